Context: an optimization exercise on an open-source flow, tuned for small area, a short achievable clock period and few clock cycles. The choices shown serve that exercise and are no tape-out recipe. At most, simulation tests tie the RTL to the original design; equivalence was not proved. Order is by start time. A run may have started before the one above it ended, and the first run may already hold edits. The series may have gaps, and a smaller design here may also do less where the tests do not look. No functional check of the RTL was part of runs 2, 3, 5, 6 and 9. No activity file was given, so power comes from the tool's default toggle rates.

==> design/flow/design.v <==
`timescale 1ns/1ps
module DRAM32x32(
  input  [4:0]  a,
  input  [31:0] d,
  input  [4:0]  dpra,
  input         clk,
  input         we,
  output [31:0] dpo
);
reg [31:0] mem [0:31];
always @(posedge clk)
  if (we)
    mem[a] <= d;
assign dpo = mem[dpra];
endmodule
`timescale 1ns / 1ps
module REGFILE(
    input CLK,
    input RA2SEL,
    input WASEL,
    input WERF,
    input [4:0] RA,
    input [4:0] RB,
    input [4:0] RC,
    input [31:0] WDATA,
    output reg [31:0] RADATA,
    output reg [31:0] RBDATA
    );
reg [4:0] rc_i;
reg [4:0] rb_i;
wire [31:0] rd1_i;
wire [31:0] rd2_i;
DRAM32x32 A_DIST (
  .a(rc_i),  
  .d(WDATA),  
  .dpra(RA),  
  .clk(CLK),  
  .we(WERF),  
  .dpo(rd1_i)  
);
DRAM32x32 B_DIST (
  .a(rc_i),  
  .d(WDATA),  
  .dpra(rb_i),  
  .clk(CLK),  
  .we(WERF),  
  .dpo(rd2_i)  
);
always @ (*) begin
	case(WASEL)
		0:rc_i=RC;
		1:rc_i=30;
	endcase
	case(RA2SEL)
		0:rb_i=RB;
		1:rb_i=RC;
	endcase
	case(RA)
		31:RADATA=0;
		default: RADATA=rd1_i;
	endcase	
	case(rb_i)
		31:RBDATA=0;
		default: RBDATA=rd2_i;
	endcase		
end
endmodule
`timescale 1ns / 1ps
module PC (
  input CLK,
  input RESET,
  input [2:0] PCSEL,
  input [15:0] ID,
  input [31:0] JT,
  output reg [31:0] PC,
  output reg [31:0] PC_INC,
  output reg [31:0] PC_OFFSET
  );
reg [31:0] pc_4;
always @ ( * ) begin
  PC_INC[30:0]=PC+4;
  PC_INC[31]=PC[31];
  PC_OFFSET[31]=PC[31];
  PC_OFFSET[30:0]=PC_INC+{{14{ID[15]}},ID,2'b00};
end
always @ ( posedge CLK ) begin
  if(!RESET  ) begin
    case(PCSEL)
      0: PC<=PC_INC;
      1: PC<=PC_OFFSET;
      2: begin
        PC[30:0]<={JT[30:2],2'b00};
        if(PC[31]==1)
          PC[31]<=PC[31] & JT[31];
      end
      3: PC<=32'b10000000000000000000000000000100;
      4: PC<=32'b10000000000000000000000000001000;
      default: PC<=0;
    endcase
  end
  else if(RESET) begin
    PC<=32'b10000000000000000000000000000000;
	 end
end
endmodule  
`timescale 1ns / 1ps
module CTL (
  input [5:0] OP,
  input RESET,
  input IRQ,
  input Z,
  output reg [5:0] ALUFN,
  output reg ASEL,
  output reg BSEL,
  output reg MOE,
  output reg MWR,
  output reg [2:0] PCSEL,
  output reg RA2SEL,
  output reg WASEL,
  output reg [1:0] WDSEL,
  output reg WERF
  );
reg mwr_i;
reg [2:0] pcsel_i;
reg wasel_i;
reg [1:0] wdsel_i;
reg werf_i;
always @ ( * ) begin
  case(OP)
    6'b011000: begin  
      ALUFN<=6'b010000;
      ASEL<=0;
      BSEL<=1;
      MOE<=1;
      mwr_i<=0;
      pcsel_i<=0;
      RA2SEL<=0;
      wasel_i<=0;
      wdsel_i<=2;
      werf_i<=1;
    end
    6'b011001: begin  
      ALUFN<=6'b010000;
      ASEL<=0;
      BSEL<=1;
      MOE<=0;
      mwr_i<=1;
      pcsel_i<=0;
      RA2SEL<=1;
      wasel_i<=0;
      wdsel_i<=2'b00;
      werf_i<=0;
    end
    6'b011011: begin  
      ALUFN<=6'b000000;
      ASEL<=0;
      BSEL<=0;
      MOE<=0;
      mwr_i<=0;
      pcsel_i<=3'b010;
      RA2SEL<=0;
      wasel_i<=0;
      wdsel_i<=2'b00;
      werf_i<=1;
    end
    6'b011100: begin  
      ALUFN<=6'b000000;
      ASEL<=0;
      BSEL<=0;
      MOE<=0;
      mwr_i<=0;
      if(Z==1)
        pcsel_i<=3'b001;
      else
        pcsel_i<=3'b000;
      RA2SEL<=0;
      wasel_i<=0;
      wdsel_i<=2'b00;
      werf_i<=1;
    end
    6'b011101: begin  
      ALUFN<=6'b000000;
      ASEL<=0;
      BSEL<=0;
      MOE<=0;
      mwr_i<=0;
      if(Z==0)
        pcsel_i<=3'b001;
      else
        pcsel_i<=3'b000;
      RA2SEL<=0;
      wasel_i<=0;
      wdsel_i<=2'b00;
      werf_i<=1;
    end
    6'b011111: begin  
      ALUFN<=6'b101010;
      ASEL<=1;
      BSEL<=0;
      MOE<=1;
      mwr_i<=0;
      pcsel_i<=3'b000;
      RA2SEL<=0;
      wasel_i<=0;
      wdsel_i<=2'b10;
      werf_i<=1;
    end
    6'b100000: begin  
      ALUFN<=6'b010000;
      ASEL<=0;
      BSEL<=0;
      MOE<=0;
      mwr_i<=0;
      pcsel_i<=3'b000;
      RA2SEL<=0;
      wasel_i<=0;
      wdsel_i<=2'b01;
      werf_i<=1;
    end
    6'b100001: begin  
      ALUFN<=6'b010001;
      ASEL<=0;
      BSEL<=0;
      MOE<=0;
      mwr_i<=0;
      pcsel_i<=3'b000;
      RA2SEL<=0;
      wasel_i<=0;
      wdsel_i<=2'b01;
      werf_i<=1;
    end
    6'b100100: begin  
      ALUFN<=6'b000011;
      ASEL<=0;
      BSEL<=0;
      MOE<=0;
      mwr_i<=0;
      pcsel_i<=3'b000;
      RA2SEL<=0;
      wasel_i<=0;
      wdsel_i<=2'b01;
      werf_i<=1;
    end
    6'b100101: begin  
      ALUFN<=6'b000101;
      ASEL<=0;
      BSEL<=0;
      MOE<=0;
      mwr_i<=0;
      pcsel_i<=3'b000;
      RA2SEL<=0;
      wasel_i<=0;
      wdsel_i<=2'b01;
      werf_i<=1;
    end
    6'b100110: begin  
      ALUFN<=6'b000111;
      ASEL<=0;
      BSEL<=0;
      MOE<=0;
      mwr_i<=0;
      pcsel_i<=3'b000;
      RA2SEL<=0;
      wasel_i<=0;
      wdsel_i<=2'b01;
      werf_i<=1;
    end
    6'b101000: begin  
      ALUFN<=6'b101000;
      ASEL<=0;
      BSEL<=0;
      MOE<=0;
      mwr_i<=0;
      pcsel_i<=3'b000;
      RA2SEL<=0;
      wasel_i<=0;
      wdsel_i<=2'b01;
      werf_i<=1;
    end
    6'b101001: begin  
      ALUFN<=6'b101110;
      ASEL<=0;
      BSEL<=0;
      MOE<=0;
      mwr_i<=0;
      pcsel_i<=3'b000;
      RA2SEL<=0;
      wasel_i<=0;
      wdsel_i<=2'b01;
      werf_i<=1;
    end
    6'b101010: begin  
      ALUFN<=6'b100110;
      ASEL<=0;
      BSEL<=0;
      MOE<=0;
      mwr_i<=0;
      pcsel_i<=3'b000;
      RA2SEL<=0;
      wasel_i<=0;
      wdsel_i<=2'b01;
      werf_i<=1;
    end
    6'b101011: begin  
      ALUFN<=6'b101001;
      ASEL<=0;
      BSEL<=0;
      MOE<=0;
      mwr_i<=0;
      pcsel_i<=3'b000;
      RA2SEL<=0;
      wasel_i<=0;
      wdsel_i<=2'b01;
      werf_i<=1;
    end
    6'b101100: begin  
      ALUFN<=6'b110000;
      ASEL<=0;
      BSEL<=0;
      MOE<=0;
      mwr_i<=0;
      pcsel_i<=3'b000;
      RA2SEL<=0;
      wasel_i<=0;
      wdsel_i<=2'b01;
      werf_i<=1;
    end
    6'b101101: begin  
      ALUFN<=6'b110001;
      ASEL<=0;
      BSEL<=0;
      MOE<=0;
      mwr_i<=0;
      pcsel_i<=3'b000;
      RA2SEL<=0;
      wasel_i<=0;
      wdsel_i<=2'b01;
      werf_i<=1;
    end
    6'b101110: begin  
      ALUFN<=6'b110011;
      ASEL<=0;
      BSEL<=0;
      MOE<=0;
      mwr_i<=0;
      pcsel_i<=3'b000;
      RA2SEL<=0;
      wasel_i<=0;
      wdsel_i<=2'b01;
      werf_i<=1;
    end
    6'b110000: begin  
      ALUFN<=6'b010000;
      ASEL<=0;
      BSEL<=1;
      MOE<=0;
      mwr_i<=0;
      pcsel_i<=3'b000;
      RA2SEL<=0;
      wasel_i<=0;
      wdsel_i<=2'b01;
      werf_i<=1;
    end
    6'b110001: begin  
      ALUFN<=6'b010001;
      ASEL<=0;
      BSEL<=1;
      MOE<=0;
      mwr_i<=0;
      pcsel_i<=3'b000;
      RA2SEL<=0;
      wasel_i<=0;
      wdsel_i<=2'b01;
      werf_i<=1;
    end
    6'b110100: begin  
      ALUFN<=6'b000011;
      ASEL<=0;
      BSEL<=1;
      MOE<=0;
      mwr_i<=0;
      pcsel_i<=3'b000;
      RA2SEL<=0;
      wasel_i<=0;
      wdsel_i<=2'b01;
      werf_i<=1;
    end
    6'b110101: begin  
      ALUFN<=6'b000101;
      ASEL<=0;
      BSEL<=1;
      MOE<=0;
      mwr_i<=0;
      pcsel_i<=3'b000;
      RA2SEL<=0;
      wasel_i<=0;
      wdsel_i<=2'b01;
      werf_i<=1;
    end
    6'b110110: begin  
      ALUFN<=6'b000111;
      ASEL<=0;
      BSEL<=1;
      MOE<=0;
      mwr_i<=0;
      pcsel_i<=3'b000;
      RA2SEL<=0;
      wasel_i<=0;
      wdsel_i<=2'b01;
      werf_i<=1;
    end
    6'b111000: begin  
      ALUFN<=6'b101000;
      ASEL<=0;
      BSEL<=1;
      MOE<=0;
      mwr_i<=0;
      pcsel_i<=3'b000;
      RA2SEL<=0;
      wasel_i<=0;
      wdsel_i<=2'b01;
      werf_i<=1;
    end
    6'b111001: begin  
      ALUFN<=6'b101110;
      ASEL<=0;
      BSEL<=1;
      MOE<=0;
      mwr_i<=0;
      pcsel_i<=3'b000;
      RA2SEL<=0;
      wasel_i<=0;
      wdsel_i<=2'b01;
      werf_i<=1;
    end
    6'b111010: begin  
      ALUFN<=6'b100110;
      ASEL<=0;
      BSEL<=1;
      MOE<=0;
      mwr_i<=0;
      pcsel_i<=3'b000;
      RA2SEL<=0;
      wasel_i<=0;
      wdsel_i<=2'b01;
      werf_i<=1;
    end
    6'b111011: begin  
      ALUFN<=6'b101001;
      ASEL<=0;
      BSEL<=1;
      MOE<=0;
      mwr_i<=0;
      pcsel_i<=3'b000;
      RA2SEL<=0;
      wasel_i<=0;
      wdsel_i<=2'b01;
      werf_i<=1;
    end
    6'b111100: begin  
      ALUFN<=6'b110000;
      ASEL<=0;
      BSEL<=1;
      MOE<=0;
      mwr_i<=0;
      pcsel_i<=3'b000;
      RA2SEL<=0;
      wasel_i<=0;
      wdsel_i<=2'b01;
      werf_i<=1;
    end
    6'b111101: begin  
      ALUFN<=6'b110001;
      ASEL<=0;
      BSEL<=1;
      MOE<=0;
      mwr_i<=0;
      pcsel_i<=3'b000;
      RA2SEL<=0;
      wasel_i<=0;
      wdsel_i<=2'b01;
      werf_i<=1;
    end
    6'b111110: begin  
      ALUFN<=6'b110011;
      ASEL<=0;
      BSEL<=1;
      MOE<=0;
      mwr_i<=0;
      pcsel_i<=3'b000;
      RA2SEL<=0;
      wasel_i<=0;
      wdsel_i<=2'b01;
      werf_i<=1;
    end
  default: begin
    ALUFN<=6'b000000;
    ASEL<=0;
    BSEL<=0;
    MOE<=0;
    mwr_i<=0;
    pcsel_i<=3'b011;
    RA2SEL<=0;
    wasel_i<=1;
    wdsel_i<=2'b00;
    werf_i<=1;
  end
  endcase
  if(IRQ) begin
    MWR<=0;
    PCSEL<=3'b100;
    WASEL<=1;
    WDSEL<=0;
    WERF<=1;
  end
  else begin
	 if(RESET)
		MWR<=0;
	 else
		MWR<=mwr_i;
    PCSEL<=pcsel_i;
    WASEL<=wasel_i;
    WDSEL<=wdsel_i;
    WERF<=werf_i;
  end
end
endmodule  
`timescale 1ns / 1ps
module CMP (
  input [1:0] CFN,
  input Z,
  input V,
  input N,
  output reg [31:0] Y
  );
  always @ ( * ) begin
    case(CFN)
      2'b01: Y<={31'b0,Z};
      2'b10: Y<={31'b0,N^V};
      2'b11: Y<={31'b0,Z | (N^V)};
      default: Y<=0;
    endcase
  end
endmodule  
`timescale 1ns / 1ps
module SHIFT (
  input [1:0] SFN,
  input signed [31:0] A,
  input [4:0] B,
  output reg [31:0] Y
  );
  always @ ( * ) begin
    case (SFN)
      2'b00: Y<=A<<B;
      2'b01: Y<=A>>B;
      2'b11: Y<=A>>>B;
      default: Y<=32'b0;
    endcase
  end
endmodule  
`timescale 1ns / 1ps
module BOOL (
  input [31:0] A,
  input [31:0] B,
  input [3:0] BFN,
  output  [31:0] Y
  );
  genvar i;
  generate
    for(i=0;i<32;i=i+1)
      MUX4 m({B[i],A[i]},BFN,Y[i]);
  endgenerate
endmodule  
module MUX4 (
  input [1:0] SEL,
  input [3:0] DIN,
  output reg OUT
  );
  always @ ( * ) begin
    OUT<=DIN[SEL];
  end
endmodule  
`timescale 1ns / 1ps
module ARITH (
  input signed [31:0] A,
  input signed [31:0] B,
  input AFN,
  output reg [31:0] S,
  output reg Z,V,N
  );
always @ ( * ) begin
    if(AFN==0)
      S<=A+B;
    else
      S<=A-B;
  N<=S[31];
  if(A[31]==(B[31]^AFN) & S[31]!=A[31])
    V<=1;
  else
    V<=0;
  if(S==0)
    Z<=1;
  else
    Z<=0;
end
endmodule  
`timescale 1ns / 1ps
module ALU (
  input [31:0] A,
  input [31:0] B,
  input [5:0] FN,
  output reg [31:0] Y,
  output reg Z,V,N
  );
  wire [31:0] shft_opt;
  wire [31:0] bool_opt;
  wire [31:0] arith_opt;
  wire [31:0] cmp_opt;
  wire z_i,v_i,n_i;
  SHIFT shft_ckt(.SFN(FN[1:0]),.A(A),.B(B[4:0]),.Y(shft_opt));
  BOOL bool_ckt(.BFN(FN[3:0]),.A(A),.B(B),.Y(bool_opt));
  ARITH arith_ckt(.AFN(FN[0]),.A(A),.B(B),.S(arith_opt),.Z(z_i),.V(v_i),.N(n_i));
  CMP cmp_ckt(.CFN(FN[2:1]),.Z(z_i),.V(v_i),.N(n_i),.Y(cmp_opt));
  always @ ( * ) begin
    case(FN[5:4])
      2'b00: Y=cmp_opt;
      2'b01: Y=arith_opt;
      2'b10: Y=bool_opt;
      2'b11: Y=shft_opt;
    endcase
	 Z<=z_i;
	 V<=v_i;
	 N<=n_i;
  end
endmodule  
`timescale 1ns / 1ps
module BETA_CORE(
    input CLK,
    input RESET,
    input IRQ,
    input [31:0] MRD,
    input [31:0] ID,
    output [31:0] IA,
    output [31:0] MA,
    output MOE,
    output  MWR,
    output [31:0] MWD
    );
reg irq_i;
reg z_i;
reg [31:0] regWriteData_i;
reg [31:0] aluA_i;
reg [31:0] aluB_i;
wire [31:0] radata_i;
wire asel_i;
wire bsel_i;
wire [5:0] alufn_i;
wire [2:0] pcsel_i;
wire ra2sel_i;
wire wasel_i;
wire [1:0] wdsel_i;
wire werf_i;
wire [31:0] pcInc_i;
wire [31:0] pcOffset_i;
CTL control_unit (
    .OP(ID[31:26]), 
    .RESET(RESET), 
    .IRQ(irq_i), 
    .Z(z_i), 
    .ALUFN(alufn_i), 
    .ASEL(asel_i), 
    .BSEL(bsel_i), 
    .MOE(MOE), 
    .MWR(MWR), 
    .PCSEL(pcsel_i), 
    .RA2SEL(ra2sel_i), 
    .WASEL(wasel_i), 
    .WDSEL(wdsel_i), 
    .WERF(werf_i)
    );
REGFILE rf (
    .CLK(CLK), 
    .RA2SEL(ra2sel_i), 
    .WASEL(wasel_i), 
    .WERF(werf_i), 
    .RA(ID[20:16]), 
    .RB(ID[15:11]), 
    .RC(ID[25:21]), 
    .WDATA(regWriteData_i), 
    .RADATA(radata_i), 
    .RBDATA(MWD)
    );
PC prog_counter (
    .CLK(CLK), 
    .RESET(RESET), 
    .PCSEL(pcsel_i), 
    .ID(ID[15:0]), 
    .JT(radata_i), 
    .PC(IA), 
    .PC_INC(pcInc_i), 
    .PC_OFFSET(pcOffset_i)
    );
ALU arithlog_unit (
    .A(aluA_i), 
    .B(aluB_i), 
    .FN(alufn_i), 
    .Y(MA)
    );
always @(*) begin
	irq_i=~IA[31] & IRQ;
	if(radata_i==0)
		z_i=1;
	else
		z_i=0;   
	case(wdsel_i)
		0: regWriteData_i=pcInc_i;
		1: regWriteData_i=MA;
		2: regWriteData_i=MRD;
		default: regWriteData_i=0;
	endcase
	case(asel_i)
		0: aluA_i=radata_i;
		1: aluA_i={1'b0,pcOffset_i[30:0]};
	endcase
	case(bsel_i)
		0: aluB_i=MWD;
		1: aluB_i={{16{ID[15]}},ID[15:0]};
	endcase
end
endmodule
==> design/flow/run.sh <==
#!/bin/bash
# synth_recipe.tcl (not shown) runs the flow's synth.tcl, then flattens the netlist and writes it again
# the make line also repeats each setting of config.mk as NAME=value (left out here)
make -C /OpenROAD-flow-scripts/flow DESIGN_CONFIG=/design/flow/config.mk WORK_HOME=/design/flow/orfs CLKGATE_MAP_FILE= SYNTH_SCRIPT=/design/flow/synth_recipe.tcl finish
==> design/flow/config.mk <==
export PLATFORM = sky130hd
export DESIGN_NAME = BETA_CORE
export DESIGN_NICKNAME = BETA_CORE
export VERILOG_FILES = /design/flow/design.v
export SDC_FILE = /design/flow/constraint.sdc
export NUM_CORES = 8
export LEC_CHECK = 0
export CAP_MARGIN = 20
export CORE_MARGIN = 2
export CORE_UTILIZATION = 40
export SETUP_SLACK_MARGIN = 0.4
export SLEW_MARGIN = 20
==> design/flow/constraint.sdc <==
create_clock -name core_clock -period 13.0 [get_ports {CLK}]
set_input_delay 2.6000 -clock core_clock [delete_from_list [all_inputs] [get_ports {CLK}]]
set_output_delay 2.6000 -clock core_clock [all_outputs]
set_load 0.01 [all_outputs]
==> flow_metrics.env, run 1 <==
export IMPL_synthCells=5763
export IMPL_cts_max_path_buffers=3
export IMPL_rows=146
export IMPL_fin_nets=6592
export IMPL_maxSlewHeadroom=0.183
export IMPL_cts_root_buf="clkbuf_16"
export IMPL_layout_min_cycle_time_ps=12440
export IMPL_fp_dieW_um=404
export IMPL_ios=165
export IMPL_seqCellArea_um2=31400
export IMPL_crit_fanout=5
export IMPL_grt_pass1_wl_mm=462
export IMPL_path_common_cell="buf_4"
export IMPL_htree_levels=3
export IMPL_coreArea_um2=159000
export IMPL_ys_seq_area_frac=0.490
export IMPL_finalCritPeriodShare=0.957
export IMPL_synth_seq_cells=1054
export IMPL_stdcell_count=8643
export IMPL_clkLatencyLatePin_ps=810
export IMPL_async_flop_share=0
export IMPL_rsz0062_at_grt="false"
export IMPL_via_per_inst=7.04
export IMPL_clk_pin_slew_ps=70
export IMPL_skew_ps=62.5
export IMPL_dp_slack_ps=-705
export IMPL_finalHoldViolCount=0
export IMPL_netlist_area_um2=64000
export IMPL_dieArea_um2=163000
export IMPL_yosys_area_top_type="edfxtp_1"
export IMPL_fmax_mhz=80.4
export IMPL_synth_avg_cell_area_um2=11.1
export IMPL_die_h_um=404
export IMPL_antenna_left=0
export IMPL_portBuffers=162
export IMPL_grt_max_degree=70
export IMPL_dp_hpwl_mm=237
export IMPL_placed_area_um2=73700
export IMPL_outcome="timing/DRC/antenna clean"
export IMPL_report_final_slew_viol_count=0
export IMPL_yosysWarnings=10
export IMPL_cts_hold_buf=0
export IMPL_dr_pass1_iters=9
export IMPL_cp_end_kind="output pin"
export IMPL_hp_class="reg -> reg"
export IMPL_drt_wl_total_mm=344
export IMPL_cts_sinks=1054
export IMPL_vias=60900
export IMPL_cts_tree="done"
export IMPL_antenna_found_initial=22
export IMPL_synth_enable_flop_cells=1024
export IMPL_synthTopCellsByArea="edfxtp_1 48%, mux4_2 6.7%, mux2i_1 6.4%, nand2_1 3.4%, a21oi_1 2.5%"
export IMPL_layout_common_cells="1024 x edfxtp_1, 813 x buf_4, 566 x nand2_1, 405 x mux2i_1, 315 x nor2_1"
export IMPL_worstPathArrival_ps=9840
export IMPL_netlist_cell_type_count=114
export IMPL_worst_slew_pin_slew_ps=1230
export IMPL_ir_worst_vdd_v=0.000121
export IMPL_track_usage=0.408
export IMPL_drt_iter0_drc=11000
export IMPL_cap_violations=0
export IMPL_place_inst=8377
export IMPL_final_util=0.496
export IMPL_synthFlopType="edfxtp_1"
export IMPL_leakagePower_nw=28.8
export IMPL_multi_input_area_um2=31400
export IMPL_fin_area_um2=78600
export IMPL_num_fill_cells=14300
export IMPL_cts_inserted_buffers=115
export IMPL_crit_type="in -> out"
export IMPL_worstPathRequired_ps=10400
export IMPL_power_density_nw_per_um2=135
export IMPL_grt_ovfl_total=0
export IMPL_start_util=0.404
export IMPL_crit_slowest_cell="o32a_1"
export IMPL_setup_tns_ps=0
export IMPL_drive_gt1_frac=0.241
export IMPL_first_global_vias=56400
export IMPL_wl_per_cell_um=39.8
export IMPL_synth_top_cell_area_share=0.481
export IMPL_crit_path_max_incr_delay_ps=380
export IMPL_drc=0
export IMPL_layout_commonest_cell="edfxtp_1"
export IMPL_setup_ws_ps=557
export IMPL_gp_congestion=1.03
export IMPL_syn2layout_area_growth_pct=22.8
export IMPL_crit_path_start_kind="input pin"
export IMPL_setup_viol=0
==> flip-flops by register name (all words and copies together) (netlist names) <==
register and cells:
rf.B_DIST.mem 1024, prog_counter.PC 30
==> metal layers <==
layer | vias to the layer above | global-route usage | wire length, um
met5 | - | 0 | 97
met2 | 5198 | 0.598 | 145000
met1 | 30300 | 0.516 | 122000
li1 | 24200 | - | -
met4 | 16 | 0.270 | 27700
met3 | 1189 | 0.131 | 48900
==> cell families after synthesis <==
group | after synthesis | synth area share
compound gates | 1694 | 0.180
simple gates | 1618 | 0.118
flops | 1054 | 0.490
mux | 692 | 0.147
buf+inv | 527 | 0.0368
xor+xnor | 113 | 0.0156
fa+ha+maj | 64 | 0.0127
other cells | 1 | 0.0000586
==> worst paths after layout <==
kind | start | endpoint | slack (ps) | depth (start not counted)
max | ID[26] | MA[29] | 560 | 38
min | prog_counter.PC[31]$_SDFFE_PP1N_ | prog_counter.PC[31]$_SDFFE_PP1N_ | 660 | 1
max reg2reg | prog_counter.PC[2]$_SDFF_PP0_ | rf.B_DIST.mem[24][31]$_DFFE_PP_ | 4220 | 32
min reg2reg | prog_counter.PC[31]$_SDFFE_PP1N_ | prog_counter.PC[31]$_SDFFE_PP1N_ | 660 | 1
==> power by group <==
| part | internal, mW | total (mW) | switching (mW) |
|---|---|---|---|
| sequential | 3.87 | 3.90 | 0.0345 |
| clock | 1.95 | 3.44 | 1.49 |
| combinational | 1.20 | 3.25 | 2.05 |
| total | 7.02 | 10.6 | 3.57 |
==> critical path, delay by kind of cell <==
kind	cells	cell delay [ps]
simple gates	5	980
xor+xnor	2	260
compound gates	19	3600
buf+inv	11	2100
fa+ha+maj	1	290
==> per-stage QoR <==
step,hold slack [ps],power [mW]
after global placement,607,7.03
after CTS,638,10.4
final,663,10.6
after detailed placement,632,7.01
after floorplan,542,5.45
after global routing,665,10.8
==> cell usage after synthesis (37+ instances only) <==
| cell type | instances |
|---|---|
| clkbuf_1 | 238 |
| o21ai_1 | 46 |
| o21ai_0 | 317 |
| mux2_2 | 86 |
| and3_1 | 94 |
| mux4_2 | 189 |
| nand2b_1 | 51 |
| a21oi_1 | 325 |
| ha_1 | 62 |
| nor2_1 | 350 |
| edfxtp_1 | 1024 |
| a221oi_1 | 56 |
| o221ai_1 | 86 |
| nor3_1 | 66 |
| inv_1 | 49 |
| buf_2 | 154 |
| nand4_1 | 39 |
| buf_1 | 37 |
| a211oi_1 | 147 |
| xor2_1 | 46 |
| a31oi_1 | 78 |
| nand2_1 | 575 |
| a21o_1 | 46 |
| buf_4 | 39 |
| o211ai_1 | 51 |
| xnor2_1 | 66 |
| mux2i_1 | 409 |
| a22oi_1 | 58 |
| nand3_1 | 259 |
| o22ai_1 | 101 |
==> repair_timing <==
| action | CTS | global route |
|---|---|---|
| buffers inserted | 12 | 24 |
| resized for setup | 55 | 76 |
| pin swaps | 28 | 49 |
| cloned | 0 | 3 |
| setup endpoints to repair | 13 | 11 |
==> final cells by class <==
type | instances | area share
sequential | 1054 | 0.399
clock inverter | 86 | 0.0122
inverter | 54 | 0.00258
tap | 2072 | 0.0330
multi-input combinational | 4184 | 0.399
clock buffer | 134 | 0.0379
timing repair buffer | 1052 | 0.116
antenna | 7 | 0.000223
Testbench counts, summed over its fixed seeds: cycles 24,729.
==> run 2, diff against run 1 <==
==> design/flow/design.v (replaced) <==
module RF_AOI222 (input a1, a2, b1, b2, c1, c2, output y);
  assign y = ~((a1 & a2) | (b1 & b2) | (c1 & c2));
endmodule
module RF_AOI22 (input a1, a2, b1, b2, output y);
  assign y = ~((a1 & a2) | (b1 & b2));
endmodule
module RF_NAND4 (input a, b, c, d, output y);
  assign y = ~(a & b & c & d);
endmodule
module RF_NAND3 (input a, b, c, output y);
  assign y = ~(a & b & c);
endmodule
module RF_OR3 (input a, b, c, output y);
  assign y = a | b | c;
endmodule
module RF_RDBIT (
  input  [30:0] Q,
  input  [30:0] S,
  input         F,
  input         W,
  output        Y
  );
  wire [10:0] l;
  wire [2:0]  h;
  genvar g;
  generate
    for (g = 0; g < 10; g = g + 1) begin : T
      RF_AOI222 u (.a1(S[3*g]), .a2(Q[3*g]), .b1(S[3*g+1]), .b2(Q[3*g+1]),
                   .c1(S[3*g+2]), .c2(Q[3*g+2]), .y(l[g]));
    end
  endgenerate
  RF_AOI22 u10 (.a1(S[30]), .a2(Q[30]), .b1(F), .b2(W), .y(l[10]));
  RF_NAND4 n0 (.a(l[0]), .b(l[1]), .c(l[2]), .d(l[3]), .y(h[0]));
  RF_NAND4 n1 (.a(l[4]), .b(l[5]), .c(l[6]), .d(l[7]), .y(h[1]));
  RF_NAND3 n2 (.a(l[8]), .b(l[9]), .c(l[10]), .y(h[2]));
  RF_OR3   o  (.a(h[0]), .b(h[1]), .c(h[2]), .y(Y));
endmodule
module REGFILE (
  input  [31*32-1:0] REGS,    
  input  [30:0]      SEL,     
  input              F,       
  input  [31:0]      W,
  output [31:0]      Y
  );
  genvar b, k;
  generate
    for (b = 0; b < 32; b = b + 1) begin : B
      wire [30:0] q;
      for (k = 0; k < 31; k = k + 1) begin : K
        assign q[k] = REGS[32*k + b];
      end
      RF_RDBIT u (.Q(q), .S(SEL), .F(F), .W(W[b]), .Y(Y[b]));
    end
  endgenerate
endmodule
module ALU_MX2I (input a, b, s, output y);
  assign y = ~(s ? b : a);
endmodule
module ALU_MX2 (input a, b, s, output y);
  assign y = s ? b : a;
endmodule
module ALU_A222OI (input a1, a2, b1, b2, c1, c2, output y);
  assign y = ~((a1 & a2) | (b1 & b2) | (c1 & c2));
endmodule
module ALU_A22OI (input a1, a2, b1, b2, output y);
  assign y = ~((a1 & a2) | (b1 & b2));
endmodule
module ALU_ND2 (input a, b, output y);
  assign y = ~(a & b);
endmodule
module ALU_AOI21 (input a1, a2, b1, output y);
  assign y = ~((a1 & a2) | b1);
endmodule
module ALU_OAI21 (input a1, a2, b1, output y);
  assign y = ~((a1 | a2) & b1);
endmodule
module ALU_NR2 (input a, b, output y);
  assign y = ~(a | b);
endmodule
module ALU_INV (input a, output y);
  assign y = ~a;
endmodule
module ALU_XNOR2 (input a, b, output y);
  assign y = ~(a ^ b);
endmodule
module ALU_XOR2 (input a, b, output y);
  assign y = a ^ b;
endmodule
module ALU_A21O (input a1, a2, b1, output y);
  assign y = (a1 & a2) | b1;
endmodule
module ALU_KSADD (
  input  [31:0] P,
  input  [31:0] G,
  input         CIN,
  output [31:0] SUM
  );
  wire [31:0] g0, g1, g2, g3, g4, g5;
  wire [31:0] p1, p2, p3, p4;
  ALU_A21O c0 (.a1(P[0]), .a2(CIN), .b1(G[0]), .y(g0[0]));
  assign g0[31:1] = G[31:1];
  genvar i;
  generate
    for (i = 0; i < 32; i = i + 1) begin : L
      if (i >= 1) begin : A1
        ALU_AOI21 g (.a1(P[i]), .a2(g0[i-1]), .b1(g0[i]), .y(g1[i]));
      end else begin : B1
        ALU_INV g (.a(g0[i]), .y(g1[i]));
      end
      if (i >= 2) begin : C1
        ALU_ND2 p (.a(P[i]), .b(P[i-1]), .y(p1[i]));
      end else begin : D1
        assign p1[i] = 1'b1;
      end
      if (i >= 2) begin : A2
        ALU_OAI21 g (.a1(p1[i]), .a2(g1[i-2]), .b1(g1[i]), .y(g2[i]));
      end else begin : B2
        ALU_INV g (.a(g1[i]), .y(g2[i]));
      end
      if (i >= 4) begin : C2
        ALU_NR2 p (.a(p1[i]), .b(p1[i-2]), .y(p2[i]));
      end else begin : D2
        assign p2[i] = 1'b0;
      end
      if (i >= 4) begin : A3
        ALU_AOI21 g (.a1(p2[i]), .a2(g2[i-4]), .b1(g2[i]), .y(g3[i]));
      end else begin : B3
        ALU_INV g (.a(g2[i]), .y(g3[i]));
      end
      if (i >= 8) begin : C3
        ALU_ND2 p (.a(p2[i]), .b(p2[i-4]), .y(p3[i]));
      end else begin : D3
        assign p3[i] = 1'b1;
      end
      if (i >= 8) begin : A4
        ALU_OAI21 g (.a1(p3[i]), .a2(g3[i-8]), .b1(g3[i]), .y(g4[i]));
      end else begin : B4
        ALU_INV g (.a(g3[i]), .y(g4[i]));
      end
      if (i >= 16) begin : C4
        ALU_NR2 p (.a(p3[i]), .b(p3[i-8]), .y(p4[i]));
      end else begin : D4
        assign p4[i] = 1'b0;
      end
      if (i >= 16) begin : A5
        ALU_AOI21 g (.a1(p4[i]), .a2(g4[i-16]), .b1(g4[i]), .y(g5[i]));
      end else begin : B5
        ALU_INV g (.a(g4[i]), .y(g5[i]));
      end
      if (i == 0) begin : S0
        ALU_XOR2 s (.a(P[0]), .b(CIN), .y(SUM[0]));
      end else begin : SN
        ALU_XNOR2 s (.a(P[i]), .b(g5[i-1]), .y(SUM[i]));
      end
    end
  endgenerate
endmodule
`timescale 1ns / 1ps
module BETA_CORE(
    input CLK,
    input RESET,
    input IRQ,
    input [31:0] MRD,
    input [31:0] ID,
    output [31:0] IA,
    output [31:0] MA,
    output MOE,
    output MWR,
    output [31:0] MWD
    );
localparam [5:0] OP_LD = 6'b011000, OP_ST = 6'b011001, OP_JMP = 6'b011011,
                 OP_BEQ = 6'b011100, OP_BNE = 6'b011101, OP_LDR = 6'b011111;
reg [31:0] pc_base;      
reg [30:0] pc_tgt;       
reg        pc_tk;        
wire [31:0] pc = pc_tk ? {pc_base[31], pc_tgt} : pc_base;
reg        s2_we;        
reg [4:0]  s2_wa;        
reg        s2_ld;        
reg        s2_st;        
reg        s2_cin;       
reg [3:0]  s2_fn;        
reg [31:0] s2_p;        
reg [31:0] s2_g;        
reg [31:0] s2_d;         
reg [4:0]  s2_sh;        
wire [31:0] sum;
  ALU_KSADD add (.P(s2_p), .G(s2_g), .CIN(s2_cin), .SUM(sum));
  wire eq = &s2_p;
  wire lt = s2_p[31] ? sum[31] : s2_g[31];
  wire cmp = s2_fn[1] ? (lt | (s2_fn[0] ? 1'b0 : eq)) : (s2_fn[0] ? lt : eq);
  wire        shl  = ~s2_fn[1] & ~s2_fn[0];
  wire        fill = s2_fn[1] & s2_p[31];
  wire [31:0] l0, l1, l2, l3, l4, l5, sh;
  genvar si2;
  generate
    for (si2 = 0; si2 < 32; si2 = si2 + 1) begin : SHF
      ALU_MX2I r0 (.a(s2_p[si2]), .b(s2_p[31-si2]), .s(shl), .y(l0[si2]));
      ALU_MX2I s0 (.a(l0[si2]), .b(si2+1  < 32 ? l0[(si2+1)%32]  : ~fill), .s(s2_sh[0]), .y(l1[si2]));
      ALU_MX2I s1 (.a(l1[si2]), .b(si2+2  < 32 ? l1[(si2+2)%32]  :  fill), .s(s2_sh[1]), .y(l2[si2]));
      ALU_MX2I s2 (.a(l2[si2]), .b(si2+4  < 32 ? l2[(si2+4)%32]  : ~fill), .s(s2_sh[2]), .y(l3[si2]));
      ALU_MX2I s3 (.a(l3[si2]), .b(si2+8  < 32 ? l3[(si2+8)%32]  :  fill), .s(s2_sh[3]), .y(l4[si2]));
      ALU_MX2I s4 (.a(l4[si2]), .b(si2+16 < 32 ? l4[(si2+16)%32] : ~fill), .s(s2_sh[4]), .y(l5[si2]));
      ALU_MX2  r1 (.a(l5[si2]), .b(l5[31-si2]), .s(shl), .y(sh[si2]));
    end
  endgenerate
  wire r_sum  = ~s2_ld & (s2_fn[3:2] == 2'b00);
  wire r_cmp  = ~s2_ld & (s2_fn[3:2] == 2'b01);
  wire r_bool = ~s2_ld & (s2_fn[3:2] == 2'b10);
  wire r_sh   = ~s2_ld & (s2_fn[3:2] == 2'b11);
  wire u_g    = r_bool & ~s2_fn[1];
  wire u_p    = r_bool & (s2_fn[1] | s2_fn[0]);
  wire [31:0] x1, x2, wdata;
  generate
    for (si2 = 0; si2 < 32; si2 = si2 + 1) begin : RES
      ALU_A222OI a (.a1(r_sum), .a2(sum[si2]), .b1(s2_ld), .b2(MRD[si2]),
                    .c1(r_sh), .c2(sh[si2]), .y(x1[si2]));
      if (si2 == 0) begin : B0
        ALU_A222OI b (.a1(u_g), .a2(s2_g[0]), .b1(u_p), .b2(s2_p[0]),
                      .c1(r_cmp), .c2(cmp), .y(x2[0]));
      end else begin : BN
        ALU_A22OI b (.a1(u_g), .a2(s2_g[si2]), .b1(u_p), .b2(s2_p[si2]), .y(x2[si2]));
      end
      ALU_ND2 n (.a(x1[si2]), .b(x2[si2]), .y(wdata[si2]));
    end
  endgenerate
assign MA  = sum;
assign MOE = s2_ld;
assign MWR = s2_st & ~RESET;
assign MWD = s2_d;
assign IA  = pc;
wire [5:0] op = ID[31:26];
wire [4:0] rc = ID[25:21];
wire [4:0] ra = ID[20:16];
wire [4:0] rb = ID[15:11];
wire [31:0] lit = {{16{ID[15]}}, ID[15:0]};
wire is_ld  = (op == OP_LD);
wire is_st  = (op == OP_ST);
wire is_jmp = (op == OP_JMP);
wire is_beq = (op == OP_BEQ);
wire is_bne = (op == OP_BNE);
wire is_ldr = (op == OP_LDR);
wire is_alu = op[5] & ((op[3:1] == 3'b000) | (op[3:2] == 2'b01 & op[1:0] != 2'b11) |
                       (op[3:2] == 2'b10) | (op[3:2] == 2'b11 & op[1:0] != 2'b11));
wire illegal = ~(is_ld | is_st | is_jmp | is_beq | is_bne | is_ldr | is_alu);
wire irq = IRQ & ~pc[31];
wire [4:0] rbx = is_st ? rc : rb;
reg [31*32-1:0] regs;
genvar gi;
generate
  for (gi = 0; gi < 31; gi = gi + 1) begin : RW
    always @(posedge CLK)
      if (wsel[gi])
        regs[gi*32 +: 32] <= wdata;
  end
endgenerate
reg [30:0] wsel, sel_a, sel_b;
integer si;
always @(*) begin
  for (si = 0; si < 31; si = si + 1) begin
    wsel[si]  = s2_we & (s2_wa == si);
    sel_a[si] = (ra == si) & ~wsel[si];
    sel_b[si] = (is_st ? (rc == si) : (rb == si)) & ~wsel[si];
  end
end
wire fwd_a = s2_we & (s2_wa == ra);
wire fwd_b = s2_we & (s2_wa == rbx);
wire [31:0] va, vb;
REGFILE rpa (.REGS(regs), .SEL(sel_a), .F(fwd_a), .W(wdata), .Y(va));
REGFILE rpb (.REGS(regs), .SEL(sel_b), .F(fwd_b), .W(wdata), .Y(vb));
wire [30:0] pc4 = pc[30:0] + 31'd4;
wire [30:0] tgt = pc4 + {lit[28:0], 2'b00};
wire z = (va == 32'b0);
wire taken = (is_beq & z) | (is_bne & ~z);
wire link = is_jmp | is_beq | is_bne;
wire sub  = is_alu & ~op[3] & (op[2] | op[0]);
wire inv  = sub | (is_alu & (op[3:0] == 4'b1011));    
always @(posedge CLK) begin
  if (RESET) begin
    pc_base <= 32'h80000000;
  end else if (irq) begin
    pc_base <= 32'h80000008;
  end else if (illegal) begin
    pc_base <= 32'h80000004;
  end else if (is_jmp) begin
    pc_base <= {pc[31] & va[31], va[30:2], 2'b00};
  end else begin
    pc_base <= {pc[31], pc4};
  end
  pc_tk  <= taken & ~irq & ~RESET;
  pc_tgt <= tgt;
end
always @(posedge CLK) begin
  if (RESET) begin
    s2_we <= 1'b0;
    s2_ld <= 1'b0;
    s2_st <= 1'b0;
  end else if (irq | illegal) begin
    s2_we <= 1'b1;
    s2_ld <= 1'b0;
    s2_st <= 1'b0;
  end else begin
    s2_we <= (is_ld | is_ldr | is_alu | link) & (rc != 5'd31);
    s2_ld <= is_ld | is_ldr;
    s2_st <= is_st;
  end
end
wire is_shift = is_alu & (op[3:2] == 2'b11);
reg [31:0] aop, bop;
always @(*) begin
  if (irq | illegal | link) begin
    aop = {pc[31], pc4};
    bop = 32'b0;
  end else if (is_ldr) begin
    aop = {1'b0, tgt};
    bop = 32'b0;
  end else begin
    aop = va;
    bop = is_shift ? 32'b0 : (((is_alu & ~op[4]) ? vb : lit) ^ {32{inv}});
  end
end
always @(posedge CLK) begin
  s2_wa  <= (irq | illegal) ? 5'd30 : rc;
  s2_fn  <= (is_alu & ~irq) ? op[3:0] : 4'b0000;
  s2_cin <= sub & ~irq;
  s2_d   <= vb;
  s2_p   <= aop ^ bop;
  s2_g   <= aop & bop;
  s2_sh  <= (~op[4]) ? vb[4:0] : lit[4:0];
end
endmodule
==> design/flow/flow/run.sh (new file) <==
#!/bin/bash
# The standard synthesis and layout (standard.sh), with these changes to
# how ORFS makes the layout (the SDC and clock period are the standard flow's):
#  - timing repair aims at a larger setup margin, so that it works on the
#    paths that set the achieved period;
#  - port buffers are buf_2 cells (every port still gets its buffer).
# The tools' full output is in flow_make.log and in orfs/logs/.
set -euo pipefail
bash standard.sh SETUP_SLACK_MARGIN=7.5 \
  "BUFFER_PORTS_ARGS=-buffer_cell sky130_fd_sc_hd__buf_2" \
  finish > flow_make.log 2>&1
==> design/flow/standard.sh (new file) <==
#!/bin/bash
# synth_recipe.tcl (not shown) runs the flow's synth.tcl, then flattens the netlist and writes it again
# the make line also repeats each setting of config.mk as NAME=value (left out here)
make -C /OpenROAD-flow-scripts/flow DESIGN_CONFIG=/design/flow/config.mk WORK_HOME=/design/flow/orfs CLKGATE_MAP_FILE= SYNTH_SCRIPT=/design/flow/synth_recipe.tcl "${@:-finish}"
--- a/design/flow/config.mk
+++ b/design/flow/config.mk
@@ -8,5 +8,8 @@
 export CAP_MARGIN = 20
 export CORE_MARGIN = 2
 export CORE_UTILIZATION = 40
-export SETUP_SLACK_MARGIN = 0.4
+export CTS_BUF_LIST = sky130_fd_sc_hd__clkbuf_8
+export CTS_CLUSTER_DIAMETER = 80
+export CTS_CLUSTER_SIZE = 16
 export SLEW_MARGIN = 20
+export SYNTH_HIERARCHICAL = 1
removed: design/flow/run.sh
==> flow_metrics.env, run 2 <==
export IMPL_first_global_vias=39700
export IMPL_final_util=0.471
export IMPL_dieArea_um2=136000
export IMPL_finalHoldViolCount=0
export IMPL_worstPathArrival_ps=6460
export IMPL_die_h_um=369
export IMPL_dr_pass1_iters=14
export IMPL_fmax_mhz=174
export IMPL_antenna_left=0
export IMPL_layout_common_cells="992 x edfxtp_1, 673 x a222oi_1, 220 x nand2_1, 207 x mux2i_1, 171 x buf_4"
export IMPL_synth_seq_cells=1170
export IMPL_yosys_area_top_type="edfxtp_1"
export IMPL_seqCellArea_um2=33400
export IMPL_leakagePower_nw=20.7
export IMPL_clk_pin_slew_ps=90
export IMPL_crit_type="in -> reg"
export IMPL_place_inst=5738
export IMPL_num_fill_cells=11600
export IMPL_pwr_share_seq=0.560
export IMPL_synthFlopType="edfxtp_1"
export IMPL_swShare=0.319
export IMPL_power_density_nw_per_um2=133
export IMPL_drive_gt1_frac=0.253
export IMPL_maxSlewHeadroom=0.203
export IMPL_gp_congestion=1.02
export IMPL_crit_chain="buf_2 -> or2_2 -> nor3_4 -> buf_4 -> a222oi_1 -> nand4_1 -> or3_1 -> mux2i_1 -> o21ai_4 -> ha_2"
export IMPL_cts_tree="done"
export IMPL_cts_hold_buf=0
export IMPL_cts_inserted_buffers=86
export IMPL_p_switching_mw=2.63
export IMPL_ys_seq_area_frac=0.627
export IMPL_stdcell_count=5975
export IMPL_synth_top_cell_area_share=0.560
export IMPL_cp_end_kind="flop"
export IMPL_drc=0
export IMPL_ios=165
export IMPL_crit_path_start_kind="input pin"
export IMPL_coreArea_um2=132000
export IMPL_dp_hpwl_mm=135
export IMPL_rows=133
export IMPL_p_int_mw=5.61
export IMPL_crit_path_max_incr_delay_ps=630
export IMPL_antenna_found_initial=11
export IMPL_synthTopCellsByArea="edfxtp_1 56%, a222oi_1 13%, dfxtp_1 6.7%, mux2i_1 4.4%, a22oi_2 2.3%"
export IMPL_skew_ps=62.9
export IMPL_cts_sinks=1170
export IMPL_worstPathRequired_ps=13710
export IMPL_report_final_slew_viol_count=0
export IMPL_yosysWarnings=7
export IMPL_yosysMostFrequentCell="edfxtp_1"
export IMPL_track_usage=0.314
export IMPL_largest_reg_flops=992
export IMPL_synth_enable_flop_cells=992
export IMPL_clkLatencyLatePin_ps=850
export IMPL_fp_dieW_um=369
export IMPL_drt_wl_total_mm=225
export IMPL_holdWs_ps=557
export IMPL_layout_commonest_cell="edfxtp_1"
export IMPL_setup_tns_ps=0
export IMPL_wl_per_cell_um=37.6
export IMPL_start_util=0.404
export IMPL_cp_buffers_inverters=2
export IMPL_drt_iter0_drc=10500
export IMPL_finalCritPeriodShare=0.443
export IMPL_cap_violations=0
export IMPL_syn2layout_area_growth_pct=16.6
export IMPL_portBuffers=164
export IMPL_clkPwrFrac=0.229
export IMPL_hp_class="reg -> reg"
export IMPL_grt_max_degree=50
export IMPL_ir_worst_vdd_v=0.0000878
export IMPL_grt_ovfl_total=0
export IMPL_crit_cells=10
export IMPL_p_comb_frac=0.211
export IMPL_fin_nets=4300
export IMPL_critPathTopFamily="simple AND/OR/NAND/NOR gates"
export IMPL_setup_viol=0
export IMPL_synthCells=3734
export IMPL_grt_pass1_wl_mm=305
export IMPL_largest_register="regs"
export IMPL_rsz0062_at_grt="true"
export IMPL_crit_slowest_cell="nor3_4"
export IMPL_netlist_cell_type_count=67
export IMPL_vias=42900
export IMPL_outcome="timing/DRC/antenna clean"
export IMPL_synth_common_cells="992 x edfxtp_1, 673 x a222oi_1, 235 x mux2i_1"
export IMPL_total_power_mw=8.24
export IMPL_worst_slew_pin_slew_ps=1190
export IMPL_crit_fanout=24
export IMPL_htree_levels=3
export IMPL_cts_max_path_buffers=3
export IMPL_ff2ff_path_depth=20
export IMPL_cts_root_buf="clkbuf_8"
export IMPL_async_flop_share=0
export IMPL_layout_min_cycle_time_ps=5750
export IMPL_synth_avg_cell_area_um2=14.3
export IMPL_holdPathStages=1
export IMPL_netlist_area_um2=53200
export IMPL_multi_input_area_um2=21100
export IMPL_via_per_inst=7.18
## run 2: changes by cell type after synthesis, sizes merged, moves of 189 or more
cell | before | now
o21ai | 367 | 87
a222oi | 0 | 673
clkbuf | 238 | 45
nand2 | 579 | 229
buf | 235 | 20
mux4 | 189 | 0
## run 2: layout make-up
cell class | count | share of cell area
timing repair buffer | 409 | 0.0581
tap | 1755 | 0.0354
sequential | 1170 | 0.539
clock buffer | 88 | 0.0195
antenna | 4 | 0.000161
multi-input combinational | 2441 | 0.340
inverter | 58 | 0.00351
clock inverter | 50 | 0.00435
## run 2: worst register-to-register path: cells and delay by family (launching register included)
kind,cells,cell delay (ps)
multiplexers,7,1650
AND/OR/NAND/NOR,8,1640
AO/OA/AOI/OAI,2,1050
buffers and inverters,2,500
flip-flops,1,360
XOR/XNOR,1,140
## run 2: metrics by stage
stage	worst slack, ps	cell area (um2)
finish	7250	62100
global route	7300	62100
CTS	7470	61200
detailed placement	5560	57900
global placement	5670	57900
floorplan	5070	53500
## run 2: routing by layer
| layer | GRT usage | wire length [um] | up-vias |
|---|---|---|---|
| li1 | - | - | 17300 |
| met1 | 0.413 | 79800 | 21200 |
| met2 | 0.463 | 95200 | 3801 |
| met3 | 0.0987 | 34400 | 608 |
| met4 | 0.168 | 15100 | 12 |
| met5 | 0 | 221 | - |
## run 2: kinds of logic after synthesis
family                     share of synthesized area
DFF                                            0.627
AOI/OAI and AO/OA                              0.187
and+or+nand+nor                               0.0807
muxes                                         0.0586
xor gates and xnor gates                      0.0215
buffers and inverters                        0.00938
adders and majority gates                     0.0159
## run 2: per-module statistics from Yosys, one instance, submodules excluded, a selection
module	area, um2	cells	flip-flops and latches
RF_OR3	6.26	1	0
ALU_INV	3.75	1	0
BETA_CORE	39600	2172	1170
ALU_A222OI	10.0	1	0
ALU_MX2	15.0	1	0
ALU_A22OI	12.5	1	0
ALU_XNOR2	8.76	1	0
RF_NAND4	6.26	1	0
ALU_ND2	3.75	1	0
## run 2: timing repair
item                                    in CTS  in global routing
resized for setup                          216                132
endpoints found under the setup margin     126                 82
pin swaps                                  107                141
gates cloned                                16                  7
setup buffers                               37                 35
## run 2: final timing paths
kind                                             from           endpoint  slack [ps]
worst max-delay path                           ID[16]   s2_p[28]$_DFF_P_        7250
worst min-delay path            pc_base[0]$_SDFF_PP0_  pc_tgt[0]$_DFF_P_         560
worst max register to register    s2_fn[0]$_SDFF_PN0_      pc_tk$_DFF_P_        7530
worst min register to register  pc_base[0]$_SDFF_PP0_  pc_tgt[0]$_DFF_P_         560
## run 2: power by group through the flow
stage,Clock [mW],Sequential [mW],Combinational (mW)
global route,2.04,4.63,1.80
global placement,0,4.68,1.53
detailed placement,0,4.68,1.55
finish,1.89,4.62,1.74
CTS,1.90,4.60,1.62
floorplan,0,4.60,0.828
==> run 3, diff against run 2 <==
--- a/design/flow/design.v
+++ b/design/flow/design.v
@@ -180,11 +180,15 @@
 reg        s2_st;        
 reg        s2_cin;       
 reg [3:0]  s2_fn;        
-reg [31:0] s2_p;        
-reg [31:0] s2_g;        
+reg [31:0] s2_a;        
+reg [31:0] s2_b;        
+reg        s2_inv;      
 reg [31:0] s2_d;         
 reg [4:0]  s2_sh;        
 wire [31:0] sum;
+  wire [31:0] s2_bi = s2_b ^ {32{s2_inv}};
+  wire [31:0] s2_p = s2_a ^ s2_bi;
+  wire [31:0] s2_g = s2_a & s2_bi;
   ALU_KSADD add (.P(s2_p), .G(s2_g), .CIN(s2_cin), .SUM(sum));
   wire eq = &s2_p;
   wire lt = s2_p[31] ? sum[31] : s2_g[31];
@@ -244,7 +248,7 @@
                        (op[3:2] == 2'b10) | (op[3:2] == 2'b11 & op[1:0] != 2'b11));
 wire illegal = ~(is_ld | is_st | is_jmp | is_beq | is_bne | is_ldr | is_alu);
 wire irq = IRQ & ~pc[31];
-wire [4:0] rbx = is_st ? rc : rb;
+wire [4:0] rbx = op[5] ? rb : rc;
 reg [31*32-1:0] regs;
 genvar gi;
 generate
@@ -260,7 +264,7 @@
   for (si = 0; si < 31; si = si + 1) begin
     wsel[si]  = s2_we & (s2_wa == si);
     sel_a[si] = (ra == si) & ~wsel[si];
-    sel_b[si] = (is_st ? (rc == si) : (rb == si)) & ~wsel[si];
+    sel_b[si] = (op[5] ? (rb == si) : (rc == si)) & ~wsel[si];
   end
 end
 wire fwd_a = s2_we & (s2_wa == ra);
@@ -316,7 +320,7 @@
     bop = 32'b0;
   end else begin
     aop = va;
-    bop = is_shift ? 32'b0 : (((is_alu & ~op[4]) ? vb : lit) ^ {32{inv}});
+    bop = is_shift ? 32'b0 : ((is_alu & ~op[4]) ? vb : lit);
   end
 end
 always @(posedge CLK) begin
@@ -324,8 +328,9 @@
   s2_fn  <= (is_alu & ~irq) ? op[3:0] : 4'b0000;
   s2_cin <= sub & ~irq;
   s2_d   <= vb;
-  s2_p   <= aop ^ bop;
-  s2_g   <= aop & bop;
+  s2_a   <= aop;
+  s2_b   <= bop;
+  s2_inv <= inv & ~irq;
   s2_sh  <= (~op[4]) ? vb[4:0] : lit[4:0];
 end
 endmodule
--- a/design/flow/config.mk
+++ b/design/flow/config.mk
@@ -8,8 +8,7 @@
 export CAP_MARGIN = 20
 export CORE_MARGIN = 2
 export CORE_UTILIZATION = 40
-export CTS_BUF_LIST = sky130_fd_sc_hd__clkbuf_8
-export CTS_CLUSTER_DIAMETER = 80
-export CTS_CLUSTER_SIZE = 16
+export CTS_CLUSTER_DIAMETER = 100
+export CTS_CLUSTER_SIZE = 20
 export SLEW_MARGIN = 20
 export SYNTH_HIERARCHICAL = 1
==> flow_metrics.env, run 3 <==
export IMPL_vias=43100
export IMPL_layout_min_cycle_time_ps=5680
export IMPL_drt_iter0_drc=10500
export IMPL_skew_ps=45.8
export IMPL_clk_pin_slew_ps=80
export IMPL_worstPathRequired_ps=10400
export IMPL_netlist_area_um2=53300
export IMPL_outcome="timing/DRC/antenna clean"
export IMPL_finalHoldViolCount=0
export IMPL_crit_fanout=6
export IMPL_timing_rr_start="s2_inv$_DFF_P_"
export IMPL_start_util=0.404
export IMPL_wl_per_cell_um=37.3
export IMPL_dp_hpwl_mm=141
export IMPL_rsz0062_at_grt="true"
export IMPL_ff2ff_path_depth=24
export IMPL_yosys_area_top_type="edfxtp_1"
export IMPL_leakagePower_nw=21.0
export IMPL_drive_gt1_frac=0.270
export IMPL_largest_register="regs"
export IMPL_rows=133
export IMPL_layout_common_cells="992 x edfxtp_1, 673 x a222oi_1, 221 x buf_4, 217 x nand2_1, 206 x mux2i_1"
export IMPL_synthTopCellsByArea="edfxtp_1 56%, a222oi_1 13%, dfxtp_1 6.7%, mux2i_1 4.3%, a22oi_2 2.2%"
export IMPL_ys_seq_area_frac=0.626
export IMPL_yosysMostFrequentCell="edfxtp_1"
export IMPL_cts_hold_buf=0
export IMPL_ir_worst_vdd_v=0.0000985
export IMPL_coreArea_um2=132000
export IMPL_report_final_slew_viol_count=0
export IMPL_synth_seq_cells=1171
export IMPL_gp_congestion=1.00
export IMPL_dieArea_um2=136000
export IMPL_syn2layout_area_growth_pct=18.1
export IMPL_synth_avg_cell_area_um2=14.2
export IMPL_cts_max_path_buffers=3
export IMPL_synthCells=3744
export IMPL_total_power_mw=9.42
export IMPL_yosysWarnings=7
export IMPL_startpoint="s2_inv$_DFF_P_"
export IMPL_grt_pass1_wl_mm=304
export IMPL_die_h_um=369
export IMPL_crit_type="reg -> out"
export IMPL_setup_viol=0
export IMPL_cp_end_kind="output pin"
export IMPL_fp_dieW_um=369
export IMPL_drc=0
export IMPL_synthFlopType="edfxtp_1"
export IMPL_antenna_left=0
export IMPL_portBuffers=164
export IMPL_clkLatencyLatePin_ps=680
export IMPL_drt_wl_total_mm=223
export IMPL_power_density_nw_per_um2=150
export IMPL_dr_pass1_iters=13
export IMPL_fmax_mhz=176
export IMPL_grt_ovfl_total=0
export IMPL_maxSlewHeadroom=0.269
export IMPL_largest_reg_flops=992
export IMPL_grt_max_degree=53
export IMPL_finalCritPeriodShare=0.437
export IMPL_num_fill_cells=11500
export IMPL_min_to="s2_a[31]$_DFF_P_"
export IMPL_worstPathArrival_ps=3080
export IMPL_r2r_slack_ps=7430
export IMPL_netlist_cell_type_count=71
export IMPL_holdPathStages=2
export IMPL_cts_root_buf="clkbuf_16"
export IMPL_cts_tree="done"
export IMPL_dp_slack_ps=6400
export IMPL_layout_commonest_cell="edfxtp_1"
export IMPL_cap_violations=0
export IMPL_cts_sinks=1171
export IMPL_via_per_inst=7.23
export IMPL_hold_start="pc_base[31]$_SDFFE_PP1P_"
export IMPL_fin_nets=4299
export IMPL_synth_common_cells="992 x edfxtp_1, 673 x a222oi_1, 252 x nand2_1"
export IMPL_async_flop_share=0
export IMPL_htree_levels=3
export IMPL_setup_tns_ps=0
export IMPL_cts_inserted_buffers=69
export IMPL_first_global_vias=39500
export IMPL_track_usage=0.312
export IMPL_ios=165
export IMPL_crit_path_start_kind="flop"
export IMPL_synth_enable_flop_cells=992
export IMPL_worst_slew_pin_slew_ps=1100
export IMPL_setup_ws_ps=7320
export IMPL_synth_top_cell_area_share=0.558
export IMPL_reg2reg_to="pc_tk$_DFF_P_"
export IMPL_antenna_found_initial=11
export IMPL_hp_class="reg -> reg"
-- run 3: cell count changes in the layout (fill, tap and decap cells not counted), sizes merged, moves of 13 or more --
cell,before,now
nor2,182,149
a21oi,144,175
o21ai,87,74
clkbuf,95,111
nand2,229,253
xnor2,110,73
inv,103,64
xor2,18,53
-- run 3: worst max-delay path by stage --
stage / endpoint / cells past startpoint / slack (ps)
floorplan: pc_tk$_DFF_P_ / 11 / 6220
global placement: pc_tk$_DFF_P_ / 20 / 6410
detailed placement: pc_tk$_DFF_P_ / 20 / 6400
CTS: pc_tk$_DFF_P_ / 23 / 7350
global route: pc_tk$_DFF_P_ / 23 / 7240
finish: MA[31] / 12 / 7320
-- run 3: timing repair --
item,in CTS,in global routing
gates cloned,3,1
pin swaps,63,72
buffers inserted,62,33
endpoints found under the setup margin,141,42
gates resized for setup,266,135
-- run 3: critical path: stages (launching register included) --
cell and delay (ps):
dfxtp_4 370, buf_8 160, xor2_4 190, ha_4 280, a21o_1 190, buf_4 150
inv_2 40, o21ai_4 180, a21oi_2 90, o21ai_2 210, a21oi_2 120, xnor2_2 240
buf_2 180
-- run 3: report_power, final --
| part | internal (mW) | switching [mW] |
|---|---|---|
| clock network | 1.03 | 1.24 |
| logic | 0.851 | 1.66 |
| registers | 4.49 | 0.143 |
-- run 3: layer usage --
layer  global-route usage  vias up  wire (um)
li1                     -    17300          -
met1                0.418    21600      81100
met2                0.465     3587      95900
met3               0.0795      585      30900
met4                0.166       10      14500
met5                    0        -         93
-- run 3: cell families after synthesis --
kind of cell,share of synthesized area
xor+xnor,0.0208
fa+ha+maj,0.0156
flops,0.626
mux,0.0564
compound gates,0.189
buf+inv,0.00966
simple gates,0.0825
-- run 3: area by class of cell --
| cell class | count | area, um2 | share of cell area |
|---|---|---|---|
| Clock inverter | 6 | 88.8 | 0.00141 |
| Antenna cell | 3 | 7.51 | 0.000119 |
| Inverter | 60 | 228 | 0.00362 |
| Multi-Input combinational cell | 2449 | 22100 | 0.351 |
| Timing Repair Buffer | 415 | 3030 | 0.0481 |
| Sequential cell | 1171 | 33400 | 0.530 |
| Tap cell | 1755 | 2200 | 0.0349 |
| Clock buffer | 109 | 1910 | 0.0303 |
-- run 3: metrics by stage --
| stage | area (um2) | instances | hold slack, ps | util |
|---|---|---|---|---|
| finish | 63000 | 5968 | 553 | 0.477 |
| floorplan | 53600 | 3744 | 448 | - |
| global placement | 58000 | 5749 | 548 | 0.440 |
| detailed placement | 58000 | 5751 | 537 | 0.440 |
| CTS | 62000 | 5931 | 548 | 0.470 |
| global route | 63000 | 5965 | 584 | 0.477 |
-- run 3: modules after synthesis, one instance, submodules excluded, a selection --
module	flops+latches	cells
ALU_XOR2	0	1
RF_OR3	0	1
RF_AOI222	0	1
ALU_ND2	0	1
ALU_OAI21	0	1
ALU_MX2	0	1
ALU_A21O	0	1
RF_NAND4	0	1
RF_AOI22	0	1
ALU_XNOR2	0	1
ALU_MX2I	0	1
ALU_A22OI	0	1
ALU_AOI21	0	1
==> run 4, diff against run 3 <==
--- a/design/flow/design.v
+++ b/design/flow/design.v
@@ -1,9 +1,6 @@
 module RF_AOI222 (input a1, a2, b1, b2, c1, c2, output y);
   assign y = ~((a1 & a2) | (b1 & b2) | (c1 & c2));
 endmodule
-module RF_AOI22 (input a1, a2, b1, b2, output y);
-  assign y = ~((a1 & a2) | (b1 & b2));
-endmodule
 module RF_NAND4 (input a, b, c, d, output y);
   assign y = ~(a & b & c & d);
 endmodule
@@ -13,11 +10,18 @@
 module RF_OR3 (input a, b, c, output y);
   assign y = a | b | c;
 endmodule
+module RF_ND2 (input a, b, output y);
+  assign y = ~(a & b);
+endmodule
+module RF_A21O (input a1, a2, b1, output y);
+  assign y = (a1 & a2) | b1;
+endmodule
 module RF_RDBIT (
   input  [30:0] Q,
   input  [30:0] S,
   input         F,
   input         W,
+  output        TR,
   output        Y
   );
   wire [10:0] l;
@@ -29,17 +33,19 @@
                    .c1(S[3*g+2]), .c2(Q[3*g+2]), .y(l[g]));
     end
   endgenerate
-  RF_AOI22 u10 (.a1(S[30]), .a2(Q[30]), .b1(F), .b2(W), .y(l[10]));
+  RF_ND2   u10 (.a(S[30]), .b(Q[30]), .y(l[10]));
   RF_NAND4 n0 (.a(l[0]), .b(l[1]), .c(l[2]), .d(l[3]), .y(h[0]));
   RF_NAND4 n1 (.a(l[4]), .b(l[5]), .c(l[6]), .d(l[7]), .y(h[1]));
   RF_NAND3 n2 (.a(l[8]), .b(l[9]), .c(l[10]), .y(h[2]));
-  RF_OR3   o  (.a(h[0]), .b(h[1]), .c(h[2]), .y(Y));
+  RF_OR3   o  (.a(h[0]), .b(h[1]), .c(h[2]), .y(TR));
+  RF_A21O  f  (.a1(F), .a2(W), .b1(TR), .y(Y));
 endmodule
 module REGFILE (
   input  [31*32-1:0] REGS,    
   input  [30:0]      SEL,     
   input              F,       
   input  [31:0]      W,
+  output [31:0]      TR,      
   output [31:0]      Y
   );
   genvar b, k;
@@ -49,7 +55,7 @@
       for (k = 0; k < 31; k = k + 1) begin : K
         assign q[k] = REGS[32*k + b];
       end
-      RF_RDBIT u (.Q(q), .S(SEL), .F(F), .W(W[b]), .Y(Y[b]));
+      RF_RDBIT u (.Q(q), .S(SEL), .F(F), .W(W[b]), .TR(TR[b]), .Y(Y[b]));
     end
   endgenerate
 endmodule
@@ -182,30 +188,40 @@
 reg [3:0]  s2_fn;        
 reg [31:0] s2_a;        
 reg [31:0] s2_b;        
-reg        s2_inv;      
 reg [31:0] s2_d;         
 reg [4:0]  s2_sh;        
 wire [31:0] sum;
-  wire [31:0] s2_bi = s2_b ^ {32{s2_inv}};
-  wire [31:0] s2_p = s2_a ^ s2_bi;
-  wire [31:0] s2_g = s2_a & s2_bi;
+  wire [31:0] s2_p = s2_a ^ s2_b;
+  wire [31:0] s2_g = s2_a & s2_b;
   ALU_KSADD add (.P(s2_p), .G(s2_g), .CIN(s2_cin), .SUM(sum));
   wire eq = &s2_p;
   wire lt = s2_p[31] ? sum[31] : s2_g[31];
   wire cmp = s2_fn[1] ? (lt | (s2_fn[0] ? 1'b0 : eq)) : (s2_fn[0] ? lt : eq);
   wire        shl  = ~s2_fn[1] & ~s2_fn[0];
-  wire        fill = s2_fn[1] & s2_p[31];
-  wire [31:0] l0, l1, l2, l3, l4, l5, sh;
+  wire        fill = s2_fn[1] & s2_a[31];
+  wire [4:0]  sk = ~s2_sh;
+  wire [4:0]  sl = s2_sh & {5{shl}};
+  wire [4:0]  sr = s2_sh & {5{~shl}};
+  wire [31:0] l0, l1, l2, l3, l4, sh;
   genvar si2;
   generate
     for (si2 = 0; si2 < 32; si2 = si2 + 1) begin : SHF
-      ALU_MX2I r0 (.a(s2_p[si2]), .b(s2_p[31-si2]), .s(shl), .y(l0[si2]));
-      ALU_MX2I s0 (.a(l0[si2]), .b(si2+1  < 32 ? l0[(si2+1)%32]  : ~fill), .s(s2_sh[0]), .y(l1[si2]));
-      ALU_MX2I s1 (.a(l1[si2]), .b(si2+2  < 32 ? l1[(si2+2)%32]  :  fill), .s(s2_sh[1]), .y(l2[si2]));
-      ALU_MX2I s2 (.a(l2[si2]), .b(si2+4  < 32 ? l2[(si2+4)%32]  : ~fill), .s(s2_sh[2]), .y(l3[si2]));
-      ALU_MX2I s3 (.a(l3[si2]), .b(si2+8  < 32 ? l3[(si2+8)%32]  :  fill), .s(s2_sh[3]), .y(l4[si2]));
-      ALU_MX2I s4 (.a(l4[si2]), .b(si2+16 < 32 ? l4[(si2+16)%32] : ~fill), .s(s2_sh[4]), .y(l5[si2]));
-      ALU_MX2  r1 (.a(l5[si2]), .b(l5[31-si2]), .s(shl), .y(sh[si2]));
+      ALU_INV    n  (.a(s2_a[si2]), .y(l0[si2]));
+      ALU_A222OI h0 (.a1(sk[0]), .a2(l0[si2]),
+                     .b1(sl[0]), .b2(si2 >= 1  ? l0[(si2+31)%32] : 1'b1),
+                     .c1(sr[0]), .c2(si2 + 1  < 32 ? l0[(si2+1)%32]  : ~fill), .y(l1[si2]));
+      ALU_A222OI h1 (.a1(sk[1]), .a2(l1[si2]),
+                     .b1(sl[1]), .b2(si2 >= 2  ? l1[(si2+30)%32] : 1'b0),
+                     .c1(sr[1]), .c2(si2 + 2  < 32 ? l1[(si2+2)%32]  :  fill), .y(l2[si2]));
+      ALU_A222OI h2 (.a1(sk[2]), .a2(l2[si2]),
+                     .b1(sl[2]), .b2(si2 >= 4  ? l2[(si2+28)%32] : 1'b1),
+                     .c1(sr[2]), .c2(si2 + 4  < 32 ? l2[(si2+4)%32]  : ~fill), .y(l3[si2]));
+      ALU_A222OI h3 (.a1(sk[3]), .a2(l3[si2]),
+                     .b1(sl[3]), .b2(si2 >= 8  ? l3[(si2+24)%32] : 1'b0),
+                     .c1(sr[3]), .c2(si2 + 8  < 32 ? l3[(si2+8)%32]  :  fill), .y(l4[si2]));
+      ALU_A222OI h4 (.a1(sk[4]), .a2(l4[si2]),
+                     .b1(sl[4]), .b2(si2 >= 16 ? l4[(si2+16)%32] : 1'b1),
+                     .c1(sr[4]), .c2(si2 + 16 < 32 ? l4[(si2+16)%32] : ~fill), .y(sh[si2]));
     end
   endgenerate
   wire r_sum  = ~s2_ld & (s2_fn[3:2] == 2'b00);
@@ -270,11 +286,14 @@
 wire fwd_a = s2_we & (s2_wa == ra);
 wire fwd_b = s2_we & (s2_wa == rbx);
 wire [31:0] va, vb;
-REGFILE rpa (.REGS(regs), .SEL(sel_a), .F(fwd_a), .W(wdata), .Y(va));
-REGFILE rpb (.REGS(regs), .SEL(sel_b), .F(fwd_b), .W(wdata), .Y(vb));
+wire [31:0] ta, tb;
+REGFILE rpa (.REGS(regs), .SEL(sel_a), .F(fwd_a), .W(wdata), .TR(ta), .Y(va));
+REGFILE rpb (.REGS(regs), .SEL(sel_b), .F(fwd_b), .W(wdata), .TR(tb), .Y(vb));
 wire [30:0] pc4 = pc[30:0] + 31'd4;
 wire [30:0] tgt = pc4 + {lit[28:0], 2'b00};
-wire z = (va == 32'b0);
+wire z_w = (wdata == 32'b0);
+wire z_r = (ta == 32'b0);
+wire z = z_r & (z_w | ~fwd_a);
 wire taken = (is_beq & z) | (is_bne & ~z);
 wire link = is_jmp | is_beq | is_bne;
 wire sub  = is_alu & ~op[3] & (op[2] | op[0]);
@@ -310,19 +329,28 @@
   end
 end
 wire is_shift = is_alu & (op[3:2] == 2'b11);
-reg [31:0] aop, bop;
+reg [31:0] aop;
 always @(*) begin
-  if (irq | illegal | link) begin
+  if (irq | illegal | link)
     aop = {pc[31], pc4};
-    bop = 32'b0;
-  end else if (is_ldr) begin
+  else if (is_ldr)
     aop = {1'b0, tgt};
-    bop = 32'b0;
-  end else begin
+  else
     aop = va;
-    bop = is_shift ? 32'b0 : ((is_alu & ~op[4]) ? vb : lit);
-  end
 end
+wire use_vb  = is_alu & ~op[4] & ~is_shift & ~irq;
+wire use_lit = (is_ld | is_st | (is_alu & op[4] & ~is_shift)) & ~irq;
+wire inv_e   = inv & ~irq;
+wire [31:0] lit_e = (lit ^ {32{inv_e}}) & {32{use_lit}};
+wire [31:0] b0 = use_vb ? {32{inv_e}}  : lit_e;
+wire [31:0] b1 = use_vb ? {32{~inv_e}} : lit_e;
+wire [31:0] bop;
+genvar bi;
+generate
+  for (bi = 0; bi < 32; bi = bi + 1) begin : BOP
+    ALU_MX2 m (.a(b0[bi]), .b(b1[bi]), .s(vb[bi]), .y(bop[bi]));
+  end
+endgenerate
 always @(posedge CLK) begin
   s2_wa  <= (irq | illegal) ? 5'd30 : rc;
   s2_fn  <= (is_alu & ~irq) ? op[3:0] : 4'b0000;
@@ -330,7 +358,6 @@
   s2_d   <= vb;
   s2_a   <= aop;
   s2_b   <= bop;
-  s2_inv <= inv & ~irq;
   s2_sh  <= (~op[4]) ? vb[4:0] : lit[4:0];
 end
 endmodule
--- a/design/flow/flow/run.sh
+++ b/design/flow/flow/run.sh
@@ -6,6 +6,6 @@
 #  - port buffers are buf_2 cells (every port still gets its buffer).
 # The tools' full output is in flow_make.log and in orfs/logs/.
 set -euo pipefail
-bash standard.sh SETUP_SLACK_MARGIN=7.5 \
+bash standard.sh SETUP_SLACK_MARGIN=7.8 \
   "BUFFER_PORTS_ARGS=-buffer_cell sky130_fd_sc_hd__buf_2" \
   finish > flow_make.log 2>&1
==> flow_metrics.env, run 4 <==
export IMPL_yosysMostFrequentCell="edfxtp_1"
export IMPL_cts_hold_buf=0
export IMPL_vias=45200
export IMPL_seqCellArea_um2=33400
export IMPL_layout_commonest_cell="edfxtp_1"
export IMPL_cap_violations=0
export IMPL_drt_iter0_drc=12300
export IMPL_synth_seq_cells=1170
export IMPL_skew_ps=50.2
export IMPL_wl_per_cell_um=37.8
export IMPL_synth_common_cells="992 x edfxtp_1, 833 x a222oi_1, 289 x nand2_1"
export IMPL_ios=165
export IMPL_timing_rr_start="s2_we$_SDFF_PP0_"
export IMPL_grt_ovfl_total=0
export IMPL_multi_input_area_um2=20900
export IMPL_gp_congestion=0.977
export IMPL_antenna_found_initial=23
export IMPL_outcome="timing/DRC/antenna clean"
export IMPL_first_global_vias=40900
export IMPL_grt_pass1_wl_mm=313
export IMPL_start_util=0.403
export IMPL_track_usage=0.322
export IMPL_crit_cells=14
export IMPL_syn2layout_area_growth_pct=17.6
export IMPL_place_inst=5872
export IMPL_synthCells=3836
export IMPL_yosysWarnings=7
export IMPL_finalCritPeriodShare=0.443
export IMPL_crit_fanout=34
export IMPL_crit_chain="nor2b_1 -> nand3_1 -> nor2_4 -> buf_4 -> nor3_2 -> buf_4 -> a222oi_1 -> nand4_1 -> or3_4 -> nor4_4 -> nand4_1 -> nor3_2 -> xnor2_1 -> nor3_1"
export IMPL_yosys_area_top_type="edfxtp_1"
export IMPL_setup_ws_ps=7240
export IMPL_reg2reg_to="pc_tk$_DFF_P_"
export IMPL_cts_root_buf="clkbuf_16"
export IMPL_cp_end_kind="flop"
export IMPL_maxSlewHeadroom=0.332
export IMPL_layout_min_cycle_time_ps=5760
export IMPL_leakagePower_nw=20.8
export IMPL_min_to="s2_a[31]$_DFF_P_"
export IMPL_netlist_cell_type_count=72
export IMPL_critPathTopFamily="simple AND/OR/NAND/NOR gates"
export IMPL_setup_viol=0
export IMPL_ir_worst_vdd_v=0.000106
export IMPL_htree_levels=3
export IMPL_setup_tns_ps=0
export IMPL_ys_seq_area_frac=0.630
export IMPL_synth_enable_flop_cells=992
export IMPL_coreArea_um2=131000
export IMPL_power_density_nw_per_um2=146
export IMPL_fmax_mhz=174
export IMPL_finalHoldViolCount=0
export IMPL_async_flop_share=0
export IMPL_rows=133
export IMPL_crit_path_max_incr_delay_ps=720
export IMPL_layout_common_cells="992 x edfxtp_1, 833 x a222oi_1, 268 x nand2_1, 199 x buf_4, 151 x buf_2"
export IMPL_synth_avg_cell_area_um2=13.8
export IMPL_crit_slowest_cell="dfxtp_1"
export IMPL_worstPathArrival_ps=6360
export IMPL_largest_reg_flops=992
export IMPL_worst_slew_pin_slew_ps=1000
export IMPL_report_final_slew_viol_count=0
export IMPL_final_util=0.474
export IMPL_total_power_mw=9.08
export IMPL_rsz0062_at_grt="true"
export IMPL_via_per_inst=7.43
export IMPL_drc=0
export IMPL_ff2ff_path_depth=14
export IMPL_fin_nets=4410
export IMPL_synthTopCellsByArea="edfxtp_1 56%, a222oi_1 16%, dfxtp_1 6.7%, nand2_1 2.0%, nand4_1 1.7%"
export IMPL_grt_max_degree=50
export IMPL_crit_path_start_kind="flop"
export IMPL_antenna_left=0
export IMPL_portBuffers=164
export IMPL_die_h_um=368
export IMPL_netlist_area_um2=53000
export IMPL_r2r_slack_ps=7240
export IMPL_synthFlopType="edfxtp_1"
export IMPL_cts_inserted_buffers=70
export IMPL_gr_usage_met3=0.0939
export IMPL_synth_top_cell_area_share=0.562
export IMPL_hold_start="pc_base[31]$_SDFFE_PP1P_"
export IMPL_stdcell_count=6089
export IMPL_gr_max_usage_layer="met2"
export IMPL_cp_buffers_inverters=2
export IMPL_hp_class="reg -> reg"
export IMPL_cts_max_path_buffers=3
export IMPL_fin_area_um2=62300
export IMPL_dp_hpwl_mm=142
export IMPL_dr_pass1_iters=20
export IMPL_drt_wl_total_mm=230
export IMPL_worstPathRequired_ps=13610
export IMPL_grtUsageMet1=0.419
export IMPL_clk_pin_slew_ps=90
export IMPL_clkLatencyLatePin_ps=690
export IMPL_holdWs_ps=482
export IMPL_drive_gt1_frac=0.229
export IMPL_met2_usage=0.479
export IMPL_cts_tree="done"
export IMPL_holdPathStages=2
export IMPL_dieArea_um2=135000
export IMPL_fp_dieW_um=368
export IMPL_cts_sinks=1170
export IMPL_largest_register="regs"
export IMPL_dp_slack_ps=5930
export IMPL_crit_type="reg -> reg"
export IMPL_num_fill_cells=11500
export IMPL_placed_area_um2=57700
==> run 4: cell types whose count changed after synthesis, sizes merged, moves of 10 or more <==
cell and delta:
nand2 +37, clkbuf +13, inv +51, o21ai +26, nor4 +10, a21o +57
nor3 +10, o22ai +13, mux2i -196, a222oi +160, a22o +17, a22oi -61
xor2 -32
==> run 4: area by class of cell <==
class | count | area share
multi-input cells | 2514 | 0.336
flip-flops and latches | 1170 | 0.536
diodes | 13 | 0.000522
repair inverters | 1 | 0.0000804
clock inverters | 9 | 0.00161
repair buffers | 412 | 0.0515
clock buffers | 104 | 0.0315
inverters | 111 | 0.00681
well taps | 1755 | 0.0353
==> run 4: modules after synthesis, one instance, submodules excluded, excerpt <==
module / cells inside / flip-flops and latches / times used
ALU_XNOR2: 1 / 0 / 31
BETA_CORE: 2210 / 1170 / 1
ALU_OAI21: 1 / 0 / 52
RF_OR3: 1 / 0 / 64
RF_NAND3: 1 / 0 / 64
ALU_AOI21: 1 / 0 / 72
RF_A21O: 1 / 0 / 64
==> run 4: worst min-delay path: stages (launching register included) <==
cell and delay [ps]:
dfxtp_1 340, nand2_1 60, nand2_1 40
==> run 4: what timing repair did <==
action,4_1_cts,5_1_grt
endpoints found under the setup margin,129,86
cloned,5,4
setup buffers,31,51
resized for setup,209,164
pin swaps,46,92
==> run 4: report_power, final <==
group          switching, mW  internal (mW)
Combinational           1.49          0.659
Clock                   1.27           1.06
Sequential             0.134           4.46
Total                   2.90           6.18
==> run 4: cell families after synthesis <==
kind of cell | count (synthesis) | share of synthesized area
compound gates | 1306 | 0.221
flops | 1170 | 0.630
simple gates | 943 | 0.0877
buf+inv | 181 | 0.0135
xor+xnor | 92 | 0.0152
mux | 79 | 0.0183
fa+ha+maj | 63 | 0.0150
other cells | 2 | 0.000142
==> run 4: layer usage <==
| layer | routed length, um | part of all wire |
|---|---|---|
| met2 | 97800 | 0.43 |
| met1 | 79300 | 0.34 |
| met4 | 17500 | 0.076 |
| met5 | 264 | 0.0011 |
| met3 | 35100 | 0.15 |
==> run 4: worst max-delay path by stage <==
stage                     startpoint                to
finish              s2_we$_SDFF_PP0_     pc_tk$_DFF_P_
global route        s2_sh[0]$_DFF_P_     pc_tk$_DFF_P_
CTS                            RESET               MWR
detailed placement            ID[19]     pc_tk$_DFF_P_
global placement              ID[19]     pc_tk$_DFF_P_
floorplan                     ID[20]  s2_a[26]$_DFF_P_
Testbench counts for the RTL of run 4, summed over its fixed seeds: cycles 24,737.
==> run 5, diff against run 4 <==
--- a/design/flow/design.v
+++ b/design/flow/design.v
@@ -10,6 +10,9 @@
 module RF_OR3 (input a, b, c, output y);
   assign y = a | b | c;
 endmodule
+module RF_NOR3 (input a, b, c, output y);
+  assign y = ~(a | b | c);
+endmodule
 module RF_ND2 (input a, b, output y);
   assign y = ~(a & b);
 endmodule
@@ -22,6 +25,7 @@
   input         F,
   input         W,
   output        TR,
+  output        ZN,      
   output        Y
   );
   wire [10:0] l;
@@ -38,6 +42,7 @@
   RF_NAND4 n1 (.a(l[4]), .b(l[5]), .c(l[6]), .d(l[7]), .y(h[1]));
   RF_NAND3 n2 (.a(l[8]), .b(l[9]), .c(l[10]), .y(h[2]));
   RF_OR3   o  (.a(h[0]), .b(h[1]), .c(h[2]), .y(TR));
+  RF_NOR3  z  (.a(h[0]), .b(h[1]), .c(h[2]), .y(ZN));
   RF_A21O  f  (.a1(F), .a2(W), .b1(TR), .y(Y));
 endmodule
 module REGFILE (
@@ -46,6 +51,7 @@
   input              F,       
   input  [31:0]      W,
   output [31:0]      TR,      
+  output [31:0]      ZN,      
   output [31:0]      Y
   );
   genvar b, k;
@@ -55,7 +61,7 @@
       for (k = 0; k < 31; k = k + 1) begin : K
         assign q[k] = REGS[32*k + b];
       end
-      RF_RDBIT u (.Q(q), .S(SEL), .F(F), .W(W[b]), .TR(TR[b]), .Y(Y[b]));
+      RF_RDBIT u (.Q(q), .S(SEL), .F(F), .W(W[b]), .TR(TR[b]), .ZN(ZN[b]), .Y(Y[b]));
     end
   endgenerate
 endmodule
@@ -286,13 +292,13 @@
 wire fwd_a = s2_we & (s2_wa == ra);
 wire fwd_b = s2_we & (s2_wa == rbx);
 wire [31:0] va, vb;
-wire [31:0] ta, tb;
-REGFILE rpa (.REGS(regs), .SEL(sel_a), .F(fwd_a), .W(wdata), .TR(ta), .Y(va));
-REGFILE rpb (.REGS(regs), .SEL(sel_b), .F(fwd_b), .W(wdata), .TR(tb), .Y(vb));
+wire [31:0] ta, tb, tan, tbn;
+REGFILE rpa (.REGS(regs), .SEL(sel_a), .F(fwd_a), .W(wdata), .TR(ta), .ZN(tan), .Y(va));
+REGFILE rpb (.REGS(regs), .SEL(sel_b), .F(fwd_b), .W(wdata), .TR(tb), .ZN(tbn), .Y(vb));
 wire [30:0] pc4 = pc[30:0] + 31'd4;
 wire [30:0] tgt = pc4 + {lit[28:0], 2'b00};
 wire z_w = (wdata == 32'b0);
-wire z_r = (ta == 32'b0);
+wire z_r = &tan;
 wire z = z_r & (z_w | ~fwd_a);
 wire taken = (is_beq & z) | (is_bne & ~z);
 wire link = is_jmp | is_beq | is_bne;
--- a/design/flow/flow/run.sh
+++ b/design/flow/flow/run.sh
@@ -6,6 +6,6 @@
 #  - port buffers are buf_2 cells (every port still gets its buffer).
 # The tools' full output is in flow_make.log and in orfs/logs/.
 set -euo pipefail
-bash standard.sh SETUP_SLACK_MARGIN=7.8 \
+bash standard.sh SETUP_SLACK_MARGIN=7.5 \
   "BUFFER_PORTS_ARGS=-buffer_cell sky130_fd_sc_hd__buf_2" \
   finish > flow_make.log 2>&1
==> flow_metrics.env, run 5 <==
export IMPL_drt_iter0_drc=11300
export IMPL_largest_register="regs"
export IMPL_rows=133
export IMPL_seqCellArea_um2=33400
export IMPL_p_comb_frac=0.230
export IMPL_hp_class="reg -> reg"
export IMPL_crit_path_start_kind="input pin"
export IMPL_worstPathRequired_ps=13560
export IMPL_cts_tree="done"
export IMPL_ios=165
export IMPL_layout_common_cells="992 x edfxtp_1, 833 x a222oi_1, 292 x nand2_1, 188 x buf_4, 169 x dfxtp_1"
export IMPL_skew_ps=54.8
export IMPL_num_fill_cells=11800
export IMPL_r2r_slack_ps=7390
export IMPL_cp_end_kind="flop"
export IMPL_drive_gt1_frac=0.199
export IMPL_timing_rr_start="s2_fn[1]$_SDFF_PN0_"
export IMPL_outcome="timing/DRC/antenna clean"
export IMPL_synthCells=3827
export IMPL_cts_sinks=1170
export IMPL_grt_pass1_wl_mm=304
export IMPL_antenna_left=0
export IMPL_die_h_um=369
export IMPL_dp_slack_ps=6570
export IMPL_coreArea_um2=132000
export IMPL_netlist_area_um2=53200
export IMPL_drt_wl_total_mm=222
export IMPL_wl_per_cell_um=37.0
export IMPL_cap_violations=0
export IMPL_rsz0062_at_grt="true"
export IMPL_gp_congestion=1.04
export IMPL_grt_max_degree=51
export IMPL_setup_tns_ps=0
export IMPL_ir_worst_vdd_v=0.0000975
export IMPL_clk_pin_slew_ps=90
export IMPL_htree_levels=3
export IMPL_p_switching_mw=2.81
export IMPL_fp_dieW_um=369
export IMPL_vias=43900
export IMPL_antenna_found_initial=18
export IMPL_reg2reg_to="pc_tk$_DFF_P_"
export IMPL_maxSlewHeadroom=0.226
export IMPL_finalCritPeriodShare=0.442
export IMPL_worstSetupEndpoint="pc_tk$_DFF_P_"
export IMPL_via_per_inst=7.32
export IMPL_total_power_mw=8.91
export IMPL_multi_input_area_um2=20400
export IMPL_report_final_slew_viol_count=0
export IMPL_clkLatencyLatePin_ps=680
export IMPL_worst_slew_pin_slew_ps=1150
export IMPL_power_density_nw_per_um2=147
export IMPL_drc=0
export IMPL_start_util=0.404
export IMPL_cts_root_buf="clkbuf_16"
export IMPL_dr_pass1_iters=19
export IMPL_crit_fanout=24
export IMPL_fmax_mhz=174
export IMPL_track_usage=0.312
export IMPL_first_global_vias=39700
export IMPL_startpoint="ID[19]"
export IMPL_layout_min_cycle_time_ps=5740
export IMPL_swShare=0.315
export IMPL_dp_hpwl_mm=143
export IMPL_cts_max_path_buffers=3
export IMPL_leakagePower_nw=20.3
export IMPL_cts_inserted_buffers=69
export IMPL_synth_avg_cell_area_um2=13.9
export IMPL_final_util=0.461
export IMPL_largest_reg_flops=992
export IMPL_clkPwrFrac=0.257
export IMPL_setup_ws_ps=7260
export IMPL_ff2ff_path_depth=18
export IMPL_dieArea_um2=136000
export IMPL_grt_ovfl_total=0
export IMPL_yosysWarnings=7
export IMPL_portBuffers=164
export IMPL_fin_nets=4343
export IMPL_syn2layout_area_growth_pct=14.1
export IMPL_worstPathArrival_ps=6300
export IMPL_p_int_mw=6.10
export IMPL_setup_viol=0
export IMPL_pwr_share_seq=0.514
export IMPL_finalHoldViolCount=0
export IMPL_crit_type="in -> reg"
export IMPL_layout_commonest_cell="edfxtp_1"
-- run 5: through the flow --
step	cells	hold slack, ps	instance area [um2]
5_1_grt	5996	532	60700
6_report	6000	517	60700
3_3_place_gp	5864	546	57900
4_1_cts	5963	523	60200
3_5_place_dp	5864	551	57900
2_1_floorplan	3856	442	53500
-- run 5: how the worst min path moves through the flow --
stage                              from                       end  slack, ps  cells after the start
5_1_grt        pc_base[31]$_SDFFE_PP1P_          s2_a[31]$_DFF_P_        530                      2
3_3_place_gp   pc_base[31]$_SDFFE_PP1P_  pc_base[31]$_SDFFE_PP1P_        550                      2
4_1_cts        pc_base[31]$_SDFFE_PP1P_          s2_a[31]$_DFF_P_        520                      2
2_1_floorplan  pc_base[31]$_SDFFE_PP1P_          s2_a[31]$_DFF_P_        440                      2
3_5_place_dp   pc_base[31]$_SDFFE_PP1P_  pc_base[31]$_SDFFE_PP1P_        550                      2
6_report       pc_base[31]$_SDFFE_PP1P_          s2_a[31]$_DFF_P_        520                      2
-- run 5: layout make-up --
class	count	area share
Sequential cell	1170	0.549
Multi-Input combinational cell	2518	0.337
Timing Repair Buffer	358	0.0387
Tap cell	1755	0.0362
Clock buffer	88	0.0308
Inverter	95	0.00600
Clock inverter	8	0.00204
Antenna cell	7	0.000288
Timing Repair inverter	1	0.0000824
-- run 5: power groups by stage --
stage	clock network, mW	logic [mW]	registers, mW
global route	2.43	2.10	4.57
global placement	0	1.86	4.64
detailed placement	0	1.87	4.64
floorplan	0	0.983	4.58
finish	2.29	2.05	4.58
CTS	2.31	1.90	4.56
-- run 5: critical path, stage by stage --
cell and delay (ps):
buf_2 210, nand3b_1 320, nor3_2 180, buf_4 330, a222oi_1 710, nand4_1 500
nor3_2 290, nand4_1 210, nor4_1 380, nand3_1 190, xor2_1 220, nor3_1 160
-- run 5: metal layers --
| layer | GRT usage | wire, um |
|---|---|---|
| met1 | 0.417 | 81700 |
| met5 | 0 | 43 |
| met4 | 0.172 | 14000 |
| met3 | 0.0779 | 30600 |
| met2 | 0.465 | 95500 |
-- run 5: timing repair --
item                       in CTS  in global routing
setup endpoints to repair      63                 53
pin swaps                       4                 44
hold buffers                    0                  0
hold endpoints to repair        0                  0
gates resized for setup        62                 56
buffers inserted                2                 29
cloned                          1                  0
==> run 6, diff against run 5 <==
--- a/design/flow/design.v
+++ b/design/flow/design.v
@@ -10,9 +10,6 @@
 module RF_OR3 (input a, b, c, output y);
   assign y = a | b | c;
 endmodule
-module RF_NOR3 (input a, b, c, output y);
-  assign y = ~(a | b | c);
-endmodule
 module RF_ND2 (input a, b, output y);
   assign y = ~(a & b);
 endmodule
@@ -25,7 +22,6 @@
   input         F,
   input         W,
   output        TR,
-  output        ZN,      
   output        Y
   );
   wire [10:0] l;
@@ -42,7 +38,6 @@
   RF_NAND4 n1 (.a(l[4]), .b(l[5]), .c(l[6]), .d(l[7]), .y(h[1]));
   RF_NAND3 n2 (.a(l[8]), .b(l[9]), .c(l[10]), .y(h[2]));
   RF_OR3   o  (.a(h[0]), .b(h[1]), .c(h[2]), .y(TR));
-  RF_NOR3  z  (.a(h[0]), .b(h[1]), .c(h[2]), .y(ZN));
   RF_A21O  f  (.a1(F), .a2(W), .b1(TR), .y(Y));
 endmodule
 module REGFILE (
@@ -51,7 +46,6 @@
   input              F,       
   input  [31:0]      W,
   output [31:0]      TR,      
-  output [31:0]      ZN,      
   output [31:0]      Y
   );
   genvar b, k;
@@ -61,9 +55,33 @@
       for (k = 0; k < 31; k = k + 1) begin : K
         assign q[k] = REGS[32*k + b];
       end
-      RF_RDBIT u (.Q(q), .S(SEL), .F(F), .W(W[b]), .TR(TR[b]), .ZN(ZN[b]), .Y(Y[b]));
+      RF_RDBIT u (.Q(q), .S(SEL), .F(F), .W(W[b]), .TR(TR[b]), .Y(Y[b]));
+    end
+  endgenerate
+endmodule
+module RF_AOI21 (input a1, a2, b1, output y);
+  assign y = ~((a1 & a2) | b1);
+endmodule
+module RF_ZTREE (
+  input  [30:0] Z,
+  input  [30:0] S,
+  input         D31,
+  output        Y
+  );
+  wire [10:0] l;
+  wire [2:0]  h;
+  genvar g;
+  generate
+    for (g = 0; g < 10; g = g + 1) begin : T
+      RF_AOI222 u (.a1(S[3*g]), .a2(Z[3*g]), .b1(S[3*g+1]), .b2(Z[3*g+1]),
+                   .c1(S[3*g+2]), .c2(Z[3*g+2]), .y(l[g]));
     end
   endgenerate
+  RF_AOI21 u10 (.a1(S[30]), .a2(Z[30]), .b1(D31), .y(l[10]));
+  RF_NAND4 n0 (.a(l[0]), .b(l[1]), .c(l[2]), .d(l[3]), .y(h[0]));
+  RF_NAND4 n1 (.a(l[4]), .b(l[5]), .c(l[6]), .d(l[7]), .y(h[1]));
+  RF_NAND3 n2 (.a(l[8]), .b(l[9]), .c(l[10]), .y(h[2]));
+  RF_OR3   o  (.a(h[0]), .b(h[1]), .c(h[2]), .y(Y));
 endmodule
 module ALU_MX2I (input a, b, s, output y);
   assign y = ~(s ? b : a);
@@ -292,14 +310,23 @@
 wire fwd_a = s2_we & (s2_wa == ra);
 wire fwd_b = s2_we & (s2_wa == rbx);
 wire [31:0] va, vb;
-wire [31:0] ta, tb, tan, tbn;
-REGFILE rpa (.REGS(regs), .SEL(sel_a), .F(fwd_a), .W(wdata), .TR(ta), .ZN(tan), .Y(va));
-REGFILE rpb (.REGS(regs), .SEL(sel_b), .F(fwd_b), .W(wdata), .TR(tb), .ZN(tbn), .Y(vb));
+wire [31:0] ta, tb;
+REGFILE rpa (.REGS(regs), .SEL(sel_a), .F(fwd_a), .W(wdata), .TR(ta), .Y(va));
+REGFILE rpb (.REGS(regs), .SEL(sel_b), .F(fwd_b), .W(wdata), .TR(tb), .Y(vb));
 wire [30:0] pc4 = pc[30:0] + 31'd4;
 wire [30:0] tgt = pc4 + {lit[28:0], 2'b00};
 wire z_w = (wdata == 32'b0);
-wire z_r = &tan;
-wire z = z_r & (z_w | ~fwd_a);
+reg [30:0] zf;
+generate
+  for (gi = 0; gi < 31; gi = gi + 1) begin : ZW
+    always @(posedge CLK)
+      if (wsel[gi])
+        zf[gi] <= z_w;
+  end
+endgenerate
+wire z_r;
+RF_ZTREE zt (.Z(zf), .S(sel_a), .D31(ra == 5'd31), .Y(z_r));
+wire z = z_r | (fwd_a & z_w);
 wire taken = (is_beq & z) | (is_bne & ~z);
 wire link = is_jmp | is_beq | is_bne;
 wire sub  = is_alu & ~op[3] & (op[2] | op[0]);
==> flow_metrics.env, run 6 <==
export IMPL_outcome="timing/DRC/antenna clean"
export IMPL_setup_tns_ps=0
export IMPL_vias=44800
export IMPL_ir_worst_vdd_v=0.0000982
export IMPL_synth_avg_cell_area_um2=14.0
export IMPL_crit_slowest_cell="nand4_1"
export IMPL_netlist_area_um2=54100
export IMPL_grt_ovfl_total=0
export IMPL_antenna_left=0
export IMPL_cts_root_buf="clkbuf_16"
export IMPL_rsz0062_at_grt="true"
export IMPL_layout_min_cycle_time_ps=5630
export IMPL_netlist_cell_type_count=80
export IMPL_finalHoldViolCount=0
export IMPL_synth_enable_flop_cells=1023
export IMPL_ios=165
export IMPL_hp_class="reg -> reg"
export IMPL_layout_commonest_cell="edfxtp_1"
export IMPL_synth_top_cell_area_share=0.567
export IMPL_start_util=0.404
export IMPL_place_inst=5916
export IMPL_grt_max_degree=45
export IMPL_gp_congestion=0.967
export IMPL_drive_gt1_frac=0.194
export IMPL_synthCells=3863
export IMPL_drc=0
export IMPL_r2r_slack_ps=7390
export IMPL_crit_path_max_incr_delay_ps=620
export IMPL_maxSlewHeadroom=0.226
export IMPL_synthTopCellsByArea="edfxtp_1 57%, a222oi_1 16%, dfxtp_1 6.6%, nand2_1 2.0%, nand4_1 1.7%"
export IMPL_power_density_nw_per_um2=146
export IMPL_async_flop_share=0
export IMPL_die_h_um=372
export IMPL_coreArea_um2=134000
export IMPL_stdcell_count=6071
export IMPL_fin_area_um2=61900
export IMPL_worstPathArrival_ps=6180
export IMPL_dr_pass1_iters=15
export IMPL_drt_wl_total_mm=230
export IMPL_antenna_found_initial=29
export IMPL_layout_common_cells="1023 x edfxtp_1, 843 x a222oi_1, 279 x nand2_1, 172 x buf_4, 169 x dfxtp_1"
export IMPL_clkLatencyLatePin_ps=690
export IMPL_holdWs_ps=561
export IMPL_grt_pass1_wl_mm=314
export IMPL_dp_slack_ps=6070
export IMPL_crit_type="in -> reg"
export IMPL_worst_slew_pin_slew_ps=1160
export IMPL_setup_ws_ps=7370
export IMPL_synthFlopType="edfxtp_1"
export IMPL_cts_max_path_buffers=3
export IMPL_fp_dieW_um=372
export IMPL_finalCritPeriodShare=0.433
export IMPL_crit_chain="buf_2 -> nor2_1 -> a31oi_1 -> nor2_4 -> buf_4 -> a222oi_1 -> nand4_1 -> or3_1 -> a21o_1 -> mux2_4"
export IMPL_setup_viol=0
export IMPL_cts_tree="done"
export IMPL_largest_reg_flops=992
export IMPL_placed_area_um2=58900
export IMPL_clk_pin_slew_ps=90
export IMPL_crit_fanout=32
export IMPL_cts_inserted_buffers=71
export IMPL_synth_seq_cells=1201
export IMPL_cts_sinks=1201
export IMPL_yosysWarnings=7
export IMPL_report_final_slew_viol_count=0
export IMPL_dp_hpwl_mm=145
export IMPL_portBuffers=164
export IMPL_largest_register="regs"
export IMPL_cp_end_kind="flop"
export IMPL_crit_path_start_kind="input pin"
export IMPL_yosysMostFrequentCell="edfxtp_1"
export IMPL_fmax_mhz=178
export IMPL_leakagePower_nw=20.8
export IMPL_yosys_area_top_type="edfxtp_1"
export IMPL_synth_common_cells="1023 x edfxtp_1, 843 x a222oi_1, 286 x nand2_1"
export IMPL_cap_violations=0
export IMPL_fin_nets=4382
export IMPL_skew_ps=54.0
export IMPL_dieArea_um2=138000
export IMPL_drt_iter0_drc=11200
export IMPL_syn2layout_area_growth_pct=14.3
export IMPL_via_per_inst=7.38
export IMPL_num_fill_cells=11900
export IMPL_htree_levels=3
export IMPL_rows=134
export IMPL_track_usage=0.319
export IMPL_wl_per_cell_um=37.9
export IMPL_ys_seq_area_frac=0.633
export IMPL_worstPathRequired_ps=13550
export IMPL_first_global_vias=40900
## run 6: cell types whose count changed in the layout (fill, tap and decap cells not counted), moves of 9 or more
cell / change
nand4_1: -12
clkbuf_1: +16
nand2_1: -13
nor3_2: -41
xnor2_2: +9
a222oi_1: +10
edfxtp_1: +31
a31oi_1: -11
nor4_2: +9
a21o_1: -11
buf_4: -16
## run 6: where the power goes
part / switching [mW] / internal [mW] / total, mW
combinational: 1.42 / 0.567 / 1.99
sequential: 0.120 / 4.55 / 4.67
clock: 1.27 / 1.07 / 2.35
## run 6: Yosys stat by module, one instance, submodules excluded, excerpt
module,times used,flops+latches,area (um2),cells
ALU_XNOR2,31,0,8.76,1
ALU_INV,63,0,3.75,1
RF_ND2,64,0,3.75,1
ALU_A21O,1,0,7.51,1
RF_AOI21,1,0,8.76,1
ALU_XOR2,1,0,8.76,1
ALU_MX2,32,0,15.0,1
RF_NAND3,65,0,5.00,1
ALU_OAI21,52,0,5.00,1
ALU_A22OI,31,0,12.5,1
RF_NAND4,130,0,6.26,1
RF_A21O,64,0,7.51,1
ALU_A222OI,193,0,10.0,1
RF_OR3,65,0,6.26,1
## run 6: logic make-up after synthesis
group | synth area share
buffers and inverters | 0.0122
adders and majority gates | 0.0154
DFF | 0.633
AOI/OAI and AO/OA | 0.218
muxes | 0.0183
xor gates and xnor gates | 0.0157
other | 0.000139
and+or+nand+nor | 0.0870
## run 6: through the flow
step | power (mW) | utilization
2_1_floorplan | 5.63 | -
3_3_place_gp | 6.55 | 0.440
4_1_cts | 8.87 | 0.458
6_report | 9.00 | 0.462
5_1_grt | 9.19 | 0.462
3_5_place_dp | 6.55 | 0.440
## run 6: cell type report
class,count,area [um2],area share
Clock inverter,7,85.1,0.00138
Timing Repair Buffer,348,2300,0.0373
Inverter,97,372,0.00601
Timing Repair inverter,1,7.51,0.000121
Multi-Input combinational cell,2529,20600,0.332
Sequential cell,1201,34300,0.554
Clock buffer,106,1990,0.0322
Tap cell,1768,2210,0.0358
Antenna cell,14,35.0,0.000566
## run 6: worst max-delay path, delay by kind of cell
kind                   cells  cell delay [ps]
AO/OA/AOI/OAI              3             1180
buffers and inverters      2              690
AND/OR/NAND/NOR            4             1340
multiplexers               1              300
## run 6: timing repair
action | 4_1_cts | 5_1_grt
pin swaps | 13 | 31
cloned | 2 | 0
hold endpoints to repair | 0 | 0
hold buffers | 0 | 0
setup buffers | 11 | 15
setup endpoints to repair | 113 | 91
resized for setup | 68 | 73
## run 6: path summary, 6_finish.rpt
check,cells after the start,endpoint,from
worst max-delay path,10,s2_b[16]$_DFF_P_,ID[11]
worst max register to register,18,pc_tk$_DFF_P_,s2_fn[0]$_SDFF_PN0_
worst min register to register,1,pc_tgt[1]$_DFF_P_,pc_base[1]$_SDFF_PP0_
worst min-delay path,1,pc_tgt[1]$_DFF_P_,pc_base[1]$_SDFF_PP0_
## run 6: per-layer routing
metal  wire (um)  global-route usage  share of wire  vias up
met5         112                   0        0.00049        -
met4       13000               0.155          0.056       18
met3       33600              0.0894           0.15      550
met2      100000               0.482           0.44     3756
met1       83300               0.423           0.36    22400
li1            -                   -              -    18100
==> run 7, diff against run 6 <==
--- a/design/flow/design.v
+++ b/design/flow/design.v
@@ -59,30 +59,6 @@
     end
   endgenerate
 endmodule
-module RF_AOI21 (input a1, a2, b1, output y);
-  assign y = ~((a1 & a2) | b1);
-endmodule
-module RF_ZTREE (
-  input  [30:0] Z,
-  input  [30:0] S,
-  input         D31,
-  output        Y
-  );
-  wire [10:0] l;
-  wire [2:0]  h;
-  genvar g;
-  generate
-    for (g = 0; g < 10; g = g + 1) begin : T
-      RF_AOI222 u (.a1(S[3*g]), .a2(Z[3*g]), .b1(S[3*g+1]), .b2(Z[3*g+1]),
-                   .c1(S[3*g+2]), .c2(Z[3*g+2]), .y(l[g]));
-    end
-  endgenerate
-  RF_AOI21 u10 (.a1(S[30]), .a2(Z[30]), .b1(D31), .y(l[10]));
-  RF_NAND4 n0 (.a(l[0]), .b(l[1]), .c(l[2]), .d(l[3]), .y(h[0]));
-  RF_NAND4 n1 (.a(l[4]), .b(l[5]), .c(l[6]), .d(l[7]), .y(h[1]));
-  RF_NAND3 n2 (.a(l[8]), .b(l[9]), .c(l[10]), .y(h[2]));
-  RF_OR3   o  (.a(h[0]), .b(h[1]), .c(h[2]), .y(Y));
-endmodule
 module ALU_MX2I (input a, b, s, output y);
   assign y = ~(s ? b : a);
 endmodule
@@ -316,17 +292,8 @@
 wire [30:0] pc4 = pc[30:0] + 31'd4;
 wire [30:0] tgt = pc4 + {lit[28:0], 2'b00};
 wire z_w = (wdata == 32'b0);
-reg [30:0] zf;
-generate
-  for (gi = 0; gi < 31; gi = gi + 1) begin : ZW
-    always @(posedge CLK)
-      if (wsel[gi])
-        zf[gi] <= z_w;
-  end
-endgenerate
-wire z_r;
-RF_ZTREE zt (.Z(zf), .S(sel_a), .D31(ra == 5'd31), .Y(z_r));
-wire z = z_r | (fwd_a & z_w);
+wire z_r = (ta == 32'b0);
+wire z = z_r & (z_w | ~fwd_a);
 wire taken = (is_beq & z) | (is_bne & ~z);
 wire link = is_jmp | is_beq | is_bne;
 wire sub  = is_alu & ~op[3] & (op[2] | op[0]);
==> flow_metrics.env, run 7 <==
export IMPL_outcome="timing/DRC/antenna clean"
export IMPL_crit_chain="buf_4 -> nand2b_4 -> or2_4 -> nor4_2 -> buf_4 -> a222oi_1 -> nand4_1 -> or3_4 -> nor4_4 -> nand4_1 -> nor3_2 -> xnor2_1 -> nor3_1"
export IMPL_largest_register="regs"
export IMPL_fin_nets=4366
export IMPL_stdcell_count=6039
export IMPL_holdWs_ps=517
export IMPL_drive_gt1_frac=0.192
export IMPL_layout_min_cycle_time_ps=5600
export IMPL_via_per_inst=7.44
export IMPL_place_inst=5869
export IMPL_crit_path_start_kind="input pin"
export IMPL_clkLatencyLatePin_ps=690
export IMPL_p_comb_frac=0.233
export IMPL_cts_hold_buf=0
export IMPL_startpoint="ID[17]"
export IMPL_worstPathRequired_ps=13560
export IMPL_p_switching_mw=2.88
export IMPL_final_util=0.462
export IMPL_fp_dieW_um=368
export IMPL_dieArea_um2=135000
export IMPL_report_final_slew_viol_count=0
export IMPL_htree_levels=3
export IMPL_synth_common_cells="992 x edfxtp_1, 833 x a222oi_1, 289 x nand2_1"
export IMPL_maxSlewHeadroom=0.243
export IMPL_cts_tree="done"
export IMPL_first_global_vias=40400
export IMPL_placed_area_um2=57700
export IMPL_layout_commonest_cell="edfxtp_1"
export IMPL_synth_enable_flop_cells=992
export IMPL_hold_start="pc_base[31]$_SDFFE_PP1P_"
export IMPL_synth_top_cell_area_share=0.562
export IMPL_dr_pass1_iters=21
export IMPL_cap_violations=0
export IMPL_dp_hpwl_mm=143
export IMPL_grt_max_degree=46
export IMPL_yosys_area_top_type="edfxtp_1"
export IMPL_syn2layout_area_growth_pct=14.6
export IMPL_ys_seq_area_frac=0.630
export IMPL_async_flop_share=0
export IMPL_setup_tns_ps=0
export IMPL_synthFlopType="edfxtp_1"
export IMPL_crit_slowest_cell="or3_4"
export IMPL_gp_congestion=1.01
export IMPL_cp_end_kind="flop"
export IMPL_rows=133
export IMPL_total_power_mw=8.95
export IMPL_coreArea_um2=131000
export IMPL_drt_iter0_drc=13300
export IMPL_wl_per_cell_um=38.1
export IMPL_portBuffers=164
export IMPL_largest_reg_flops=992
export IMPL_setup_ws_ps=7400
export IMPL_p_int_mw=6.07
export IMPL_swShare=0.322
export IMPL_track_usage=0.321
export IMPL_finalCritPeriodShare=0.431
export IMPL_yosysMostFrequentCell="edfxtp_1"
export IMPL_pwr_share_seq=0.512
export IMPL_cts_inserted_buffers=69
export IMPL_fmax_mhz=178
export IMPL_die_h_um=368
export IMPL_netlist_area_um2=53000
export IMPL_crit_path_max_incr_delay_ps=610
export IMPL_synth_avg_cell_area_um2=13.8
export IMPL_setup_viol=0
export IMPL_worstPathArrival_ps=6170
export IMPL_timing_rr_start="s2_fn[1]$_SDFF_PN0_"
export IMPL_grt_ovfl_total=0
export IMPL_start_util=0.403
export IMPL_crit_type="in -> reg"
export IMPL_drt_wl_total_mm=230
export IMPL_antenna_found_initial=23
export IMPL_synthTopCellsByArea="edfxtp_1 56%, a222oi_1 16%, dfxtp_1 6.7%, nand2_1 2.0%, nand4_1 1.7%"
export IMPL_num_fill_cells=11700
export IMPL_layout_common_cells="992 x edfxtp_1, 833 x a222oi_1, 284 x nand2_1, 185 x buf_4, 174 x dfxtp_1"
export IMPL_cts_max_path_buffers=3
export IMPL_rsz0062_at_grt="true"
export IMPL_worst_slew_pin_slew_ps=1140
export IMPL_synth_seq_cells=1170
export IMPL_ios=165
export IMPL_crit_fanout=32
export IMPL_skew_ps=33.9
export IMPL_leakagePower_nw=20.2
export IMPL_fin_area_um2=60700
export IMPL_yosysWarnings=7
export IMPL_drc=0
export IMPL_grt_pass1_wl_mm=312
export IMPL_cts_root_buf="clkbuf_16"
export IMPL_hp_class="reg -> reg"
export IMPL_power_density_nw_per_um2=147
export IMPL_clkPwrFrac=0.255
export IMPL_ir_worst_vdd_v=0.000127
export IMPL_finalHoldViolCount=0
export IMPL_clk_pin_slew_ps=90
export IMPL_dp_slack_ps=6380
export IMPL_netlist_cell_type_count=72
export IMPL_antenna_left=0
export IMPL_synthCells=3836
export IMPL_vias=44900
export IMPL_cts_sinks=1170
-- run 7: changes by cell type in the layout (fill, tap and decap cells not counted), sizes merged, moves of 7 or more --
cell    delta
edfxtp    -31
buf       +17
inv       +16
a222oi    -10
nor4      +10
and3       -8
and2       +7
mux2       -7
-- run 7: cell families after synthesis --
| logic type | synth area share |
|---|---|
| compound gates | 0.221 |
| buf+inv | 0.0135 |
| simple gates | 0.0877 |
| other cells | 0.000142 |
| mux | 0.0183 |
| fa+ha+maj | 0.0150 |
| flops | 0.630 |
| xor+xnor | 0.0152 |
-- run 7: per-layer routing --
metal / vias to the layer above / global-route usage / routed length, um
met1: 22100 / 0.418 / 81800
met5: - / 0 / 34
met3: 767 / 0.0891 / 32700
met4: 6 / 0.181 / 17700
li1: 18000 / - / -
met2: 4044 / 0.481 / 97700
-- run 7: critical path, delay by kind of cell --
family | cells | cell delay, ps
AO/OA/AOI/OAI | 1 | 400
XOR/XNOR | 1 | 160
buffers and inverters | 2 | 540
AND/OR/NAND/NOR | 9 | 2420
-- run 7: final timing paths --
kind / end / slack [ps] / depth (start not counted)
hold reg to reg: s2_a[31]$_DFF_P_ / 520 / 2
setup / recovery: pc_tk$_DFF_P_ / 7400 / 13
hold / removal: s2_a[31]$_DFF_P_ / 520 / 2
setup reg to reg: pc_tk$_DFF_P_ / 7570 / 17
-- run 7: final cells by class --
class	count	area, um2	area share
Antenna cell	11	27.5	0.000453
Clock buffer	98	1860	0.0306
Clock inverter	10	141	0.00233
Inverter	111	424	0.00698
Multi-Input combinational cell	2514	20200	0.333
Sequential cell	1170	33400	0.549
Tap cell	1755	2200	0.0362
Timing Repair Buffer	369	2510	0.0414
Timing Repair inverter	1	7.51	0.000124
-- run 7: power by group through the flow --
stage	Clock, mW	Sequential, mW	Combinational, mW
3_3_place_gp	0	4.66	1.86
2_1_floorplan	0	4.59	0.985
3_5_place_dp	0	4.65	1.88
6_report	2.28	4.58	2.08
4_1_cts	2.29	4.57	1.92
5_1_grt	2.42	4.58	2.13
-- run 7: Yosys stat by module (local to each module, per instance), excerpt --
| module | cells inside | times used | flops+latches |
|---|---|---|---|
| ALU_NR2 | 1 | 42 | 0 |
| ALU_INV | 1 | 63 | 0 |
| RF_ND2 | 1 | 64 | 0 |
| RF_A21O | 1 | 64 | 0 |
| RF_NAND3 | 1 | 64 | 0 |
| BETA_CORE | 2210 | 1 | 1170 |
| ALU_XOR2 | 1 | 1 | 0 |
| ALU_OAI21 | 1 | 52 | 0 |
| ALU_MX2 | 1 | 32 | 0 |
| ALU_XNOR2 | 1 | 31 | 0 |
| RF_NAND4 | 1 | 128 | 0 |
| ALU_A21O | 1 | 1 | 0 |
| ALU_A222OI | 1 | 193 | 0 |
| ALU_ND2 | 1 | 84 | 0 |
| ALU_A22OI | 1 | 31 | 0 |
| RF_OR3 | 1 | 64 | 0 |
-- run 7: timing repair --
action,CTS,global route
buffers inserted,13,33
gates resized for setup,42,109
pin swaps,17,60
endpoints found under the setup margin,48,78
cloned,1,4
Testbench counts for the RTL of run 7, summed over its fixed seeds: cycles 24,737.
==> run 8, diff against run 7 <==
--- a/design/flow/design.v
+++ b/design/flow/design.v
@@ -247,6 +247,8 @@
 assign MA  = sum;
 assign MOE = s2_ld;
 assign MWR = s2_st & ~RESET;
+reg rst;
+always @(posedge CLK) rst <= RESET;
 assign MWD = s2_d;
 assign IA  = pc;
 wire [5:0] op = ID[31:26];
@@ -299,7 +301,7 @@
 wire sub  = is_alu & ~op[3] & (op[2] | op[0]);
 wire inv  = sub | (is_alu & (op[3:0] == 4'b1011));    
 always @(posedge CLK) begin
-  if (RESET) begin
+  if (rst) begin
     pc_base <= 32'h80000000;
   end else if (irq) begin
     pc_base <= 32'h80000008;
@@ -310,11 +312,11 @@
   end else begin
     pc_base <= {pc[31], pc4};
   end
-  pc_tk  <= taken & ~irq & ~RESET;
+  pc_tk  <= taken & ~irq & ~rst;
   pc_tgt <= tgt;
 end
 always @(posedge CLK) begin
-  if (RESET) begin
+  if (rst) begin
     s2_we <= 1'b0;
     s2_ld <= 1'b0;
     s2_st <= 1'b0;
--- a/design/flow/flow/run.sh
+++ b/design/flow/flow/run.sh
@@ -6,6 +6,6 @@
 #  - port buffers are buf_2 cells (every port still gets its buffer).
 # The tools' full output is in flow_make.log and in orfs/logs/.
 set -euo pipefail
-bash standard.sh SETUP_SLACK_MARGIN=7.5 \
+bash standard.sh SETUP_SLACK_MARGIN=7.6 \
   "BUFFER_PORTS_ARGS=-buffer_cell sky130_fd_sc_hd__buf_2" \
   finish > flow_make.log 2>&1
--- a/design/flow/config.mk
+++ b/design/flow/config.mk
@@ -7,7 +7,7 @@
 export LEC_CHECK = 0
 export CAP_MARGIN = 20
 export CORE_MARGIN = 2
-export CORE_UTILIZATION = 40
+export CORE_UTILIZATION = 55
 export CTS_CLUSTER_DIAMETER = 100
 export CTS_CLUSTER_SIZE = 20
 export SLEW_MARGIN = 20
==> flow_metrics.env, run 8 <==
export IMPL_synth_avg_cell_area_um2=13.9
export IMPL_yosysWarnings=7
export IMPL_synthCells=3796
export IMPL_largest_register="regs"
export IMPL_layout_min_cycle_time_ps=5660
export IMPL_placed_area_um2=56900
export IMPL_drt_wl_total_mm=231
export IMPL_final_util=0.633
export IMPL_vias=45600
export IMPL_cts_root_buf="clkbuf_16"
export IMPL_synthTopCellsByArea="edfxtp_1 56%, a222oi_1 16%, dfxtp_1 6.8%, nand2_1 2.1%, nand4_1 1.8%"
export IMPL_crit_type="in -> reg"
export IMPL_cts_sinks=1171
export IMPL_cp_end_kind="flop"
export IMPL_rsz0062_at_grt="true"
export IMPL_syn2layout_area_growth_pct=14.0
export IMPL_worstPathArrival_ps=6240
export IMPL_ff2ff_path_depth=15
export IMPL_dieArea_um2=98500
export IMPL_htree_levels=3
export IMPL_maxSlewHeadroom=0.200
export IMPL_leakagePower_nw=20.2
export IMPL_drt_iter0_drc=13200
export IMPL_clkLatencyLatePin_ps=710
export IMPL_wl_per_cell_um=41.8
export IMPL_layout_commonest_cell="edfxtp_1"
export IMPL_hp_class="reg -> reg"
export IMPL_cts_tree="done"
export IMPL_fp_dieW_um=314
export IMPL_rows=113
export IMPL_place_inst=5338
export IMPL_antenna_found_initial=22
export IMPL_yosys_area_top_type="edfxtp_1"
export IMPL_fmax_mhz=177
export IMPL_finalCritPeriodShare=0.436
export IMPL_first_global_vias=42500
export IMPL_track_usage=0.452
export IMPL_finalHoldViolCount=0
export IMPL_synth_seq_cells=1171
export IMPL_crit_fanout=32
export IMPL_ys_seq_area_frac=0.632
export IMPL_ir_worst_vdd_v=0.000173
export IMPL_cts_max_path_buffers=3
export IMPL_antenna_left=0
export IMPL_largest_reg_flops=992
export IMPL_via_per_inst=8.27
export IMPL_synth_common_cells="992 x edfxtp_1, 833 x a222oi_1, 296 x nand2_1"
export IMPL_layout_common_cells="992 x edfxtp_1, 833 x a222oi_1, 292 x nand2_1, 189 x buf_4, 162 x buf_2"
export IMPL_clkPwrFrac=0.255
export IMPL_drc=0
export IMPL_drive_gt1_frac=0.201
export IMPL_cap_violations=0
export IMPL_pwr_share_seq=0.511
export IMPL_p_switching_mw=2.87
export IMPL_grt_max_degree=51
export IMPL_yosysMostFrequentCell="edfxtp_1"
export IMPL_portBuffers=164
export IMPL_netlist_cell_type_count=67
export IMPL_report_final_slew_viol_count=0
export IMPL_fin_area_um2=60200
export IMPL_start_util=0.555
export IMPL_skew_ps=41.9
export IMPL_synth_top_cell_area_share=0.564
export IMPL_ios=165
export IMPL_netlist_area_um2=52800
export IMPL_async_flop_share=0
export IMPL_outcome="timing/DRC/antenna clean"
export IMPL_synth_enable_flop_cells=992
export IMPL_worstPathRequired_ps=13580
export IMPL_dp_hpwl_mm=141
export IMPL_clk_pin_slew_ps=90
export IMPL_swShare=0.320
export IMPL_crit_path_start_kind="input pin"
export IMPL_dr_pass1_iters=20
export IMPL_p_comb_frac=0.234
export IMPL_setup_viol=0
export IMPL_holdPathStages=1
export IMPL_stdcell_count=5513
export IMPL_worst_slew_pin_slew_ps=1200
export IMPL_p_int_mw=6.10
export IMPL_power_density_nw_per_um2=149
export IMPL_num_fill_cells=7233
export IMPL_die_h_um=314
export IMPL_grt_ovfl_total=0
export IMPL_fin_nets=4328
export IMPL_coreArea_um2=95000
export IMPL_setup_tns_ps=0
export IMPL_gp_congestion=1.02
export IMPL_cts_inserted_buffers=69
export IMPL_synthFlopType="edfxtp_1"
export IMPL_grt_pass1_wl_mm=315
[run 8: cell types whose count changed after synthesis, sizes merged, moves of 8 or more]
| cell | before | now |
|---|---|---|
| a21o | 71 | 86 |
| a31oi | 16 | 25 |
| buf | 13 | 22 |
| inv | 111 | 96 |
| nand3 | 100 | 89 |
| nor2 | 150 | 141 |
| nor4 | 31 | 22 |
| o21ai | 100 | 92 |
[run 8: final timing paths]
check,slack (ps),startpoint,endpoint
max,7340,ID[20],pc_tk$_DFF_P_
min,570,rst$_DFF_P_,pc_base[3]$_SDFF_PP0_
max reg2reg,7610,s2_fn[1]$_SDFF_PN0_,s2_a[28]$_DFF_P_
min reg2reg,570,rst$_DFF_P_,pc_base[3]$_SDFF_PP0_
[run 8: what timing repair did]
| action | in CTS | in global routing |
|---|---|---|
| setup buffers | 26 | 26 |
| resized for setup | 101 | 88 |
| pin swaps | 22 | 37 |
| hold buffers | 0 | 0 |
| endpoints found under the setup margin | 97 | 61 |
| gates cloned | 1 | 1 |
[run 8: cells by family (layout without fill, tap and decap cells)]
kind of cell,Yosys count,in the layout,synth area share
other cells,2,40,0.000142
flops,1171,1171,0.632
simple gates,921,921,0.0856
mux,74,74,0.0175
buf+inv,169,583,0.0128
compound gates,1300,1300,0.221
fa+ha+maj,63,63,0.0151
xor+xnor,96,96,0.0161
[run 8: layout make-up]
type / instances / area (um2) / area share
clock inverter: 9 / 145 / 0.00241
clock buffer: 103 / 1880 / 0.0312
tap: 1265 / 1580 / 0.0263
sequential: 1171 / 33400 / 0.555
timing repair inverter: 2 / 12.5 / 0.000208
antenna: 9 / 22.5 / 0.000374
multi-input combinational: 2485 / 20300 / 0.337
inverter: 96 / 364 / 0.00605
timing repair buffer: 373 / 2500 / 0.0416
[run 8: critical path, stage by stage]
cell and delay, ps:
buf_2 160, or3b_4 290, nor3_2 50, buf_4 310, a222oi_1 430, nand4_1 570, or3_4 590, nor4_2 320
nand4_1 330, nor3_2 350, xnor2_1 160, nor3_1 50
[run 8: routing by layer]
| layer | track usage | routed length [um] | up-vias |
|---|---|---|---|
| met5 | 0 | 81 | - |
| met4 | 0.339 | 22500 | 12 |
| met3 | 0.144 | 36000 | 1030 |
| met2 | 0.676 | 98900 | 4852 |
| met1 | 0.549 | 73000 | 21900 |
| li1 | - | - | 17800 |
[run 8: modules after synthesis, one instance, submodules excluded, excerpt]
| module | flops+latches | copies in the design |
|---|---|---|
| ALU_AOI21 | 0 | 72 |
| ALU_XOR2 | 0 | 1 |
| ALU_ND2 | 0 | 84 |
| RF_AOI222 | 0 | 640 |
| RF_ND2 | 0 | 64 |
| ALU_A21O | 0 | 1 |
| ALU_A22OI | 0 | 31 |
| ALU_INV | 0 | 63 |
[run 8: power by group through the flow]
stage	logic, mW	clock network [mW]	registers [mW]
2_1_floorplan	0.967	0	4.59
3_3_place_gp	1.81	0	4.64
3_5_place_dp	1.85	0	4.65
4_1_cts	1.95	2.27	4.57
5_1_grt	2.14	2.39	4.59
6_report	2.10	2.28	4.59
[run 8: per-stage QoR]
stage | hold WS, ps | power (mW) | setup slack, ps
after CTS | 554 | 8.79 | 7480
after global routing | 579 | 9.12 | 7380
after global placement | 547 | 6.46 | 6390
after detailed placement | 528 | 6.50 | 6500
final | 568 | 8.97 | 7340
after floorplan | 402 | 5.56 | 7040
Testbench counts for the RTL of run 8, summed over its fixed seeds: cycles 24,745.
==> run 9, diff against run 8 <==
--- a/design/flow/design.v
+++ b/design/flow/design.v
@@ -59,6 +59,30 @@
     end
   endgenerate
 endmodule
+module RF_AOI21 (input a1, a2, b1, output y);
+  assign y = ~((a1 & a2) | b1);
+endmodule
+module RF_ZTREE (
+  input  [30:0] Z,
+  input  [30:0] S,
+  input         D31,
+  output        Y
+  );
+  wire [10:0] l;
+  wire [2:0]  h;
+  genvar g;
+  generate
+    for (g = 0; g < 10; g = g + 1) begin : T
+      RF_AOI222 u (.a1(S[3*g]), .a2(Z[3*g]), .b1(S[3*g+1]), .b2(Z[3*g+1]),
+                   .c1(S[3*g+2]), .c2(Z[3*g+2]), .y(l[g]));
+    end
+  endgenerate
+  RF_AOI21 u10 (.a1(S[30]), .a2(Z[30]), .b1(D31), .y(l[10]));
+  RF_NAND4 n0 (.a(l[0]), .b(l[1]), .c(l[2]), .d(l[3]), .y(h[0]));
+  RF_NAND4 n1 (.a(l[4]), .b(l[5]), .c(l[6]), .d(l[7]), .y(h[1]));
+  RF_NAND3 n2 (.a(l[8]), .b(l[9]), .c(l[10]), .y(h[2]));
+  RF_OR3   o  (.a(h[0]), .b(h[1]), .c(h[2]), .y(Y));
+endmodule
 module ALU_MX2I (input a, b, s, output y);
   assign y = ~(s ? b : a);
 endmodule
@@ -294,8 +318,17 @@
 wire [30:0] pc4 = pc[30:0] + 31'd4;
 wire [30:0] tgt = pc4 + {lit[28:0], 2'b00};
 wire z_w = (wdata == 32'b0);
-wire z_r = (ta == 32'b0);
-wire z = z_r & (z_w | ~fwd_a);
+reg [30:0] zf;
+generate
+  for (gi = 0; gi < 31; gi = gi + 1) begin : ZW
+    always @(posedge CLK)
+      if (wsel[gi])
+        zf[gi] <= z_w;
+  end
+endgenerate
+wire z_r;
+RF_ZTREE zt (.Z(zf), .S(sel_a), .D31(ra == 5'd31), .Y(z_r));
+wire z = z_r | (fwd_a & z_w);
 wire taken = (is_beq & z) | (is_bne & ~z);
 wire link = is_jmp | is_beq | is_bne;
 wire sub  = is_alu & ~op[3] & (op[2] | op[0]);
==> design/flow/flow/run.sh (replaced) <==
#!/bin/bash
# The standard synthesis and layout (standard.sh), with these changes to
# how ORFS makes the layout (the SDC and clock period are the standard flow's):
#  - timing repair aims at a larger setup margin, so that it works on the
#    paths that set the achieved period;
#  - port buffers are buf_2 cells (every port still gets its buffer);
#  - ABC maps with a 1 fF output load per module instead of 5 fF, so the
#    small one-cell modules get minimum-size cells (registers unchanged).
# The tools' full output is in flow_make.log and in orfs/logs/.
set -euo pipefail
bash standard.sh SETUP_SLACK_MARGIN=7.6 ABC_LOAD_IN_FF=1 \
  "BUFFER_PORTS_ARGS=-buffer_cell sky130_fd_sc_hd__buf_2" \
  finish > flow_make.log 2>&1
--- a/design/flow/config.mk
+++ b/design/flow/config.mk
@@ -7,7 +7,7 @@
 export LEC_CHECK = 0
 export CAP_MARGIN = 20
 export CORE_MARGIN = 2
-export CORE_UTILIZATION = 55
+export CORE_UTILIZATION = 40
 export CTS_CLUSTER_DIAMETER = 100
 export CTS_CLUSTER_SIZE = 20
 export SLEW_MARGIN = 20
==> flow_metrics.env, run 9 <==
export IMPL_num_fill_cells=11900
export IMPL_cp_end_kind="output pin"
export IMPL_dp_slack_ps=6580
export IMPL_synth_seq_cells=1202
export IMPL_stdcell_count=6111
export IMPL_dr_pass1_iters=20
export IMPL_htree_levels=3
export IMPL_layout_common_cells="1023 x edfxtp_1, 843 x a222oi_1, 289 x nand2_1, 193 x buf_4, 159 x buf_2"
export IMPL_crit_type="in -> out"
export IMPL_hold_start="pc_base[31]$_SDFFE_PP1P_"
export IMPL_ys_seq_area_frac=0.639
export IMPL_setup_viol=0
export IMPL_worstPathArrival_ps=2900
export IMPL_largest_register="regs"
export IMPL_worst_slew_pin_slew_ps=1070
export IMPL_async_flop_share=0
export IMPL_synth_enable_flop_cells=1023
export IMPL_worstPathRequired_ps=10400
export IMPL_drt_iter0_drc=12200
export IMPL_report_final_slew_viol_count=0
export IMPL_leakagePower_nw=20.7
export IMPL_synth_common_cells="1023 x edfxtp_1, 843 x a222oi_1, 292 x nand2_1"
export IMPL_synthTopCellsByArea="edfxtp_1 57%, a222oi_1 16%, dfxtp_1 6.7%, nand2_1 2.0%, nand4_1 1.8%"
export IMPL_cap_violations=0
export IMPL_layout_commonest_cell="edfxtp_1"
export IMPL_rows=134
export IMPL_fp_dieW_um=370
export IMPL_outcome="timing/DRC/antenna clean"
export IMPL_vias=45300
export IMPL_drc=0
export IMPL_cts_sinks=1202
export IMPL_antenna_found_initial=22
export IMPL_crit_chain="buf_6 -> nor2b_1 -> buf_2"
export IMPL_synthFlopType="edfxtp_1"
export IMPL_syn2layout_area_growth_pct=14.9
export IMPL_ios=165
export IMPL_cts_inserted_buffers=70
export IMPL_routed_top_layer="met5"
export IMPL_fmax_mhz=182
export IMPL_via_per_inst=7.42
export IMPL_cts_tree="done"
export IMPL_largest_reg_flops=992
export IMPL_dp_hpwl_mm=144
export IMPL_grt_max_degree=61
export IMPL_wl_met1_mm=83.2
export IMPL_wl_per_cell_um=37.8
export IMPL_coreArea_um2=133000
export IMPL_crit_path_start_kind="input pin"
export IMPL_start_util=0.403
export IMPL_finalHoldViolCount=0
export IMPL_netlist_area_um2=53700
export IMPL_startpoint="RESET"
export IMPL_cts_root_buf="clkbuf_16"
export IMPL_clkLatencyLatePin_ps=670
export IMPL_synth_top_cell_area_share=0.572
export IMPL_track_usage=0.321
export IMPL_route_met3_wl_mm=33.3
export IMPL_crit_fanout=2
export IMPL_yosysMostFrequentCell="edfxtp_1"
export IMPL_yosys_area_top_type="edfxtp_1"
export IMPL_crit_path_max_incr_delay_ps=130
export IMPL_clk_pin_slew_ps=90
export IMPL_skew_ps=38.1
export IMPL_dieArea_um2=137000
export IMPL_antenna_left=0
export IMPL_portBuffers=164
export IMPL_setup_tns_ps=0
export IMPL_cts_max_path_buffers=3
export IMPL_drt_wl_total_mm=231
export IMPL_hp_class="reg -> reg"
export IMPL_place_inst=5937
export IMPL_power_density_nw_per_um2=144
export IMPL_crit_slowest_cell="buf_2"
export IMPL_drive_gt1_frac=0.177
export IMPL_maxSlewHeadroom=0.282
export IMPL_first_global_vias=40600
export IMPL_route_met2_wl_mm=100
export IMPL_die_h_um=370
export IMPL_timing_rr_start="s2_fn[1]$_SDFF_PN0_"
export IMPL_fin_nets=4421
export IMPL_netlist_cell_type_count=76
export IMPL_grt_pass1_wl_mm=314
export IMPL_setup_ws_ps=7500
export IMPL_ir_worst_vdd_v=0.0000908
export IMPL_synthCells=3889
export IMPL_layout_min_cycle_time_ps=5500
export IMPL_finalCritPeriodShare=0.423
export IMPL_gp_congestion=1.04
export IMPL_synth_avg_cell_area_um2=13.8
export IMPL_yosysWarnings=7
export IMPL_grt_ovfl_total=0
export IMPL_rsz0062_at_grt="true"
-- run 9: cell count changes in the layout (fill, tap and decap cells not counted), moves of 30 or more --
| cell | change |
|---|---|
| a22oi_1 | +32 |
| edfxtp_1 | +31 |
| a21oi_1 | +40 |
| a21oi_2 | -34 |
| a22oi_2 | -31 |
| nor2_1 | +30 |
-- run 9: repair_timing --
action / CTS / global route
gates resized for setup: 86 / 87
hold buffers: 0 / 0
setup buffers: 8 / 36
gates cloned: 3 / 0
pin swaps: 10 / 60
endpoints found under the setup margin: 112 / 100
-- run 9: critical path, delay by kind of cell --
family	cells	cell delay [ps]
simple gates	1	80
buf+inv	2	220
-- run 9: stage by stage --
step	power, mW	hold WS, ps	util	area, um2
2_1_floorplan	5.56	402	-	54100
3_3_place_gp	6.40	533	0.439	58500
3_5_place_dp	6.41	538	0.439	58500
4_1_cts	8.68	551	0.457	60900
5_1_grt	9.04	585	0.462	61600
6_report	8.85	559	0.463	61600
-- run 9: cells by family (layout without fill, tap and decap cells) --
family / Yosys count / count (layout) / share of synthesized area
buffers and inverters: 169 / 584 / 0.0128
AND/OR/NAND/NOR: 947 / 949 / 0.0876
adder cells (fa/ha/maj): 66 / 66 / 0.0155
other: 2 / 39 / 0.000140
multiplexers: 81 / 81 / 0.0163
flip-flops: 1202 / 1202 / 0.639
XOR/XNOR: 93 / 93 / 0.0154
AO/OA/AOI/OAI: 1329 / 1329 / 0.213
-- run 9: power by group --
group | leakage (nW) | internal [mW] | switching (mW) | total (mW)
Sequential | 10.8 | 4.53 | 0.133 | 4.67
Combinational | 8.92 | 0.558 | 1.31 | 1.87
Clock | 0.969 | 1.05 | 1.27 | 2.32
Total | 20.7 | 6.14 | 2.71 | 8.85
-- run 9: cell type report --
| cell class | count | area (um2) | area share |
|---|---|---|---|
| clock buffers | 114 | 1960 | 0.0318 |
| well taps | 1768 | 2210 | 0.0359 |
| repair buffers | 368 | 2460 | 0.0398 |
| clock inverters | 5 | 70.1 | 0.00114 |
| diodes | 8 | 20.0 | 0.000325 |
| flip-flops and latches | 1202 | 34400 | 0.557 |
| inverters | 96 | 368 | 0.00597 |
| multi-input cells | 2549 | 20200 | 0.328 |
| repair inverters | 1 | 7.51 | 0.000122 |
-- run 9: layer usage --
layer | global-route usage | vias to the layer above
met5 | 0 | -
met4 | 0.168 | 10
met3 | 0.0803 | 590
met2 | 0.480 | 3938
met1 | 0.431 | 22600
li1 | - | 18200
-- run 9: worst paths after layout --
check,depth (start not counted),slack [ps],endpoint
setup / recovery,3,7500,MWR
hold / removal,2,560,pc_base[31]$_SDFFE_PP1P_
setup reg to reg,19,7530,pc_tk$_DFF_P_
hold reg to reg,2,560,pc_base[31]$_SDFFE_PP1P_
-- run 9: per-module statistics from Yosys, one instance, submodules excluded, excerpt --
module	flops+latches	copies in the design	area, um2	cells
RF_AOI222	0	650	10.0	1
ALU_XNOR2	0	31	8.76	1
ALU_OAI21	0	52	5.00	1
RF_ND2	0	64	3.75	1
ALU_A22OI	0	31	7.51	1
ALU_A222OI	0	193	10.0	1
==> run 10, diff against run 9 <==
--- a/design/flow/design.v
+++ b/design/flow/design.v
@@ -59,30 +59,6 @@
     end
   endgenerate
 endmodule
-module RF_AOI21 (input a1, a2, b1, output y);
-  assign y = ~((a1 & a2) | b1);
-endmodule
-module RF_ZTREE (
-  input  [30:0] Z,
-  input  [30:0] S,
-  input         D31,
-  output        Y
-  );
-  wire [10:0] l;
-  wire [2:0]  h;
-  genvar g;
-  generate
-    for (g = 0; g < 10; g = g + 1) begin : T
-      RF_AOI222 u (.a1(S[3*g]), .a2(Z[3*g]), .b1(S[3*g+1]), .b2(Z[3*g+1]),
-                   .c1(S[3*g+2]), .c2(Z[3*g+2]), .y(l[g]));
-    end
-  endgenerate
-  RF_AOI21 u10 (.a1(S[30]), .a2(Z[30]), .b1(D31), .y(l[10]));
-  RF_NAND4 n0 (.a(l[0]), .b(l[1]), .c(l[2]), .d(l[3]), .y(h[0]));
-  RF_NAND4 n1 (.a(l[4]), .b(l[5]), .c(l[6]), .d(l[7]), .y(h[1]));
-  RF_NAND3 n2 (.a(l[8]), .b(l[9]), .c(l[10]), .y(h[2]));
-  RF_OR3   o  (.a(h[0]), .b(h[1]), .c(h[2]), .y(Y));
-endmodule
 module ALU_MX2I (input a, b, s, output y);
   assign y = ~(s ? b : a);
 endmodule
@@ -318,17 +294,8 @@
 wire [30:0] pc4 = pc[30:0] + 31'd4;
 wire [30:0] tgt = pc4 + {lit[28:0], 2'b00};
 wire z_w = (wdata == 32'b0);
-reg [30:0] zf;
-generate
-  for (gi = 0; gi < 31; gi = gi + 1) begin : ZW
-    always @(posedge CLK)
-      if (wsel[gi])
-        zf[gi] <= z_w;
-  end
-endgenerate
-wire z_r;
-RF_ZTREE zt (.Z(zf), .S(sel_a), .D31(ra == 5'd31), .Y(z_r));
-wire z = z_r | (fwd_a & z_w);
+wire z_r = (ta == 32'b0);
+wire z = z_r & (z_w | ~fwd_a);
 wire taken = (is_beq & z) | (is_bne & ~z);
 wire link = is_jmp | is_beq | is_bne;
 wire sub  = is_alu & ~op[3] & (op[2] | op[0]);
==> flow_metrics.env, run 10 <==
export IMPL_drt_wl_total_mm=228
export IMPL_grt_pass1_wl_mm=308
export IMPL_dr_pass1_iters=19
export IMPL_gp_congestion=0.964
export IMPL_vias=44600
export IMPL_synth_top_family_by_area="compound AO/OA/AOI/OAI gates"
export IMPL_crit_path_start_kind="input pin"
export IMPL_cts_root_buf="clkbuf_16"
export IMPL_setup_viol=0
export IMPL_htree_levels=3
export IMPL_yosysWarnings=7
export IMPL_synth_common_cells="992 x edfxtp_1, 833 x a222oi_1, 296 x nand2_1"
export IMPL_finalHoldViolCount=0
export IMPL_ir_worst_vdd_v=0.0000829
export IMPL_dieArea_um2=133000
export IMPL_num_fill_cells=11500
export IMPL_ys_seq_area_frac=0.639
export IMPL_netlist_cell_type_count=66
export IMPL_total_power_mw=8.82
export IMPL_outcome="timing/DRC/antenna clean"
export IMPL_cts_inserted_buffers=68
export IMPL_clk_pin_slew_ps=100
export IMPL_die_h_um=365
export IMPL_hp_class="reg -> reg"
export IMPL_worst_slew_pin_slew_ps=995
export IMPL_skew_ps=43.3
export IMPL_synth_seq_cells=1171
export IMPL_fmax_mhz=182
export IMPL_largest_reg_flops=992
export IMPL_final_util=0.466
export IMPL_synth_compound_area_frac=0.215
export IMPL_synth_enable_flop_cells=992
export IMPL_netlist_area_um2=52200
export IMPL_start_util=0.403
export IMPL_crit_fanout=2
export IMPL_setup_tns_ps=0
export IMPL_grt_ovfl_total=0
export IMPL_coreArea_um2=129000
export IMPL_maxSlewHeadroom=0.337
export IMPL_leakagePower_nw=20.2
export IMPL_yosys_area_top_type="edfxtp_1"
export IMPL_yosys_area_share_adder=0.0152
export IMPL_synthTopCellsByArea="edfxtp_1 57%, a222oi_1 16%, dfxtp_1 6.9%, nand2_1 2.1%, nand4_1 1.8%"
export IMPL_cp_end_kind="output pin"
export IMPL_fin_nets=4332
export IMPL_post_synth_mux_area_share=0.0154
export IMPL_synth_top_cell_area_share=0.570
export IMPL_clkLatencyLatePin_ps=690
export IMPL_report_final_slew_viol_count=0
export IMPL_power_density_nw_per_um2=146
export IMPL_drc=0
export IMPL_cts_max_path_buffers=3
export IMPL_cts_tree="done"
export IMPL_portBuffers=164
export IMPL_grt_max_degree=51
export IMPL_worstPathRequired_ps=10400
export IMPL_crit_path_max_incr_delay_ps=100
export IMPL_drt_iter0_drc=12300
export IMPL_synthCells=3796
export IMPL_finalCritPeriodShare=0.424
export IMPL_async_flop_share=0
export IMPL_ios=165
export IMPL_worstPathArrival_ps=2910
export IMPL_cap_violations=0
export IMPL_rows=132
export IMPL_antenna_left=0
export IMPL_drive_gt1_frac=0.186
export IMPL_layout_min_cycle_time_ps=5510
export IMPL_r2r_slack_ps=7570
export IMPL_fp_dieW_um=365
export IMPL_fin_area_um2=60300
export IMPL_synth_avg_cell_area_um2=13.8
export IMPL_crit_chain="buf_8 -> nor2b_4 -> buf_6"
export IMPL_synth_simple_area_share=0.0865
export IMPL_layout_commonest_cell="edfxtp_1"
export IMPL_synthFlopType="edfxtp_1"
export IMPL_cts_hold_buf=0
export IMPL_track_usage=0.326
export IMPL_crit_type="in -> out"
export IMPL_layout_common_cells="992 x edfxtp_1, 833 x a222oi_1, 290 x nand2_1, 177 x buf_4, 159 x buf_2"
export IMPL_antenna_found_initial=21
export IMPL_yosysMostFrequentCell="edfxtp_1"
export IMPL_via_per_inst=7.43
export IMPL_largest_register="regs"
export IMPL_synthXorXnorAreaFrac=0.0162
export IMPL_rsz0062_at_grt="true"
export IMPL_cts_sinks=1171
export IMPL_placed_area_um2=57000
export IMPL_first_global_vias=39900
export IMPL_dp_hpwl_mm=139
export IMPL_syn2layout_area_growth_pct=15.5
export IMPL_wl_per_cell_um=38.0
export IMPL_crit_slowest_cell="buf_8"
==> run 10: modules after synthesis, one instance, submodules excluded, a selection <==
module / cells / flops+latches / times used / area, um2
RF_NAND4: 1 / 0 / 128 / 6.26
ALU_XNOR2: 1 / 0 / 31 / 8.76
RF_AOI222: 1 / 0 / 640 / 10.0
ALU_A21O: 1 / 0 / 1 / 7.51
ALU_XOR2: 1 / 0 / 1 / 8.76
ALU_NR2: 1 / 0 / 42 / 3.75
ALU_OAI21: 1 / 0 / 52 / 5.00
==> run 10: path summary, 6_finish.rpt <==
path | startpoint | to | depth (start not counted)
worst min register to register | pc_base[31]$_SDFFE_PP1P_ | pc_base[31]$_SDFFE_PP1P_ | 2
worst max-delay path | RESET | MWR | 3
worst min-delay path | pc_base[31]$_SDFFE_PP1P_ | pc_base[31]$_SDFFE_PP1P_ | 2
worst max register to register | s2_fn[1]$_SDFF_PN0_ | s2_a[18]$_DFF_P_ | 16
==> run 10: cell type report <==
class / count / area (um2) / share of cell area
flip-flops and latches: 1171 / 33400 / 0.554
multi-input cells: 2485 / 19700 / 0.326
repair buffers: 379 / 2690 / 0.0446
well taps: 1742 / 2180 / 0.0361
clock buffers: 109 / 1880 / 0.0311
inverters: 96 / 368 / 0.00610
clock inverters: 6 / 75.1 / 0.00124
diodes: 11 / 27.5 / 0.000456
repair inverters: 1 / 7.51 / 0.000124
==> run 10: power breakdown <==
part | total (mW) | leakage [nW] | internal [mW] | switching, mW
registers | 4.58 | 10.5 | 4.46 | 0.123
clock network | 2.24 | 0.934 | 1.01 | 1.23
logic | 2.00 | 8.70 | 0.590 | 1.41
total | 8.82 | 20.2 | 6.05 | 2.76
==> run 10: per-layer routing <==
layer,part of all wire,up-vias,track usage
met5,0.00045,-,0
met4,0.068,10,0.175
met3,0.15,633,0.0967
met2,0.43,4032,0.495
met1,0.35,22100,0.420
li1,-,17800,-
==> run 10: critical path, delay by kind of cell <==
family                 cells  cell delay (ps)
buffers and inverters      2              200
and+or+nand+nor            1              100
==> run 10: metrics by stage <==
stage                     setup slack [ps]  cells  hold slack, ps
after floorplan                       7030   3825             402
after global placement                6470   5821             522
after detailed placement              6430   5821             518
after CTS                             7490   5950             537
after global routing                  7490   5993             555
final                                 7490   6000             537
==> run 10: logic make-up after synthesis <==
family                     count (synthesis)
xor gates and xnor gates                  96
and+or+nand+nor                          921
AOI/OAI and AO/OA                       1300
muxes                                     74
other                                      2
adders and majority gates                 63
DFF                                     1171
buffers and inverters                    169
==> run 10: timing repair <==
action	CTS	global route
setup endpoints to repair	75	71
resized for setup	88	163
setup buffers	13	36
pin swaps	20	80
cloned	1	3
Testbench counts for the RTL of run 10, summed over its fixed seeds: cycles 24,745.
==> run 11, diff against run 10 <==
--- a/design/flow/flow/run.sh
+++ b/design/flow/flow/run.sh
@@ -8,6 +8,6 @@
 #    small one-cell modules get minimum-size cells (registers unchanged).
 # The tools' full output is in flow_make.log and in orfs/logs/.
 set -euo pipefail
-bash standard.sh SETUP_SLACK_MARGIN=7.6 ABC_LOAD_IN_FF=1 \
+bash standard.sh SETUP_SLACK_MARGIN=7.75 ABC_LOAD_IN_FF=1 \
   "BUFFER_PORTS_ARGS=-buffer_cell sky130_fd_sc_hd__buf_2" \
   finish > flow_make.log 2>&1
==> flow_metrics.env, run 11 <==
export IMPL_yosysMostFrequentCell="edfxtp_1"
export IMPL_yosys_area_share_adder=0.0152
export IMPL_leakagePower_nw=20.2
export IMPL_setup_viol=0
export IMPL_synthCells=3796
export IMPL_p_switching_mw=2.81
export IMPL_grt_ovfl_total=0
export IMPL_cts_sinks=1171
export IMPL_seqCellArea_um2=33500
export IMPL_finalCritPeriodShare=0.423
export IMPL_fmax_mhz=182
export IMPL_rsz0062_at_grt="true"
export IMPL_worstPathRequired_ps=10400
export IMPL_crit_slowest_cell="buf_8"
export IMPL_start_util=0.403
export IMPL_clk_pin_slew_ps=90
export IMPL_holdWs_ps=560
export IMPL_total_power_mw=8.90
export IMPL_worst_slew_pin_slew_ps=1090
export IMPL_htree_levels=3
export IMPL_pwr_share_seq=0.516
export IMPL_synth_common_cells="992 x edfxtp_1, 833 x a222oi_1, 296 x nand2_1"
export IMPL_wl_per_cell_um=38.1
export IMPL_dp_hpwl_mm=139
export IMPL_skew_ps=59.4
export IMPL_fin_nets=4320
export IMPL_netlist_cell_type_count=66
export IMPL_synth_avg_cell_area_um2=13.8
export IMPL_swShare=0.316
export IMPL_synth_top_family_by_area="compound AO/OA/AOI/OAI gates"
export IMPL_reg2reg_to="s2_a[23]$_DFF_P_"
export IMPL_ios=165
export IMPL_timing_rr_start="s2_sh[0]$_DFF_P_"
export IMPL_async_flop_share=0
export IMPL_ys_seq_area_frac=0.639
export IMPL_crit_path_max_incr_delay_ps=100
export IMPL_synth_seq_cells=1171
export IMPL_hp_class="reg -> reg"
export IMPL_multi_input_area_um2=20100
export IMPL_yosysWarnings=7
export IMPL_synth_simple_area_share=0.0865
export IMPL_fp_dieW_um=365
export IMPL_cp_end_kind="output pin"
export IMPL_finalHoldViolCount=0
export IMPL_synthFlopType="edfxtp_1"
export IMPL_synth_top_cell_area_share=0.570
export IMPL_dieArea_um2=133000
export IMPL_crit_type="in -> out"
export IMPL_antenna_found_initial=24
export IMPL_dr_pass1_iters=20
export IMPL_drc=0
export IMPL_layout_common_cells="992 x edfxtp_1, 833 x a222oi_1, 287 x nand2_1, 176 x buf_4, 160 x buf_2"
export IMPL_drt_wl_total_mm=228
export IMPL_first_global_vias=40200
export IMPL_via_per_inst=7.41
export IMPL_die_h_um=365
export IMPL_crit_chain="buf_8 -> nor2b_4 -> buf_6"
export IMPL_num_fill_cells=11500
export IMPL_ir_worst_vdd_v=0.000114
export IMPL_synth_enable_flop_cells=992
export IMPL_ff2ff_path_depth=13
export IMPL_setup_tns_ps=0
export IMPL_track_usage=0.327
export IMPL_min_to="pc_base[3]$_SDFF_PP0_"
export IMPL_r2r_slack_ps=7600
export IMPL_cap_violations=0
export IMPL_vias=44300
export IMPL_critPathTopFamily="buffers and inverters"
export IMPL_holdPathStages=1
export IMPL_drt_iter0_drc=11800
export IMPL_p_comb_frac=0.225
export IMPL_grt_max_degree=51
export IMPL_netlist_area_um2=52200
export IMPL_synthTopCellsByArea="edfxtp_1 57%, a222oi_1 16%, dfxtp_1 6.9%, nand2_1 2.1%, nand4_1 1.8%"
export IMPL_antenna_left=0
export IMPL_drive_gt1_frac=0.198
export IMPL_cts_inserted_buffers=69
export IMPL_layout_commonest_cell="edfxtp_1"
export IMPL_power_density_nw_per_um2=147
export IMPL_post_synth_mux_area_share=0.0154
export IMPL_largest_reg_flops=992
export IMPL_cts_tree="done"
export IMPL_cp_buffers_inverters=2
export IMPL_largest_register="regs"
export IMPL_layout_min_cycle_time_ps=5490
export IMPL_worstPathArrival_ps=2890
export IMPL_p_int_mw=6.09
export IMPL_grt_pass1_wl_mm=309
export IMPL_report_final_slew_viol_count=0
export IMPL_clkPwrFrac=0.259
export IMPL_maxSlewHeadroom=0.276
export IMPL_yosys_area_top_type="edfxtp_1"
export IMPL_outcome="timing/DRC/antenna clean"
export IMPL_syn2layout_area_growth_pct=16.2
export IMPL_synthXorXnorAreaFrac=0.0162
export IMPL_hold_start="rst$_DFF_P_"
export IMPL_crit_fanout=2
export IMPL_coreArea_um2=129000
export IMPL_portBuffers=164
export IMPL_synth_compound_area_frac=0.215
export IMPL_rows=132
export IMPL_gp_congestion=1.00
export IMPL_cts_root_buf="clkbuf_16"
export IMPL_cts_max_path_buffers=3
export IMPL_clkLatencyLatePin_ps=710
export IMPL_crit_path_start_kind="input pin"
-- run 11: cell counts after synthesis --
No cell type changed its count.
-- run 11: area by class of cell --
cell class                      count  area share
Timing Repair Buffer              365      0.0406
Sequential cell                  1171       0.551
Multi-Input combinational cell   2485       0.331
Tap cell                         1742      0.0359
Timing Repair inverter              2    0.000206
Clock buffer                      107      0.0310
Inverter                           96     0.00606
Antenna cell                        7    0.000289
Clock inverter                      9     0.00297
-- run 11: timing repair --
item                       CTS  global route
buffers inserted            13            28
hold buffers                 0             0
gates cloned                 2             2
pin swaps                   33            51
gates resized for setup    208           115
setup endpoints to repair  104            78
-- run 11: power by group through the flow --
stage	clock network (mW)	registers (mW)	logic [mW]
after floorplan	0	4.59	0.937
after global placement	0	4.66	1.74
after detailed placement	0	4.65	1.76
after CTS	2.31	4.58	1.84
after global routing	2.45	4.59	2.07
final	2.30	4.59	2.00
-- run 11: metal layers --
metal | vias up | track usage | part of all wire
met5 | - | 0 | 0.00024
met4 | 8 | 0.194 | 0.073
met3 | 643 | 0.106 | 0.16
met2 | 4132 | 0.485 | 0.42
met1 | 21700 | 0.418 | 0.35
li1 | 17800 | - | -
-- run 11: worst max-delay path by stage --
stage / start / to / cells after the start
final: RESET / MWR / 3
after CTS: RESET / MWR / 3
after floorplan: ID[31] / s2_b[0]$_DFF_P_ / 10
after global routing: RESET / MWR / 3
after global placement: ID[31] / s2_a[17]$_DFF_P_ / 9
after detailed placement: ID[31] / s2_a[17]$_DFF_P_ / 9
-- run 11: Yosys stat by module (local to each module, per instance), a selection --
module | flip-flops and latches | cell area (um2)
ALU_MX2 | 0 | 11.3
RF_AOI222 | 0 | 10.0
ALU_XNOR2 | 0 | 8.76
ALU_XOR2 | 0 | 8.76
ALU_A22OI | 0 | 7.51
RF_A21O | 0 | 7.51
RF_OR3 | 0 | 6.26
ALU_ND2 | 0 | 3.75
ALU_NR2 | 0 | 3.75
RF_ND2 | 0 | 3.75
-- run 11: through the flow --
step / area [um2] / setup slack [ps] / cells / utilization
floorplan: 52600 / 7030 / 3825 / -
global placement: 57000 / 6570 / 5816 / 0.440
detailed placement: 57000 / 6470 / 5816 / 0.440
CTS: 59900 / 7510 / 5947 / 0.463
global route: 60700 / 7480 / 5979 / 0.469
finish: 60700 / 7510 / 5984 / 0.469
-- run 11: logic make-up (layout without fill, tap and decap cells) --
group,after synthesis,count (layout)
muxes,74,74
adders and majority gates,63,63
and+or+nand+nor,921,921
xor gates and xnor gates,96,96
DFF,1171,1171
AOI/OAI and AO/OA,1300,1300
other,2,38
buffers and inverters,169,579
==> run 12, diff against run 11 <==
==> design/flow/flow/run.sh (replaced) <==
#!/bin/bash
# The standard synthesis and layout (standard.sh), with these changes to
# how ORFS makes the layout (the SDC and clock period are the standard flow's):
#  - timing repair aims at a larger setup margin, so that it works on the
#    paths that set the achieved period;
#  - port buffers are buf_1 cells (every port still gets its buffer);
#  - ABC maps with a 1 fF output load per module instead of 5 fF, so the
#    small one-cell modules get minimum-size cells (registers unchanged).
# The tools' full output is in flow_make.log and in orfs/logs/.
set -euo pipefail
bash standard.sh SETUP_SLACK_MARGIN=7.6 ABC_LOAD_IN_FF=1 \
  "BUFFER_PORTS_ARGS=-buffer_cell sky130_fd_sc_hd__buf_1" \
  finish > flow_make.log 2>&1
==> flow_metrics.env, run 12 <==
export IMPL_syn2layout_area_growth_pct=15.7
export IMPL_antenna_found_initial=20
export IMPL_leakagePower_nw=19.8
export IMPL_synthTopCellsByArea="edfxtp_1 57%, a222oi_1 16%, dfxtp_1 6.9%, nand2_1 2.1%, nand4_1 1.8%"
export IMPL_first_global_vias=39800
export IMPL_synth_compound_area_frac=0.215
export IMPL_stdcell_count=6001
export IMPL_grt_max_degree=51
export IMPL_via_per_inst=7.40
export IMPL_holdWs_ps=524
export IMPL_yosysWarnings=7
export IMPL_skew_ps=53.6
export IMPL_async_flop_share=0
export IMPL_power_density_nw_per_um2=145
export IMPL_drc=0
export IMPL_cts_max_path_buffers=3
export IMPL_crit_fanout=2
export IMPL_finalCritPeriodShare=0.427
export IMPL_rsz0062_at_grt="true"
export IMPL_synth_top_family_by_area="compound AO/OA/AOI/OAI gates"
export IMPL_cp_end_kind="output pin"
export IMPL_coreArea_um2=129000
export IMPL_ir_worst_vdd_v=0.0000848
export IMPL_worstPathRequired_ps=10400
export IMPL_drt_wl_total_mm=228
export IMPL_clkLatencyLatePin_ps=690
export IMPL_yosys_area_share_adder=0.0152
export IMPL_yosys_area_top_type="edfxtp_1"
export IMPL_crit_path_start_kind="input pin"
export IMPL_vias=44400
export IMPL_hp_class="reg -> reg"
export IMPL_ios=165
export IMPL_gp_congestion=0.972
export IMPL_cts_tree="done"
export IMPL_ys_seq_area_frac=0.639
export IMPL_wl_per_cell_um=38.0
export IMPL_synthXorXnorAreaFrac=0.0162
export IMPL_report_final_slew_viol_count=0
export IMPL_dp_hpwl_mm=139
export IMPL_post_synth_mux_area_share=0.0154
export IMPL_synth_common_cells="992 x edfxtp_1, 833 x a222oi_1, 296 x nand2_1"
export IMPL_fmax_mhz=180
export IMPL_netlist_cell_type_count=66
export IMPL_layout_commonest_cell="edfxtp_1"
export IMPL_grt_ovfl_total=0
export IMPL_synthCells=3796
export IMPL_synthFlopType="edfxtp_1"
export IMPL_drive_gt1_frac=0.155
export IMPL_synth_enable_flop_cells=992
export IMPL_die_h_um=365
export IMPL_track_usage=0.324
export IMPL_cts_hold_buf=0
export IMPL_fin_nets=4348
export IMPL_layout_min_cycle_time_ps=5550
export IMPL_layout_common_cells="992 x edfxtp_1, 833 x a222oi_1, 289 x nand2_1, 191 x buf_4, 154 x dfxtp_1"
export IMPL_place_inst=5820
export IMPL_synth_avg_cell_area_um2=13.8
export IMPL_cts_root_buf="clkbuf_16"
export IMPL_dr_pass1_iters=22
export IMPL_maxSlewHeadroom=0.253
export IMPL_grt_pass1_wl_mm=306
export IMPL_finalHoldViolCount=0
export IMPL_start_util=0.403
export IMPL_synth_top_cell_area_share=0.570
export IMPL_r2r_slack_ps=7560
export IMPL_dieArea_um2=133000
export IMPL_portBuffers=164
export IMPL_cap_violations=0
export IMPL_cts_inserted_buffers=68
export IMPL_worstPathArrival_ps=2950
export IMPL_rows=132
export IMPL_setup_viol=0
export IMPL_largest_register="regs"
export IMPL_netlist_area_um2=52200
export IMPL_htree_levels=3
export IMPL_fp_dieW_um=365
export IMPL_crit_type="in -> out"
export IMPL_yosysMostFrequentCell="edfxtp_1"
export IMPL_largest_reg_flops=992
export IMPL_clk_pin_slew_ps=80
export IMPL_setup_tns_ps=0
export IMPL_synth_simple_area_share=0.0865
export IMPL_worst_slew_pin_slew_ps=1120
export IMPL_antenna_left=0
export IMPL_synth_seq_cells=1171
export IMPL_outcome="timing/DRC/antenna clean"
export IMPL_drt_iter0_drc=11900
export IMPL_cts_sinks=1171
==> run 12: cell counts after synthesis <==
Identical to the previous run, type by type.
==> run 12: layout make-up <==
| class | count | area, um2 |
|---|---|---|
| multi-input cells | 2485 | 19800 |
| inverters | 96 | 368 |
| flip-flops and latches | 1171 | 33400 |
| well taps | 1742 | 2180 |
| repair inverters | 2 | 12.5 |
| repair buffers | 394 | 2740 |
| diodes | 11 | 27.5 |
| clock buffers | 92 | 1790 |
| fillers | 11500 | 69000 |
| clock inverters | 8 | 116 |
==> run 12: worst max-delay path, cell delays in order <==
cell,delay (ps)
buf_8,100
nor2b_4,130
buf_6,110
==> run 12: logic make-up after synthesis <==
group / count (synthesis)
compound gates: 1300
other cells: 2
fa+ha+maj: 63
buf+inv: 169
simple gates: 921
xor+xnor: 96
flops: 1171
mux: 74
==> run 12: final timing paths <==
kind	to	cells after the start	start
setup / recovery	MWR	3	RESET
hold / removal	pc_base[31]$_SDFFE_PP1P_	2	pc_base[31]$_SDFFE_PP1P_
setup reg to reg	s2_a[21]$_DFF_P_	14	s2_sh[0]$_DFF_P_
hold reg to reg	pc_base[31]$_SDFFE_PP1P_	2	pc_base[31]$_SDFFE_PP1P_
==> run 12: metrics by stage <==
step / power (mW) / util / instance area [um2] / worst slack, ps
final: 8.77 / 0.467 / 60400 / 7450
after global routing: 8.96 / 0.467 / 60400 / 7460
after CTS: 8.60 / 0.457 / 59200 / 7450
after detailed placement: 6.41 / 0.439 / 56800 / 6480
after floorplan: 5.52 / - / 52600 / 7030
after global placement: 6.40 / 0.439 / 56800 / 6510
==> run 12: routing by layer <==
layer	up-vias	part of all wire	track usage
met5	-	0.00075	0.00763
met4	6	0.069	0.184
met3	641	0.15	0.100
met2	4041	0.43	0.482
met1	21800	0.35	0.420
li1	17900	-	-
==> run 12: power breakdown <==
| group | leakage [nW] | switching [mW] | internal (mW) |
|---|---|---|---|
| registers | 10.5 | 0.122 | 4.46 |
| clock network | 0.919 | 1.25 | 0.982 |
| logic | 8.37 | 1.40 | 0.561 |
==> run 12: repair_timing <==
item                                    in CTS  in global routing
gates resized for setup                    106                178
endpoints found under the setup margin      83                 59
pin swaps                                   20                 85
cloned                                       1                  7
buffers inserted                             8                 54
==> run 12: per-module statistics from Yosys, one instance, submodules excluded, excerpt <==
module	times used	area (um2)	flops+latches
RF_ND2	64	3.75	0
RF_NAND4	128	6.26	0
RF_NAND3	64	5.00	0
RF_AOI222	640	10.0	0
ALU_NR2	42	3.75	0
ALU_A21O	1	7.51	0
ALU_XOR2	1	8.76	0
ALU_MX2	32	11.3	0
==> run 13, diff against run 12 <==
--- a/design/flow/flow/run.sh
+++ b/design/flow/flow/run.sh
@@ -8,6 +8,6 @@
 #    small one-cell modules get minimum-size cells (registers unchanged).
 # The tools' full output is in flow_make.log and in orfs/logs/.
 set -euo pipefail
-bash standard.sh SETUP_SLACK_MARGIN=7.6 ABC_LOAD_IN_FF=1 \
+bash standard.sh SETUP_SLACK_MARGIN=7.75 ABC_LOAD_IN_FF=1 \
   "BUFFER_PORTS_ARGS=-buffer_cell sky130_fd_sc_hd__buf_1" \
   finish > flow_make.log 2>&1
==> flow_metrics.env, run 13 <==
export IMPL_first_global_vias=40200
export IMPL_netlist_cell_type_count=66
export IMPL_cp_end_kind="output pin"
export IMPL_largest_register="regs"
export IMPL_ios=165
export IMPL_outcome="timing/DRC/antenna clean"
export IMPL_synth_seq_cells=1171
export IMPL_worstPathRequired_ps=10400
export IMPL_die_h_um=365
export IMPL_setup_tns_ps=0
export IMPL_synth_top_cell_area_share=0.570
export IMPL_finalCritPeriodShare=0.427
export IMPL_fmax_mhz=180
export IMPL_setup_viol=0
export IMPL_drive_gt1_frac=0.171
export IMPL_clk_pin_slew_ps=90
export IMPL_skew_ps=53.5
export IMPL_fp_dieW_um=365
export IMPL_portBuffers=164
export IMPL_ys_seq_area_frac=0.639
export IMPL_grt_ovfl_total=0
export IMPL_synth_enable_flop_cells=992
export IMPL_coreArea_um2=129000
export IMPL_gr_max_usage_layer="met2"
export IMPL_gr_usage_met3=0.100
export IMPL_fin_area_um2=60900
export IMPL_cts_tree="done"
export IMPL_timing_rr_start="s2_sh[1]$_DFF_P_"
export IMPL_drt_wl_total_mm=223
export IMPL_syn2layout_area_growth_pct=16.5
export IMPL_via_per_inst=7.41
export IMPL_grt_max_degree=51
export IMPL_final_util=0.470
export IMPL_track_usage=0.320
export IMPL_synthTopCellsByArea="edfxtp_1 57%, a222oi_1 16%, dfxtp_1 6.9%, nand2_1 2.1%, nand4_1 1.8%"
export IMPL_ff2ff_path_depth=16
export IMPL_r2r_slack_ps=7670
export IMPL_rsz0062_at_grt="true"
export IMPL_antenna_found_initial=22
export IMPL_hp_class="reg -> reg"
export IMPL_layout_common_cells="992 x edfxtp_1, 833 x a222oi_1, 282 x nand2_1, 151 x nand4_1, 150 x buf_4"
export IMPL_holdWs_ps=507
export IMPL_yosys_area_top_type="edfxtp_1"
export IMPL_reg2reg_to="s2_a[29]$_DFF_P_"
export IMPL_met2_usage=0.481
export IMPL_clkLatencyLatePin_ps=700
export IMPL_dieArea_um2=133000
export IMPL_rows=132
export IMPL_layout_min_cycle_time_ps=5550
export IMPL_min_to="s2_a[31]$_DFF_P_"
export IMPL_power_density_nw_per_um2=147
export IMPL_grt_pass1_wl_mm=303
export IMPL_hold_start="pc_base[31]$_SDFFE_PP1P_"
export IMPL_dr_pass1_iters=17
export IMPL_cts_root_buf="clkbuf_16"
export IMPL_async_flop_share=0
export IMPL_placed_area_um2=56800
export IMPL_synth_common_cells="992 x edfxtp_1, 833 x a222oi_1, 296 x nand2_1"
export IMPL_synthFlopType="edfxtp_1"
export IMPL_maxSlewHeadroom=0.256
export IMPL_layout_commonest_cell="edfxtp_1"
export IMPL_worst_slew_pin_slew_ps=1120
export IMPL_wl_per_cell_um=37.4
export IMPL_finalHoldViolCount=0
export IMPL_ir_worst_vdd_v=0.000106
export IMPL_drt_iter0_drc=12400
export IMPL_stdcell_count=5980
export IMPL_cts_max_path_buffers=3
export IMPL_netlist_area_um2=52200
export IMPL_grtUsageMet1=0.413
export IMPL_synthCells=3796
export IMPL_synth_avg_cell_area_um2=13.8
export IMPL_start_util=0.403
export IMPL_yosysWarnings=7
export IMPL_antenna_left=0
export IMPL_yosysMostFrequentCell="edfxtp_1"
export IMPL_gp_congestion=0.993
export IMPL_cts_inserted_buffers=70
export IMPL_worstPathArrival_ps=2950
export IMPL_cap_violations=0
export IMPL_dp_hpwl_mm=136
export IMPL_htree_levels=3
export IMPL_crit_fanout=2
export IMPL_cts_sinks=1171
export IMPL_report_final_slew_viol_count=0
export IMPL_place_inst=5818
export IMPL_holdPathStages=2
export IMPL_drc=0
export IMPL_largest_reg_flops=992
export IMPL_crit_type="in -> out"
export IMPL_cts_hold_buf=0
export IMPL_fin_nets=4323
export IMPL_leakagePower_nw=19.9
export IMPL_vias=44300
export IMPL_crit_path_start_kind="input pin"
[run 13: cell counts after synthesis]
Identical to the previous run, type by type.
[run 13: worst max-delay path: stages]
cell	delay (ps)
buf_8	100
nor2b_4	130
buf_6	110
[run 13: Yosys stat by module, one instance, submodules excluded, a selection]
module     flip-flops and latches  copies in the design
ALU_A22OI                       0                    31
ALU_XOR2                        0                     1
ALU_XNOR2                       0                    31
BETA_CORE                    1171                     1
RF_AOI222                       0                   640
RF_A21O                         0                    64
RF_NAND4                        0                   128
ALU_A21O                        0                     1
[run 13: area by class of cell]
cell class                 instances  area (um2)
antenna                           13        32.5
clock buffer                      94        1860
clock inverter                    10         170
fill                           11400       68600
inverter                          96         368
multi-input combinational       2485       20300
sequential                      1171       33400
tap                             1742        2180
timing repair buffer             367        2500
timing repair inverter             2        12.5
[run 13: report_power, final]
part / internal, mW / switching [mW]
clock network: 1.04 / 1.27
logic: 0.601 / 1.45
registers: 4.46 / 0.115
[run 13: how the worst max path moves through the flow]
stage | slack, ps | end | cells after the start | from
3_5_place_dp | 6340 | s2_a[17]$_DFF_P_ | 9 | ID[31]
5_1_grt | 7440 | MWR | 3 | RESET
3_3_place_gp | 6340 | s2_a[17]$_DFF_P_ | 9 | ID[30]
2_1_floorplan | 7030 | s2_b[0]$_DFF_P_ | 10 | ID[31]
4_1_cts | 7440 | MWR | 3 | RESET
6_report | 7450 | MWR | 3 | RESET
[run 13: cells by family after synthesis]
family | synth area share
AOI/OAI and AO/OA | 0.215
xor gates and xnor gates | 0.0162
adders and majority gates | 0.0152
buffers and inverters | 0.0129
DFF | 0.639
muxes | 0.0154
other | 0.000144
and+or+nand+nor | 0.0865
[run 13: routing by layer]
layer	wire length [um]	vias to the layer above	share of wire
li1	-	17800	-
met1	77600	21900	0.35
met3	34400	671	0.15
met5	110	-	0.00049
met2	95900	3939	0.43
met4	15400	12	0.069
[run 13: repair_timing]
item                                    in CTS  in global routing
setup buffers                               21                 19
cloned                                       1                  4
endpoints found under the setup margin     120                 91
pin swaps                                   45                 72
resized for setup                          211                203
[run 13: through the flow]
stage / total power [mW] / setup slack [ps]
after floorplan: 5.52 / 7030
after global placement: 6.40 / 6340
after detailed placement: 6.41 / 6340
after CTS: 8.74 / 7440
after global routing: 9.13 / 7440
final: 8.94 / 7450

## what the ideal ports hide
How much do the figures lean on ideal ports? The routed layouts below were timed once more, with nothing changed but the port constraints. Step 1 (the two cells are an assumption about what drives the block):
set clk [get_ports {CLK}]
set_driving_cell -lib_cell sky130_fd_sc_hd__clkbuf_16 $clk
set_driving_cell -lib_cell sky130_fd_sc_hd__buf_2 [delete_from_list [all_inputs] $clk]
Step 2 times the ports against the registers' clock, not the clock port: input delays grow and output delays shrink by t, the midpoint of the rising clock arrivals with the driver on. Three values: no drivers, after step 1, after step 2; two values: the first two.
run | shift t [ns] | slack for setup (ns) | slew at the worst register clock pin (ns)
run 1 | 0.858 | 0.557 / 0.530 / 0.530 | 0.07 / 0.07
run 2 | 0.887 | 7.246 / 7.266 / 6.379 | 0.12 / 0.12
run 3 | 0.741 | 7.319 / 7.236 / 6.578 | 0.09 / 0.09
run 4 | 0.740 | 7.244 / 7.214 / 6.473 | 0.09 / 0.09
run 5 | 0.730 | 7.258 / 7.234 / 6.504 | 0.09 / 0.09
run 6 | 0.739 | 7.370 / 7.378 / 6.639 | 0.10 / 0.10
run 7 | 0.740 | 7.396 / 7.405 / 6.665 | 0.09 / 0.09
run 8 | 0.758 | 7.336 / 7.314 / 6.557 | 0.09 / 0.09
run 9 | 0.718 | 7.496 / 7.465 / 6.883 | 0.09 / 0.09
run 10 | 0.740 | 7.492 / 7.449 / 6.812 | 0.10 / 0.10
run 11 | 0.754 | 7.507 / 7.468 / 6.808 | 0.09 / 0.09
run 12 | 0.735 | 7.451 / 7.409 / 6.751 | 0.09 / 0.09
run 13 | 0.746 | 7.445 / 7.405 / 6.885 | 0.09 / 0.09
After both steps every run listed still meets setup and hold. For run 2, which loses most, drivers alone change the setup slack by +0.020 ns; drivers and shift together by -0.867 ns.
